From an optimization exercise on the open Yosys and OpenROAD flow, aimed at small area; shortcuts taken in it are not production practice. The RTL was checked by simulation tests, not by an equivalence proof against the original design. Order is by start time. A run may have started before the one above it ended, and the first run may already hold edits. The series may have gaps, and a smaller design here may also do less where the tests do not look. No activity file was given, so power comes from the tool's default toggle rates.

## flow/config.mk

```make
export PLATFORM = sky130hd
export DESIGN_NAME = moving_average_v4
export DESIGN_NICKNAME = moving_average_v4
export VERILOG_FILES = /design/flow/design.v
export SDC_FILE = /design/flow/constraint.sdc
export NUM_CORES = 4
export LEC_CHECK = 0
export CAP_MARGIN = 20
export CELL_PAD_IN_SITES_GLOBAL_PLACEMENT = 2
export CORE_MARGIN = 2
export CORE_UTILIZATION = 25
export PLACE_DENSITY = 0.3
export SLEW_MARGIN = 20
```

## flow/constraint.sdc

```tcl
create_clock -name core_clock -period 11.0 [get_ports {clk}]
set_input_delay 2.2000 -clock core_clock [delete_from_list [all_inputs] [get_ports {clk}]]
set_output_delay 2.2000 -clock core_clock [all_outputs]
set_load 0.01 [all_outputs]
```

## flow/design.v

```verilog
`timescale 1ns / 1ps
module moving_average_v4 #(
    parameter DATA_WIDTH = 16
) (
    input wire clk,
    input wire rst_n,
    input wire enable,
    input wire data_refresh,
    input wire output_refresh_mode,
    input wire signed [DATA_WIDTH-1:0] din,
    input wire [2:0] mode,
    output reg signed [DATA_WIDTH-1:0] dout,
    output reg output_pulse
);
reg signed [DATA_WIDTH-1:0] history [0:15];
reg [3:0] ptr;
reg full_flag;
always @(posedge clk or negedge rst_n) begin
    if (!rst_n) begin
        ptr <= 4'b0;
        full_flag <= 1'b0;
        for (integer i=0; i<16; i=i+1) begin
            history[i] <= 16'b0;
        end
        dout <= 16'b0;
        output_pulse <= 1'b0;
    end
    else if (enable) begin
        if (data_refresh) begin
            history[ptr] <= din;
            ptr <= ptr + 1;
            if (ptr == 4'b1111) full_flag <= 1'b1;
        end
        output_pulse <= 1'b0;
        if (data_refresh && enable) begin
            if (output_refresh_mode) begin
                output_pulse <= 1'b1;
            end
            else begin
                case (mode)
                    3'b000: output_pulse <= 1'b1;
                    3'b001: output_pulse <= (ptr[0] == 1'b1);
                    3'b010: output_pulse <= (ptr[1:0] == 2'b10);
                    3'b011: output_pulse <= (ptr[1:0] == 2'b11);
                    3'b100: output_pulse <= (ptr[2:0] == 3'b111);
                    3'b101: output_pulse <= (ptr == 4'b1111);
                    default: output_pulse <= 1'b1;
                endcase
            end
        end
        case (mode)
            3'b000: dout <= din;
            3'b001: dout <= (history[(ptr < 1) ? (16 + ptr - 1) : (ptr - 1)] + din) >>> 1;
            3'b010: dout <= (history[(ptr < 2) ? (16 + ptr - 2) : (ptr - 2)] + 
                          history[(ptr < 1) ? (16 + ptr - 1) : (ptr - 1)] + din) >>> 2;
            3'b011: dout <= (history[(ptr < 3) ? (16 + ptr - 3) : (ptr - 3)] + 
                          history[(ptr < 2) ? (16 + ptr - 2) : (ptr - 2)] + 
                          history[(ptr < 1) ? (16 + ptr - 1) : (ptr - 1)] + din) >>> 2;
            3'b100: begin
                localparam SUM8_WIDTH = DATA_WIDTH + 3;
                reg signed [SUM8_WIDTH-1:0] sum8;
                sum8 = history[(ptr < 7) ? (16 + ptr - 7) : (ptr - 7)] + 
                       history[(ptr < 6) ? (16 + ptr - 6) : (ptr - 6)] + 
                       history[(ptr < 5) ? (16 + ptr - 5) : (ptr - 5)] + 
                       history[(ptr < 4) ? (16 + ptr - 4) : (ptr - 4)] + 
                       history[(ptr < 3) ? (16 + ptr - 3) : (ptr - 3)] + 
                       history[(ptr < 2) ? (16 + ptr - 2) : (ptr - 2)] + 
                       history[(ptr < 1) ? (16 + ptr - 1) : (ptr - 1)] + 
                       din;
                dout <= sum8[SUM8_WIDTH-1:3];
            end
            3'b101: begin
                localparam SUM16_WIDTH = DATA_WIDTH + 4;
                reg signed [SUM16_WIDTH-1:0] sum16;
                sum16 = history[0] + history[1] + history[2] + history[3] +
                         history[4] + history[5] + history[6] + history[7] +
                         history[8] + history[9] + history[10] + history[11] +
                         history[12] + history[13] + history[14] + history[15];
                dout <= sum16[SUM16_WIDTH-1:4];
            end
            default: dout <= din;
        endcase
    end
end
endmodule
```

## flow/run.sh

```bash
#!/bin/bash
# synth_recipe.tcl (not shown) runs the flow's synth.tcl, then flattens the netlist and writes it again
# the make line also repeats each setting of config.mk as NAME=value (left out here)
make -C /OpenROAD-flow-scripts/flow DESIGN_CONFIG=/design/flow/config.mk WORK_HOME=/design/flow/orfs CLKGATE_MAP_FILE= SYNTH_SCRIPT=/design/flow/synth_recipe.tcl finish
```

==> results of run 1 <==
## routing by layer
metal  GRT usage, %  routed length (µm)  vias up  part of all wire (%)
met5              0                  82        -                 0.029
met2           56.2              117000     2954                    41
met4           31.7               28800       12                    10
li1               -                   -    14200                     -
met1           46.4              107000    19200                    38
met3           12.9               28600      958                    10
## sequential cells by signal (all words and copies together), names as in the netlist
register	cells
history	256
dout	16
ptr	4
output_pulse	1
## how the worst max path moves through the flow
stage | startpoint | end | slack, ns | depth (start not counted)
finish | ptr[0] | dout[15] | 1.42 | 28
global route | ptr[0] | dout[15] | 1.26 | 28
CTS | ptr[0] | dout[15] | 1.66 | 28
detailed placement | ptr[0] | dout[15] | 1.68 | 28
global placement | ptr[0] | dout[12] | 1.60 | 28
floorplan | ptr[1] | dout[9] | 3.80 | 26
## cells in the final DEF (no fill, tap or decap), types with 92 or more instances in the layout
cell type	netlist	layout
inv_1	447	447
fa_1	346	346
nand2_1	281	280
dfrtp_1	277	276
a22oi_1	235	235
buf_4	3	213
o21ai_0	199	199
mux2_2	185	185
nor2_1	192	172
a22o_1	166	166
a221oi_1	165	165
a21oi_1	139	139
a222oi_1	96	96
and3_1	104	95
ha_1	98	92
## cell families after synthesis
logic type      after synthesis  share of synthesized area [%]
fa+ha+maj                   444                           23.2
flops                       277                           19.7
buf+inv                     961                           10.4
xor+xnor                     78                           1.94
mux                         212                           6.80
simple gates                819                           11.0
compound gates             1264                           26.9
## metrics by stage
stage / cell area (µm²) / setup slack [ns] / cells
3_3_place_gp: 37800 / 1.60 / 5672
3_5_place_dp: 37800 / 1.68 / 5672
6_report: 39100 / 1.42 / 5753
2_1_floorplan: 35200 / 3.80 / 4055
4_1_cts: 39100 / 1.66 / 5742
5_1_grt: 39100 / 1.26 / 5742
## worst max-delay path: cells and delay by family (launching register included)
family | cells | cell delay [ns]
adder cells (fa/ha/maj) | 7 | 3.79
flip-flops | 1 | 0.55
buffers and inverters | 7 | 1.07
XOR/XNOR | 1 | 0.13
AND/OR/NAND/NOR | 5 | 1.87
AO/OA/AOI/OAI | 8 | 2.03
## final cells by class
class / instances / area share (%)
repair buffers: 255 / 5.21
diodes: 11 / 0.0703
inverters: 447 / 4.29
well taps: 1876 / 6.00
clock buffers: 60 / 2.98
multi-input cells: 2817 / 63.5
clock inverters: 10 / 0.246
flip-flops and latches: 277 / 17.7
==> flow_metrics.py, run 1 <==
metrics = {
    "clocking": {
        "numCtsBuffers": 41,
        "htreeDepth": 2,
        "cts_tree": "done",
        "hold_buffers": 0,
        "cts_setup_buffers": 0,
        "clk_latency_ns": 0.65,
        "cts_max_path_buffers": 3,
        "root_buffer": "clkbuf_16",
        "clk_pin_slew_ns": 0.06,
        "cts-resized-gates": 0,
        "numClockSinks": 277,
    },
    "place": {
        "gp_congestion": 1.05,
        "io_buffer_count": 40,
        "hpwlAfterDp_um": 205000,
    },
    "worst_setup_path": {
        "crit_path_start_kind": "register",
        "reg2reg_slack_ns": 1.42,
        "critPathKind": "reg -> reg",
        "reg2reg_depth": 28,
        "timing.rr.start": "ptr[0]",
        "worst-endpoint-required_ns": 11.53,
        "max_stage_delay_ns": 0.82,
        "critPathArrivalTime_ns": 10.12,
        "r2r_end": "dout[15]",
        "critPathMaxFanout": 28,
        "worstSetupEndpointType": "register",
        "cpMaxStageDelayCell": "ha_2",
    },
    "drt": {
        "drt_iter0_drc": 6078,
        "vias": 37300,
        "drtAntennaViolNets": 0,
        "drcViolationCount": 0,
        "routed_wirelength_um": 282000,
        "drt-vias-per-instance": 6.48,
        "routedWlPerCell_um": 48.9,
        "drtPass1Iterations": 14,
    },
    "floorplanning": {
        "die_w_um": 379,
        "die_y_um": 379,
        "core_um2": 140000,
        "start_util_pct": 25.2,
        "dieArea_um2": 144000,
        "pin_count": 41,
        "row_count": 137,
    },
    "sta": {
        "timing.final.crit_share_pct": 87.1,
        "setup_violations": 0,
        "fmax_ghz": 0.104,
        "final_hold_viol_count": 0,
        "rsz0062_at_grt": "false",
        "relSlewSlack_pct": 11.3,
        "skew_ns": 0.0292,
        "holdWs_ns": 0.508,
        "period_needed_ns": 9.58,
        "tightest_slew_ns": 1.32,
        "drv_slew": 0,
        "fin_setup_tns_ns": 0,
    },
    "final_layout": {
        "area.growth.synth_to_final_pct": 11.3,
        "seqCellArea_um2": 6930,
        "multi_input_area_um2": 24900,
        "final_nets": 4307,
        "drive_gt1_share_pct": 14.2,
        "utilization_pct": 28.1,
        "n_fill_cell": 15000,
    },
    "synth": {
        "netlist.area_leader.share_pct": 19.7,
        "avgSynthCellArea_um2": 8.67,
        "netlist_instances": 4055,
        "yosysMostFrequentCell": "inv_1",
        "seq_area_frac_synth_pct": 19.7,
        "synth_edf_count": 0,
        "ys_types": 78,
        "synth_commonest_cells": "inv_1 (447), clkbuf_1 (431), fa_1 (346)",
        "yosys_warnings": 2,
        "ys_ff_latch": 277,
        "async_flop_share_pct": 100,
        "syn-cell-area_um2": 35200,
        "ys.flop_type": "dfrtp_1",
        "synth_top_area_cell": "dfrtp_1",
        "synth_area_leaders": "dfrtp_1 (20%), fa_1 (20%), mux2_2 (5.9%), a22oi_1 (5.0%), inv_1 (4.8%)",
    },
    "global_routing": {
        "antenna_found_initial": 13,
        "grt_start_max_net_pins": 85,
        "grt-ovfl-total": 0,
        "track_usage_pct": 38.7,
        "grt_pass1_vias": 36800,
        "grt_pass1_wl_um": 368000,
    },
    "job": {
        "drv_cap": 0,
    },
    "worst_hold_path": {
        "worstHoldEndpoint": "dout[9]",
        "worst_hold_path.num_cells": 1,
        "min-delay-start": "dout[9]",
        "hold_path_class": "reg -> reg",
    },
    "status": {
        "status": "timing/DRC/antenna clean",
    },
}
Power of run 1 is not shown: default switching activity piles up to over one toggle a cycle in this logic, so the estimate is an artifact.
==> inputs of run 2 (changes only) <==
==> flow/design.v (replaced) <==
`timescale 1ns / 1ps
module moving_average_v4 #(
    parameter DATA_WIDTH = 16
) (
    input wire clk,
    input wire rst_n,
    input wire enable,
    input wire data_refresh,
    input wire output_refresh_mode,
    input wire signed [DATA_WIDTH-1:0] din,
    input wire [2:0] mode,
    output reg signed [DATA_WIDTH-1:0] dout,
    output reg output_pulse
);
reg [15:0] h [1:16];
reg [3:0] c;
reg full;
reg [18:0] r7;
reg [19:0] r16;
wire we = enable & data_refresh;
wire v1  = full | (c != 4'd0);
wire v2  = full | (c >= 4'd2);
wire v3  = full | (c >= 4'd3);
wire v7  = full | (c >= 4'd7);
wire [15:0] h1m  = v1 ? h[1] : 16'd0;
wire [15:0] h2m  = (v2 && mode[1]) ? h[2] : 16'd0;
wire [15:0] h3m  = (v3 && mode[1] && mode[0]) ? h[3] : 16'd0;
wire [15:0] h7m  = v7 ? h[7] : 16'd0;
wire [15:0] h16m = full ? h[16] : 16'd0;
wire [19:0] dinx = {{4{din[15]}}, din};
wire [15:0] p0, q0, p1, q1;
csa #(16) u_c0 (.a(din), .b(h1m), .c(h2m), .s(p0), .co(q0));
csa #(16) u_c1 (.a(p0), .b({q0[14:0], 1'b0}), .c(h3m), .s(p1), .co(q1));
wire [15:0] s16;
rca #(16) u_a0 (.a(p1), .b({q1[14:0], 1'b0}), .ci(1'b0), .s(s16));
wire [18:0] s8, r7n;
rca #(19) u_a1 (.a(r7), .b(dinx[18:0]), .ci(1'b0), .s(s8));
rca #(19) u_a2 (.a(s8), .b(~{{3{h7m[15]}}, h7m}), .ci(1'b1), .s(r7n));
wire [19:0] hn = ~{{4{h16m[15]}}, h16m};
wire [19:0] p2, q2, r16n;
csa #(20) u_c2 (.a(r16), .b(dinx), .c(hn), .s(p2), .co(q2));
rca #(20) u_a3 (.a(p2), .b({q2[18:0], 1'b1}), .ci(1'b0), .s(r16n));
integer i;
always @(posedge clk) begin
    if (we) begin
        h[1] <= din;
        for (i = 2; i <= 16; i = i + 1) h[i] <= h[i-1];
    end
end
always @(posedge clk or negedge rst_n) begin
    if (!rst_n) begin
        c <= 4'd0;
        full <= 1'b0;
        r7 <= 19'd0;
        r16 <= 20'd0;
        dout <= 16'd0;
        output_pulse <= 1'b0;
    end else if (enable) begin
        if (data_refresh) begin
            c <= c + 4'd1;
            if (c == 4'd15) full <= 1'b1;
            r7 <= r7n;
            r16 <= r16n;
        end
        if (!data_refresh)
            output_pulse <= 1'b0;
        else if (output_refresh_mode)
            output_pulse <= 1'b1;
        else
            case (mode)
                3'b001: output_pulse <= c[0];
                3'b010: output_pulse <= (c[1:0] == 2'b10);
                3'b011: output_pulse <= (c[1:0] == 2'b11);
                3'b100: output_pulse <= (c[2:0] == 3'b111);
                3'b101: output_pulse <= (c == 4'b1111);
                default: output_pulse <= 1'b1;
            endcase
        case (mode)
            3'b001: dout <= {s16[15], s16[15:1]};
            3'b010,
            3'b011: dout <= {{2{s16[15]}}, s16[15:2]};
            3'b100: dout <= s8[18:3];
            3'b101: dout <= r16[19:4];
            default: dout <= din;
        endcase
    end
end
endmodule
module fa (
    input wire a,
    input wire b,
    input wire ci,
    output wire s,
    output wire co
);
assign s = a ^ b ^ ci;
assign co = (a & b) | (a & ci) | (b & ci);
endmodule
module csa #(
    parameter W = 16
) (
    input wire [W-1:0] a,
    input wire [W-1:0] b,
    input wire [W-1:0] c,
    output wire [W-1:0] s,
    output wire [W-1:0] co
);
genvar k;
generate
    for (k = 0; k < W; k = k + 1) begin : g
        fa u (.a(a[k]), .b(b[k]), .ci(c[k]), .s(s[k]), .co(co[k]));
    end
endgenerate
endmodule
module rca #(
    parameter W = 16
) (
    input wire [W-1:0] a,
    input wire [W-1:0] b,
    input wire ci,
    output wire [W-1:0] s
);
wire [W:0] cy;
assign cy[0] = ci;
genvar k;
generate
    for (k = 0; k < W; k = k + 1) begin : g
        fa u (.a(a[k]), .b(b[k]), .ci(cy[k]), .s(s[k]), .co(cy[k+1]));
    end
endgenerate
endmodule
--- a/flow/config.mk
+++ b/flow/config.mk
@@ -8,6 +8,6 @@
 export CAP_MARGIN = 20
-export CELL_PAD_IN_SITES_GLOBAL_PLACEMENT = 2
 export CORE_MARGIN = 2
-export CORE_UTILIZATION = 25
-export PLACE_DENSITY = 0.3
+export CORE_UTILIZATION = 60
+export PLACE_DENSITY = 0.7
 export SLEW_MARGIN = 20
+export SYNTH_HIERARCHICAL = 1
==> flow_metrics.py, run 2 <==
metrics = {
    "floorplanning": {
        "dieArea_um2": 24300,
        "die_w_um": 156,
        "start_util_pct": 61.1,
        "pin_count": 41,
        "core_um2": 22600,
        "die_y_um": 156,
        "row_count": 55,
    },
    "worst_setup_path": {
        "critPathArrivalTime_ns": 10.95,
        "critPathKind": "in -> reg",
        "crit_path_start_kind": "input pin",
        "worstSetupEndpointType": "register",
        "critPathMaxFanout": 5,
        "worst-endpoint-required_ns": 11.39,
    },
    "drt": {
        "routedWlPerCell_um": 22.0,
        "routed_wirelength_um": 25000,
        "drt-vias-per-instance": 5.77,
        "drt_iter0_drc": 466,
        "topRoutingLayerUsed": "met4",
        "wl_met2_um": 12600,
        "drtPass1Iterations": 5,
        "vias": 6548,
        "drtAntennaViolNets": 0,
        "route.met3.wl_um": 1110,
        "m1WireLength_um": 10600,
        "drcViolationCount": 0,
    },
    "sta": {
        "tightest_slew_ns": 1.04,
        "fmax_ghz": 0.0947,
        "period_needed_ns": 10.56,
        "timing.final.ws_setup_ns": 0.442,
        "final_hold_viol_count": 0,
        "drv_slew": 0,
        "setup_violations": 0,
        "timing.final.crit_share_pct": 96.0,
        "skew_ns": 0.0224,
        "relSlewSlack_pct": 30.4,
        "rsz0062_at_grt": "false",
    },
    "global_routing": {
        "antenna_found_initial": 1,
        "grt_start_max_net_pins": 132,
        "track_usage_pct": 21.7,
        "grt_pass1_wl_um": 39300,
        "grt_pass1_vias": 7221,
        "grt-ovfl-total": 0,
    },
    "status": {
        "status": "timing/DRC/antenna clean",
    },
    "place": {
        "post-place-cells": 1074,
        "gp_congestion": 0.822,
        "hpwlAfterDp_um": 15800,
        "pre_cts_slack_ns": -0.742,
        "io_buffer_count": 40,
    },
    "worst_hold_path": {
        "hold_path_class": "reg -> reg",
    },
    "clocking": {
        "clk_pin_slew_ns": 0.06,
        "hold_buffers": 0,
        "cts_tree": "done",
        "clk_latency_ns": 0.51,
        "htreeDepth": 2,
        "root_buffer": "clkbuf_16",
        "numClockSinks": 317,
        "cts_max_path_buffers": 3,
        "numCtsBuffers": 34,
    },
    "final_layout": {
        "reg_top3": "h: 256 flops, r16: 20 flops, r7: 19 flops",
        "largest_reg_flops": 256,
        "num_antenna_cells": 0,
        "layout_common_cells": "edfxtp_1 (256), fa_1 (116), dfrtp_1 (61)",
        "top_register": "h",
        "final_common_cell": "edfxtp_1",
        "n_fill_cell": 1456,
        "final_nets": 980,
        "area.growth.synth_to_final_pct": 13.7,
        "drive_gt1_share_pct": 14.6,
        "fin_cells": 1134,
    },
    "pwr": {
        "power_density_nw_per_um2": 269,
        "peakVddDrop_mv": 0.139,
        "p_leak_nw": 5.69,
        "p_total_mw": 4.22,
    },
    "synth": {
        "yosysMostFrequentCell": "edfxtp_1",
        "netlist_instances": 752,
        "ys.flop_type": "edfxtp_1",
        "avgSynthCellArea_um2": 18.4,
        "ys_types": 43,
        "netlist.area_leader.share_pct": 55.6,
        "synth_edf_count": 256,
        "syn-cell-area_um2": 13800,
        "ys_ff_latch": 317,
        "async_flop_share_pct": 19.2,
        "synth_area_leaders": "edfxtp_1 (56%), fa_1 (18%), dfrtp_1 (11%), mux2_2 (3.3%), and2_1 (1.4%)",
        "seq_area_frac_synth_pct": 66.6,
        "yosys_warnings": 8,
        "synth_top_area_cell": "edfxtp_1",
        "synth_commonest_cells": "edfxtp_1 (256), fa_1 (126), dfrtp_1 (61)",
    },
    "job": {
        "drv_cap": 0,
    },
}
[run 2: worst max-delay path: stages]
cell and delay, ns:
dlymetal6s2s_1 0.16, buf_6 0.15, fa_1 0.37, fa_1 0.41, fa_2 0.36, fa_1 0.39, fa_1 0.39, fa_1 0.43
fa_1 0.41, fa_2 0.37, fa_1 0.45, fa_2 0.36, fa_1 0.44, fa_1 0.49, fa_1 0.46, fa_1 0.39
fa_1 0.39, fa_1 0.40, fa_1 0.41, fa_1 0.40, fa_1 0.39, fa_1 0.44, mux2_2 0.27
[run 2: per-stage QoR]
step	hold WS (ns)	setup TNS (ns)	utilization (%)	cell area [µm²]
2_1_floorplan	0.400	0	-	13800
3_3_place_gp	0.401	-0.923	64.5	14600
3_5_place_dp	0.405	-1.63	64.5	14600
4_1_cts	0.418	0	69.3	15700
5_1_grt	0.423	0	69.4	15700
6_report	0.415	0	69.4	15700
[run 2: timing repair]
action	CTS	global route
resized for setup	4	8
endpoints found under the hold margin	0	0
pin swaps	1	4
setup endpoints to repair	1	2
setup buffers	0	1
[run 2: per-layer routing]
layer	track usage, %	up-vias
met5	0	-
met4	7.43	0
met3	4.08	52
met2	35.9	159
met1	29.5	3497
li1	-	2840
[run 2: final timing paths]
| path | start | end | slack, ns | cells past startpoint |
|---|---|---|---|---|
| setup reg to reg | c[1] | r7[18] | 1.75 | 24 |
| setup / recovery | din[0] | r7[18] | 0.44 | 23 |
| hold / removal | h[13][14] | h[14][14] | 0.42 | 0 |
| hold reg to reg | h[13][14] | h[14][14] | 0.42 | 0 |
| max in group asynchronous | rst_n | output_pulse | 8.53 | 2 |
| min in group asynchronous | rst_n | r16[8] | 1.90 | 2 |
[run 2: area by class of cell]
| class | count | area (µm²) | share of cell area [%] |
|---|---|---|---|
| Clock inverter | 16 | 140 | 0.892 |
| Clock buffer | 43 | 927 | 5.90 |
| Tap cell | 285 | 357 | 2.27 |
| Inverter | 20 | 82.6 | 0.526 |
| Sequential cell | 317 | 9210 | 58.6 |
| Timing Repair Buffer | 60 | 552 | 3.51 |
| Multi-Input combinational cell | 393 | 4440 | 28.3 |
[run 2: logic make-up after synthesis]
group / after synthesis / share of synthesized area, %
flops: 317 / 66.6
fa+ha+maj: 130 / 18.6
xor+xnor: 2 / 0.127
compound gates: 75 / 3.79
mux: 60 / 4.71
buf+inv: 47 / 1.54
other cells: 2 / 0.0543
simple gates: 119 / 4.53
[run 2: Yosys stat by module (local to each module, per instance), excerpt]
module / flip-flops and latches / copies in the design
fa: 0 / 126
moving_average_v4: 317 / 1
[run 2: where the power goes]
part | switching [mW] | internal [mW]
clock network | 0.447 | 0.645
registers | 0.125 | 1.46
logic | 0.767 | 0.780
total | 1.34 | 2.88
==> inputs of run 3 (changes only) <==
--- a/flow/design.v
+++ b/flow/design.v
@@ -37,4 +37,6 @@
 rca #(19) u_a1 (.a(r7), .b(dinx[18:0]), .ci(1'b0), .s(s8));
-rca #(19) u_a2 (.a(s8), .b(~{{3{h7m[15]}}, h7m}), .ci(1'b1), .s(r7n));
-wire [19:0] hn = ~{{4{h16m[15]}}, h16m};
+wire [15:0] t7 = we ? h7m : din;
+rca #(19) u_a2 (.a(s8), .b(~{{3{t7[15]}}, t7}), .ci(1'b1), .s(r7n));
+wire [15:0] t16 = we ? h16m : din;
+wire [19:0] hn = ~{{4{t16[15]}}, t16};
 wire [19:0] p2, q2, r16n;
@@ -42,8 +44,20 @@
 rca #(20) u_a3 (.a(p2), .b({q2[18:0], 1'b1}), .ci(1'b0), .s(r16n));
+wire wen = ~we;
+wire [15:0] hd [1:16];
+wire [15:0] hsrc [1:16];
+assign hsrc[1] = din;
+genvar g, b;
+generate
+    for (g = 1; g <= 16; g = g + 1) begin : gh
+        if (g > 1) begin : gs
+            assign hsrc[g] = h[g-1];
+        end
+        for (b = 0; b < 16; b = b + 1) begin : gb
+            sel2 u_s (.s(we), .sn(wen), .a(hsrc[g][b]), .b(h[g][b]), .y(hd[g][b]));
+        end
+    end
+endgenerate
 integer i;
 always @(posedge clk) begin
-    if (we) begin
-        h[1] <= din;
-        for (i = 2; i <= 16; i = i + 1) h[i] <= h[i-1];
-    end
+    for (i = 1; i <= 16; i = i + 1) h[i] <= hd[i];
 end
@@ -57,3 +71,6 @@
         output_pulse <= 1'b0;
-    end else if (enable) begin
+    end else begin
+        r7 <= r7n;
+        r16 <= r16n;
+        if (enable) begin
         if (data_refresh) begin
@@ -61,4 +78,2 @@
             if (c == 4'd15) full <= 1'b1;
-            r7 <= r7n;
-            r16 <= r16n;
         end
@@ -85,2 +100,3 @@
         endcase
+        end
     end
@@ -131 +147,10 @@
 endmodule
+module sel2 (
+    input wire s,
+    input wire sn,
+    input wire a,
+    input wire b,
+    output wire y
+);
+assign y = (s & a) | (sn & b);
+endmodule
--- a/flow/config.mk
+++ b/flow/config.mk
@@ -9,4 +9,5 @@
 export CORE_MARGIN = 2
-export CORE_UTILIZATION = 60
-export PLACE_DENSITY = 0.7
+export CORE_UTILIZATION = 70
+export CTS_BUF_LIST = sky130_fd_sc_hd__clkbuf_4
+export PLACE_DENSITY = 0.8
 export SLEW_MARGIN = 20
==> flow_metrics.py, run 3 <==
metrics = {
    "status": {
        "status": "timing/DRC/antenna clean",
    },
    "sta": {
        "holdWs_ns": 0.470,
        "drv_slew": 0,
        "setup_violations": 0,
        "skew_ns": 0.0401,
        "rsz0062_at_grt": "false",
        "timing.final.crit_share_pct": 98.2,
        "period_needed_ns": 10.81,
        "tightest_slew_ns": 0.992,
        "fmax_ghz": 0.0925,
        "final_hold_viol_count": 0,
        "fin_setup_tns_ns": 0,
        "relSlewSlack_pct": 33.8,
    },
    "global_routing": {
        "grt_start_max_net_pins": 142,
        "grt_pass1_wl_um": 45200,
        "antenna_found_initial": 1,
        "track_usage_pct": 28.7,
        "grt_pass1_vias": 8752,
        "grt-ovfl-total": 0,
    },
    "floorplanning": {
        "dieArea_um2": 19900,
        "pin_count": 41,
        "die_y_um": 141,
        "start_util_pct": 70.9,
        "die_w_um": 141,
        "core_um2": 18600,
        "row_count": 50,
    },
    "clocking": {
        "clk_latency_ns": 0.68,
        "clk_pin_slew_ns": 0.07,
        "htreeDepth": 3,
        "hold_buffers": 0,
        "cts-resized-gates": 0,
        "numCtsBuffers": 77,
        "cts_setup_buffers": 0,
        "cts_max_path_buffers": 3,
        "cts_tree": "done",
        "root_buffer": "clkbuf_4",
        "numClockSinks": 317,
    },
    "synth": {
        "synth_commonest_cells": "a22o_1 (260), dfxtp_1 (256), fa_1 (126)",
        "netlist_instances": 955,
        "synth_area_leaders": "dfxtp_1 (39%), fa_1 (19%), a22o_1 (17%), dfrtp_1 (12%), a22oi_1 (2.2%)",
        "async_flop_share_pct": 19.2,
        "seq_area_frac_synth_pct": 50.5,
        "ys_ff_latch": 317,
        "synth_top_area_cell": "dfxtp_1",
        "yosysMostFrequentCell": "a22o_1",
        "avgSynthCellArea_um2": 13.8,
        "ys.flop_type": "dfxtp_1",
        "syn-cell-area_um2": 13200,
        "ys_types": 48,
        "netlist.area_leader.share_pct": 38.9,
        "synth_edf_count": 0,
        "yosys_warnings": 9,
    },
    "final_layout": {
        "multi_input_area_um2": 6380,
        "top_register": "h",
        "seqCellArea_um2": 6650,
        "area.growth.synth_to_final_pct": 13.5,
        "final_nets": 1236,
        "largest_reg_flops": 256,
        "reg_top3": "h: 256 flops, r16: 20 flops, r7: 19 flops",
        "utilization_pct": 80.4,
        "drive_gt1_share_pct": 16.1,
        "n_fill_cell": 1124,
        "final_common_cell": "a22o_1",
        "layout_common_cells": "a22o_1 (260), dfxtp_1 (256), fa_1 (122)",
    },
    "drt": {
        "vias": 8677,
        "routedWlPerCell_um": 19.8,
        "drcViolationCount": 0,
        "drt_iter0_drc": 763,
        "drtPass1Iterations": 5,
        "drt-vias-per-instance": 6.31,
        "drtAntennaViolNets": 0,
        "routed_wirelength_um": 27300,
    },
    "worst_setup_path": {
        "worstSetupEndpointType": "register",
        "crit_family": "adder cells",
        "max_stage_delay_ns": 0.47,
        "cpMaxStageDelayCell": "fa_1",
        "critPathArrivalTime_ns": 11.32,
        "r2r_end": "dout[13]",
        "crit_path_start_kind": "input pin",
        "worst-endpoint-required_ns": 11.51,
        "critPathMaxFanout": 3,
        "reg2reg_depth": 24,
        "timing.rr.start": "full",
        "critPathKind": "in -> reg",
        "path_buf_inv": 2,
        "cp_common_cell": "fa_1",
        "reg2reg_slack_ns": 1.80,
    },
    "pwr": {
        "power_density_nw_per_um2": 266,
        "peakVddDrop_mv": 0.156,
        "p_leak_nw": 6.26,
    },
    "worst_hold_path": {
        "worstHoldEndpoint": "h[5][1]",
        "worst_hold_path.num_cells": 1,
        "min-delay-start": "h[5][1]",
        "hold_path_class": "reg -> reg",
    },
    "place": {
        "gp_congestion": 0.864,
        "io_buffer_count": 40,
        "hpwlAfterDp_um": 17500,
    },
    "job": {
        "drv_cap": 0,
    },
}
-- run 3: worst max-delay path by stage --
stage	start	to	slack (ns)	depth (start not counted)
6_report	enable	r16[19]	0.19	25
5_1_grt	enable	r16[19]	0.05	25
4_1_cts	data_refresh	r16[19]	0.07	24
3_5_place_dp	data_refresh	r16[19]	-0.62	24
3_3_place_gp	data_refresh	r16[19]	-0.47	24
2_1_floorplan	enable	r16[19]	0.008	25
-- run 3: power by group --
| group | leakage [nW] | internal (mW) | total, mW | switching (mW) |
|---|---|---|---|---|
| registers | 2.81 | 1.47 | 1.69 | 0.217 |
| clock network | 0.571 | 0.486 | 0.937 | 0.450 |
| logic | 2.88 | 0.690 | 1.36 | 0.665 |
| total | 6.26 | 2.65 | 3.98 | 1.33 |
-- run 3: area by class of cell --
cell class	instances	area share, %
flip-flops and latches	317	44.5
multi-input cells	609	42.7
well taps	234	1.96
clock inverters	20	0.569
inverters	10	0.301
clock buffers	117	5.88
diodes	1	0.0167
repair buffers	67	4.04
-- run 3: metal layers --
| metal | up-vias | share of wire, % | track usage (%) |
|---|---|---|---|
| li1 | 3926 | - | - |
| met1 | 4427 | 44 | 40.7 |
| met2 | 268 | 47 | 43.1 |
| met3 | 56 | 5.3 | 6.49 |
| met4 | 0 | 3.2 | 12.4 |
| met5 | - | 0 | 0 |
-- run 3: cells by family after synthesis --
kind of cell	after synthesis	synth area share, %
flip-flops	317	50.5
other	2	0.0570
XOR/XNOR	2	0.133
adder cells (fa/ha/maj)	130	19.5
buffers and inverters	34	1.35
AO/OA/AOI/OAI	370	23.1
multiplexers	12	0.922
AND/OR/NAND/NOR	88	4.34
-- run 3: per-stage QoR --
step / setup slack (ns) / cells / power (mW) / cell area, µm²
finish: 0.194 / 1375 / 3.98 / 14900
CTS: 0.0712 / 1374 / 4.01 / 14900
floorplan: 0.00823 / 960 / 2.60 / 13200
detailed placement: -0.623 / 1237 / 3.06 / 14000
global route: 0.0483 / 1375 / 4.28 / 14900
global placement: -0.469 / 1237 / 2.97 / 14000
-- run 3: Yosys stat by module, one instance, submodules excluded, excerpt --
module / flops+latches / cells / cell area, µm²
fa: 0 / 1 / 20.0
moving_average_v4: 317 / 573 / 8400
sel2: 0 / 1 / 8.76
==> inputs of run 4 (changes only) <==
--- a/flow/config.mk
+++ b/flow/config.mk
@@ -10,3 +10,5 @@
 export CORE_UTILIZATION = 70
-export CTS_BUF_LIST = sky130_fd_sc_hd__clkbuf_4
+export CTS_BUF_LIST = sky130_fd_sc_hd__clkbuf_16
+export CTS_CLUSTER_DIAMETER = 60
+export CTS_CLUSTER_SIZE = 25
 export PLACE_DENSITY = 0.8
==> flow_metrics.py, run 4 <==
metrics = {
    "worst_setup_path": {
        "crit_path_start_kind": "input pin",
        "cp_common_cell": "fa_1",
        "reg2reg_depth": 24,
        "worstSetupEndpointType": "register",
        "crit_family": "adder cells",
        "worst-endpoint-required_ns": 11.38,
        "path_buf_inv": 4,
        "critPathArrivalTime_ns": 11.23,
        "critPathMaxFanout": 32,
        "path_depth": 26,
        "critPathKind": "in -> reg",
        "cpMaxStageDelayCell": "fa_1",
        "max_stage_delay_ns": 0.46,
    },
    "clocking": {
        "clk_latency_ns": 0.51,
        "cts_max_path_buffers": 3,
        "cts_tree": "done",
        "clk_pin_slew_ns": 0.09,
        "htreeDepth": 1,
        "root_buffer": "clkbuf_16",
        "numCtsBuffers": 19,
        "numClockSinks": 317,
    },
    "synth": {
        "synth-simple-area-share_pct": 4.34,
        "synth_commonest_cells": "a22o_1 (260), dfxtp_1 (256), fa_1 (126)",
        "netlist_instances": 955,
        "synth_top_area_cell": "dfxtp_1",
        "netlist.area_leader.share_pct": 38.9,
        "yosys_warnings": 9,
        "avgSynthCellArea_um2": 13.8,
        "muxShareOfSynthArea_pct": 0.922,
        "yosysMostFrequentCell": "a22o_1",
        "synth_fa_ha_area_share_pct": 19.5,
        "async_flop_share_pct": 19.2,
        "synth_xor_xnor_area_share_pct": 0.133,
        "syn-cell-area_um2": 13200,
        "synth_top_family_by_area": "compound AO/OA/AOI/OAI gates",
        "synth_compound_area_share_pct": 23.1,
        "ys_ff_latch": 317,
        "ys.flop_type": "dfxtp_1",
        "synth_edf_count": 0,
        "ys_types": 48,
        "seq_area_frac_synth_pct": 50.5,
        "synth_area_leaders": "dfxtp_1 (39%), fa_1 (19%), a22o_1 (17%), dfrtp_1 (12%), a22oi_1 (2.2%)",
    },
    "sta": {
        "skew_ns": 0.0163,
        "fin_setup_tns_ns": 0,
        "timing.final.crit_share_pct": 98.6,
        "final_hold_viol_count": 0,
        "timing.final.ws_setup_ns": 0.155,
        "holdWs_ns": 0.476,
        "fmax_ghz": 0.0922,
        "relSlewSlack_pct": 36.9,
        "setup_violations": 0,
        "drv_slew": 0,
        "period_needed_ns": 10.85,
        "tightest_slew_ns": 0.945,
    },
    "place": {
        "gp_congestion": 0.864,
        "hpwlAfterDp_um": 17500,
        "io_buffer_count": 40,
        "pre_cts_slack_ns": -0.623,
    },
    "floorplanning": {
        "dieArea_um2": 19900,
        "pin_count": 41,
        "die_w_um": 141,
        "row_count": 50,
        "die_y_um": 141,
        "core_um2": 18600,
        "start_util_pct": 70.9,
    },
    "drt": {
        "drtAntennaViolNets": 0,
        "routed_wirelength_um": 26700,
        "vias": 8264,
        "drcViolationCount": 0,
        "drt_iter0_drc": 695,
        "drt-vias-per-instance": 6.51,
        "routedWlPerCell_um": 21.0,
        "drtPass1Iterations": 6,
    },
    "worst_hold_path": {
        "worst_hold_path.num_cells": 1,
        "hold_path_class": "reg -> reg",
    },
    "global_routing": {
        "grt-ovfl-total": 0,
        "grt_start_max_net_pins": 142,
        "grt_pass1_vias": 8176,
        "antenna_found_initial": 0,
        "grt_pass1_wl_um": 44100,
        "track_usage_pct": 27.8,
    },
    "final_layout": {
        "final_nets": 1179,
        "multi_input_area_um2": 6400,
        "reg_top3": "h: 256 flops, r16: 20 flops, r7: 19 flops",
        "drive_gt1_share_pct": 9.37,
        "final_common_cell": "a22o_1",
        "largest_reg_flops": 256,
        "n_fill_cell": 1166,
        "layout_common_cells": "a22o_1 (260), dfxtp_1 (256), fa_1 (116)",
        "num_antenna_cells": 0,
        "area.growth.synth_to_final_pct": 10.8,
        "seqCellArea_um2": 6650,
        "top_register": "h",
    },
    "pwr": {
        "power_density_nw_per_um2": 261,
        "p_leak_nw": 5.99,
        "peakVddDrop_mv": 0.187,
    },
    "job": {
        "drv_cap": 0,
    },
    "status": {
        "status": "timing/DRC/antenna clean",
    },
}
## run 4: cell counts after synthesis
Identical to the previous run, type by type.
## run 4: layout make-up
| class | count | area share (%) |
|---|---|---|
| multi-input combinational | 609 | 43.9 |
| timing repair buffer | 68 | 4.17 |
| tap | 234 | 2.01 |
| clock buffer | 19 | 3.26 |
| sequential | 317 | 45.6 |
| clock inverter | 12 | 0.772 |
| inverter | 10 | 0.309 |
## run 4: Yosys stat by module, one instance, submodules excluded, a selection
module	flip-flops and latches	copies in the design	cells inside	cell area [µm²]
sel2	0	256	1	8.76
fa	0	126	1	20.0
moving_average_v4	317	1	573	8400
## run 4: through the flow
stage               std cells  cell area, µm²  util (%)  total power [mW]
finish                   1269           14600      78.5              3.81
global route             1269           14600      78.5              4.07
detailed placement       1237           14000      75.2              3.06
CTS                      1268           14600      78.3              3.80
floorplan                 960           13200         -              2.60
global placement         1237           14000      75.2              2.97
## run 4: power breakdown
group	internal [mW]	switching (mW)	total [mW]
sequential	1.47	0.217	1.69
clock	0.335	0.400	0.734
combinational	0.707	0.678	1.38
## run 4: logic make-up after synthesis
kind of cell,Yosys count
adders and majority gates,130
other,2
AOI/OAI and AO/OA,370
and+or+nand+nor,88
DFF,317
buffers and inverters,34
xor gates and xnor gates,2
muxes,12
## run 4: what timing repair did
item / in CTS / in global routing
pin swaps: 1 / 3
hold buffers: 0 / 0
setup endpoints to repair: 1 / 2
setup buffers: 0 / 1
resized for setup: 2 / 7
## run 4: final timing paths
check                            to  startpoint  slack, ns
max                          r7[18]      enable       0.15
min reg2reg                 h[5][1]     h[5][1]       0.48
max in group asynchronous    r7[13]       rst_n       8.57
min                         h[5][1]     h[5][1]       0.48
min in group asynchronous     r7[0]       rst_n       1.85
max reg2reg                dout[13]        full       1.81
## run 4: worst reg2reg max path, cell delays in order, from the launching register on
cell	delay, ns
dfrtp_1	0.43
or2_4	0.30
nor3b_4	0.32
buf_4	0.30
nor2b_1	0.10
fa_1	0.49
fa_1	0.53
fa_1	0.44
fa_1	0.43
fa_1	0.40
fa_1	0.40
fa_1	0.41
fa_1	0.39
fa_1	0.39
fa_1	0.39
fa_1	0.40
fa_1	0.39
fa_1	0.39
fa_1	0.40
fa_1	0.42
fa_1	0.40
fa_1	0.52
mux2i_1	0.15
a22oi_1	0.11
a22o_1	0.21
## run 4: metal layers
metal | routed length (µm) | vias up | track usage [%]
met5 | 0 | - | 0
met4 | 850 | 0 | 9.37
met3 | 1110 | 55 | 3.46
met2 | 12800 | 221 | 43.2
met1 | 11900 | 4228 | 41.3
li1 | - | 3760 | -
==> inputs of run 5 (changes only) <==
--- a/flow/config.mk
+++ b/flow/config.mk
@@ -10,5 +10,5 @@
 export CORE_UTILIZATION = 70
-export CTS_BUF_LIST = sky130_fd_sc_hd__clkbuf_16
-export CTS_CLUSTER_DIAMETER = 60
-export CTS_CLUSTER_SIZE = 25
+export CTS_BUF_LIST = sky130_fd_sc_hd__clkbuf_8
+export CTS_CLUSTER_DIAMETER = 50
+export CTS_CLUSTER_SIZE = 15
 export PLACE_DENSITY = 0.8
==> flow_metrics.py, run 5 <==
metrics = {
    "clocking": {
        "htreeDepth": 1,
        "numClockSinks": 317,
        "cts_max_path_buffers": 3,
        "clk_pin_slew_ns": 0.09,
        "numCtsBuffers": 28,
        "cts_setup_buffers": 0,
        "cts_tree": "done",
        "clk_latency_ns": 0.58,
        "root_buffer": "clkbuf_8",
    },
    "synth": {
        "ys_types": 48,
        "synth_xor_xnor_area_share_pct": 0.133,
        "ys_ff_latch": 317,
        "synth_edf_count": 0,
        "async_flop_share_pct": 19.2,
        "synth_top_family_by_area": "compound AO/OA/AOI/OAI gates",
        "avgSynthCellArea_um2": 13.8,
        "netlist.area_leader.share_pct": 38.9,
        "yosysMostFrequentCell": "a22o_1",
        "syn-cell-area_um2": 13200,
        "yosys_warnings": 9,
        "ys.flop_type": "dfxtp_1",
        "synth_area_leaders": "dfxtp_1 (39%), fa_1 (19%), a22o_1 (17%), dfrtp_1 (12%), a22oi_1 (2.2%)",
        "synth-simple-area-share_pct": 4.34,
        "seq_area_frac_synth_pct": 50.5,
        "synth_commonest_cells": "a22o_1 (260), dfxtp_1 (256), fa_1 (126)",
        "synth_top_area_cell": "dfxtp_1",
        "netlist_instances": 955,
        "synth_fa_ha_area_share_pct": 19.5,
        "muxShareOfSynthArea_pct": 0.922,
        "synth_compound_area_share_pct": 23.1,
    },
    "worst_setup_path": {
        "critPathKind": "in -> reg",
        "critPathMaxFanout": 3,
        "worst-endpoint-required_ns": 11.47,
        "crit_path_start_kind": "input pin",
        "critPathArrivalTime_ns": 11.28,
        "worstSetupEndpointType": "register",
        "reg2reg_depth": 24,
    },
    "final_layout": {
        "top_register": "h",
        "utilization_pct": 78.2,
        "largest_reg_flops": 256,
        "final_common_cell": "a22o_1",
        "layout_common_cells": "a22o_1 (260), dfxtp_1 (256), fa_1 (121)",
        "reg_top3": "h: 256 flops, r16: 20 flops, r7: 19 flops",
        "area.growth.synth_to_final_pct": 10.4,
        "final_nets": 1187,
        "drive_gt1_share_pct": 9.91,
        "num_antenna_cells": 0,
    },
    "place": {
        "io_buffer_count": 40,
        "hpwlAfterDp_um": 17500,
        "gp_congestion": 0.864,
    },
    "sta": {
        "skew_ns": 0.0242,
        "drv_slew": 0,
        "rsz0062_at_grt": "false",
        "period_needed_ns": 10.82,
        "final_hold_viol_count": 0,
        "timing.final.crit_share_pct": 98.3,
        "relSlewSlack_pct": 35.0,
        "tightest_slew_ns": 0.972,
        "setup_violations": 0,
        "fmax_ghz": 0.0925,
    },
    "drt": {
        "vias": 8324,
        "drtAntennaViolNets": 0,
        "routedWlPerCell_um": 21.0,
        "drt_iter0_drc": 648,
        "routed_wirelength_um": 26900,
        "drt-vias-per-instance": 6.49,
        "drcViolationCount": 0,
        "drtPass1Iterations": 6,
    },
    "floorplanning": {
        "row_count": 50,
        "core_um2": 18600,
        "pin_count": 41,
        "die_w_um": 141,
        "dieArea_um2": 19900,
        "start_util_pct": 70.9,
        "die_y_um": 141,
    },
    "pwr": {
        "p_leak_nw": 6.00,
        "p_total_mw": 3.75,
        "peakVddDrop_mv": 0.155,
        "power_density_nw_per_um2": 258,
    },
    "status": {
        "status": "timing/DRC/antenna clean",
    },
    "global_routing": {
        "grt-ovfl-total": 0,
        "track_usage_pct": 27.8,
        "grt_start_max_net_pins": 142,
        "antenna_found_initial": 0,
        "grt_pass1_wl_um": 44300,
        "grt_pass1_vias": 8244,
    },
    "job": {
        "drv_cap": 0,
    },
    "worst_hold_path": {
        "hold_path_class": "reg -> reg",
        "worst_hold_path.num_cells": 1,
    },
}
## run 5: worst max-delay path, stage by stage
cell and delay, ns:
clkdlybuf4s50_1 0.39, buf_4 0.16, and3_1 0.19, a22oi_2 0.14
fa_1 0.47, fa_2 0.41, fa_1 0.38, fa_1 0.39
fa_1 0.38, fa_1 0.38, fa_1 0.39, fa_1 0.39
fa_1 0.38, fa_1 0.39, fa_1 0.39, fa_1 0.38
fa_1 0.38, fa_1 0.40, fa_2 0.38, fa_2 0.36
fa_2 0.36, fa_1 0.40, fa_1 0.39, fa_2 0.35
fa_1 0.42
## run 5: kinds of logic (layout without fill, tap and decap cells)
| family | Yosys count | count (layout) |
|---|---|---|
| compound gates | 370 | 370 |
| flops | 317 | 317 |
| fa+ha+maj | 130 | 130 |
| simple gates | 88 | 88 |
| buf+inv | 34 | 123 |
| mux | 12 | 12 |
| other cells | 2 | 7 |
| xor+xnor | 2 | 2 |
## run 5: report_power, final
| group | internal [mW] | switching (mW) | leakage [nW] |
|---|---|---|---|
| Clock | 0.297 | 0.391 | 0.312 |
| Combinational | 0.697 | 0.677 | 2.88 |
| Sequential | 1.47 | 0.217 | 2.81 |
| Total | 2.46 | 1.28 | 6.00 |
## run 5: Yosys stat by module (local to each module, per instance), excerpt
| module | area, µm² | flops+latches | copies in the design |
|---|---|---|---|
| sel2 | 8.76 | 0 | 256 |
| moving_average_v4 | 8400 | 317 | 1 |
| fa | 20.0 | 0 | 126 |
## run 5: worst paths after layout
path	startpoint	end	slack [ns]
max in group asynchronous	rst_n	r16[11]	8.64
min	h[11][6]	h[11][6]	0.47
max reg2reg	full	dout[13]	1.83
min in group asynchronous	rst_n	dout[1]	1.80
min reg2reg	h[11][6]	h[11][6]	0.47
max	enable	r16[19]	0.18
## run 5: cell type report
class,count,area (µm²)
clock buffers,32,440
clock inverters,14,113
fillers,1178,4050
inverters,10,45.0
multi-input cells,609,6390
flip-flops and latches,317,6650
well taps,234,293
repair buffers,67,604
## run 5: metrics by stage
stage,cell area [µm²],worst slack (ns),instances,setup TNS (ns),hold slack [ns]
2_1_floorplan,13200,0.00823,960,0,0.440
6_report,14500,0.185,1283,0,0.474
3_3_place_gp,14000,-0.469,1237,-0.807,0.452
4_1_cts,14500,0.0129,1283,0,0.479
5_1_grt,14500,0.0214,1283,0,0.489
3_5_place_dp,14000,-0.623,1237,-1.56,0.453
## run 5: repair_timing
item                                    CTS  global route
hold buffers                              0             0
endpoints found under the setup margin    0             1
gates resized for setup                   0             4
## run 5: metal layers
metal	vias to the layer above	GRT usage, %	wire length, µm
li1	3761	-	-
met1	4245	41.5	11800
met5	-	0	0
met4	0	8.16	782
met3	58	3.77	1400
met2	260	43.3	12900
==> inputs of run 6 (changes only) <==
==> flow/flow/run.sh (new file) <==
#!/bin/bash
# Standard layout, with smaller port buffers and a clock tree without dummy loads.
set -e
export BUFFER_PORTS_ARGS="-buffer_cell sky130_fd_sc_hd__buf_1"
export CTS_ARGS="-sink_clustering_enable -repair_clock_nets -sink_clustering_size 25 -sink_clustering_max_diameter 60 -buf_list sky130_fd_sc_hd__clkbuf_16 -dont_use_dummy_load"
bash standard.sh > standard.log 2>&1
==> flow/standard.sh (new file) <==
#!/bin/bash
# synth_recipe.tcl (not shown) runs the flow's synth.tcl, then flattens the netlist and writes it again
# the make line also repeats each setting of config.mk as NAME=value (left out here)
make -C /OpenROAD-flow-scripts/flow DESIGN_CONFIG=/design/flow/config.mk WORK_HOME=/design/flow/orfs CLKGATE_MAP_FILE= SYNTH_SCRIPT=/design/flow/synth_recipe.tcl "${@:-finish}"
--- a/flow/config.mk
+++ b/flow/config.mk
@@ -10,5 +10,2 @@
 export CORE_UTILIZATION = 70
-export CTS_BUF_LIST = sky130_fd_sc_hd__clkbuf_8
-export CTS_CLUSTER_DIAMETER = 50
-export CTS_CLUSTER_SIZE = 15
 export PLACE_DENSITY = 0.8
removed: flow/run.sh
==> flow_metrics.py, run 6 <==
metrics = {
    "worst_setup_path": {
        "crit_family": "adder cells",
        "reg2reg_depth": 23,
        "reg2reg_slack_ns": 1.73,
        "path_buf_inv": 1,
        "critPathKind": "in -> reg",
        "timing.rr.start": "full",
        "critPathMaxFanout": 2,
        "r2r_end": "r16[19]",
        "max_stage_delay_ns": 0.50,
        "critPathArrivalTime_ns": 11.13,
        "worst-endpoint-required_ns": 11.38,
        "crit_chain": "buf_1, and3_1, a22oi_2, fa_1, fa_2, fa_1, fa_1, fa_1, fa_1, fa_1, fa_1, fa_1, fa_1, fa_1, fa_1, fa_1, fa_1, fa_1, fa_1, fa_1, fa_1, fa_1, fa_2, fa_1",
        "cpMaxStageDelayCell": "fa_1",
        "worstSetupEndpointType": "register",
        "cp_common_cell": "fa_1",
        "crit_path_start_kind": "input pin",
    },
    "clocking": {
        "numClockSinks": 317,
        "clk_pin_slew_ns": 0.09,
        "cts_tree": "done",
        "clk_latency_ns": 0.52,
        "hold_buffers": 0,
        "htreeDepth": 1,
        "cts_setup_buffers": 0,
        "numCtsBuffers": 20,
        "root_buffer": "clkbuf_16",
        "cts-resized-gates": 0,
        "cts_max_path_buffers": 3,
    },
    "sta": {
        "timing.final.crit_share_pct": 97.7,
        "fin_setup_tns_ns": 0,
        "fmax_ghz": 0.0930,
        "drv_slew": 0,
        "final_hold_viol_count": 0,
        "tightest_slew_ns": 1.04,
        "holdWs_ns": 0.447,
        "relSlewSlack_pct": 30.7,
        "setup_violations": 0,
        "rsz0062_at_grt": "false",
        "period_needed_ns": 10.75,
        "skew_ns": 0.0404,
        "timing.final.ws_setup_ns": 0.252,
    },
    "job": {
        "drv_cap": 0,
    },
    "place": {
        "pre_cts_slack_ns": -0.252,
        "io_buffer_count": 40,
        "dpl-instance-area_um2": 13700,
        "gp_congestion": 0.874,
        "hpwlAfterDp_um": 16800,
    },
    "global_routing": {
        "track_usage_pct": 27.1,
        "antenna_found_initial": 0,
        "grt_pass1_wl_um": 43600,
        "grt-ovfl-total": 0,
        "grt_start_max_net_pins": 155,
        "grt_pass1_vias": 8307,
    },
    "pwr": {
        "peakVddDrop_mv": 0.145,
        "p_total_mw": 3.64,
        "p_leak_nw": 5.80,
        "power_density_nw_per_um2": 257,
    },
    "synth": {
        "netlist_instances": 955,
        "synth_top_area_cell": "dfxtp_1",
        "seq_area_frac_synth_pct": 50.5,
        "avgSynthCellArea_um2": 13.8,
        "ys_types": 48,
        "synth_commonest_cells": "a22o_1 (260), dfxtp_1 (256), fa_1 (126)",
        "yosysMostFrequentCell": "a22o_1",
        "synth_edf_count": 0,
        "netlist.area_leader.share_pct": 38.9,
        "ys_ff_latch": 317,
        "yosys_warnings": 9,
        "ys.flop_type": "dfxtp_1",
        "async_flop_share_pct": 19.2,
        "syn-cell-area_um2": 13200,
        "synth_area_leaders": "dfxtp_1 (39%), fa_1 (19%), a22o_1 (17%), dfrtp_1 (12%), a22oi_1 (2.2%)",
    },
    "floorplanning": {
        "die_w_um": 141,
        "row_count": 50,
        "pin_count": 41,
        "die_y_um": 141,
        "core_um2": 18600,
        "dieArea_um2": 19900,
        "start_util_pct": 70.9,
    },
    "drt": {
        "drt-vias-per-instance": 6.52,
        "drtAntennaViolNets": 0,
        "routed_wirelength_um": 25800,
        "drt_iter0_drc": 559,
        "routedWlPerCell_um": 20.6,
        "drcViolationCount": 0,
        "drtPass1Iterations": 5,
        "vias": 8144,
    },
    "final_layout": {
        "drive_gt1_share_pct": 7.39,
        "n_fill_cell": 1192,
        "final_nets": 1171,
        "area.growth.synth_to_final_pct": 7.80,
        "reg_top3": "h: 256 flops, r16: 20 flops, r7: 19 flops",
        "largest_reg_flops": 256,
        "layout_common_cells": "a22o_1 (260), dfxtp_1 (256), fa_1 (124)",
        "top_register": "h",
        "post-route-cell-area_um2": 14200,
        "num_antenna_cells": 0,
        "final_common_cell": "a22o_1",
    },
    "worst_hold_path": {
        "min-delay-start": "h[11][10]",
        "hold_path_class": "reg -> reg",
        "worstHoldEndpoint": "h[12][10]",
        "worst_hold_path.num_cells": 1,
    },
    "status": {
        "status": "timing/DRC/antenna clean",
    },
}
run 6: cell types whose count changed in the layout (fill, tap and decap cells not counted), sizes merged, moves of 3 or more:
cell,change
buf,+29
clkinv,-3
clkbuf,-10
clkdlybuf4s50,-38
inv,-10
run 6: cells by family (layout without fill, tap and decap cells):
| group | Yosys count | after routing | synth area share, % |
|---|---|---|---|
| AOI/OAI and AO/OA | 370 | 370 | 23.1 |
| other | 2 | 7 | 0.0570 |
| and+or+nand+nor | 88 | 88 | 4.34 |
| DFF | 317 | 317 | 50.5 |
| buffers and inverters | 34 | 89 | 1.35 |
| muxes | 12 | 12 | 0.922 |
| adders and majority gates | 130 | 130 | 19.5 |
| xor gates and xnor gates | 2 | 2 | 0.133 |
run 6: routing by layer:
layer,wire length (µm),share of wire (%),track usage (%)
met5,0,0,0
met4,698,2.7,7.47
met3,1340,5.2,4.18
met2,12200,47,42.6
met1,11500,45,40.1
run 6: per-module statistics from Yosys, one instance, submodules excluded, a selection:
module	times used	area (µm²)	flip-flops and latches	cells
fa	126	20.0	0	1
moving_average_v4	1	8400	317	573
sel2	256	8.76	0	1
run 6: final cells by class:
type	count	area [µm²]	share of cell area [%]
Sequential cell	317	6650	46.9
Multi-Input combinational cell	609	6380	45.0
Clock buffer	20	500	3.53
Timing Repair Buffer	59	320	2.26
Tap cell	234	293	2.06
Inverter	10	45.0	0.317
run 6: worst max-delay path by stage:
stage                  from      end  cells past startpoint
3_5_place_dp         enable  r16[19]                     25
2_1_floorplan        enable  r16[19]                     25
6_report       data_refresh  r16[19]                     24
4_1_cts              enable  r16[19]                     25
5_1_grt              enable  r16[19]                     25
3_3_place_gp         enable  r16[19]                     25
run 6: stage by stage:
step | instances | utilization (%)
6_report | 1249 | 76.4
3_5_place_dp | 1229 | 73.7
4_1_cts | 1249 | 76.4
3_3_place_gp | 1229 | 73.7
2_1_floorplan | 960 | -
5_1_grt | 1249 | 76.4
run 6: report_power, final:
group          internal [mW]  switching, mW  leakage [nW]
Combinational          0.632          0.654          2.74
Sequential              1.47          0.214          2.81
Clock                  0.323          0.349         0.246
Total                   2.43           1.22          5.80
==> inputs of run 7 (changes only) <==
==> flow/flow/run.sh (replaced) <==
#!/bin/bash
# Standard layout, with smaller port buffers and a clock tree without dummy loads.
set -e
export BUFFER_PORTS_ARGS="-buffer_cell sky130_fd_sc_hd__buf_1"
export CTS_ARGS="-sink_clustering_enable -repair_clock_nets -sink_clustering_size 30 -sink_clustering_max_diameter 70 -buf_list sky130_fd_sc_hd__clkbuf_16 -dont_use_dummy_load"
bash standard.sh > standard.log 2>&1
--- a/flow/config.mk
+++ b/flow/config.mk
@@ -9,4 +9,4 @@
 export CORE_MARGIN = 2
-export CORE_UTILIZATION = 70
-export PLACE_DENSITY = 0.8
+export CORE_UTILIZATION = 85
+export PLACE_DENSITY = 0.9
 export SLEW_MARGIN = 20
==> flow_metrics.py, run 7 <==
metrics = {
    "sta": {
        "relSlewSlack_pct": 23.2,
        "period_needed_ns": 10.90,
        "setup_violations": 0,
        "tightest_slew_ns": 1.15,
        "skew_ns": 0.0386,
        "timing.final.crit_share_pct": 99.1,
        "fmax_ghz": 0.0917,
        "holdWs_ns": 0.478,
        "drv_slew": 0,
        "final_hold_viol_count": 0,
        "rsz0062_at_grt": "false",
    },
    "floorplanning": {
        "pin_count": 41,
        "row_count": 45,
        "die_y_um": 128,
        "die_w_um": 128,
        "start_util_pct": 86.9,
        "core_um2": 15100,
        "dieArea_um2": 16500,
    },
    "place": {
        "gp_congestion": 0.885,
        "hpwlAfterDp_um": 19700,
        "post-place-cells": 1184,
        "io_buffer_count": 40,
    },
    "worst_setup_path": {
        "critPathKind": "in -> reg",
        "path_buf_inv": 2,
        "worst-endpoint-required_ns": 11.38,
        "max_stage_delay_ns": 0.48,
        "critPathMaxFanout": 2,
        "crit_family": "adder cells",
        "worstSetupEndpointType": "register",
        "cpMaxStageDelayCell": "fa_1",
        "cp_common_cell": "fa_1",
        "critPathArrivalTime_ns": 11.28,
        "reg2reg_depth": 24,
        "path_depth": 25,
        "crit_path_start_kind": "input pin",
    },
    "drt": {
        "vias": 9302,
        "routedWlPerCell_um": 29.3,
        "drcViolationCount": 0,
        "drt-vias-per-instance": 7.76,
        "drtAntennaViolNets": 0,
        "drtPass1Iterations": 6,
        "routed_wirelength_um": 35100,
        "drt_iter0_drc": 1221,
    },
    "synth": {
        "synth_top_area_cell": "dfxtp_1",
        "yosys_warnings": 9,
        "ys_ff_latch": 317,
        "synth_edf_count": 0,
        "ys.flop_type": "dfxtp_1",
        "ys_types": 48,
        "netlist.area_leader.share_pct": 38.9,
        "yosysMostFrequentCell": "a22o_1",
        "seq_area_frac_synth_pct": 50.5,
        "synth_commonest_cells": "a22o_1 (260), dfxtp_1 (256), fa_1 (126)",
        "synth_area_leaders": "dfxtp_1 (39%), fa_1 (19%), a22o_1 (17%), dfrtp_1 (12%), a22oi_1 (2.2%)",
        "avgSynthCellArea_um2": 13.8,
        "netlist_instances": 955,
        "syn-cell-area_um2": 13200,
        "async_flop_share_pct": 19.2,
    },
    "global_routing": {
        "grt_pass1_wl_um": 54700,
        "grt_start_max_net_pins": 145,
        "antenna_found_initial": 0,
        "grt_pass1_vias": 9666,
        "track_usage_pct": 44.0,
        "grt-ovfl-total": 0,
    },
    "final_layout": {
        "top_register": "h",
        "area.growth.synth_to_final_pct": 6.37,
        "fin_cells": 1199,
        "drive_gt1_share_pct": 7.32,
        "final_nets": 1167,
        "num_antenna_cells": 0,
        "n_fill_cell": 478,
        "reg_top3": "h: 256 flops, r16: 20 flops, r7: 19 flops",
        "largest_reg_flops": 256,
        "final_common_cell": "a22o_1",
        "layout_common_cells": "a22o_1 (260), dfxtp_1 (256), fa_1 (121)",
    },
    "clocking": {
        "htreeDepth": 1,
        "clk_pin_slew_ns": 0.10,
        "cts_tree": "done",
        "numCtsBuffers": 15,
        "cts_setup_buffers": 0,
        "root_buffer": "clkbuf_16",
        "numClockSinks": 317,
        "clk_latency_ns": 0.51,
        "cts_max_path_buffers": 3,
    },
    "pwr": {
        "peakVddDrop_mv": 0.216,
        "p_leak_nw": 5.73,
        "power_density_nw_per_um2": 274,
    },
    "worst_hold_path": {
        "hold_path_class": "reg -> reg",
        "worst_hold_path.num_cells": 1,
    },
    "status": {
        "status": "timing/DRC/antenna clean",
    },
    "job": {
        "drv_cap": 0,
    },
}
## run 7: cell count changes in the layout (fill, tap and decap cells not counted)
cell | before | now
clkbuf_16 | 20 | 15
fa_1 | 124 | 121
fa_2 | 2 | 5
buf_12 | 2 | 0
buf_4 | 17 | 19
buf_6 | 0 | 1
## run 7: power breakdown
part | internal, mW | switching, mW | total [mW]
combinational | 0.689 | 0.824 | 1.51
sequential | 1.47 | 0.254 | 1.72
clock | 0.247 | 0.348 | 0.595
total | 2.41 | 1.43 | 3.83
## run 7: per-module statistics from Yosys (local to each module, per instance), a selection
| module | times used | flops+latches | area, µm² | cells inside |
|---|---|---|---|---|
| sel2 | 256 | 0 | 8.76 | 1 |
| fa | 126 | 0 | 20.0 | 1 |
| moving_average_v4 | 1 | 317 | 8400 | 573 |
## run 7: per-layer routing
layer  global-route usage, %  share of wire [%]
met1                    53.5                 34
met3                    10.7                9.7
met5                       0                  0
met2                    71.1                 48
met4                    28.8                8.4
## run 7: timing repair
item / 4_1_cts / 5_1_grt
endpoints found under the setup margin: 0 / 1
resized for setup: 0 / 3
hold buffers: 0 / 0
## run 7: final cells by class
class | count | area [µm²] | share of cell area (%)
Sequential cell | 317 | 6650 | 47.5
Multi-Input combinational cell | 609 | 6390 | 45.6
Clock buffer | 15 | 375 | 2.68
Timing Repair Buffer | 60 | 307 | 2.19
Tap cell | 188 | 235 | 1.68
Inverter | 10 | 45.0 | 0.322
## run 7: through the flow
stage	setup TNS (ns)	power (mW)	util (%)	worst slack [ns]	area, µm²
floorplan	0	2.60	-	0.00823	13200
global placement	0	2.88	89.9	0.0285	13600
detailed placement	-0.439	3.06	89.9	-0.388	13600
CTS	0	3.74	92.4	0.0295	14000
global route	0	3.99	92.5	0.0209	14000
finish	0	3.83	92.5	0.0993	14000
## run 7: worst paths after layout
check	startpoint	to	slack (ns)
setup / recovery	enable	r16[19]	0.1
setup reg to reg	c[0]	dout[13]	1.28
hold reg to reg	h[6][12]	h[7][12]	0.48
hold / removal	h[6][12]	h[7][12]	0.48
min in group asynchronous	rst_n	dout[1]	1.87
max in group asynchronous	rst_n	r7[12]	8.54
## run 7: cell families (layout without fill, tap and decap cells)
family                     count (synthesis)  count (layout)  share of synthesized area (%)
and+or+nand+nor                           88              88                           4.34
buffers and inverters                     34              85                           1.35
AOI/OAI and AO/OA                        370             370                           23.1
DFF                                      317             317                           50.5
other                                      2               7                         0.0570
xor gates and xnor gates                   2               2                          0.133
adders and majority gates                130             130                           19.5
muxes                                     12              12                          0.922
==> inputs of run 8 (changes only) <==
==> flow/design.v (replaced) <==
`timescale 1ns / 1ps
module moving_average_v4 #(
    parameter DATA_WIDTH = 16
) (
    input wire clk,
    input wire rst_n,
    input wire enable,
    input wire data_refresh,
    input wire output_refresh_mode,
    input wire signed [DATA_WIDTH-1:0] din,
    input wire [2:0] mode,
    output reg signed [DATA_WIDTH-1:0] dout,
    output reg output_pulse
);
reg [15:0] h [1:16];
reg [3:0] c;
reg full;
reg [18:0] r7;
reg [19:0] r16;
wire we = enable & data_refresh;
wire wen = ~we;
wire v1 = full | (c != 4'd0);
wire v2 = full | (c >= 4'd2);
wire v3 = full | (c >= 4'd3);
wire v7 = full | (c >= 4'd7);
wire [15:0] h1m  = v1 ? h[1] : 16'd0;
wire [15:0] h2m  = (v2 && mode[1]) ? h[2] : 16'd0;
wire [15:0] h3m  = (v3 && mode[1] && mode[0]) ? h[3] : 16'd0;
wire [15:0] h7m  = v7 ? h[7] : 16'd0;
wire [15:0] h16m = full ? h[16] : 16'd0;
wire [15:0] t7  = we ? h7m : din;
wire [15:0] t16 = we ? h16m : din;
genvar k;
wire [15:0] p0, q0, p1, q1;
wire [15:0] s16;
wire [16:0] ca;
generate
    for (k = 0; k < 16; k = k + 1) begin : g_s16
        fa u_r0 (.a(din[k]), .b(h1m[k]), .ci(h2m[k]), .s(p0[k]), .co(q0[k]));
        if (k == 0) begin : b0
            assign q1[0] = p0[0] & h3m[0];
            assign p1[0] = 1'b0;
            assign s16[0] = 1'b0;
            assign ca[1] = 1'b0;
        end else begin : bk
            fa u_r1 (.a(p0[k]), .b(q0[k-1]), .ci(h3m[k]), .s(p1[k]), .co(q1[k]));
            if (k == 1) begin : b1
                assign s16[1] = p1[1] ^ q1[0];
                assign ca[2] = p1[1] & q1[0];
            end else begin : bc
                fa u_a (.a(p1[k]), .b(q1[k-1]), .ci(ca[k]), .s(s16[k]), .co(ca[k+1]));
            end
        end
    end
endgenerate
wire [18:0] dinx7 = {{3{din[15]}}, din};
wire [18:0] nt7 = ~{{3{t7[15]}}, t7};
wire [18:0] s8, r7n;
wire [19:0] cb, cc;
assign s8[0] = r7[0] ^ din[0];
assign cb[1] = r7[0] & din[0];
assign r7n[0] = s8[0] ^ t7[0];
assign cc[1] = s8[0] | nt7[0];
generate
    for (k = 1; k < 19; k = k + 1) begin : g_s8
        fa u_a (.a(r7[k]), .b(dinx7[k]), .ci(cb[k]), .s(s8[k]), .co(cb[k+1]));
        fa u_b (.a(s8[k]), .b(nt7[k]), .ci(cc[k]), .s(r7n[k]), .co(cc[k+1]));
    end
endgenerate
wire [19:0] dinx16 = {{4{din[15]}}, din};
wire [19:0] nt16 = ~{{4{t16[15]}}, t16};
wire [19:0] p2, q2, r16n;
wire [20:0] cd;
generate
    for (k = 0; k < 20; k = k + 1) begin : g_r16
        fa u_r (.a(r16[k]), .b(dinx16[k]), .ci(nt16[k]), .s(p2[k]), .co(q2[k]));
        if (k == 0) begin : b0
            assign r16n[0] = ~p2[0];
            assign cd[1] = p2[0];
        end else begin : bk
            fa u_a (.a(p2[k]), .b(q2[k-1]), .ci(cd[k]), .s(r16n[k]), .co(cd[k+1]));
        end
    end
endgenerate
wire [15:0] hd [1:16];
wire [15:0] hsrc [1:16];
assign hsrc[1] = din;
genvar g;
generate
    for (g = 1; g <= 16; g = g + 1) begin : gh
        if (g > 1) begin : gs
            assign hsrc[g] = h[g-1];
        end
        for (k = 0; k < 16; k = k + 1) begin : gb
            sel2 u_s (.s(we), .sn(wen), .a(hsrc[g][k]), .b(h[g][k]), .y(hd[g][k]));
        end
    end
endgenerate
integer i;
always @(posedge clk) begin
    for (i = 1; i <= 16; i = i + 1) h[i] <= hd[i];
end
wire e_din = enable & ((mode == 3'b000) | (mode[2] & mode[1]));
wire e_1   = enable & (mode == 3'b001);
wire e_23  = enable & (mode[2:1] == 2'b01);
wire e_4   = enable & (mode == 3'b100);
wire e_5   = enable & (mode == 3'b101);
wire e_h   = ~enable;
wire [15:0] m1  = {s16[15], s16[15:1]};
wire [15:0] m23 = {{2{s16[15]}}, s16[15:2]};
wire [15:0] dn;
generate
    for (k = 0; k < 16; k = k + 1) begin : g_out
        ao6 u_o (.a0(e_din), .b0(din[k]), .a1(e_1), .b1(m1[k]), .a2(e_23), .b2(m23[k]),
                 .a3(e_4), .b3(s8[k+3]), .a4(e_5), .b4(r16[k+4]), .a5(e_h), .b5(dout[k]),
                 .y(dn[k]));
    end
endgenerate
always @(posedge clk or negedge rst_n) begin
    if (!rst_n) begin
        c <= 4'd0;
        full <= 1'b0;
        r7 <= 19'd0;
        r16 <= 20'd0;
        dout <= 16'd0;
        output_pulse <= 1'b0;
    end else begin
        r7 <= r7n;
        r16 <= r16n;
        dout <= dn;
        if (enable) begin
            if (data_refresh) begin
                c <= c + 4'd1;
                if (c == 4'd15) full <= 1'b1;
            end
            if (!data_refresh)
                output_pulse <= 1'b0;
            else if (output_refresh_mode)
                output_pulse <= 1'b1;
            else
                case (mode)
                    3'b001: output_pulse <= c[0];
                    3'b010: output_pulse <= (c[1:0] == 2'b10);
                    3'b011: output_pulse <= (c[1:0] == 2'b11);
                    3'b100: output_pulse <= (c[2:0] == 3'b111);
                    3'b101: output_pulse <= (c == 4'b1111);
                    default: output_pulse <= 1'b1;
                endcase
        end
    end
end
endmodule
module fa (
    input wire a,
    input wire b,
    input wire ci,
    output wire s,
    output wire co
);
assign s = a ^ b ^ ci;
assign co = (a & b) | (a & ci) | (b & ci);
endmodule
module sel2 (
    input wire s,
    input wire sn,
    input wire a,
    input wire b,
    output wire y
);
assign y = (s & a) | (sn & b);
endmodule
module ao6 (
    input wire a0, input wire b0,
    input wire a1, input wire b1,
    input wire a2, input wire b2,
    input wire a3, input wire b3,
    input wire a4, input wire b4,
    input wire a5, input wire b5,
    output wire y
);
assign y = (a0 & b0) | (a1 & b1) | (a2 & b2) | (a3 & b3) | (a4 & b4) | (a5 & b5);
endmodule
==> flow/flow/run.sh (replaced) <==
#!/bin/bash
# Standard layout, with smaller port buffers and a clock tree without dummy loads.
set -e
export BUFFER_PORTS_ARGS="-buffer_cell sky130_fd_sc_hd__buf_1"
export CTS_ARGS="-sink_clustering_enable -repair_clock_nets -sink_clustering_size 25 -sink_clustering_max_diameter 60 -buf_list sky130_fd_sc_hd__clkbuf_16 -dont_use_dummy_load"
bash standard.sh > standard.log 2>&1
--- a/flow/config.mk
+++ b/flow/config.mk
@@ -9,4 +9,4 @@
 export CORE_MARGIN = 2
-export CORE_UTILIZATION = 85
-export PLACE_DENSITY = 0.9
+export CORE_UTILIZATION = 70
+export PLACE_DENSITY = 0.8
 export SLEW_MARGIN = 20
==> flow_metrics.py, run 8 <==
metrics = {
    "global_routing": {
        "antenna_found_initial": 0,
        "grt_pass1_wl_um": 43800,
        "grt-ovfl-total": 0,
        "grt_start_max_net_pins": 161,
        "grt_pass1_vias": 8498,
        "track_usage_pct": 28.0,
    },
    "synth": {
        "yosys_warnings": 9,
        "avgSynthCellArea_um2": 14.2,
        "async_flop_share_pct": 19.2,
        "synth_top_area_cell": "dfxtp_1",
        "yosysMostFrequentCell": "a22o_1",
        "ys_ff_latch": 317,
        "netlist.area_leader.share_pct": 40.3,
        "synth_fa_ha_area_share_pct": 19.6,
        "synth_xor_xnor_area_share_pct": 0.138,
        "muxShareOfSynthArea_pct": 0.0885,
        "synth-simple-area-share_pct": 4.22,
        "synth_edf_count": 0,
        "syn-cell-area_um2": 12700,
        "ys_types": 36,
        "netlist_instances": 899,
        "synth_top_family_by_area": "compound AO/OA/AOI/OAI gates",
        "seq_area_frac_synth_pct": 52.3,
        "synth_area_leaders": "dfxtp_1 (40%), fa_1 (19%), a22o_1 (18%), dfrtp_1 (12%), a22oi_1 (4.7%)",
        "synth_compound_area_share_pct": 23.0,
        "ys.flop_type": "dfxtp_1",
        "synth_commonest_cells": "a22o_1 (257), dfxtp_1 (256), fa_1 (120)",
    },
    "clocking": {
        "root_buffer": "clkbuf_16",
        "cts_tree": "done",
        "cts_max_path_buffers": 3,
        "numClockSinks": 317,
        "numCtsBuffers": 18,
        "cts_setup_buffers": 0,
        "htreeDepth": 1,
        "clk_pin_slew_ns": 0.07,
        "clk_latency_ns": 0.52,
    },
    "sta": {
        "skew_ns": 0.0432,
        "rsz0062_at_grt": "false",
        "fin_setup_tns_ns": 0,
        "tightest_slew_ns": 1.06,
        "fmax_ghz": 0.0936,
        "period_needed_ns": 10.69,
        "holdWs_ns": 0.469,
        "final_hold_viol_count": 0,
        "drv_slew": 0,
        "setup_violations": 0,
        "timing.final.crit_share_pct": 97.2,
        "relSlewSlack_pct": 28.7,
    },
    "final_layout": {
        "top_register": "h",
        "final_common_cell": "a22o_1",
        "reg_top3": "h: 256 flops, r16: 20 flops, r7: 19 flops",
        "utilization_pct": 76.9,
        "final_nets": 1119,
        "layout_common_cells": "a22o_1 (257), dfxtp_1 (256), fa_1 (120)",
        "drive_gt1_share_pct": 6.11,
        "post-route-cell-area_um2": 13800,
        "num_antenna_cells": 0,
        "area.growth.synth_to_final_pct": 8.12,
        "largest_reg_flops": 256,
    },
    "worst_setup_path": {
        "critPathArrivalTime_ns": 11.05,
        "cp_common_cell": "fa_1",
        "worstSetupEndpointType": "register",
        "critPathKind": "in -> reg",
        "worst-endpoint-required_ns": 11.36,
        "cpMaxStageDelayCell": "fa_1",
        "max_stage_delay_ns": 0.50,
        "critPathMaxFanout": 5,
        "timing.rr.start": "c[3]",
        "crit_path_start_kind": "input pin",
        "reg2reg_slack_ns": 1.64,
        "reg2reg_depth": 22,
        "crit_chain": "buf_1, and3_1, a22oi_1, fa_1, fa_1, fa_1, fa_1, fa_1, fa_1, fa_1, fa_1, fa_1, fa_1, fa_1, fa_1, fa_1, fa_1, fa_1, fa_1, fa_1, fa_1, fa_1, fa_1",
        "r2r_end": "dout[14]",
    },
    "drt": {
        "routed_wirelength_um": 26400,
        "drtAntennaViolNets": 0,
        "routedWlPerCell_um": 22.1,
        "drt-vias-per-instance": 6.76,
        "drt_iter0_drc": 746,
        "drtPass1Iterations": 6,
        "vias": 8073,
        "drcViolationCount": 0,
    },
    "job": {
        "drv_cap": 0,
    },
    "floorplanning": {
        "core_um2": 17900,
        "start_util_pct": 71.1,
        "die_w_um": 139,
        "row_count": 49,
        "dieArea_um2": 19300,
        "pin_count": 41,
        "die_y_um": 139,
    },
    "status": {
        "status": "timing/DRC/antenna clean",
    },
    "worst_hold_path": {
        "worstHoldEndpoint": "h[7][12]",
        "worst_hold_path.num_cells": 1,
        "min-delay-start": "h[6][12]",
        "hold_path_class": "reg -> reg",
    },
    "place": {
        "hpwlAfterDp_um": 17300,
        "dpl-instance-area_um2": 13300,
        "gp_congestion": 0.903,
        "io_buffer_count": 40,
    },
    "pwr": {
        "power_density_nw_per_um2": 260,
        "p_leak_nw": 5.64,
        "peakVddDrop_mv": 0.206,
    },
}
-- run 8: changes by cell type in the layout (fill, tap and decap cells not counted), moves of 6 or more --
cell	before	now
a21oi_1	37	3
and2_2	6	0
a22oi_1	37	78
o22ai_1	11	0
mux2i_1	11	0
nand3_1	1	16
nand2_1	11	1
conb_1	7	0
nor2b_1	24	15
-- run 8: timing repair --
item	4_1_cts	5_1_grt
hold endpoints to repair	0	0
endpoints found under the setup margin	0	1
hold buffers	0	0
resized for setup	0	1
-- run 8: cell families after synthesis --
logic type | after synthesis
compound gates | 347
xor+xnor | 2
fa+ha+maj | 127
buf+inv | 21
flops | 317
mux | 1
simple gates | 84
-- run 8: metal layers --
metal  GRT usage (%)  part of all wire, %  up-vias
met5               0                    0        -
met4            10.8                  3.6        0
met3            4.49                  6.0       75
met2            45.0                   48      316
met1            39.1                   42     4110
li1                -                    -     3572
-- run 8: how the worst max path moves through the flow --
stage / from / slack (ns) / cells after the start / endpoint
after global routing: enable / 0.02 / 23 / r16[19]
final: enable / 0.31 / 23 / r16[19]
after floorplan: data_refresh / 0.29 / 23 / r16[19]
after CTS: enable / 0.28 / 23 / r16[19]
after detailed placement: enable / -0.14 / 23 / r16[19]
after global placement: enable / 0.17 / 23 / r16[19]
-- run 8: layout make-up --
cell class                 instances  area [µm²]
sequential                       317        6650
multi-input combinational        561        6020
fill                            1115        4140
clock buffer                      18         450
timing repair buffer              61         309
tap                              229         287
inverter                           9        41.3
-- run 8: where the power goes --
| group | switching (mW) | internal (mW) |
|---|---|---|
| Sequential | 0.222 | 1.47 |
| Combinational | 0.635 | 0.605 |
| Clock | 0.349 | 0.293 |
| Total | 1.21 | 2.37 |
-- run 8: Yosys stat by module, one instance, submodules excluded --
module / times used / area, µm² / cells inside / flops+latches
ao6: 16 / 27.5 / 4 / 0
fa: 120 / 20.0 / 1 / 0
moving_average_v4: 1 / 7640 / 459 / 317
sel2: 256 / 8.76 / 1 / 0
-- run 8: critical path: cells and delay by family --
kind | cells | cell delay (ns)
adders and majority gates | 20 | 8.17
and+or+nand+nor | 1 | 0.31
buffers and inverters | 1 | 0.23
AOI/OAI and AO/OA | 1 | 0.12
-- run 8: per-stage QoR --
| stage | std cells | worst slack (ns) | power, mW |
|---|---|---|---|
| after floorplan | 899 | 0.293 | 2.53 |
| after global placement | 1177 | 0.175 | 2.81 |
| after detailed placement | 1177 | -0.139 | 2.92 |
| after CTS | 1195 | 0.285 | 3.59 |
| after global routing | 1195 | 0.0178 | 3.83 |
| final | 1195 | 0.312 | 3.57 |
==> inputs of run 9 (changes only) <==
==> flow/flow/run.sh (replaced) <==
#!/bin/bash
# Standard layout, with smaller port buffers and a clock tree without dummy loads.
set -e
export BUFFER_PORTS_ARGS="-buffer_cell sky130_fd_sc_hd__buf_1"
export CTS_ARGS="-sink_clustering_enable -repair_clock_nets -sink_clustering_size 15 -sink_clustering_max_diameter 50 -buf_list sky130_fd_sc_hd__clkbuf_8 -dont_use_dummy_load"
bash standard.sh > standard.log 2>&1
==> flow_metrics.py, run 9 <==
metrics = {
    "final_layout": {
        "area.growth.synth_to_final_pct": 7.57,
        "largest_reg_flops": 256,
        "top_register": "h",
        "fin_cells": 1205,
        "reg_top3": "h: 256 flops, r16: 20 flops, r7: 19 flops",
        "seqCellArea_um2": 6650,
        "multi_input_area_um2": 6020,
        "drive_gt1_share_pct": 6.97,
        "utilization_pct": 76.5,
        "final_nets": 1129,
        "final_common_cell": "a22o_1",
        "layout_common_cells": "a22o_1 (257), dfxtp_1 (256), fa_1 (120)",
        "num_antenna_cells": 0,
        "n_fill_cell": 1146,
    },
    "worst_setup_path": {
        "reg2reg_depth": 22,
        "critPathMaxFanout": 5,
        "r2r_end": "dout[14]",
        "reg2reg_slack_ns": 1.72,
        "crit_family": "adder cells",
        "worst-endpoint-required_ns": 11.42,
        "critPathKind": "in -> reg",
        "crit_chain": "buf_1, and3_1, a22oi_1, fa_1, fa_1, fa_1, fa_1, fa_1, fa_1, fa_1, fa_1, fa_1, fa_1, fa_1, fa_1, fa_1, fa_1, fa_1, fa_1, fa_1, fa_1, fa_1, fa_1",
        "path_depth": 23,
        "worstSetupEndpointType": "register",
        "max_stage_delay_ns": 0.48,
        "cpMaxStageDelayCell": "fa_1",
        "cp_common_cell": "fa_1",
        "path_buf_inv": 1,
        "crit_path_start_kind": "input pin",
        "critPathArrivalTime_ns": 10.97,
        "timing.rr.start": "c[3]",
    },
    "synth": {
        "yosysMostFrequentCell": "a22o_1",
        "muxShareOfSynthArea_pct": 0.0885,
        "syn-cell-area_um2": 12700,
        "synth-simple-area-share_pct": 4.22,
        "avgSynthCellArea_um2": 14.2,
        "netlist.area_leader.share_pct": 40.3,
        "ys_ff_latch": 317,
        "synth_area_leaders": "dfxtp_1 (40%), fa_1 (19%), a22o_1 (18%), dfrtp_1 (12%), a22oi_1 (4.7%)",
        "yosys_warnings": 9,
        "ys_types": 36,
        "seq_area_frac_synth_pct": 52.3,
        "synth_edf_count": 0,
        "synth_xor_xnor_area_share_pct": 0.138,
        "synth_top_family_by_area": "compound AO/OA/AOI/OAI gates",
        "synth_fa_ha_area_share_pct": 19.6,
        "ys.flop_type": "dfxtp_1",
        "synth_compound_area_share_pct": 23.0,
        "async_flop_share_pct": 19.2,
        "netlist_instances": 899,
        "synth_commonest_cells": "a22o_1 (257), dfxtp_1 (256), fa_1 (120)",
        "synth_top_area_cell": "dfxtp_1",
    },
    "sta": {
        "drv_slew": 0,
        "tightest_slew_ns": 1.04,
        "skew_ns": 0.0508,
        "fmax_ghz": 0.0948,
        "setup_violations": 0,
        "timing.final.crit_share_pct": 95.9,
        "relSlewSlack_pct": 30.3,
        "timing.final.ws_setup_ns": 0.455,
        "final_hold_viol_count": 0,
        "period_needed_ns": 10.55,
        "rsz0062_at_grt": "false",
    },
    "global_routing": {
        "grt_pass1_vias": 8440,
        "track_usage_pct": 27.7,
        "grt-ovfl-total": 0,
        "grt_pass1_wl_um": 43500,
        "grt_start_max_net_pins": 161,
        "antenna_found_initial": 0,
    },
    "pwr": {
        "peakVddDrop_mv": 0.148,
        "p_leak_nw": 5.62,
        "power_density_nw_per_um2": 254,
    },
    "floorplanning": {
        "die_w_um": 139,
        "die_y_um": 139,
        "start_util_pct": 71.1,
        "row_count": 49,
        "core_um2": 17900,
        "dieArea_um2": 19300,
        "pin_count": 41,
    },
    "clocking": {
        "hold_buffers": 0,
        "cts_setup_buffers": 0,
        "clk_latency_ns": 0.59,
        "htreeDepth": 1,
        "numCtsBuffers": 28,
        "cts_max_path_buffers": 3,
        "numClockSinks": 317,
        "clk_pin_slew_ns": 0.09,
        "cts-resized-gates": 0,
        "root_buffer": "clkbuf_8",
        "cts_tree": "done",
    },
    "drt": {
        "drt_iter0_drc": 691,
        "drt-vias-per-instance": 6.69,
        "vias": 8062,
        "routedWlPerCell_um": 21.6,
        "routed_wirelength_um": 26100,
        "drcViolationCount": 0,
        "drtAntennaViolNets": 0,
        "drtPass1Iterations": 5,
    },
    "place": {
        "gp_congestion": 0.903,
        "pre_cts_slack_ns": -0.139,
        "post-place-cells": 1177,
        "hpwlAfterDp_um": 17300,
        "io_buffer_count": 40,
    },
    "job": {
        "drv_cap": 0,
    },
    "status": {
        "status": "timing/DRC/antenna clean",
    },
    "worst_hold_path": {
        "min-delay-start": "h[14][15]",
        "hold_path_class": "reg -> reg",
        "worst_hold_path.num_cells": 1,
        "worstHoldEndpoint": "h[15][15]",
    },
}
## run 9: changes by cell type in the layout (fill, tap and decap cells not counted)
cell       previous run  this run
clkbuf_8              0        28
clkbuf_16            18         0
a22oi_1              78        79
a22oi_2               1         0
## run 9: worst max-delay path by stage
stage	from	to
6_report	enable	r16[19]
5_1_grt	enable	r16[19]
4_1_cts	enable	r16[19]
3_5_place_dp	enable	r16[19]
3_3_place_gp	enable	r16[19]
2_1_floorplan	data_refresh	r16[19]
## run 9: cell type report
class                           count  area share [%]
Clock buffer                       28            2.81
Inverter                            9           0.302
Timing Repair Buffer               61            2.26
Tap cell                          229            2.09
Sequential cell                   317            48.6
Multi-Input combinational cell    561            44.0
## run 9: logic make-up (layout without fill, tap and decap cells)
group,after synthesis,count (layout)
compound gates,347,347
mux,1,1
simple gates,84,84
buf+inv,21,98
flops,317,317
fa+ha+maj,127,127
xor+xnor,2,2
## run 9: routing by layer
layer	track usage [%]	up-vias	share of wire, %
met5	0	-	0
met4	10.5	0	3.8
met3	4.66	81	5.7
met2	43.8	267	48
met1	39.2	4127	42
li1	-	3587	-
## run 9: worst reg2reg max path, delay by kind of cell, from the launching register on
| family | cells | cell delay [ns] |
|---|---|---|
| AND/OR/NAND/NOR | 4 | 1.59 |
| adder cells (fa/ha/maj) | 17 | 6.93 |
| AO/OA/AOI/OAI | 1 | 0.23 |
| flip-flops | 1 | 0.44 |
## run 9: where the power goes
part           switching [mW]  internal, mW  leakage [nW]
logic                   0.618         0.597          2.59
clock network           0.350         0.227         0.201
registers               0.220          1.47          2.83
## run 9: Yosys stat by module, one instance, submodules excluded
module | cells | flops+latches | area [µm²] | copies in the design
ao6 | 4 | 0 | 27.5 | 16
fa | 1 | 0 | 20.0 | 120
moving_average_v4 | 459 | 317 | 7640 | 1
sel2 | 1 | 0 | 8.76 | 256
## run 9: stage by stage
stage / power [mW] / hold slack (ns) / TNS [ns] / instance area [µm²]
after floorplan: 2.53 / 0.440 / 0 / 12700
after global placement: 2.81 / 0.452 / 0 / 13300
after detailed placement: 2.92 / 0.455 / -0.139 / 13300
after CTS: 3.51 / 0.453 / 0 / 13700
after global routing: 3.74 / 0.464 / 0 / 13700
final: 3.48 / 0.460 / 0 / 13700
==> inputs of run 10 (changes only) <==
==> flow/flow/run.sh (replaced) <==
#!/bin/bash
# Standard layout, with smaller port buffers and a clock tree without dummy loads.
set -e
export BUFFER_PORTS_ARGS="-buffer_cell sky130_fd_sc_hd__buf_1"
export CTS_ARGS="-sink_clustering_enable -repair_clock_nets -sink_clustering_size 20 -sink_clustering_max_diameter 60 -buf_list sky130_fd_sc_hd__clkbuf_8 -dont_use_dummy_load"
bash standard.sh > standard.log 2>&1
==> flow_metrics.py, run 10 <==
metrics = {
    "clocking": {
        "cts_setup_buffers": 0,
        "hold_buffers": 0,
        "clk_latency_ns": 0.56,
        "numCtsBuffers": 20,
        "cts_max_path_buffers": 3,
        "clk_pin_slew_ns": 0.12,
        "cts-resized-gates": 0,
        "root_buffer": "clkbuf_8",
        "cts_tree": "done",
        "numClockSinks": 317,
        "htreeDepth": 1,
    },
    "place": {
        "io_buffer_count": 40,
        "hpwlAfterDp_um": 17300,
        "post-place-cells": 1177,
        "pre_cts_slack_ns": -0.139,
        "gp_congestion": 0.903,
    },
    "final_layout": {
        "final_common_cell": "a22o_1",
        "final_nets": 1121,
        "n_fill_cell": 1159,
        "drive_gt1_share_pct": 6.20,
        "fin_cells": 1197,
        "num_antenna_cells": 0,
        "top_register": "h",
        "area.growth.synth_to_final_pct": 6.70,
        "reg_top3": "h: 256 flops, r16: 20 flops, r7: 19 flops",
        "largest_reg_flops": 256,
        "layout_common_cells": "a22o_1 (257), dfxtp_1 (256), fa_1 (120)",
    },
    "worst_setup_path": {
        "critPathArrivalTime_ns": 10.98,
        "max_stage_delay_ns": 0.48,
        "cpMaxStageDelayCell": "fa_1",
        "worstSetupEndpointType": "register",
        "crit_chain": "buf_1, and3_1, a22oi_1, fa_1, fa_1, fa_1, fa_1, fa_1, fa_1, fa_1, fa_1, fa_1, fa_1, fa_1, fa_1, fa_1, fa_1, fa_1, fa_1, fa_1, fa_1, fa_1, fa_1",
        "timing.rr.start": "full",
        "cp_common_cell": "fa_1",
        "critPathMaxFanout": 5,
        "reg2reg_slack_ns": 1.63,
        "worst-endpoint-required_ns": 11.43,
        "reg2reg_depth": 22,
        "r2r_end": "dout[14]",
        "crit_path_start_kind": "input pin",
        "critPathKind": "in -> reg",
    },
    "floorplanning": {
        "die_w_um": 139,
        "row_count": 49,
        "start_util_pct": 71.1,
        "core_um2": 17900,
        "dieArea_um2": 19300,
        "pin_count": 41,
        "die_y_um": 139,
    },
    "pwr": {
        "peakVddDrop_mv": 0.179,
        "power_density_nw_per_um2": 251,
        "p_leak_nw": 5.56,
    },
    "global_routing": {
        "grt_start_max_net_pins": 161,
        "grt_pass1_wl_um": 43100,
        "antenna_found_initial": 0,
        "grt_pass1_vias": 8377,
        "track_usage_pct": 27.4,
        "grt-ovfl-total": 0,
    },
    "synth": {
        "async_flop_share_pct": 19.2,
        "ys.flop_type": "dfxtp_1",
        "yosys_warnings": 9,
        "seq_area_frac_synth_pct": 52.3,
        "ys_types": 36,
        "synth_area_leaders": "dfxtp_1 (40%), fa_1 (19%), a22o_1 (18%), dfrtp_1 (12%), a22oi_1 (4.7%)",
        "netlist.area_leader.share_pct": 40.3,
        "synth_commonest_cells": "a22o_1 (257), dfxtp_1 (256), fa_1 (120)",
        "netlist_instances": 899,
        "synth_edf_count": 0,
        "yosysMostFrequentCell": "a22o_1",
        "ys_ff_latch": 317,
        "avgSynthCellArea_um2": 14.2,
        "syn-cell-area_um2": 12700,
        "synth_top_area_cell": "dfxtp_1",
    },
    "sta": {
        "timing.final.ws_setup_ns": 0.445,
        "drv_slew": 0,
        "fin_setup_tns_ns": 0,
        "final_hold_viol_count": 0,
        "rsz0062_at_grt": "false",
        "setup_violations": 0,
        "holdWs_ns": 0.466,
        "tightest_slew_ns": 1.06,
        "skew_ns": 0.0475,
        "timing.final.crit_share_pct": 96.0,
        "fmax_ghz": 0.0947,
        "period_needed_ns": 10.56,
        "relSlewSlack_pct": 29.4,
    },
    "worst_hold_path": {
        "worstHoldEndpoint": "h[9][0]",
        "hold_path_class": "reg -> reg",
        "min-delay-start": "h[8][0]",
        "worst_hold_path.num_cells": 1,
    },
    "drt": {
        "drtAntennaViolNets": 0,
        "drt-vias-per-instance": 6.71,
        "routedWlPerCell_um": 21.5,
        "vias": 8028,
        "drt_iter0_drc": 732,
        "routed_wirelength_um": 25800,
        "drtPass1Iterations": 5,
        "drcViolationCount": 0,
    },
    "job": {
        "drv_cap": 0,
    },
    "status": {
        "status": "timing/DRC/antenna clean",
    },
}
-- run 10: cell types whose count changed in the layout (fill, tap and decap cells not counted), sizes merged --
cell	previous run	this run
clkbuf	29	21
-- run 10: power by group --
| part | total (mW) | internal (mW) | switching [mW] |
|---|---|---|---|
| clock | 0.497 | 0.165 | 0.332 |
| combinational | 1.22 | 0.598 | 0.619 |
| sequential | 1.69 | 1.47 | 0.220 |
-- run 10: logic make-up (layout without fill, tap and decap cells) --
family	Yosys count	after routing	synth area share [%]
compound gates	347	347	23.0
flops	317	317	52.3
fa+ha+maj	127	127	19.6
simple gates	84	84	4.22
buf+inv	21	90	0.708
xor+xnor	2	2	0.138
mux	1	1	0.0885
-- run 10: per-stage QoR --
stage          util [%]  total power [mW]  area (µm²)
6_report           75.9              3.40       13600
3_3_place_gp       74.3              2.81       13300
3_5_place_dp       74.3              2.92       13300
5_1_grt            75.9              3.67       13600
2_1_floorplan         -              2.53       12700
4_1_cts            75.9              3.43       13600
-- run 10: worst max-delay path, delay by kind of cell --
kind / cells / cell delay, ns
AOI/OAI and AO/OA: 1 / 0.12
adders and majority gates: 20 / 8.14
buffers and inverters: 1 / 0.23
and+or+nand+nor: 1 / 0.29
-- run 10: area by class of cell --
type                       count  area, µm²  share of cell area [%]
tap                          229        287                    2.11
clock buffer                  20        275                    2.03
sequential                   317       6650                    49.0
timing repair buffer          61        309                    2.28
multi-input combinational    561       6020                    44.3
inverter                       9       41.3                   0.304
-- run 10: layer usage --
metal / track usage (%) / wire length, µm / up-vias
li1: - / - / 3570
met1: 38.7 / 11000 / 4128
met2: 43.9 / 12500 / 270
met3: 5.01 / 1540 / 60
met4: 9.30 / 769 / 0
met5: 0 / 0 / -
-- run 10: how the worst max path moves through the flow --
stage / slack, ns / from / endpoint
2_1_floorplan: 0.29 / data_refresh / r16[19]
6_report: 0.44 / enable / r16[19]
5_1_grt: 0.19 / enable / r16[19]
3_3_place_gp: 0.17 / enable / r16[19]
4_1_cts: 0.49 / enable / r16[19]
3_5_place_dp: -0.14 / enable / r16[19]
-- run 10: Yosys stat by module (local to each module, per instance) --
module             cells  times used  area, µm²
ao6                    4          16       27.5
fa                     1         120       20.0
sel2                   1         256       8.76
moving_average_v4    459           1       7640
==> inputs of run 11 (changes only) <==
==> flow/flow/run.sh (replaced) <==
#!/bin/bash
# Standard layout, with smaller port buffers and a clock tree without dummy loads.
set -e
export BUFFER_PORTS_ARGS="-buffer_cell sky130_fd_sc_hd__buf_1"
export CTS_ARGS="-sink_clustering_enable -repair_clock_nets -sink_clustering_size 8 -sink_clustering_max_diameter 30 -buf_list sky130_fd_sc_hd__clkbuf_4 -dont_use_dummy_load"
bash standard.sh > standard.log 2>&1
==> flow_metrics.py, run 11 <==
metrics = {
    "clocking": {
        "clk_pin_slew_ns": 0.09,
        "cts_setup_buffers": 0,
        "cts_max_path_buffers": 3,
        "numCtsBuffers": 53,
        "hold_buffers": 0,
        "numClockSinks": 317,
        "cts_tree": "done",
        "htreeDepth": 2,
        "clk_latency_ns": 0.70,
        "root_buffer": "clkbuf_4",
        "cts-resized-gates": 0,
    },
    "synth": {
        "ys_types": 36,
        "yosys_warnings": 9,
        "synth_top_area_cell": "dfxtp_1",
        "seq_area_frac_synth_pct": 52.3,
        "netlist.area_leader.share_pct": 40.3,
        "synth_area_leaders": "dfxtp_1 (40%), fa_1 (19%), a22o_1 (18%), dfrtp_1 (12%), a22oi_1 (4.7%)",
        "ys_ff_latch": 317,
        "async_flop_share_pct": 19.2,
        "avgSynthCellArea_um2": 14.2,
        "syn-cell-area_um2": 12700,
        "synth_edf_count": 0,
        "synth_commonest_cells": "a22o_1 (257), dfxtp_1 (256), fa_1 (120)",
        "netlist_instances": 899,
        "ys.flop_type": "dfxtp_1",
        "yosysMostFrequentCell": "a22o_1",
    },
    "floorplanning": {
        "row_count": 49,
        "die_y_um": 139,
        "start_util_pct": 71.1,
        "pin_count": 41,
        "die_w_um": 139,
        "core_um2": 17900,
        "dieArea_um2": 19300,
    },
    "final_layout": {
        "largest_reg_flops": 256,
        "area.growth.synth_to_final_pct": 7.67,
        "multi_input_area_um2": 6020,
        "final_common_cell": "a22o_1",
        "num_antenna_cells": 0,
        "top_register": "h",
        "reg_top3": "h: 256 flops, r16: 20 flops, r7: 19 flops",
        "final_nets": 1154,
        "seqCellArea_um2": 6650,
        "utilization_pct": 76.6,
        "drive_gt1_share_pct": 9.29,
        "layout_common_cells": "a22o_1 (257), dfxtp_1 (256), fa_1 (120)",
        "n_fill_cell": 1154,
    },
    "pwr": {
        "pwr-share-clk_pct": 16.8,
        "p_sw_share_pct": 34.5,
        "seq_power_share_pct": 48.4,
        "p_leak_nw": 5.66,
        "p_total_mw": 3.49,
        "pwr-share-comb_pct": 34.7,
        "power_density_nw_per_um2": 255,
        "internal-power_mw": 2.29,
        "peakVddDrop_mv": 0.143,
        "power.switching_mw": 1.21,
    },
    "job": {
        "drv_cap": 0,
    },
    "global_routing": {
        "antenna_found_initial": 0,
        "grt_pass1_vias": 8701,
        "grt-ovfl-total": 0,
        "grt_start_max_net_pins": 161,
        "busiest_layer": "met2",
        "use_met1_pct": 39.2,
        "track_usage_pct": 28.1,
        "grt_pass1_wl_um": 44100,
        "use_met3_pct": 6.15,
        "met2_usage_pct": 43.9,
    },
    "sta": {
        "fmax_ghz": 0.0958,
        "rsz0062_at_grt": "false",
        "setup_violations": 0,
        "period_needed_ns": 10.44,
        "relSlewSlack_pct": 29.7,
        "timing.final.crit_share_pct": 94.9,
        "skew_ns": 0.0844,
        "fin_setup_tns_ns": 0,
        "final_hold_viol_count": 0,
        "holdWs_ns": 0.445,
        "drv_slew": 0,
        "tightest_slew_ns": 1.05,
    },
    "drt": {
        "routed_wirelength_um": 26200,
        "drt_iter0_drc": 697,
        "vias": 8196,
        "routedWlPerCell_um": 21.3,
        "drt-vias-per-instance": 6.66,
        "drtPass1Iterations": 5,
        "drtAntennaViolNets": 0,
        "drcViolationCount": 0,
    },
    "place": {
        "hpwlAfterDp_um": 17300,
        "io_buffer_count": 40,
        "gp_congestion": 0.903,
    },
    "worst_setup_path": {
        "critPathMaxFanout": 5,
        "critPathKind": "in -> reg",
        "worstSetupEndpointType": "register",
        "critPathArrivalTime_ns": 10.96,
        "worst-endpoint-required_ns": 11.51,
        "crit_path_start_kind": "input pin",
    },
    "worst_hold_path": {
        "hold_path_class": "reg -> reg",
    },
    "status": {
        "status": "timing/DRC/antenna clean",
    },
}
run 11: changes by cell type in the layout (fill, tap and decap cells not counted):
| cell | previous run | this run |
|---|---|---|
| clkbuf_8 | 20 | 0 |
| clkbuf_4 | 0 | 53 |
run 11: routing by layer:
metal / vias up / wire length, µm
met5: - / 0
met4: 0 / 983
met3: 83 / 1600
met2: 284 / 12500
met1: 4175 / 11100
li1: 3654 / -
run 11: area by class of cell:
class | count | area share (%)
inverter | 9 | 0.301
timing repair buffer | 61 | 2.25
clock buffer | 53 | 2.90
sequential | 317 | 48.5
multi-input combinational | 561 | 43.9
tap | 229 | 2.09
run 11: kinds of logic after synthesis:
group           Yosys count  synth area share [%]
fa+ha+maj               127                  19.6
xor+xnor                  2                 0.138
flops                   317                  52.3
simple gates             84                  4.22
buf+inv                  21                 0.708
compound gates          347                  23.0
mux                       1                0.0885
run 11: final timing paths:
path                       startpoint   endpoint  slack [ns]  cells past startpoint
max                            enable    r16[19]        0.56                     23
min                         h[11][10]  h[12][10]        0.44                      1
max reg2reg                      c[3]   dout[14]        1.61                     22
min reg2reg                 h[11][10]  h[12][10]        0.44                      1
max in group asynchronous       rst_n   dout[12]        8.70                      2
min in group asynchronous       rst_n      r7[1]        1.70                      2
run 11: worst max-delay path: stages:
cell and delay [ns]:
buf_1 0.23, and3_1 0.29, a22oi_1 0.12, fa_1 0.48, fa_1 0.45, fa_1 0.40
fa_1 0.39, fa_1 0.40, fa_1 0.39, fa_1 0.39, fa_1 0.39, fa_1 0.39
fa_1 0.40, fa_1 0.39, fa_1 0.39, fa_1 0.40, fa_1 0.40, fa_1 0.41
fa_1 0.40, fa_1 0.39, fa_1 0.40, fa_1 0.41, fa_1 0.43
run 11: power by group through the flow:
stage	clock network, mW	registers (mW)	logic, mW
5_1_grt	0.656	1.73	1.39
6_report	0.588	1.69	1.21
3_3_place_gp	0	1.70	1.11
3_5_place_dp	0	1.71	1.21
4_1_cts	0.603	1.69	1.23
2_1_floorplan	0	1.65	0.872
run 11: per-module statistics from Yosys, one instance, submodules excluded:
| module | flip-flops and latches | cell area [µm²] | times used |
|---|---|---|---|
| moving_average_v4 | 317 | 7640 | 1 |
| ao6 | 0 | 27.5 | 16 |
| fa | 0 | 20.0 | 120 |
| sel2 | 0 | 8.76 | 256 |
run 11: stage by stage:
stage / std cells / cell area [µm²] / worst slack, ns
floorplan: 899 / 12700 / 0.293
global placement: 1177 / 13300 / 0.175
detailed placement: 1177 / 13300 / -0.139
CTS: 1230 / 13700 / 0.587
global route: 1230 / 13700 / 0.281
finish: 1230 / 13700 / 0.556
==> inputs of run 12 (changes only) <==
==> flow/flow/run.sh (replaced) <==
#!/bin/bash
# Standard layout, with smaller port buffers and a clock tree without dummy loads.
set -e
export BUFFER_PORTS_ARGS="-buffer_cell sky130_fd_sc_hd__buf_1"
export CTS_ARGS="-sink_clustering_enable -repair_clock_nets -sink_clustering_size 18 -sink_clustering_max_diameter 55 -buf_list sky130_fd_sc_hd__clkbuf_8 -dont_use_dummy_load"
bash standard.sh > standard.log 2>&1
--- a/flow/config.mk
+++ b/flow/config.mk
@@ -9,4 +9,4 @@
 export CORE_MARGIN = 2
-export CORE_UTILIZATION = 70
-export PLACE_DENSITY = 0.8
+export CORE_UTILIZATION = 80
+export PLACE_DENSITY = 0.85
 export SLEW_MARGIN = 20
==> flow_metrics.py, run 12 <==
metrics = {
    "status": {
        "status": "timing/DRC/antenna clean",
    },
    "floorplanning": {
        "start_util_pct": 81.0,
        "pin_count": 41,
        "die_w_um": 130,
        "die_y_um": 130,
        "core_um2": 15700,
        "row_count": 46,
        "dieArea_um2": 16900,
    },
    "worst_setup_path": {
        "critPathArrivalTime_ns": 10.84,
        "crit_family": "adder cells",
        "cp_common_cell": "fa_1",
        "cpMaxStageDelayCell": "fa_1",
        "critPathMaxFanout": 5,
        "critPathKind": "in -> reg",
        "max_stage_delay_ns": 0.49,
        "worstSetupEndpointType": "register",
        "crit_chain": "buf_1, and3_1, a22oi_1, fa_1, fa_1, fa_1, fa_1, fa_1, fa_1, fa_1, fa_1, fa_1, fa_1, fa_1, fa_1, fa_1, fa_1, fa_1, fa_1, fa_1, fa_1, fa_1, fa_1",
        "crit_path_start_kind": "input pin",
        "path_buf_inv": 1,
        "worst-endpoint-required_ns": 11.45,
    },
    "synth": {
        "synth_top_area_cell": "dfxtp_1",
        "yosysMostFrequentCell": "a22o_1",
        "syn-cell-area_um2": 12700,
        "netlist_instances": 899,
        "yosys_warnings": 9,
        "seq_area_frac_synth_pct": 52.3,
        "synth_area_leaders": "dfxtp_1 (40%), fa_1 (19%), a22o_1 (18%), dfrtp_1 (12%), a22oi_1 (4.7%)",
        "async_flop_share_pct": 19.2,
        "synth_commonest_cells": "a22o_1 (257), dfxtp_1 (256), fa_1 (120)",
        "ys_types": 36,
        "synth_edf_count": 0,
        "ys.flop_type": "dfxtp_1",
        "avgSynthCellArea_um2": 14.2,
        "ys_ff_latch": 317,
        "netlist.area_leader.share_pct": 40.3,
    },
    "clocking": {
        "clk_pin_slew_ns": 0.11,
        "numCtsBuffers": 22,
        "numClockSinks": 317,
        "hold_buffers": 0,
        "cts-resized-gates": 0,
        "cts_setup_buffers": 0,
        "cts_max_path_buffers": 3,
        "root_buffer": "clkbuf_8",
        "htreeDepth": 1,
        "clk_latency_ns": 0.57,
        "cts_tree": "done",
    },
    "final_layout": {
        "post-route-cell-area_um2": 13600,
        "layout_common_cells": "a22o_1 (257), dfxtp_1 (256), fa_1 (120)",
        "largest_reg_flops": 256,
        "top_register": "h",
        "area.growth.synth_to_final_pct": 6.74,
        "final_common_cell": "a22o_1",
        "reg_top3": "h: 256 flops, r16: 20 flops, r7: 19 flops",
        "n_fill_cell": 812,
        "final_nets": 1121,
        "utilization_pct": 86.5,
        "drive_gt1_share_pct": 6.30,
        "fin_cells": 1185,
    },
    "sta": {
        "period_needed_ns": 10.39,
        "timing.final.ws_setup_ns": 0.615,
        "fmax_ghz": 0.0963,
        "rsz0062_at_grt": "false",
        "drv_slew": 0,
        "timing.final.crit_share_pct": 94.4,
        "final_hold_viol_count": 0,
        "setup_violations": 0,
        "relSlewSlack_pct": 28.5,
        "fin_setup_tns_ns": 0,
        "tightest_slew_ns": 1.07,
        "holdWs_ns": 0.455,
        "skew_ns": 0.0476,
    },
    "global_routing": {
        "grt_pass1_wl_um": 43600,
        "grt-ovfl-total": 0,
        "grt_start_max_net_pins": 147,
        "track_usage_pct": 33.1,
        "antenna_found_initial": 1,
        "grt_pass1_vias": 8357,
    },
    "pwr": {
        "peakVddDrop_mv": 0.189,
        "p_leak_nw": 5.57,
        "p_total_mw": 3.44,
        "power_density_nw_per_um2": 254,
    },
    "drt": {
        "vias": 8201,
        "drt-vias-per-instance": 6.92,
        "drtPass1Iterations": 5,
        "routed_wirelength_um": 27200,
        "routedWlPerCell_um": 23.0,
        "drt_iter0_drc": 804,
        "drcViolationCount": 0,
        "drtAntennaViolNets": 0,
    },
    "place": {
        "post-place-cells": 1162,
        "pre_cts_slack_ns": 0.0228,
        "gp_congestion": 0.922,
        "hpwlAfterDp_um": 17600,
        "io_buffer_count": 40,
        "dpl-instance-area_um2": 13300,
    },
    "job": {
        "drv_cap": 0,
    },
    "worst_hold_path": {
        "hold_path_class": "reg -> reg",
    },
}
-- run 12: cell types whose count changed in the layout (fill, tap and decap cells not counted) --
cell and delta:
diode_2 +1, nor2_1 -1, buf_6 +1, clkbuf_8 +22
buf_4 -3, nor2_2 +1, clkbuf_4 -53
-- run 12: per-module statistics from Yosys (local to each module, per instance) --
module	flops+latches	cells inside	area (µm²)	copies in the design
moving_average_v4	317	459	7640	1
ao6	0	4	27.5	16
sel2	0	1	8.76	256
fa	0	1	20.0	120
-- run 12: cell families after synthesis --
family	Yosys count	share of synthesized area, %
AO/OA/AOI/OAI	347	23.0
flip-flops	317	52.3
adder cells (fa/ha/maj)	127	19.6
AND/OR/NAND/NOR	84	4.22
buffers and inverters	21	0.708
XOR/XNOR	2	0.138
multiplexers	1	0.0885
-- run 12: layer usage --
layer	track usage (%)	vias to the layer above	wire (µm)
met3	6.64	105	1930
met5	0	-	0
met4	13.9	0	1170
met1	45.1	4143	10800
li1	-	3576	-
met2	53.0	377	13300
-- run 12: layout make-up --
| cell class | count | area, µm² | share of cell area, % |
|---|---|---|---|
| flip-flops and latches | 317 | 6650 | 49.0 |
| well taps | 216 | 270 | 1.99 |
| multi-input cells | 561 | 6020 | 44.3 |
| inverters | 9 | 41.3 | 0.304 |
| clock buffers | 22 | 303 | 2.23 |
| diodes | 1 | 2.50 | 0.0184 |
| repair buffers | 59 | 298 | 2.19 |
-- run 12: final timing paths --
kind | slack (ns) | startpoint | to | depth (start not counted)
setup / recovery | 0.61 | enable | r16[19] | 23
hold / removal | 0.45 | h[4][15] | h[5][15] | 1
setup reg to reg | 1.79 | c[3] | dout[15] | 22
hold reg to reg | 0.45 | h[4][15] | h[5][15] | 1
max in group asynchronous | 8.63 | rst_n | r16[11] | 2
min in group asynchronous | 1.82 | rst_n | r16[12] | 2
-- run 12: worst register-to-register path, cell delays in order, from the launching register on --
cell	delay, ns
dfrtp_1	0.46
or3_4	0.42
nor2_2	0.60
and2b_1	0.28
fa_1	0.51
fa_1	0.51
ha_1	0.24
fa_1	0.41
fa_1	0.41
fa_1	0.39
fa_1	0.39
fa_1	0.39
fa_1	0.39
fa_1	0.39
fa_1	0.39
fa_1	0.39
fa_1	0.39
fa_1	0.40
fa_1	0.42
fa_1	0.41
fa_1	0.55
a22oi_1	0.27
nand3_1	0.11
-- run 12: report_power, final --
group	internal (mW)	switching (mW)	leakage, nW
Clock	0.180	0.338	0.158
Combinational	0.594	0.631	2.58
Sequential	1.47	0.231	2.83
Total	2.25	1.20	5.57
==> inputs of run 13 (changes only) <==
--- a/flow/config.mk
+++ b/flow/config.mk
@@ -9,4 +9,4 @@
 export CORE_MARGIN = 2
-export CORE_UTILIZATION = 80
-export PLACE_DENSITY = 0.85
+export CORE_UTILIZATION = 70
+export PLACE_DENSITY = 0.8
 export SLEW_MARGIN = 20
==> flow_metrics.py, run 13 <==
metrics = {
    "status": {
        "status": "timing/DRC/antenna clean",
    },
    "floorplanning": {
        "dieArea_um2": 19300,
        "start_util_pct": 71.1,
        "pin_count": 41,
        "die_w_um": 139,
        "core_um2": 17900,
        "die_y_um": 139,
        "row_count": 49,
    },
    "clocking": {
        "numCtsBuffers": 24,
        "clk_latency_ns": 0.56,
        "numClockSinks": 317,
        "htreeDepth": 1,
        "hold_buffers": 0,
        "cts_setup_buffers": 0,
        "root_buffer": "clkbuf_8",
        "cts-resized-gates": 0,
        "cts_tree": "done",
        "cts_max_path_buffers": 3,
        "clk_pin_slew_ns": 0.08,
    },
    "worst_setup_path": {
        "critPathMaxFanout": 5,
        "timing.rr.start": "c[3]",
        "crit_path_start_kind": "input pin",
        "reg2reg_depth": 22,
        "r2r_end": "dout[14]",
        "critPathKind": "in -> reg",
        "reg2reg_slack_ns": 1.66,
        "worstSetupEndpointType": "register",
        "worst-endpoint-required_ns": 11.40,
        "critPathArrivalTime_ns": 10.95,
    },
    "drt": {
        "drt-vias-per-instance": 6.67,
        "drcViolationCount": 0,
        "routed_wirelength_um": 25900,
        "drtAntennaViolNets": 0,
        "routedWlPerCell_um": 21.6,
        "vias": 8011,
        "drt_iter0_drc": 661,
        "drtPass1Iterations": 6,
    },
    "synth": {
        "synth_commonest_cells": "a22o_1 (257), dfxtp_1 (256), fa_1 (120)",
        "async_flop_share_pct": 19.2,
        "avgSynthCellArea_um2": 14.2,
        "yosysMostFrequentCell": "a22o_1",
        "yosys_warnings": 9,
        "synth_fa_ha_area_share_pct": 19.6,
        "muxShareOfSynthArea_pct": 0.0885,
        "netlist.area_leader.share_pct": 40.3,
        "ys_types": 36,
        "syn-cell-area_um2": 12700,
        "synth_xor_xnor_area_share_pct": 0.138,
        "synth_top_family_by_area": "compound AO/OA/AOI/OAI gates",
        "synth_edf_count": 0,
        "synth_compound_area_share_pct": 23.0,
        "ys_ff_latch": 317,
        "synth_top_area_cell": "dfxtp_1",
        "ys.flop_type": "dfxtp_1",
        "seq_area_frac_synth_pct": 52.3,
        "synth-simple-area-share_pct": 4.22,
        "netlist_instances": 899,
        "synth_area_leaders": "dfxtp_1 (40%), fa_1 (19%), a22o_1 (18%), dfrtp_1 (12%), a22oi_1 (4.7%)",
    },
    "final_layout": {
        "num_antenna_cells": 0,
        "layout_common_cells": "a22o_1 (257), dfxtp_1 (256), fa_1 (120)",
        "final_common_cell": "a22o_1",
        "drive_gt1_share_pct": 6.58,
        "area.growth.synth_to_final_pct": 7.14,
        "reg_top3": "h: 256 flops, r16: 20 flops, r7: 19 flops",
        "fin_cells": 1201,
        "largest_reg_flops": 256,
        "final_nets": 1125,
        "top_register": "h",
    },
    "sta": {
        "skew_ns": 0.0436,
        "period_needed_ns": 10.55,
        "final_hold_viol_count": 0,
        "timing.final.crit_share_pct": 96.0,
        "relSlewSlack_pct": 30.7,
        "drv_slew": 0,
        "holdWs_ns": 0.471,
        "rsz0062_at_grt": "false",
        "setup_violations": 0,
        "fmax_ghz": 0.0947,
        "tightest_slew_ns": 1.04,
    },
    "place": {
        "gp_congestion": 0.903,
        "hpwlAfterDp_um": 17300,
        "io_buffer_count": 40,
        "post-place-cells": 1177,
    },
    "global_routing": {
        "grt_pass1_wl_um": 43200,
        "grt-ovfl-total": 0,
        "grt_start_max_net_pins": 161,
        "track_usage_pct": 27.5,
        "antenna_found_initial": 0,
        "grt_pass1_vias": 8382,
    },
    "worst_hold_path": {
        "hold_path_class": "reg -> reg",
        "worst_hold_path.num_cells": 1,
        "min-delay-start": "h[14][15]",
        "worstHoldEndpoint": "h[15][15]",
    },
    "pwr": {
        "internal-power_mw": 2.27,
        "p_leak_nw": 5.59,
        "p_sw_share_pct": 34.3,
        "peakVddDrop_mv": 0.180,
        "power_density_nw_per_um2": 253,
        "pwr-share-clk_pct": 15.7,
        "power.switching_mw": 1.18,
        "seq_power_share_pct": 49.1,
        "pwr-share-comb_pct": 35.3,
    },
    "job": {
        "drv_cap": 0,
    },
}
run 13: cell counts after synthesis:
Identical to the previous run, type by type.
run 13: layer usage:
metal  up-vias  global-route usage (%)  share of wire (%)  routed length, µm
li1       3574                       -                  -                  -
met1      4105                    39.1                 43              11100
met2       270                    43.6                 48              12300
met3        62                    4.56                5.8               1520
met4         0                    10.2                3.7                966
met5         -                       0                  0                  0
run 13: worst max-delay path by stage:
stage,from,endpoint,slack (ns),depth (start not counted)
floorplan,data_refresh,r16[19],0.29,23
global placement,enable,r16[19],0.17,23
detailed placement,enable,r16[19],-0.14,23
CTS,enable,r16[19],0.45,23
global route,enable,r16[19],0.14,23
finish,enable,r16[19],0.45,23
run 13: cell families after synthesis:
logic type                 Yosys count
DFF                                317
muxes                                1
adders and majority gates          127
xor gates and xnor gates             2
AOI/OAI and AO/OA                  347
and+or+nand+nor                     84
buffers and inverters               21
run 13: layout make-up:
| cell class | instances | area, µm² |
|---|---|---|
| inverter | 9 | 41.3 |
| timing repair buffer | 61 | 309 |
| clock buffer | 24 | 330 |
| multi-input combinational | 561 | 6020 |
| tap | 229 | 287 |
| fill | 1149 | 4260 |
| sequential | 317 | 6650 |
run 13: per-stage QoR:
| step | power (mW) | worst slack [ns] | util [%] | setup TNS (ns) | instance area (µm²) |
|---|---|---|---|---|---|
| 3_3_place_gp | 2.81 | 0.175 | 74.3 | 0 | 13300 |
| 2_1_floorplan | 2.53 | 0.293 | - | 0 | 12700 |
| 6_report | 3.45 | 0.445 | 76.2 | 0 | 13600 |
| 4_1_cts | 3.47 | 0.450 | 76.2 | 0 | 13600 |
| 3_5_place_dp | 2.92 | -0.139 | 74.3 | -0.139 | 13300 |
| 5_1_grt | 3.70 | 0.137 | 76.2 | 0 | 13600 |
run 13: critical path: stages:
cell and delay [ns]:
buf_1 0.22, and3_1 0.30, a22oi_1 0.12, fa_1 0.48, fa_1 0.45, fa_1 0.40
fa_1 0.39, fa_1 0.40, fa_1 0.39, fa_1 0.39, fa_1 0.39, fa_1 0.40
fa_1 0.40, fa_1 0.39, fa_1 0.39, fa_1 0.40, fa_1 0.40, fa_1 0.42
fa_1 0.40, fa_1 0.39, fa_1 0.40, fa_1 0.41, fa_1 0.43
run 13: modules after synthesis (local to each module, per instance):
module	times used	cells inside	flip-flops and latches
sel2	256	1	0
fa	120	1	0
moving_average_v4	1	459	317
ao6	16	4	0
run 13: power by group through the flow:
stage                     sequential, mW  clock (mW)  combinational (mW)
after global routing                1.73       0.592                1.39
final                               1.69       0.540                1.22
after CTS                           1.69       0.551                1.23
after global placement              1.70           0                1.11
after floorplan                     1.65           0               0.872
after detailed placement            1.71           0                1.21
==> inputs of run 14 (changes only) <==
--- a/flow/design.v
+++ b/flow/design.v
@@ -113,5 +113,6 @@
     for (k = 0; k < 16; k = k + 1) begin : g_out
-        ao6 u_o (.a0(e_din), .b0(din[k]), .a1(e_1), .b1(m1[k]), .a2(e_23), .b2(m23[k]),
-                 .a3(e_4), .b3(s8[k+3]), .a4(e_5), .b4(r16[k+4]), .a5(e_h), .b5(dout[k]),
-                 .y(dn[k]));
+        wire y0, y1;
+        ao3n u_o0 (.a0(e_din), .b0(din[k]), .a1(e_1), .b1(m1[k]), .a2(e_23), .b2(m23[k]), .y(y0));
+        ao3n u_o1 (.a0(e_4), .b0(s8[k+3]), .a1(e_5), .b1(r16[k+4]), .a2(e_h), .b2(dout[k]), .y(y1));
+        assign dn[k] = ~(y0 & y1);
     end
@@ -171,3 +172,3 @@
 endmodule
-module ao6 (
+module ao3n (
     input wire a0, input wire b0,
@@ -175,8 +176,5 @@
     input wire a2, input wire b2,
-    input wire a3, input wire b3,
-    input wire a4, input wire b4,
-    input wire a5, input wire b5,
     output wire y
 );
-assign y = (a0 & b0) | (a1 & b1) | (a2 & b2) | (a3 & b3) | (a4 & b4) | (a5 & b5);
+assign y = ~((a0 & b0) | (a1 & b1) | (a2 & b2));
 endmodule
==> flow/flow/run.sh (replaced) <==
#!/bin/bash
# Standard layout, with smaller port buffers and a clock tree without dummy loads.
set -e
export BUFFER_PORTS_ARGS="-buffer_cell sky130_fd_sc_hd__buf_1"
export CTS_ARGS="-sink_clustering_enable -repair_clock_nets -sink_clustering_size 20 -sink_clustering_max_diameter 60 -buf_list sky130_fd_sc_hd__clkbuf_8 -dont_use_dummy_load"
bash standard.sh > standard.log 2>&1
==> flow_metrics.py, run 14 <==
metrics = {
    "final_layout": {
        "drive_gt1_share_pct": 6.31,
        "area.growth.synth_to_final_pct": 6.74,
        "num_antenna_cells": 0,
        "post-route-cell-area_um2": 13500,
        "final_nets": 1104,
        "largest_reg_flops": 256,
        "final_common_cell": "a22o_1",
        "layout_common_cells": "a22o_1 (257), dfxtp_1 (256), fa_1 (120)",
        "fin_cells": 1180,
        "utilization_pct": 75.8,
        "reg_top3": "h: 256 flops, r16: 20 flops, r7: 19 flops",
        "top_register": "h",
    },
    "clocking": {
        "numCtsBuffers": 21,
        "cts-resized-gates": 0,
        "clk_pin_slew_ns": 0.11,
        "htreeDepth": 1,
        "clk_latency_ns": 0.55,
        "cts_setup_buffers": 0,
        "cts_tree": "done",
        "hold_buffers": 0,
        "cts_max_path_buffers": 3,
        "root_buffer": "clkbuf_8",
        "numClockSinks": 317,
    },
    "synth": {
        "ys.flop_type": "dfxtp_1",
        "avgSynthCellArea_um2": 14.3,
        "synth_top_area_cell": "dfxtp_1",
        "seq_area_frac_synth_pct": 52.5,
        "yosysMostFrequentCell": "a22o_1",
        "netlist_instances": 883,
        "synth_area_leaders": "dfxtp_1 (40%), fa_1 (19%), a22o_1 (18%), dfrtp_1 (12%), a222oi_1 (2.5%)",
        "netlist.area_leader.share_pct": 40.5,
        "ys_types": 36,
        "async_flop_share_pct": 19.2,
        "ys_ff_latch": 317,
        "synth_edf_count": 0,
        "syn-cell-area_um2": 12700,
        "yosys_warnings": 9,
        "synth_commonest_cells": "a22o_1 (257), dfxtp_1 (256), fa_1 (120)",
    },
    "global_routing": {
        "antenna_found_initial": 0,
        "grt-ovfl-total": 0,
        "track_usage_pct": 26.8,
        "grt_pass1_wl_um": 42000,
        "grt_start_max_net_pins": 159,
        "grt_pass1_vias": 8180,
    },
    "worst_setup_path": {
        "critPathArrivalTime_ns": 10.88,
        "crit_path_start_kind": "input pin",
        "r2r_end": "r16[19]",
        "startpoint": "enable",
        "timing.rr.start": "full",
        "critPathMaxFanout": 4,
        "critPathKind": "in -> reg",
        "crit_end": "r16[19]",
        "worstSetupEndpointType": "register",
        "worst-endpoint-required_ns": 11.43,
        "reg2reg_slack_ns": 1.96,
        "reg2reg_depth": 22,
    },
    "worst_hold_path": {
        "min-delay-start": "h[11][14]",
        "hold_path_class": "reg -> reg",
    },
    "sta": {
        "fmax_ghz": 0.0958,
        "setup_violations": 0,
        "drv_slew": 0,
        "timing.final.crit_share_pct": 94.9,
        "tightest_slew_ns": 1.03,
        "rsz0062_at_grt": "false",
        "skew_ns": 0.0455,
        "relSlewSlack_pct": 31.1,
        "period_needed_ns": 10.44,
        "holdWs_ns": 0.457,
        "final_hold_viol_count": 0,
    },
    "pwr": {
        "power_density_nw_per_um2": 252,
        "peakVddDrop_mv": 0.204,
        "p_leak_nw": 5.56,
    },
    "drt": {
        "routedWlPerCell_um": 21.3,
        "drt_iter0_drc": 866,
        "vias": 7984,
        "topRoutingLayerUsed": "met4",
        "routed_wirelength_um": 25200,
        "drcViolationCount": 0,
        "drtAntennaViolNets": 0,
        "wl_met2_um": 12300,
        "route.met3.wl_um": 1250,
        "drt-vias-per-instance": 6.77,
        "m1WireLength_um": 10800,
        "drtPass1Iterations": 6,
    },
    "floorplanning": {
        "row_count": 49,
        "core_um2": 17800,
        "die_w_um": 139,
        "die_y_um": 139,
        "start_util_pct": 71.0,
        "dieArea_um2": 19200,
        "pin_count": 41,
    },
    "place": {
        "hpwlAfterDp_um": 16600,
        "io_buffer_count": 40,
        "dpl-instance-area_um2": 13200,
        "gp_congestion": 0.851,
        "post-place-cells": 1159,
    },
    "job": {
        "drv_cap": 0,
    },
    "status": {
        "status": "timing/DRC/antenna clean",
    },
}
## run 14: area by class of cell
| cell class | instances | area [µm²] |
|---|---|---|
| clock buffers | 21 | 289 |
| inverters | 9 | 41.3 |
| repair buffers | 59 | 294 |
| flip-flops and latches | 317 | 6650 |
| well taps | 229 | 287 |
| fillers | 1152 | 4320 |
| multi-input cells | 545 | 5960 |
## run 14: kinds of logic after synthesis
| group | synth area share (%) |
|---|---|
| buffers and inverters | 0.711 |
| DFF | 52.5 |
| xor gates and xnor gates | 0.138 |
| adders and majority gates | 19.7 |
| and+or+nand+nor | 4.08 |
| muxes | 0.0889 |
| AOI/OAI and AO/OA | 22.8 |
## run 14: stage by stage
| step | total power, mW | worst slack, ns | setup TNS, ns |
|---|---|---|---|
| 2_1_floorplan | 2.53 | 0.293 | 0 |
| 3_3_place_gp | 2.79 | 0.176 | 0 |
| 3_5_place_dp | 2.92 | -0.0662 | -0.0662 |
| 4_1_cts | 3.43 | 0.570 | 0 |
| 5_1_grt | 3.66 | 0.316 | 0 |
| 6_report | 3.41 | 0.557 | 0 |
## run 14: Yosys stat by module, one instance, submodules excluded
module	flops+latches	times used	cell area [µm²]	cells
ao3n	0	32	10.0	1
moving_average_v4	317	1	7700	475
sel2	0	256	8.76	1
fa	0	120	20.0	1
## run 14: routing by layer
layer | up-vias | GRT usage [%]
met5 | - | 0
met4 | 0 | 8.22
met3 | 65 | 4.49
met2 | 254 | 42.5
met1 | 4131 | 38.7
li1 | 3534 | -
## run 14: worst min-delay path by stage
stage,depth (start not counted),end
floorplan,1,h[10][0]
global placement,1,h[14][15]
detailed placement,1,h[14][10]
CTS,1,h[12][14]
global route,1,h[12][14]
finish,1,h[12][14]
## run 14: report_power, final
group / leakage, nW / total, mW / internal, mW / switching, mW
clock network: 0.151 / 0.506 / 0.173 / 0.333
registers: 2.83 / 1.69 / 1.47 / 0.220
logic: 2.58 / 1.21 / 0.596 / 0.615
## run 14: critical path, stage by stage
cell and delay (ns):
buf_1 0.17, and3_1 0.28, a22oi_1 0.11, fa_1 0.50, fa_1 0.45, fa_1 0.40, fa_1 0.40, fa_1 0.40
fa_1 0.38, fa_1 0.39, fa_1 0.39, fa_1 0.39, fa_1 0.40, fa_1 0.41, fa_1 0.40, fa_1 0.39
fa_1 0.40, fa_1 0.39, fa_1 0.39, fa_1 0.39, fa_1 0.39, fa_1 0.41, fa_1 0.44
==> inputs of run 15 (changes only) <==
==> flow/flow/run.sh (replaced) <==
#!/bin/bash
# Standard layout, with smaller port buffers and a clock tree without dummy loads.
set -e
export BUFFER_PORTS_ARGS="-buffer_cell sky130_fd_sc_hd__buf_1"
export CTS_ARGS="-sink_clustering_enable -repair_clock_nets -sink_clustering_size 18 -sink_clustering_max_diameter 55 -buf_list sky130_fd_sc_hd__clkbuf_8 -dont_use_dummy_load"
bash standard.sh > standard.log 2>&1
==> flow_metrics.py, run 15 <==
metrics = {
    "status": {
        "status": "timing/DRC/antenna clean",
    },
    "clocking": {
        "hold_buffers": 0,
        "clk_latency_ns": 0.58,
        "cts_setup_buffers": 0,
        "htreeDepth": 1,
        "cts_tree": "done",
        "root_buffer": "clkbuf_8",
        "numClockSinks": 317,
        "cts_max_path_buffers": 3,
        "numCtsBuffers": 25,
        "clk_pin_slew_ns": 0.11,
        "cts-resized-gates": 0,
    },
    "global_routing": {
        "antenna_found_initial": 0,
        "grt_pass1_vias": 8224,
        "grt-ovfl-total": 0,
        "grt_start_max_net_pins": 159,
        "met2_usage_pct": 42.2,
        "track_usage_pct": 26.8,
        "busiest_layer": "met2",
        "use_met3_pct": 4.97,
        "use_met1_pct": 38.5,
        "grt_pass1_wl_um": 42000,
    },
    "worst_hold_path": {
        "hold_path_class": "reg -> reg",
        "min-delay-start": "h[6][3]",
    },
    "final_layout": {
        "drive_gt1_share_pct": 6.70,
        "fin_cells": 1184,
        "n_fill_cell": 1131,
        "num_antenna_cells": 0,
        "reg_top3": "h: 256 flops, r16: 20 flops, r7: 19 flops",
        "area.growth.synth_to_final_pct": 7.18,
        "seqCellArea_um2": 6650,
        "largest_reg_flops": 256,
        "final_common_cell": "a22o_1",
        "final_nets": 1108,
        "multi_input_area_um2": 5960,
        "top_register": "h",
        "layout_common_cells": "a22o_1 (257), dfxtp_1 (256), fa_1 (120)",
    },
    "worst_setup_path": {
        "cp_common_cell": "fa_1",
        "worstSetupEndpointType": "register",
        "critPathKind": "in -> reg",
        "cpMaxStageDelayCell": "fa_1",
        "r2r_end": "r16[19]",
        "path_buf_inv": 1,
        "critPathMaxFanout": 4,
        "critPathArrivalTime_ns": 10.87,
        "max_stage_delay_ns": 0.50,
        "worst-endpoint-required_ns": 11.44,
        "path_depth": 23,
        "crit_end": "r16[19]",
        "crit_path_start_kind": "input pin",
        "startpoint": "enable",
        "timing.rr.start": "full",
        "crit_chain": "buf_1, and3_1, a22oi_1, fa_1, fa_1, fa_1, fa_1, fa_1, fa_1, fa_1, fa_1, fa_1, fa_1, fa_1, fa_1, fa_1, fa_1, fa_1, fa_1, fa_1, fa_1, fa_1, fa_1",
        "reg2reg_slack_ns": 2.00,
        "crit_family": "adder cells",
        "reg2reg_depth": 22,
    },
    "place": {
        "io_buffer_count": 40,
        "hpwlAfterDp_um": 16600,
        "gp_congestion": 0.851,
        "post-place-cells": 1159,
    },
    "sta": {
        "relSlewSlack_pct": 31.3,
        "setup_violations": 0,
        "holdWs_ns": 0.433,
        "final_hold_viol_count": 0,
        "fin_setup_tns_ns": 0,
        "skew_ns": 0.0571,
        "timing.final.crit_share_pct": 94.8,
        "fmax_ghz": 0.0959,
        "tightest_slew_ns": 1.03,
        "drv_slew": 0,
        "rsz0062_at_grt": "false",
        "period_needed_ns": 10.43,
    },
    "synth": {
        "yosysMostFrequentCell": "a22o_1",
        "syn-cell-area_um2": 12700,
        "synth_edf_count": 0,
        "netlist.area_leader.share_pct": 40.5,
        "ys_ff_latch": 317,
        "synth_top_area_cell": "dfxtp_1",
        "yosys_warnings": 9,
        "netlist_instances": 883,
        "synth_commonest_cells": "a22o_1 (257), dfxtp_1 (256), fa_1 (120)",
        "async_flop_share_pct": 19.2,
        "synth_area_leaders": "dfxtp_1 (40%), fa_1 (19%), a22o_1 (18%), dfrtp_1 (12%), a222oi_1 (2.5%)",
        "seq_area_frac_synth_pct": 52.5,
        "avgSynthCellArea_um2": 14.3,
        "ys_types": 36,
        "ys.flop_type": "dfxtp_1",
    },
    "floorplanning": {
        "start_util_pct": 71.0,
        "pin_count": 41,
        "dieArea_um2": 19200,
        "die_w_um": 139,
        "row_count": 49,
        "core_um2": 17800,
        "die_y_um": 139,
    },
    "drt": {
        "vias": 7966,
        "drcViolationCount": 0,
        "drtAntennaViolNets": 0,
        "drtPass1Iterations": 6,
        "drt_iter0_drc": 779,
        "drt-vias-per-instance": 6.73,
        "routedWlPerCell_um": 21.2,
        "routed_wirelength_um": 25100,
    },
    "pwr": {
        "power_density_nw_per_um2": 254,
        "p_leak_nw": 5.59,
        "peakVddDrop_mv": 0.189,
        "p_total_mw": 3.45,
    },
    "job": {
        "drv_cap": 0,
    },
}
-- run 15: cells by family (layout without fill, tap and decap cells) --
logic type,count (synthesis),after routing,synth area share [%]
adder cells (fa/ha/maj),127,127,19.7
flip-flops,317,317,52.5
AND/OR/NAND/NOR,84,84,4.08
multiplexers,1,1,0.0889
buffers and inverters,21,93,0.711
AO/OA/AOI/OAI,331,331,22.8
XOR/XNOR,2,2,0.138
-- run 15: worst min path at each step --
stage,endpoint,slack [ns],depth (start not counted)
floorplan,h[10][0],0.44,1
global placement,h[14][15],0.45,1
detailed placement,h[14][10],0.45,1
CTS,h[7][3],0.42,1
global route,h[5][4],0.46,1
finish,h[7][3],0.43,1
-- run 15: stage by stage --
step	worst slack (ns)	util, %	instance area, µm²
6_report	0.570	76.1	13600
2_1_floorplan	0.293	-	12700
3_3_place_gp	0.176	74.1	13200
4_1_cts	0.560	76.1	13600
5_1_grt	0.324	76.1	13600
3_5_place_dp	-0.0662	74.2	13200
-- run 15: routing by layer --
metal	vias up	part of all wire [%]	wire, µm
li1	3539	-	-
met1	4084	42	10600
met4	0	2.7	669
met2	281	49	12200
met5	-	0	0
met3	62	6.7	1680
-- run 15: final cells by class --
cell class                      count  area share (%)
Sequential cell                   317            49.0
Multi-Input combinational cell    545            43.9
Clock buffer                       25            2.53
Timing Repair Buffer               59            2.17
Tap cell                          229            2.11
Inverter                            9           0.304
-- run 15: worst register-to-register path, delay by kind of cell, from the launching register on --
kind                       cells  cell delay [ns]
AOI/OAI and AO/OA              1             0.19
adders and majority gates     20             8.12
DFF                            1             0.42
and+or+nand+nor                1             0.22
-- run 15: power breakdown --
| part | internal, mW | total (mW) | leakage [nW] | switching [mW] |
|---|---|---|---|---|
| sequential | 1.47 | 1.69 | 2.83 | 0.218 |
| combinational | 0.597 | 1.21 | 2.58 | 0.617 |
| clock | 0.203 | 0.547 | 0.180 | 0.343 |
| total | 2.27 | 3.45 | 5.59 | 1.18 |
-- run 15: per-module statistics from Yosys (local to each module, per instance) --
module	times used	flops+latches
moving_average_v4	1	317
fa	120	0
ao3n	32	0
sel2	256	0
==> inputs of run 16 (changes only) <==
--- a/flow/config.mk
+++ b/flow/config.mk
@@ -7,3 +7,3 @@
 export LEC_CHECK = 0
-export CAP_MARGIN = 20
+export CAP_MARGIN = 0
 export CORE_MARGIN = 2
@@ -11,3 +11,3 @@
 export PLACE_DENSITY = 0.8
-export SLEW_MARGIN = 20
+export SLEW_MARGIN = 0
 export SYNTH_HIERARCHICAL = 1
==> flow_metrics.py, run 16 <==
metrics = {
    "worst_setup_path": {
        "worst-endpoint-required_ns": 11.44,
        "max_stage_delay_ns": 0.49,
        "critPathMaxFanout": 4,
        "crit_chain": "buf_1, and3_1, a22oi_1, fa_1, fa_1, fa_1, fa_1, fa_1, fa_1, fa_1, fa_1, fa_1, fa_1, fa_1, fa_1, fa_1, fa_1, fa_1, fa_1, fa_1, fa_1, fa_1, fa_1",
        "worstSetupEndpointType": "register",
        "critPathKind": "in -> reg",
        "critPathArrivalTime_ns": 10.89,
        "crit_path_start_kind": "input pin",
        "cpMaxStageDelayCell": "fa_1",
        "cp_common_cell": "fa_1",
    },
    "global_routing": {
        "track_usage_pct": 27.1,
        "antenna_found_initial": 0,
        "grt-ovfl-total": 0,
        "grt_start_max_net_pins": 159,
        "grt_pass1_wl_um": 42300,
        "grt_pass1_vias": 8244,
    },
    "pwr": {
        "p_leak_nw": 5.58,
        "power_density_nw_per_um2": 254,
        "peakVddDrop_mv": 0.186,
    },
    "synth": {
        "synth_top_area_cell": "dfxtp_1",
        "muxShareOfSynthArea_pct": 0.0889,
        "yosysMostFrequentCell": "a22o_1",
        "ys_ff_latch": 317,
        "netlist_instances": 883,
        "synth_compound_area_share_pct": 22.8,
        "synth_top_family_by_area": "compound AO/OA/AOI/OAI gates",
        "synth-simple-area-share_pct": 4.08,
        "netlist.area_leader.share_pct": 40.5,
        "synth_edf_count": 0,
        "syn-cell-area_um2": 12700,
        "ys.flop_type": "dfxtp_1",
        "avgSynthCellArea_um2": 14.3,
        "ys_types": 36,
        "synth_area_leaders": "dfxtp_1 (40%), fa_1 (19%), a22o_1 (18%), dfrtp_1 (12%), a222oi_1 (2.5%)",
        "synth_xor_xnor_area_share_pct": 0.138,
        "synth_fa_ha_area_share_pct": 19.7,
        "synth_commonest_cells": "a22o_1 (257), dfxtp_1 (256), fa_1 (120)",
        "seq_area_frac_synth_pct": 52.5,
        "async_flop_share_pct": 19.2,
        "yosys_warnings": 9,
    },
    "final_layout": {
        "reg_top3": "h: 256 flops, r16: 20 flops, r7: 19 flops",
        "num_antenna_cells": 0,
        "layout_common_cells": "a22o_1 (257), dfxtp_1 (256), fa_1 (120)",
        "top_register": "h",
        "largest_reg_flops": 256,
        "drive_gt1_share_pct": 6.50,
        "final_common_cell": "a22o_1",
        "final_nets": 1107,
        "area.growth.synth_to_final_pct": 7.00,
    },
    "floorplanning": {
        "die_w_um": 139,
        "dieArea_um2": 19200,
        "pin_count": 41,
        "core_um2": 17800,
        "start_util_pct": 71.0,
        "die_y_um": 139,
        "row_count": 49,
    },
    "drt": {
        "drtAntennaViolNets": 0,
        "drt-vias-per-instance": 6.74,
        "vias": 7970,
        "drcViolationCount": 0,
        "routedWlPerCell_um": 21.4,
        "drtPass1Iterations": 6,
        "drt_iter0_drc": 758,
        "routed_wirelength_um": 25300,
    },
    "sta": {
        "drv_slew": 0,
        "skew_ns": 0.0453,
        "final_hold_viol_count": 0,
        "setup_violations": 0,
        "period_needed_ns": 10.45,
        "timing.final.crit_share_pct": 95.0,
        "fmax_ghz": 0.0957,
        "holdWs_ns": 0.459,
        "tightest_slew_ns": 1.38,
        "timing.final.ws_setup_ns": 0.546,
        "rsz0062_at_grt": "false",
        "relSlewSlack_pct": 7.67,
    },
    "place": {
        "hpwlAfterDp_um": 16600,
        "io_buffer_count": 40,
        "gp_congestion": 0.851,
        "pre_cts_slack_ns": -0.0661,
    },
    "clocking": {
        "cts-resized-gates": 0,
        "cts_tree": "done",
        "clk_pin_slew_ns": 0.11,
        "hold_buffers": 0,
        "clk_latency_ns": 0.57,
        "numCtsBuffers": 24,
        "cts_setup_buffers": 0,
        "cts_max_path_buffers": 3,
        "root_buffer": "clkbuf_8",
        "htreeDepth": 1,
        "numClockSinks": 317,
    },
    "job": {
        "drv_cap": 0,
    },
    "status": {
        "status": "timing/DRC/antenna clean",
    },
    "worst_hold_path": {
        "hold_path_class": "reg -> reg",
    },
}
## run 16: cell type report
| type | instances | area (µm²) |
|---|---|---|
| multi-input combinational | 545 | 5950 |
| clock buffer | 24 | 330 |
| timing repair buffer | 59 | 294 |
| tap | 229 | 287 |
| fill | 1148 | 4280 |
| sequential | 317 | 6650 |
| inverter | 9 | 41.3 |
## run 16: cells by family after synthesis
family                   after synthesis
XOR/XNOR                               2
AO/OA/AOI/OAI                        331
flip-flops                           317
multiplexers                           1
buffers and inverters                 21
AND/OR/NAND/NOR                       84
adder cells (fa/ha/maj)              127
## run 16: routing by layer
layer | global-route usage [%] | wire, µm | vias to the layer above
li1 | - | - | 3541
met1 | 38.8 | 10800 | 4088
met2 | 42.2 | 12100 | 263
met3 | 5.11 | 1500 | 78
met4 | 10.4 | 906 | 0
met5 | 0 | 0 | -
## run 16: worst paths after layout
| check | from | end | slack, ns | cells past startpoint |
|---|---|---|---|---|
| max | enable | r16[19] | 0.55 | 23 |
| min | h[6][3] | h[7][3] | 0.46 | 1 |
| max reg2reg | full | r16[19] | 1.95 | 22 |
| min reg2reg | h[6][3] | h[7][3] | 0.46 | 1 |
| max in group asynchronous | rst_n | c[3] | 8.60 | 2 |
| min in group asynchronous | rst_n | r16[5] | 1.81 | 2 |
## run 16: per-stage QoR
step | area, µm² | TNS [ns] | power (mW) | util (%) | std cells
floorplan | 12700 | 0 | 2.53 | - | 883
global placement | 13200 | 0 | 2.79 | 74.1 | 1159
detailed placement | 13200 | -0.0661 | 2.92 | 74.1 | 1159
CTS | 13600 | 0 | 3.47 | 76.0 | 1183
global route | 13600 | 0 | 3.71 | 76.0 | 1183
finish | 13600 | 0 | 3.44 | 76.0 | 1183
## run 16: critical path, delay by kind of cell
family,cells,cell delay (ns)
adder cells (fa/ha/maj),20,8.14
AND/OR/NAND/NOR,1,0.28
buffers and inverters,1,0.17
AO/OA/AOI/OAI,1,0.11
## run 16: per-module statistics from Yosys, one instance, submodules excluded
module | cells | times used
ao3n | 1 | 32
moving_average_v4 | 475 | 1
fa | 1 | 120
sel2 | 1 | 256
## run 16: power by group
| part | internal (mW) | switching [mW] |
|---|---|---|
| Combinational | 0.598 | 0.618 |
| Sequential | 1.47 | 0.220 |
| Clock | 0.196 | 0.339 |
==> inputs of run 17 (changes only) <==
--- a/flow/design.v
+++ b/flow/design.v
@@ -69,15 +69,21 @@
 endgenerate
-wire [19:0] dinx16 = {{4{din[15]}}, din};
-wire [19:0] nt16 = ~{{4{t16[15]}}, t16};
-wire [19:0] p2, q2, r16n;
+wire [15:0] nt16 = ~t16;
+wire [16:0] d;
+wire [16:0] ce;
+wire [19:0] r16n;
 wire [20:0] cd;
+assign d[0] = ~(din[0] ^ nt16[0]);
+assign ce[1] = din[0] | nt16[0];
 generate
-    for (k = 0; k < 20; k = k + 1) begin : g_r16
-        fa u_r (.a(r16[k]), .b(dinx16[k]), .ci(nt16[k]), .s(p2[k]), .co(q2[k]));
-        if (k == 0) begin : b0
-            assign r16n[0] = ~p2[0];
-            assign cd[1] = p2[0];
-        end else begin : bk
-            fa u_a (.a(p2[k]), .b(q2[k-1]), .ci(cd[k]), .s(r16n[k]), .co(cd[k+1]));
-        end
+    for (k = 1; k < 16; k = k + 1) begin : g_d
+        fa u_d (.a(din[k]), .b(nt16[k]), .ci(ce[k]), .s(d[k]), .co(ce[k+1]));
+    end
+endgenerate
+assign d[16] = din[15] ^ nt16[15] ^ ce[16];
+wire [19:0] dx = {{3{d[16]}}, d};
+assign r16n[0] = r16[0] ^ d[0];
+assign cd[1] = r16[0] & d[0];
+generate
+    for (k = 1; k < 20; k = k + 1) begin : g_r16
+        fa u_a (.a(r16[k]), .b(dx[k]), .ci(cd[k]), .s(r16n[k]), .co(cd[k+1]));
     end
--- a/flow/config.mk
+++ b/flow/config.mk
@@ -7,3 +7,3 @@
 export LEC_CHECK = 0
-export CAP_MARGIN = 0
+export CAP_MARGIN = 20
 export CORE_MARGIN = 2
@@ -11,3 +11,3 @@
 export PLACE_DENSITY = 0.8
-export SLEW_MARGIN = 0
+export SLEW_MARGIN = 20
 export SYNTH_HIERARCHICAL = 1
==> flow_metrics.py, run 17 <==
metrics = {
    "global_routing": {
        "antenna_found_initial": 0,
        "track_usage_pct": 27.4,
        "grt-ovfl-total": 0,
        "met2_usage_pct": 42.9,
        "use_met1_pct": 38.7,
        "busiest_layer": "met2",
        "grt_pass1_vias": 8298,
        "use_met3_pct": 5.37,
        "grt_pass1_wl_um": 43000,
        "grt_start_max_net_pins": 263,
    },
    "worst_setup_path": {
        "reg2reg_depth": 25,
        "worstSetupEndpointType": "register",
        "crit_path_start_kind": "input pin",
        "critPathMaxFanout": 3,
        "worst-endpoint-required_ns": 11.38,
        "critPathKind": "in -> reg",
        "r2r_end": "r16[19]",
        "reg2reg_slack_ns": 1.71,
        "critPathArrivalTime_ns": 11.04,
        "timing.rr.start": "full",
    },
    "pwr": {
        "p_leak_nw": 5.61,
        "power_density_nw_per_um2": 247,
        "peakVddDrop_mv": 0.157,
    },
    "clocking": {
        "root_buffer": "clkbuf_8",
        "hold_buffers": 0,
        "numCtsBuffers": 26,
        "htreeDepth": 1,
        "clk_latency_ns": 0.57,
        "cts_tree": "done",
        "numClockSinks": 317,
        "cts_max_path_buffers": 3,
        "cts_setup_buffers": 0,
        "clk_pin_slew_ns": 0.10,
    },
    "synth": {
        "synth_commonest_cells": "a22o_1 (256), dfxtp_1 (256), fa_1 (115)",
        "synth_top_area_cell": "dfxtp_1",
        "synth_area_leaders": "dfxtp_1 (41%), fa_1 (18%), a22o_1 (18%), dfrtp_1 (12%), a222oi_1 (2.5%)",
        "seq_area_frac_synth_pct": 52.7,
        "ys_ff_latch": 317,
        "netlist_instances": 889,
        "netlist.area_leader.share_pct": 40.6,
        "ys.flop_type": "dfxtp_1",
        "yosys_warnings": 9,
        "syn-cell-area_um2": 12600,
        "avgSynthCellArea_um2": 14.2,
        "synth_edf_count": 0,
        "ys_types": 35,
        "async_flop_share_pct": 19.2,
    },
    "final_layout": {
        "reg_top3": "h: 256 flops, r16: 20 flops, r7: 19 flops",
        "drive_gt1_share_pct": 6.85,
        "num_antenna_cells": 0,
        "top_register": "h",
        "layout_common_cells": "a22o_1 (256), dfxtp_1 (256), fa_1 (115)",
        "largest_reg_flops": 256,
        "area.growth.synth_to_final_pct": 7.69,
        "utilization_pct": 76.2,
        "final_nets": 1114,
    },
    "drt": {
        "drt-vias-per-instance": 6.72,
        "routed_wirelength_um": 25400,
        "routedWlPerCell_um": 21.3,
        "vias": 8020,
        "drtPass1Iterations": 6,
        "drtAntennaViolNets": 0,
        "drt_iter0_drc": 868,
        "drcViolationCount": 0,
    },
    "sta": {
        "final_hold_viol_count": 0,
        "relSlewSlack_pct": 9.01,
        "fmax_ghz": 0.0938,
        "skew_ns": 0.0541,
        "fin_setup_tns_ns": 0,
        "period_needed_ns": 10.66,
        "rsz0062_at_grt": "false",
        "setup_violations": 0,
        "drv_slew": 0,
        "tightest_slew_ns": 1.36,
        "timing.final.crit_share_pct": 96.9,
    },
    "worst_hold_path": {
        "worst_hold_path.num_cells": 1,
        "worstHoldEndpoint": "h[12][2]",
        "hold_path_class": "reg -> reg",
        "min-delay-start": "h[11][2]",
    },
    "floorplanning": {
        "dieArea_um2": 19100,
        "die_w_um": 138,
        "die_y_um": 138,
        "row_count": 49,
        "pin_count": 41,
        "start_util_pct": 70.7,
        "core_um2": 17800,
    },
    "place": {
        "io_buffer_count": 40,
        "gp_congestion": 0.831,
        "hpwlAfterDp_um": 16500,
    },
    "status": {
        "status": "timing/DRC/antenna clean",
    },
    "job": {
        "drv_cap": 0,
    },
}
==> run 17: cell count changes after synthesis, moves of 2 or more <==
cell | before | now
o21ai_0 | 2 | 4
nand3b_1 | 3 | 0
nand2_1 | 18 | 24
fa_1 | 120 | 115
ha_1 | 7 | 9
inv_1 | 8 | 10
nor2_1 | 3 | 6
==> run 17: metrics by stage <==
step           total power [mW]  hold WS, ns  instance area (µm²)  setup slack [ns]  instances
2_1_floorplan              2.45        0.439                12700          0.000845        889
3_3_place_gp               2.71        0.452                13200          -0.00411       1167
3_5_place_dp               2.83        0.453                13200            -0.300       1167
4_1_cts                    3.39        0.441                13600             0.248       1193
5_1_grt                    3.61        0.460                13600             0.123       1193
6_report                   3.36        0.437                13600             0.339       1193
==> run 17: logic make-up (layout without fill, tap and decap cells) <==
family	after synthesis	in the layout	synth area share, %
muxes	1	1	0.0892
adders and majority gates	124	124	19.1
buffers and inverters	22	97	0.744
DFF	317	317	52.7
and+or+nand+nor	90	90	4.16
AOI/OAI and AO/OA	331	331	22.9
xor gates and xnor gates	4	4	0.278
==> run 17: layout make-up <==
cell class	count	area (µm²)
inverters	11	67.6
multi-input cells	550	5910
clock buffers	26	358
well taps	229	287
repair buffers	60	315
fillers	1126	4250
flip-flops and latches	317	6650
==> run 17: how the worst max path moves through the flow <==
stage                     slack [ns]  startpoint  cells after the start      end
after floorplan               0.0008      enable                     25  r16[19]
after global placement        -0.004      enable                     26  r16[19]
after detailed placement       -0.30      enable                     26  r16[19]
after CTS                       0.25      enable                     26  r16[19]
after global routing            0.12      enable                     26  r16[19]
final                           0.34      enable                     26  r16[19]
==> run 17: Yosys stat by module (local to each module, per instance) <==
module             flip-flops and latches  copies in the design  cells inside
sel2                                    0                   256             1
fa                                      0                   115             1
moving_average_v4                     317                     1           486
ao3n                                    0                    32             1
==> run 17: power by group <==
part / switching (mW) / internal [mW] / leakage (nW) / total, mW
Combinational: 0.575 / 0.550 / 2.60 / 1.12
Sequential: 0.219 / 1.47 / 2.83 / 1.69
Clock: 0.340 / 0.211 / 0.187 / 0.551
Total: 1.13 / 2.23 / 5.61 / 3.36
==> run 17: routing by layer <==
| metal | vias up | share of wire, % |
|---|---|---|
| li1 | 3577 | - |
| met1 | 4119 | 42 |
| met2 | 247 | 49 |
| met3 | 77 | 5.8 |
| met4 | 0 | 3.8 |
| met5 | - | 0 |
==> run 17: worst max-delay path, stage by stage <==
cell      delay [ns]
clkbuf_2        0.16
and3_1          0.22
nand2_1         0.08
o21ai_2         0.05
ha_1            0.16
inv_1           0.05
fa_1            0.45
fa_1            0.45
fa_1            0.41
fa_1            0.41
fa_1            0.44
fa_1            0.40
fa_1            0.39
fa_1            0.38
fa_1            0.39
fa_1            0.39
fa_1            0.39
fa_1            0.40
fa_1            0.39
fa_1            0.39
fa_1            0.40
fa_1            0.39
fa_1            0.40
fa_1            0.40
fa_1            0.40
fa_1            0.44
==> run 17: timing repair <==
item,4_1_cts,5_1_grt
endpoints found under the hold margin,0,0
resized for setup,0,1
endpoints found under the setup margin,0,1
==> inputs of run 18 (changes only) <==
--- a/flow/config.mk
+++ b/flow/config.mk
@@ -10,2 +10,4 @@
 export CORE_UTILIZATION = 70
+export GPL_ROUTABILITY_DRIVEN = 0
+export GPL_TIMING_DRIVEN = 0
 export PLACE_DENSITY = 0.8
==> flow_metrics.py, run 18 <==
metrics = {
    "place": {
        "post-place-cells": 1161,
        "io_buffer_count": 38,
        "dpl-instance-area_um2": 13200,
        "hpwlAfterDp_um": 16500,
    },
    "synth": {
        "synth_area_leaders": "dfxtp_1 (41%), fa_1 (18%), a22o_1 (18%), dfrtp_1 (12%), a222oi_1 (2.5%)",
        "ys.flop_type": "dfxtp_1",
        "netlist_instances": 889,
        "seq_area_frac_synth_pct": 52.7,
        "ys_ff_latch": 317,
        "yosys_warnings": 9,
        "async_flop_share_pct": 19.2,
        "synth_edf_count": 0,
        "netlist.area_leader.share_pct": 40.6,
        "ys_types": 35,
        "syn-cell-area_um2": 12600,
        "synth_commonest_cells": "a22o_1 (256), dfxtp_1 (256), fa_1 (115)",
        "synth_top_area_cell": "dfxtp_1",
        "avgSynthCellArea_um2": 14.2,
    },
    "drt": {
        "drcViolationCount": 0,
        "routed_wirelength_um": 26600,
        "drtAntennaViolNets": 0,
        "drtPass1Iterations": 5,
        "drt_iter0_drc": 694,
        "drt-vias-per-instance": 6.75,
        "routedWlPerCell_um": 22.4,
        "vias": 8023,
    },
    "worst_hold_path": {
        "min-delay-start": "h[13][15]",
        "worst_hold_path.num_cells": 1,
        "hold_path_class": "reg -> reg",
        "worstHoldEndpoint": "h[14][15]",
    },
    "floorplanning": {
        "row_count": 49,
        "pin_count": 41,
        "core_um2": 17800,
        "start_util_pct": 70.7,
        "dieArea_um2": 19100,
        "die_y_um": 138,
        "die_w_um": 138,
    },
    "pwr": {
        "p_leak_nw": 5.60,
        "peakVddDrop_mv": 0.145,
        "p_total_mw": 3.34,
        "power_density_nw_per_um2": 246,
    },
    "status": {
        "status": "timing/DRC/antenna clean",
    },
    "clocking": {
        "numClockSinks": 317,
        "clk_latency_ns": 0.55,
        "cts_tree": "done",
        "root_buffer": "clkbuf_8",
        "numCtsBuffers": 23,
        "cts_max_path_buffers": 3,
        "htreeDepth": 1,
        "clk_pin_slew_ns": 0.11,
    },
    "worst_setup_path": {
        "crit_path_start_kind": "input pin",
        "critPathKind": "in -> reg",
        "reg2reg_slack_ns": 1.55,
        "critPathMaxFanout": 33,
        "worst-endpoint-required_ns": 11.42,
        "reg2reg_depth": 25,
        "timing.rr.start": "full",
        "worstSetupEndpointType": "register",
        "critPathArrivalTime_ns": 11.24,
        "r2r_end": "r16[19]",
    },
    "sta": {
        "setup_violations": 0,
        "period_needed_ns": 10.82,
        "final_hold_viol_count": 0,
        "skew_ns": 0.0369,
        "drv_slew": 0,
        "timing.final.crit_share_pct": 98.4,
        "rsz0062_at_grt": "false",
        "fin_setup_tns_ns": 0,
        "tightest_slew_ns": 0.977,
        "fmax_ghz": 0.0924,
        "relSlewSlack_pct": 34.8,
    },
    "final_layout": {
        "reg_top3": "h: 256 flops, r16: 20 flops, r7: 19 flops",
        "drive_gt1_share_pct": 6.78,
        "area.growth.synth_to_final_pct": 7.64,
        "final_nets": 1109,
        "layout_common_cells": "a22o_1 (256), dfxtp_1 (256), fa_1 (115)",
        "seqCellArea_um2": 6650,
        "top_register": "h",
        "fin_cells": 1188,
        "multi_input_area_um2": 5920,
        "num_antenna_cells": 0,
        "post-route-cell-area_um2": 13600,
        "utilization_pct": 76.1,
        "largest_reg_flops": 256,
        "n_fill_cell": 1090,
    },
    "global_routing": {
        "track_usage_pct": 28.0,
        "grt-ovfl-total": 0,
        "grt_pass1_wl_um": 43700,
        "grt_start_max_net_pins": 137,
        "grt_pass1_vias": 8353,
        "antenna_found_initial": 0,
    },
    "job": {
        "drv_cap": 0,
    },
}
## run 18: cell counts after synthesis
No cell type changed its count.
## run 18: what timing repair did
item,CTS,global route
buffers inserted,2,0
gates resized for setup,5,4
hold buffers,0,0
pin swaps,1,0
cloned,2,1
endpoints found under the setup margin,1,1
## run 18: routing by layer
metal  routed length, µm  GRT usage, %  vias up
met5                   0             0        -
met2               13200          45.0      248
met4                 727          8.97        0
met3                1410          4.54       51
met1               11300          39.8     4165
li1                    -             -     3559
## run 18: area by class of cell
type | instances | area share, %
Sequential cell | 317 | 49.0
Multi-Input combinational cell | 550 | 43.6
Clock buffer | 23 | 2.33
Tap cell | 229 | 2.11
Timing Repair Buffer | 45 | 1.72
Inverter | 11 | 0.497
Buffer | 10 | 0.461
Timing Repair inverter | 3 | 0.322
## run 18: metrics by stage
step	setup WS, ns	hold slack (ns)
after floorplan	0.000845	0.439
after global placement	-1.21	0.452
final	0.177	0.439
after CTS	0.0520	0.431
after detailed placement	-0.972	0.453
after global routing	0.00717	0.472
## run 18: power breakdown
| part | leakage, nW | switching, mW | internal, mW | total, mW |
|---|---|---|---|---|
| Clock | 0.165 | 0.336 | 0.188 | 0.525 |
| Combinational | 2.60 | 0.580 | 0.553 | 1.13 |
| Sequential | 2.83 | 0.211 | 1.47 | 1.68 |
## run 18: cell families (layout without fill, tap and decap cells)
logic type / after synthesis / count (layout) / share of synthesized area, %
AOI/OAI and AO/OA: 331 / 331 / 22.9
DFF: 317 / 317 / 52.7
adders and majority gates: 124 / 124 / 19.1
and+or+nand+nor: 90 / 90 / 4.16
buffers and inverters: 22 / 92 / 0.744
xor gates and xnor gates: 4 / 4 / 0.278
muxes: 1 / 1 / 0.0892
## run 18: worst max-delay path, cell delays in order
cell and delay, ns:
buf_2 0.15, nand2_8 0.16, clkinv_16 0.15, o21ai_2 0.13, ha_1 0.16, inv_1 0.05
fa_1 0.39, fa_1 0.41, fa_1 0.39, fa_1 0.41, fa_1 0.41, fa_1 0.40
fa_1 0.40, fa_1 0.47, fa_1 0.46, fa_1 0.41, fa_1 0.40, fa_1 0.42
fa_1 0.41, fa_1 0.40, fa_1 0.40, fa_1 0.40, fa_1 0.39, fa_1 0.41
fa_1 0.40, fa_1 0.45
## run 18: worst max path at each step
stage,start,end,slack [ns],cells after the start
6_report,enable,r16[19],0.18,26
5_1_grt,enable,r16[19],0.007,26
4_1_cts,data_refresh,r16[19],0.05,26
3_5_place_dp,enable,r16[19],-0.97,26
3_3_place_gp,enable,r16[19],-1.21,17
2_1_floorplan,enable,r16[19],0.0008,25
## run 18: Yosys stat by module, one instance, submodules excluded
module             cells inside  area [µm²]  flip-flops and latches
moving_average_v4           486        7750                     317
fa                            1        20.0                       0
ao3n                          1        10.0                       0
sel2                          1        8.76                       0
==> inputs of run 19 (changes only) <==
==> flow/flow/run.sh (replaced) <==
#!/bin/bash
# Standard layout, with smaller port buffers and a clock tree without dummy loads.
set -e
export BUFFER_PORTS_ARGS="-buffer_cell sky130_fd_sc_hd__buf_1"
export CTS_ARGS="-sink_clustering_enable -repair_clock_nets -sink_clustering_size 20 -sink_clustering_max_diameter 60 -buf_list sky130_fd_sc_hd__clkbuf_8 -dont_use_dummy_load"
bash standard.sh > standard.log 2>&1
--- a/flow/config.mk
+++ b/flow/config.mk
@@ -10,4 +10,2 @@
 export CORE_UTILIZATION = 70
-export GPL_ROUTABILITY_DRIVEN = 0
-export GPL_TIMING_DRIVEN = 0
 export PLACE_DENSITY = 0.8
==> flow_metrics.py, run 19 <==
metrics = {
    "worst_setup_path": {
        "reg2reg_depth": 23,
        "worstSetupEndpointType": "register",
        "startpoint": "enable",
        "crit_path_start_kind": "input pin",
        "worst-endpoint-required_ns": 11.44,
        "timing.rr.start": "full",
        "critPathKind": "in -> reg",
        "critPathArrivalTime_ns": 11.15,
        "critPathMaxFanout": 3,
        "reg2reg_slack_ns": 1.71,
        "r2r_end": "r16[19]",
    },
    "pwr": {
        "p_leak_nw": 5.58,
        "p_total_mw": 3.33,
        "peakVddDrop_mv": 0.149,
        "power_density_nw_per_um2": 246,
    },
    "drt": {
        "drt-vias-per-instance": 6.71,
        "drtAntennaViolNets": 0,
        "drt_iter0_drc": 837,
        "drtPass1Iterations": 8,
        "vias": 7980,
        "drcViolationCount": 0,
        "routed_wirelength_um": 25300,
        "routedWlPerCell_um": 21.3,
    },
    "place": {
        "hpwlAfterDp_um": 16500,
        "io_buffer_count": 40,
        "gp_congestion": 0.831,
        "post-place-cells": 1167,
        "pre_cts_slack_ns": -0.300,
    },
    "global_routing": {
        "track_usage_pct": 27.2,
        "grt_start_max_net_pins": 263,
        "grt_pass1_vias": 8283,
        "use_met1_pct": 38.0,
        "grt_pass1_wl_um": 42800,
        "use_met3_pct": 5.37,
        "met2_usage_pct": 43.0,
        "antenna_found_initial": 0,
        "busiest_layer": "met2",
        "grt-ovfl-total": 0,
    },
    "sta": {
        "fin_setup_tns_ns": 0,
        "tightest_slew_ns": 1.32,
        "timing.final.ws_setup_ns": 0.285,
        "fmax_ghz": 0.0933,
        "timing.final.crit_share_pct": 97.4,
        "setup_violations": 0,
        "relSlewSlack_pct": 12.1,
        "rsz0062_at_grt": "false",
        "final_hold_viol_count": 0,
        "skew_ns": 0.0521,
        "period_needed_ns": 10.71,
        "drv_slew": 0,
    },
    "final_layout": {
        "top_register": "h",
        "fin_cells": 1189,
        "reg_top3": "h: 256 flops, r16: 20 flops, r7: 19 flops",
        "n_fill_cell": 1138,
        "multi_input_area_um2": 5910,
        "layout_common_cells": "a22o_1 (256), dfxtp_1 (256), fa_1 (115)",
        "final_nets": 1110,
        "drive_gt1_share_pct": 6.35,
        "largest_reg_flops": 256,
        "num_antenna_cells": 0,
        "seqCellArea_um2": 6650,
        "area.growth.synth_to_final_pct": 7.25,
    },
    "synth": {
        "synth_edf_count": 0,
        "synth_area_leaders": "dfxtp_1 (41%), fa_1 (18%), a22o_1 (18%), dfrtp_1 (12%), a222oi_1 (2.5%)",
        "synth_commonest_cells": "a22o_1 (256), dfxtp_1 (256), fa_1 (115)",
        "ys_types": 35,
        "netlist_instances": 889,
        "ys_ff_latch": 317,
        "avgSynthCellArea_um2": 14.2,
        "syn-cell-area_um2": 12600,
        "seq_area_frac_synth_pct": 52.7,
        "yosys_warnings": 9,
        "ys.flop_type": "dfxtp_1",
        "synth_top_area_cell": "dfxtp_1",
        "async_flop_share_pct": 19.2,
        "netlist.area_leader.share_pct": 40.6,
    },
    "clocking": {
        "numCtsBuffers": 22,
        "cts_max_path_buffers": 3,
        "clk_latency_ns": 0.55,
        "numClockSinks": 317,
        "clk_pin_slew_ns": 0.11,
        "cts_setup_buffers": 0,
        "htreeDepth": 1,
        "cts_tree": "done",
        "hold_buffers": 0,
        "cts-resized-gates": 0,
        "root_buffer": "clkbuf_8",
    },
    "job": {
        "drv_cap": 0,
    },
    "floorplanning": {
        "dieArea_um2": 19100,
        "pin_count": 41,
        "start_util_pct": 70.7,
        "core_um2": 17800,
        "die_w_um": 138,
        "row_count": 49,
        "die_y_um": 138,
    },
    "worst_hold_path": {
        "min-delay-start": "h[11][2]",
        "worst_hold_path.num_cells": 1,
        "worstHoldEndpoint": "h[12][2]",
        "hold_path_class": "reg -> reg",
    },
    "status": {
        "status": "timing/DRC/antenna clean",
    },
}
run 19: how the worst max path moves through the flow:
stage / end / slack (ns) / cells past startpoint
2_1_floorplan: r16[19] / 0.0008 / 25
3_3_place_gp: r16[19] / -0.004 / 26
3_5_place_dp: r16[19] / -0.30 / 26
4_1_cts: r16[19] / 0.28 / 26
5_1_grt: r16[19] / 0.06 / 26
6_report: r16[19] / 0.29 / 26
run 19: area by class of cell:
cell class	count	area share [%]
multi-input combinational	550	43.7
inverter	11	0.499
tap	229	2.12
sequential	317	49.1
clock buffer	22	2.24
timing repair buffer	60	2.32
run 19: per-module statistics from Yosys, one instance, submodules excluded:
module	area, µm²	cells
ao3n	10.0	1
fa	20.0	1
moving_average_v4	7750	486
sel2	8.76	1
run 19: stage by stage:
stage          hold WS (ns)  util [%]  instance area (µm²)
2_1_floorplan         0.439         -                12700
3_3_place_gp          0.452      74.1                13200
3_5_place_dp          0.453      74.1                13200
4_1_cts               0.440      75.8                13500
5_1_grt               0.452      75.9                13500
6_report              0.434      75.9                13500
run 19: critical path, stage by stage:
cell	delay, ns
buf_1	0.24
and3_1	0.26
nand2_1	0.08
o21ai_2	0.05
ha_1	0.15
inv_1	0.05
fa_1	0.45
fa_1	0.43
fa_1	0.41
fa_1	0.40
fa_1	0.44
fa_1	0.40
fa_1	0.39
fa_1	0.38
fa_1	0.39
fa_1	0.39
fa_1	0.39
fa_1	0.40
fa_1	0.39
fa_1	0.39
fa_1	0.41
fa_1	0.40
fa_1	0.40
fa_1	0.41
fa_1	0.40
fa_1	0.44
run 19: kinds of logic (layout without fill, tap and decap cells):
family          count (synthesis)  after routing  share of synthesized area [%]
compound gates                331            331                           22.9
xor+xnor                        4              4                          0.278
fa+ha+maj                     124            124                           19.1
buf+inv                        22             93                          0.744
flops                         317            317                           52.7
mux                             1              1                         0.0892
simple gates                   90             90                           4.16
run 19: per-layer routing:
metal,part of all wire [%],vias to the layer above
met5,0,-
met4,4.0,0
met3,5.8,81
met2,48,238
met1,42,4094
li1,-,3567
run 19: power breakdown:
part | leakage, nW | switching (mW) | total (mW) | internal [mW]
clock network | 0.158 | 0.333 | 0.513 | 0.180
registers | 2.83 | 0.218 | 1.69 | 1.47
logic | 2.60 | 0.576 | 1.13 | 0.551
total | 5.58 | 1.13 | 3.33 | 2.20
==> inputs of run 20 (changes only) <==
--- a/flow/design.v
+++ b/flow/design.v
@@ -25,5 +25,14 @@
 wire v7 = full | (c >= 4'd7);
-wire [15:0] h1m  = v1 ? h[1] : 16'd0;
-wire [15:0] h2m  = (v2 && mode[1]) ? h[2] : 16'd0;
-wire [15:0] h3m  = (v3 && mode[1] && mode[0]) ? h[3] : 16'd0;
+wire g1 = v1;
+wire g2 = v2 & mode[1];
+wire g3 = v3 & mode[1] & mode[0];
+wire [15:0] h1m, h2m, h3m;
+genvar j;
+generate
+    for (j = 0; j < 16; j = j + 1) begin : g_m
+        an2 u_m1 (.a(g1), .b(h[1][j]), .y(h1m[j]));
+        an2 u_m2 (.a(g2), .b(h[2][j]), .y(h2m[j]));
+        an2 u_m3 (.a(g3), .b(h[3][j]), .y(h3m[j]));
+    end
+endgenerate
 wire [15:0] h7m  = v7 ? h[7] : 16'd0;
@@ -186 +195,8 @@
 endmodule
+module an2 (
+    input wire a,
+    input wire b,
+    output wire y
+);
+assign y = a & b;
+endmodule
==> flow_metrics.py, run 20 <==
metrics = {
    "synth": {
        "synth-simple-area-share_pct": 4.04,
        "synth_edf_count": 0,
        "muxShareOfSynthArea_pct": 0.0894,
        "async_flop_share_pct": 19.2,
        "synth_top_family_by_area": "compound AO/OA/AOI/OAI gates",
        "ys_types": 40,
        "synth_top_area_cell": "dfxtp_1",
        "netlist.area_leader.share_pct": 40.7,
        "ys_ff_latch": 317,
        "ys.flop_type": "dfxtp_1",
        "yosys_warnings": 9,
        "synth_commonest_cells": "a22o_1 (256), dfxtp_1 (256), fa_1 (115)",
        "syn-cell-area_um2": 12600,
        "avgSynthCellArea_um2": 14.2,
        "synth_compound_area_share_pct": 22.9,
        "synth_fa_ha_area_share_pct": 19.2,
        "synth_xor_xnor_area_share_pct": 0.278,
        "netlist_instances": 886,
        "seq_area_frac_synth_pct": 52.8,
        "synth_area_leaders": "dfxtp_1 (41%), fa_1 (18%), a22o_1 (18%), dfrtp_1 (12%), a222oi_1 (2.5%)",
    },
    "worst_setup_path": {
        "worstSetupEndpointType": "register",
        "critPathMaxFanout": 2,
        "crit_path_start_kind": "input pin",
        "critPathArrivalTime_ns": 11.15,
        "critPathKind": "in -> reg",
        "worst-endpoint-required_ns": 11.42,
        "reg2reg_depth": 25,
    },
    "clocking": {
        "htreeDepth": 1,
        "cts_max_path_buffers": 3,
        "clk_latency_ns": 0.54,
        "cts-resized-gates": 0,
        "clk_pin_slew_ns": 0.11,
        "numClockSinks": 317,
        "root_buffer": "clkbuf_8",
        "cts_tree": "done",
        "numCtsBuffers": 20,
        "cts_setup_buffers": 0,
        "hold_buffers": 0,
    },
    "final_layout": {
        "largest_reg_flops": 256,
        "num_antenna_cells": 0,
        "top_register": "h",
        "utilization_pct": 75.9,
        "final_nets": 1106,
        "layout_common_cells": "a22o_1 (256), dfxtp_1 (256), fa_1 (115)",
        "area.growth.synth_to_final_pct": 7.07,
        "drive_gt1_share_pct": 5.23,
        "reg_top3": "h: 256 flops, r16: 20 flops, r7: 19 flops",
        "n_fill_cell": 1150,
    },
    "global_routing": {
        "grt_start_max_net_pins": 263,
        "track_usage_pct": 27.2,
        "grt-ovfl-total": 0,
        "antenna_found_initial": 0,
        "grt_pass1_vias": 8256,
        "grt_pass1_wl_um": 42600,
    },
    "sta": {
        "fmax_ghz": 0.0932,
        "final_hold_viol_count": 0,
        "tightest_slew_ns": 1.30,
        "drv_slew": 0,
        "timing.final.ws_setup_ns": 0.275,
        "setup_violations": 0,
        "rsz0062_at_grt": "false",
        "skew_ns": 0.0258,
        "period_needed_ns": 10.73,
        "timing.final.crit_share_pct": 97.5,
        "relSlewSlack_pct": 13.5,
    },
    "floorplanning": {
        "start_util_pct": 70.8,
        "pin_count": 41,
        "die_y_um": 138,
        "row_count": 49,
        "dieArea_um2": 19100,
        "core_um2": 17800,
        "die_w_um": 138,
    },
    "drt": {
        "wl_met2_um": 12600,
        "drtPass1Iterations": 9,
        "m1WireLength_um": 10500,
        "topRoutingLayerUsed": "met4",
        "drt_iter0_drc": 809,
        "drtAntennaViolNets": 0,
        "drt-vias-per-instance": 6.71,
        "routedWlPerCell_um": 21.2,
        "routed_wirelength_um": 25100,
        "vias": 7946,
        "route.met3.wl_um": 1290,
        "drcViolationCount": 0,
    },
    "pwr": {
        "p_leak_nw": 5.53,
        "peakVddDrop_mv": 0.153,
        "power_density_nw_per_um2": 244,
    },
    "place": {
        "pre_cts_slack_ns": -0.401,
        "gp_congestion": 0.870,
        "io_buffer_count": 40,
        "hpwlAfterDp_um": 16800,
    },
    "job": {
        "drv_cap": 0,
    },
    "worst_hold_path": {
        "hold_path_class": "reg -> reg",
        "worst_hold_path.num_cells": 1,
    },
    "status": {
        "status": "timing/DRC/antenna clean",
    },
}
run 20: critical path, cell delays in order:
cell and delay [ns]:
buf_1 0.23, and3_1 0.22, nand2_1 0.07, o21ai_2 0.06, ha_1 0.15, inv_1 0.05, fa_1 0.47, fa_1 0.43
fa_1 0.42, fa_1 0.41, fa_1 0.40, fa_1 0.40, fa_1 0.41, fa_1 0.40, fa_1 0.40, fa_1 0.42
fa_1 0.40, fa_1 0.39, fa_1 0.41, fa_1 0.40, fa_1 0.39, fa_1 0.39, fa_1 0.40, fa_1 0.40
fa_1 0.40, fa_1 0.43
run 20: through the flow:
| stage | hold WS, ns | setup TNS [ns] | instances | power, mW | area [µm²] |
|---|---|---|---|---|---|
| after CTS | 0.477 | 0 | 1184 | 3.31 | 13500 |
| after global placement | 0.452 | -0.0598 | 1164 | 2.70 | 13200 |
| after global routing | 0.493 | 0 | 1185 | 3.53 | 13500 |
| after detailed placement | 0.454 | -0.420 | 1164 | 2.82 | 13200 |
| after floorplan | 0.439 | 0 | 886 | 2.44 | 12600 |
| final | 0.479 | 0 | 1185 | 3.29 | 13500 |
run 20: kinds of logic (layout without fill, tap and decap cells):
family / Yosys count / count (layout)
AO/OA/AOI/OAI: 331 / 331
flip-flops: 317 / 317
adder cells (fa/ha/maj): 124 / 124
AND/OR/NAND/NOR: 90 / 90
buffers and inverters: 19 / 89
XOR/XNOR: 4 / 4
multiplexers: 1 / 1
run 20: worst paths after layout:
| kind | start | end | slack [ns] |
|---|---|---|---|
| worst min-delay path | h[8][14] | h[8][14] | 0.48 |
| worst min register to register | h[8][14] | h[8][14] | 0.48 |
| max in group asynchronous | rst_n | r16[18] | 8.65 |
| min in group asynchronous | rst_n | r7[0] | 1.81 |
| worst max-delay path | data_refresh | r16[19] | 0.27 |
| worst max register to register | full | r16[19] | 1.67 |
run 20: Yosys stat by module, one instance, submodules excluded:
module,area (µm²),cells inside,copies in the design,flip-flops and latches
fa,20.0,1,115,0
sel2,8.76,1,256,0
ao3n,10.0,1,32,0
moving_average_v4,7430,435,1,317
an2,6.26,1,48,0
run 20: layout make-up:
class                   instances  area (µm²)  share of cell area [%]
clock buffers                  20         275                    2.04
inverters                      10        63.8                   0.473
multi-input cells             550        5880                    43.6
repair buffers                 59         328                    2.43
flip-flops and latches        317        6650                    49.3
well taps                     229         287                    2.12
run 20: power by group:
| part | switching [mW] | internal [mW] |
|---|---|---|
| logic | 0.568 | 0.543 |
| clock network | 0.329 | 0.165 |
| registers | 0.218 | 1.47 |
run 20: per-layer routing:
| metal | up-vias | GRT usage (%) |
|---|---|---|
| met5 | - | 0 |
| met2 | 214 | 44.1 |
| met3 | 56 | 3.95 |
| li1 | 3561 | - |
| met4 | 0 | 8.97 |
| met1 | 4115 | 38.6 |

## static timing again, ports no longer ideal
No port has a modelled driver above. Below, the same layouts with a new extraction and two added sets of constraints. Step 1 (the two cells are an assumption about what drives the block):
set clk [get_ports {clk}]
set_driving_cell -lib_cell sky130_fd_sc_hd__clkbuf_16 $clk
set_driving_cell -lib_cell sky130_fd_sc_hd__buf_2 [delete_from_list [all_inputs] $clk]
Step 2, shift: input delay + t, output delay - t, t = (earliest + latest rising clock arrival at the registers) / 2. This alone moves slack from input paths to output paths. Three values: ideal, step 1, step 2; two values: the first two.
run | shift t [ns] | setup WS [ns] | hold WS [ns] | worst data-port slew with drivers (ns)
run 1 | 0.724 | 1.418 / 1.418 / 1.418 | 0.508 / 0.508 / 0.508 | 0.06
run 2 | 0.553 | 0.442 / 0.468 / -0.085 | 0.415 / 0.415 / 0.415 | 0.06
run 3 | 0.691 | 0.194 / 0.197 / -0.494 | 0.470 / 0.470 / 0.470 | 0.04
run 4 | 0.555 | 0.155 / 0.163 / -0.393 | 0.476 / 0.476 / 0.476 | 0.04
run 5 | 0.611 | 0.185 / 0.182 / -0.429 | 0.474 / 0.474 / 0.474 | 0.05
run 6 | 0.542 | 0.252 / 0.263 / -0.279 | 0.447 / 0.447 / 0.447 | 0.05
run 7 | 0.540 | 0.099 / 0.116 / -0.424 | 0.478 / 0.478 / 0.478 | 0.07
run 8 | 0.544 | 0.312 / 0.328 / -0.216 | 0.469 / 0.469 / 0.469 | 0.05
run 9 | 0.600 | 0.455 / 0.462 / -0.138 | 0.460 / 0.460 / 0.460 | 0.05
run 10 | 0.576 | 0.445 / 0.458 / -0.118 | 0.466 / 0.466 / 0.466 | 0.04
run 11 | 0.694 | 0.556 / 0.564 / -0.130 | 0.445 / 0.445 / 0.445 | 0.04
run 12 | 0.593 | 0.615 / 0.626 / 0.033 | 0.455 / 0.455 / 0.455 | 0.06
run 13 | 0.587 | 0.445 / 0.459 / -0.128 | 0.471 / 0.471 / 0.471 | 0.05
run 14 | 0.569 | 0.557 / 0.570 / 0.001 | 0.457 / 0.457 / 0.457 | 0.04
run 15 | 0.593 | 0.570 / 0.588 / -0.006 | 0.433 / 0.433 / 0.433 | 0.04
run 16 | 0.587 | 0.546 / 0.562 / -0.025 | 0.459 / 0.459 / 0.459 | 0.04
run 17 | 0.581 | 0.339 / 0.354 / -0.226 | 0.437 / 0.437 / 0.437 | 0.04
run 18 | 0.573 | 0.177 / 0.190 / -0.382 | 0.439 / 0.439 / 0.439 | 0.04
run 19 | 0.572 | 0.285 / 0.303 / -0.269 | 0.434 / 0.434 / 0.434 | 0.04
run 20 | 0.569 | 0.275 / 0.286 / -0.283 | 0.479 / 0.479 / 0.479 | 0.05
With both steps, setup timing fails in 17 of these runs, where it was met with ideal ports. For run 3, which loses most, drivers alone change the setup slack by +0.003 ns; drivers and shift together by -0.688 ns.
